From an optimization exercise on the open Yosys and OpenROAD flow, aimed at small area and a short achievable clock period; shortcuts taken in it are not production practice. At most, simulation tests tie the RTL to the original design; equivalence was not proved. Runs are listed by start time; runs that overlapped did not see each other's results, and the first one shown may already differ from the original design. Some runs may be left out. An edit can pass the tests and still lose a function that they never use. Function not checked in runs 2 to 4, 7 and 8: the RTL went through the layout flow alone. Power figures rest on the tool's default switching activity, not on a simulated workload.

`design.v`:
```
module MUX2to1 #(parameter WIDTH = 16)(
    input wire sel,
    input wire [WIDTH-1:0] in0,
    input wire [WIDTH-1:0] in1,
    output wire [WIDTH-1:0] out
);
    assign out = sel ? in1 : in0;
endmodule
module ProgramCounter (
    input wire clk,
    input wire rst,
    input wire load,              
    input wire inc,               
    input wire [15:0] pc_in,      
    output reg [15:0] pc_out      
);
    always @(posedge clk or posedge rst) begin
        if (rst)
            pc_out <= 16'd0;
        else if (load)
            pc_out <= pc_in;
        else if (inc)
            pc_out <= pc_out + 1;
    end
endmodule
module InstructionRegister (
    input wire clk,
    input wire rst,
    input wire load,
    input wire [15:0] instr_in,
    output reg [15:0] instr_out
);
    always @(posedge clk or posedge rst) begin
        if (rst)
            instr_out <= 16'd0;
        else if (load)
            instr_out <= instr_in;
    end
endmodule
module RegisterFile (
    input wire clk,
    input wire we,
    input wire [2:0] raddr1,
    input wire [2:0] raddr2,
    input wire [2:0] waddr,
    input wire [15:0] wdata,
    input wire [2:0] reg_select,
    output wire [15:0] rdata1,
    output wire [15:0] rdata2,
    output wire [15:0] reg_data_selected
);
    reg [15:0] regs [7:0];
    always @(posedge clk) begin
        if (we && waddr != 3'b000)
            regs[waddr] <= wdata;
    end
    assign rdata1 = (raddr1 == 3'b000) ? 16'd0 : regs[raddr1];
    assign rdata2 = (raddr2 == 3'b000) ? 16'd0 : regs[raddr2];
    assign reg_data_selected = (reg_select == 3'b000) ? 16'd0 : regs[reg_select];
endmodule
module SimpleRAM (
    input wire clk,
    input wire we,                       
    input wire [5:0] addr,               
    input wire [15:0] din,               
    input wire prog_we,                  
    input wire [5:0] prog_addr,
    input wire [15:0] prog_data,
    output reg [15:0] dout               
);
    reg [15:0] mem [0:63];               
    always @(posedge clk) begin
        if (prog_we)
            mem[prog_addr] <= prog_data;
        else if (we)
            mem[addr] <= din;
        dout <= mem[addr];               
    end
endmodule
module IntegerALU (
    input wire [15:0] op1,          
    input wire [15:0] op2,          
    input wire [3:0] alu_op,        
    output reg [15:0] result,       
    output wire zero                
);
    localparam ADD = 4'b0000,
               SUB = 4'b0001,
               AND_ = 4'b0010,
               OR_  = 4'b0011,
               XOR_ = 4'b0100,
               MUL = 4'b0101,
               SLL = 4'b0110,
               SRL = 4'b0111,
               SRA = 4'b1000;
    always @(*) begin
        case (alu_op)
            ADD: result = op1 + op2;
            SUB: result = op1 - op2;
            AND_: result = op1 & op2;
            OR_:  result = op1 | op2;
            XOR_: result = op1 ^ op2;
            MUL:  result = op1 * op2;  
            SLL:  result = op1 << op2[3:0];
            SRL:  result = op1 >> op2[3:0];
            SRA:  result = $signed(op1) >>> op2[3:0];
            default: result = 16'd0;
        endcase
    end
    assign zero = (result == 16'd0);
endmodule
module FloatingPointALU (
    input wire [15:0] op1,
    input wire [15:0] op2,
    input wire [3:0] alu_op,     
    output reg [15:0] result,
    output wire zero
);
    localparam FADD = 4'b1001, FSUB = 4'b1010, FMUL = 4'b1011;
    wire sign1 = op1[15];
    wire sign2 = op2[15];
    wire [4:0] exp1 = op1[14:10];
    wire [4:0] exp2 = op2[14:10];
    wire [10:0] mant1 = {1'b1, op1[9:0]};  
    wire [10:0] mant2 = {1'b1, op2[9:0]};
    reg sign_res;
    reg [4:0] exp_res;
    reg [11:0] mant_res;  
    reg [21:0] mant_mul;  
    reg [10:0] mant_final;
    reg [4:0] exp_final;
    assign zero = (result[14:0] == 0);
    task normalize;
        input [11:0] mant_in;
        input [4:0] exp_in;
        output [10:0] mant_out;
        output [4:0] exp_out;
        reg [11:0] mant_norm;
        reg [4:0] exp_norm;
        integer i;
    begin
        mant_norm = mant_in;
        exp_norm = exp_in;
        for (i = 0; i < 31; i = i + 1) begin
            if (mant_norm[11] == 0 && exp_norm > 0) begin
                mant_norm = mant_norm << 1;
                exp_norm = exp_norm - 1;
            end
        end
        mant_out = mant_norm[11:1];
        exp_out = exp_norm;
    end
    endtask
    reg [4:0] exp_diff;
    reg [10:0] mant1_shift, mant2_shift;
    reg [11:0] mant_calc;  
    reg sign_op2;
    always @(*) begin
        sign_res = 1'b0;
        exp_res = 5'd0;
        mant_res = 12'd0;
        mant_mul = 22'd0;
        mant_final = 11'd0;
        exp_final = 5'd0;
        exp_diff = 5'd0;
        mant1_shift = 11'd0;
        mant2_shift = 11'd0;
        mant_calc = 12'd0;
        sign_op2 = 1'b0;
        case (alu_op)
            FADD, FSUB: begin
                if (exp1 > exp2) begin
                    exp_diff = exp1 - exp2;
                    mant1_shift = mant1;
                    mant2_shift = mant2 >> exp_diff;
                    exp_res = exp1;
                end else begin
                    exp_diff = exp2 - exp1;
                    mant1_shift = mant1 >> exp_diff;
                    mant2_shift = mant2;
                    exp_res = exp2;
                end
                sign_op2 = (alu_op == FSUB) ? ~sign2 : sign2;
                if (sign1 == sign_op2) begin
                    mant_calc = mant1_shift + mant2_shift;
                    sign_res = sign1;
                    if (mant_calc[11] == 1) begin
                        mant_res = mant_calc >> 1;
                        exp_res = exp_res + 1;
                    end else begin
                        mant_res = mant_calc;
                    end
                end else begin
                    if (mant1_shift >= mant2_shift) begin
                        mant_calc = mant1_shift - mant2_shift;
                        sign_res = sign1;
                        exp_res = exp_res;
                    end else begin
                        mant_calc = mant2_shift - mant1_shift;
                        sign_res = sign_op2;
                        exp_res = exp_res;
                    end
                    mant_res = mant_calc;
                end
                normalize(mant_res, exp_res, mant_final, exp_final);
                result = {sign_res, exp_final, mant_final[9:0]};
            end
            FMUL: begin
                mant_mul = mant1 * mant2;
                exp_res = exp1 + exp2 - 5'd15;
                sign_res = sign1 ^ sign2;
                if (mant_mul[21] == 1) begin
                    mant_res = mant_mul[21:10];
                    exp_res = exp_res + 1;
                end else begin
                    mant_res = mant_mul[20:9];
                end
                normalize(mant_res, exp_res, mant_final, exp_final);
                result = {sign_res, exp_final, mant_final[9:0]};
            end
            default: begin
                result = 16'd0;
            end
        endcase
    end
endmodule
module ControlUnit (
    input wire clk,
    input wire rst,
    input wire [3:0] opcode,
    input wire zero_flag,          
    output reg [2:0] state,
    output reg pc_enable,
    output reg pc_load,
    output reg ir_load,
    output reg rf_we,
    output reg mem_read,
    output reg mem_write,
    output reg [3:0] alu_op,
    output reg sel_alu_src,
    output reg pc_branch     
);
    localparam FETCH   = 3'b000,
               DECODE  = 3'b001,
               EXECUTE = 3'b010,
               MEM     = 3'b011,
               WB      = 3'b100,
               BRANCH  = 3'b101;   
    localparam OP_ADD  = 4'b0000,
               OP_SUB  = 4'b0001,
               OP_AND  = 4'b0010,
               OP_OR   = 4'b0011,
               OP_XOR  = 4'b0100,
               OP_MUL  = 4'b0101,
               OP_SLL  = 4'b0110,
               OP_SRL  = 4'b0111,
               OP_SRA  = 4'b1000,
               OP_FADD = 4'b1001,
               OP_FSUB = 4'b1010,
               OP_FMUL = 4'b1011,
               OP_LOAD = 4'b1100,
               OP_STORE= 4'b1101,
               OP_BEQ  = 4'b1110,
               OP_BNE  = 4'b1111,
               OP_JMP  = 4'b1010,
               OP_MVI  = 4'b0111,
               OP_MOV  = 4'b0110;
    reg [2:0] current_state, next_state;
    always @(posedge clk or posedge rst) begin
        if (rst)
            current_state <= FETCH;
        else
            current_state <= next_state;
    end
    always @(*) begin
        case (current_state)
            FETCH:   next_state = DECODE;
            DECODE:  begin
                case (opcode)
                    OP_LOAD, OP_STORE: next_state = EXECUTE;
                    OP_BEQ, OP_BNE, OP_JMP: next_state = BRANCH;
                    default: next_state = EXECUTE;
                endcase
            end
            EXECUTE: begin
                case (opcode)
                    OP_LOAD, OP_STORE: next_state = MEM;
                    default: next_state = WB;
                endcase
            end
            MEM:     next_state = WB;
            WB:      next_state = FETCH;
            BRANCH:  next_state = FETCH;
            default: next_state = FETCH;
        endcase
    end
    always @(*) begin
        pc_enable = 0;
        pc_load = 0;
        ir_load = 0;
        rf_we = 0;
        mem_read = 0;
        mem_write = 0;
        alu_op = 4'b0000;
        sel_alu_src = 0;
        pc_branch = 0;
        state = current_state;
        case (opcode)
            OP_ADD: alu_op = 4'b0000;
            OP_SUB: alu_op = 4'b0001;
            OP_AND: alu_op = 4'b0010;
            OP_OR: alu_op = 4'b0011;
            OP_XOR: alu_op = 4'b0100;
            OP_MUL: alu_op = 4'b0101;
            OP_SLL: alu_op = 4'b0110;
            OP_SRL: alu_op = 4'b0111;
            OP_SRA: alu_op = 4'b1000;
            OP_FADD: alu_op = 4'b1001;
            OP_FSUB: alu_op = 4'b1010;
            OP_FMUL: alu_op = 4'b1011;
            OP_LOAD, OP_STORE: alu_op = 4'b0000;  
            OP_MVI: alu_op = 4'b0000;  
            OP_MOV: alu_op = 4'b0000;  
            OP_BEQ, OP_BNE: alu_op = 4'b0001;  
            default: alu_op = 4'b0000;
        endcase
        sel_alu_src = (opcode == OP_LOAD || opcode == OP_STORE || opcode == OP_MVI || opcode == OP_SLL || opcode == OP_SRL || opcode == OP_SRA);
        case (current_state)
            FETCH: begin
                mem_read = 1;
                ir_load = 1;
                pc_enable = 1;
            end
            DECODE: begin
            end
            EXECUTE: begin
                if (opcode == OP_LOAD) mem_read = 1;
                if (opcode == OP_STORE) mem_write = 1;
            end
            MEM: begin
                if (opcode == OP_LOAD)
                    mem_read = 1;
                else if (opcode == OP_STORE)
                    mem_write = 1;
            end
            WB: begin
                if (opcode == OP_ADD || opcode == OP_SUB || opcode == OP_AND ||
                    opcode == OP_OR || opcode == OP_XOR || opcode == OP_MUL ||
                    opcode == OP_SLL || opcode == OP_SRL || opcode == OP_SRA ||
                    opcode == OP_FADD || opcode == OP_FSUB || opcode == OP_FMUL ||
                    opcode == OP_MVI || opcode == OP_MOV || opcode == OP_LOAD)
                    rf_we = 1;
            end
            BRANCH: begin
                case (opcode)
                    OP_BEQ: if (zero_flag) pc_load = 1;  
                    OP_BNE: if (!zero_flag) pc_load = 1;  
                    OP_JMP: pc_load = 1;  
                endcase
            end
        endcase
    end
endmodule
module TopLevelCPU (
    input wire clk,
    input wire rst,
    input wire mode_run,          
    input wire step,              
    input wire [2:0] reg_select,  
    input wire prog_we,           
    input wire [5:0] prog_addr,
    input wire [15:0] prog_data,
    output wire [15:0] pc_out,
    output wire [15:0] instr_out,
    output wire [15:0] reg_debug
);
    wire cpu_clk;
    assign cpu_clk = clk;
    wire [15:0] instr;
    wire [15:0] mem_out;
    wire [15:0] alu_result;
    wire [15:0] write_data;
    wire [15:0] alu_src_b;
    wire [2:0] rs = instr[8:6];
    wire [2:0] rt = instr[5:3];
    wire [2:0] rd = instr[11:9];
    wire [3:0] opcode = instr[15:12];
    wire [15:0] immediate = {13'd0, instr[2:0]};  
    wire [15:0] pc_jump_addr = {4'b0000, instr[11:0]};   
    wire pc_enable, pc_load, ir_load, rf_we, mem_read, mem_write, sel_alu_src;
    wire [3:0] alu_op;
    wire zero;
    wire [2:0] fsm_state;
    wire [15:0] op1;
    wire [15:0] op2;
    ProgramCounter PC (
        .clk(cpu_clk),
        .rst(rst),
        .load(pc_load),
        .inc(pc_enable),
        .pc_in(pc_jump_addr),
        .pc_out(pc_out)
    );
    SimpleRAM RAM (
        .clk(cpu_clk),
        .we(mem_write),
        .addr(pc_out[5:0]),   
        .din(op2),
        .prog_we(prog_we),
        .prog_addr(prog_addr),
        .prog_data(prog_data),
        .dout(mem_out)
    );
    InstructionRegister IR (
        .clk(cpu_clk),
        .rst(rst),
        .load(ir_load),
        .instr_in(mem_out),
        .instr_out(instr)
    );
    RegisterFile RF (
        .clk(cpu_clk),
        .we(rf_we),
        .raddr1(rs),
        .raddr2(rt),
        .waddr(rd),
        .wdata(write_data),
        .reg_select(reg_select),
        .rdata1(op1),
        .rdata2(op2),
        .reg_data_selected(reg_debug)
    );
    MUX2to1 #(16) alu_src_mux (
        .sel(sel_alu_src),
        .in0(op2),
        .in1(immediate),
        .out(alu_src_b)
    );
    wire [15:0] int_result, fp_result;
    wire int_zero, fp_zero;
    IntegerALU ALU (
        .op1(op1),
        .op2(alu_src_b),
        .alu_op(alu_op),
        .result(int_result),
        .zero(int_zero)
    );
    FloatingPointALU FPU (
        .op1(op1),
        .op2(alu_src_b),
        .alu_op(alu_op),
        .result(fp_result),
        .zero(fp_zero)
    );
    wire use_fp = (alu_op == 4'b1001) || (alu_op == 4'b1010) || (alu_op == 4'b1011);
    assign alu_result = use_fp ? fp_result : int_result;
    assign zero = (alu_result == 16'd0);
    MUX2to1 #(16) wb_mux (
        .sel(opcode == 4'b1100),   
        .in0(alu_result),
        .in1(mem_out),
        .out(write_data)
    );
    ControlUnit CU (
        .clk(cpu_clk),
        .rst(rst),
        .opcode(opcode),
        .zero_flag(zero),
        .state(fsm_state),
        .pc_enable(pc_enable),
        .pc_load(pc_load),
        .ir_load(ir_load),
        .rf_we(rf_we),
        .mem_read(mem_read),
        .mem_write(mem_write),
        .alu_op(alu_op),
        .sel_alu_src(sel_alu_src)
    );
    assign instr_out = instr;
endmodule
```
`config.mk`:
```
export PLATFORM = sky130hd
export DESIGN_NAME = TopLevelCPU
export DESIGN_NICKNAME = TopLevelCPU
export VERILOG_FILES = /design/flow/design.v
export SDC_FILE = /design/flow/constraint.sdc
export NUM_CORES = 4
export LEC_CHECK = 0
export CAP_MARGIN = 20
export CORE_MARGIN = 2
export CORE_UTILIZATION = 40
export PLACE_DENSITY = 0.6
export SLEW_MARGIN = 20
```
`run.sh`:
```
#!/bin/bash
# synth_recipe.tcl (not shown) runs the flow's synth.tcl, then flattens the netlist and writes it again
# the make line also repeats each setting of config.mk as NAME=value (left out here)
make -C /OpenROAD-flow-scripts/flow DESIGN_CONFIG=/design/flow/config.mk WORK_HOME=/design/flow/orfs CLKGATE_MAP_FILE= SYNTH_SCRIPT=/design/flow/synth_recipe.tcl finish
```
`constraint.sdc`:
```
create_clock -name core_clock -period 38.0 [get_ports {clk}]
set_input_delay 7.6000 -clock core_clock [delete_from_list [all_inputs] [get_ports {clk}]]
set_output_delay 7.6000 -clock core_clock [all_outputs]
set_load 0.01 [all_outputs]
```
==> flow_metrics.py, run 1 <==
metrics = {
    "run_status": {
        "status": "timing/DRC/antenna clean",
    },
    "timing": {
        "fin_worst_skew_ps": 47.31,
        "drv_slew": 0,
        "setup_viol": 0,
        "hold_viol_final": 0,
        "period_share": 0.9689,
        "fin_hold_ws_ps": 450.1,
        "worstMarginPinSlew_ps": 1084,
        "period_minus_slack_ps": 36820,
        "fmax_ghz": 0.02716,
        "relSlewSlack": 0.2715,
    },
    "worst_hold_path": {
        "holdCritPathClass": "flip-flop to flip-flop",
        "hold_path_end": "IR.instr_out[7]",
        "hold-path-cell-count": 2,
        "hold_start": "RAM.dout[7]",
    },
    "synth": {
        "synth_top_area_share": 0.3960,
        "netlist_instances": 7760,
        "ys_top_cells_by_area": "edfxtp_1 40%, mux4_2 10%, mux2i_1 3.9%",
        "yosys-top-cells-count": "1137 x edfxtp_1, 634 x nand2_1, 634 x nor2_1, 490 x inv_1, 445 x a21oi_1",
        "yosys.area.top_type": "edfxtp_1",
        "synth_cell_types": 161,
        "synth-seq-cells": 1188,
        "syn_area_per_cell_um2": 11.11,
        "async_reset_ff_frac": 0.02946,
        "ys.flop_type": "edfxtp_1",
        "synth-edff-count": 1137,
        "synthesis.area_um2": 86210,
        "synth_most_common_cell": "edfxtp_1",
        "yosysSeqAreaShare": 0.4099,
        "ys_warn_count": 7,
    },
    "drt": {
        "wl_per_cell_um": 23.73,
        "via_count": 67430,
        "dr.pass1.iters": 5,
        "routed_wl_mm": 270.2,
        "routed_via_density": 5.922,
        "ant_nets": 0,
        "dr.first_iter.drc_count": 6196,
        "route.detailed.drc": 0,
    },
    "cells_and_area": {
        "fin_nets": 8913,
        "postLayoutCellArea_um2": 103700,
        "area_delta_synth_final_pct": 20.25,
        "final_layout_size_suffix_gt1_frac": 0.2815,
    },
    "worst_setup_path": {
        "r2r_setup_slack_ps": 1180,
        "crit_fanout": 6,
        "r2r_end": "PC.pc_out[10]",
        "critPathKind": "flip-flop to flip-flop",
        "cp-end-kind": "flip-flop",
        "worst_ep_arrival_time_ps": 37390,
        "required_ps": 38570,
        "cp-start-kind": "flip-flop",
        "rr_startpoint": "IR.instr_out[4]",
        "cp_slowest_cell": "dfrtp_4",
        "cp_slowest_stage_delay_ps": 530,
        "rr_worst_depth": 199,
        "critical_path.most_common_cell": "ha_4",
    },
    "clock_network": {
        "numClockSinks": 1188,
        "cts_tree": "yes",
        "clk_path_buf_depth": 3,
        "clk_root_buffer_cell": "clkbuf_16",
        "clk_latency_ps": 730,
        "cts_max_level": 3,
        "clkTransAtPathRegs_ps": 60,
        "numCtsBuffers": 113,
    },
    "placed_design": {
        "numPortBuffers": 75,
        "dp_hpwl_mm": 194.5,
        "gp_congestion": 0.9683,
        "place_area_um2": 96490,
    },
    "grt": {
        "grt_pass1_wl_mm": 404.1,
        "antenna_found_initial": 6,
        "grt_pass1_vias": 65420,
        "overflow": 0,
        "track_usage": 0.2390,
        "grt_start_max_net_pins": 131,
    },
    "floorplanning": {
        "io_pins": 78,
        "die_w_um": 468.2,
        "core_um2": 214400,
        "start_util": 0.4021,
        "rows": 170,
        "die_h_um": 468.2,
        "die_area_um2": 219300,
    },
    "run": {
        "drv_cap": 0,
    },
}
stage by stage:
step,cells,util,TNS [ps],setup slack (ps)
floorplan,7760,-,-167690,-2474
global placement,10950,0.4500,-6045,-431.2
detailed placement,10950,0.4500,-8431,-575.6
CTS,11180,0.4695,0,6.992
global route,11390,0.4835,-4329,-316.6
finish,11390,0.4835,0,1181
placed cells by master (no fill, tap or decap), types with 37 or more instances in the layout:
master	netlist	routed
o21a_1	63	58
a31oi_1	81	77
clkbuf_16	0	114
mux2_2	182	145
a211oi_1	80	74
ha_4	0	61
nand2b_1	55	50
o211ai_1	100	100
nor2_1	634	591
mux2i_1	336	330
clkdlybuf4s50_1	0	73
or2_2	39	37
and3_1	54	50
o21ai_0	335	292
xor2_1	57	50
a22oi_1	42	41
o21ai_1	49	55
nand4_1	62	62
a21oi_1	445	416
edfxtp_1	1137	1137
nand2_1	634	592
mux4_2	389	389
inv_2	12	52
xnor2_1	155	114
and2_1	88	77
nand3_1	115	111
nor3_1	131	112
fa_1	164	157
buf_4	16	867
inv_1	490	434
a221oi_1	50	46
mux2_4	9	52
ha_1	264	185
a21o_1	89	88
o22ai_1	45	39
critical path, delay by kind of cell, from the launching register on:
family / cells / cell delay [ps]
mux: 17 / 4860
compound gates: 62 / 13420
flops: 1 / 530
fa+ha+maj: 32 / 6050
xor+xnor: 8 / 1130
simple gates: 58 / 8290
buf+inv: 22 / 2220
cells by family (layout without fill, tap and decap cells):
| kind of cell | Yosys count | count (layout) | share of synthesized area |
|---|---|---|---|
| adders and majority gates | 428 | 428 | 0.07640 |
| xor gates and xnor gates | 218 | 218 | 0.02296 |
| DFF | 1188 | 1188 | 0.4099 |
| AOI/OAI and AO/OA | 1981 | 1981 | 0.1634 |
| other | 1 | 3 | 0.00004350 |
| buffers and inverters | 918 | 1705 | 0.04215 |
| and+or+nand+nor | 2080 | 2080 | 0.1151 |
| muxes | 946 | 946 | 0.1700 |
sequential cells by signal, summed over array words and instances (netlist names):
register	cells
CU.current_state	3
RF.regs	113
PC.pc_out	16
RAM.dout	16
IR.instr_out	16
RAM.mem	1024
worst max path at each step:
stage                          start       endpoint  slack, ps  cells after the start
floorplan            IR.instr_out[4]  PC.pc_out[10]      -2470                    230
global placement     IR.instr_out[4]   PC.pc_out[9]       -430                    195
detailed placement   IR.instr_out[4]   PC.pc_out[9]       -580                    195
CTS                 IR.instr_out[15]  PC.pc_out[10]          7                    191
global route         IR.instr_out[4]  PC.pc_out[10]       -320                    200
finish               IR.instr_out[4]  PC.pc_out[10]       1180                    199
per-layer routing:
| metal | vias to the layer above | routed length, um | track usage | part of all wire |
|---|---|---|---|---|
| met2 | 2096 | 132900 | 0.4080 | 0.49 |
| met4 | 2 | 11530 | 0.09296 | 0.043 |
| met1 | 33790 | 111400 | 0.3135 | 0.41 |
| met3 | 385 | 14270 | 0.02237 | 0.053 |
| met5 | - | 12 | 0 | 0.000044 |
| li1 | 31160 | - | - | - |
area by class of cell:
cell class,count,area [um^2]
sequential,1188,35360
antenna,2,5.005
inverter,514,2008
clock inverter,70,870.8
fill,19170,110700
multi-input combinational,5654,51080
tap,2838,3551
timing repair buffer,984,7826
clock buffer,137,2969
timing repair:
item                       in CTS  in global routing
cloned                          0                  1
setup buffers                  17                208
hold buffers                    0                  0
pin swaps                      29                252
resized for setup              43                319
setup endpoints to repair      16                122
Power of run 1 is left out: the tool's default activity adds up to more than one toggle a clock period on the data nets, which glitch-free logic cannot reach.
==> run 2, diff against run 1 <==
==> design.v (replaced) <==
module ProgramCounter (
    input wire clk,
    input wire rst,
    input wire load,              
    input wire inc,               
    input wire [15:0] pc_in,
    output reg [15:0] pc_out
);
    always @(posedge clk or posedge rst) begin
        if (rst)
            pc_out <= 16'd0;
        else if (load)
            pc_out <= pc_in;
        else if (inc)
            pc_out <= pc_out + 16'd1;
    end
endmodule
module InstructionRegister (
    input wire clk,
    input wire rst,
    input wire load,
    input wire [15:0] instr_in,
    output reg [15:0] instr_out
);
    always @(posedge clk or posedge rst) begin
        if (rst)
            instr_out <= 16'd0;
        else if (load)
            instr_out <= instr_in;
    end
endmodule
module RfReadBit (
    input wire [7:1] sel,
    input wire [7:1] bits,
    output wire out
);
    wire g0, g1;
    Aoi222 u0 (.a0(sel[1]), .b0(bits[1]), .a1(sel[2]), .b1(bits[2]), .a2(sel[3]), .b2(bits[3]), .y(g0));
    Aoi222 u1 (.a0(sel[4]), .b0(bits[4]), .a1(sel[5]), .b1(bits[5]), .a2(sel[6]), .b2(bits[6]), .y(g1));
    assign out = ~(g0 & g1 & ~(sel[7] & bits[7]));
endmodule
module RegisterFile (
    input wire clk,
    input wire we,
    input wire [2:0] raddr,
    input wire [2:0] waddr,
    input wire [15:0] wdata,
    input wire [2:0] reg_select,
    output wire [15:0] rdata,
    output wire [15:0] reg_data_selected
);
    reg [15:0] regs [1:7];
    wire [15:0] regs_d [1:7];
    wire [7:0] wsel = {8{we}} & (8'd1 << waddr);
    wire [7:0] rsel = 8'd1 << raddr;
    wire [7:0] dsel = 8'd1 << reg_select;
    genvar w, b;
    generate
        for (w = 1; w < 8; w = w + 1) begin : word
            wire hold = ~wsel[w];
            for (b = 0; b < 16; b = b + 1) begin : bit_
                HoldMux hm (.ld(wsel[w]), .hold(hold), .d(wdata[b]), .q(regs[w][b]), .y(regs_d[w][b]));
            end
        end
        for (b = 0; b < 16; b = b + 1) begin : rbit
            wire [7:1] col;
            for (w = 1; w < 8; w = w + 1) begin : c
                assign col[w] = regs[w][b];
            end
            RfReadBit ra (.sel(rsel[7:1]), .bits(col), .out(rdata[b]));
            RfReadBit rd (.sel(dsel[7:1]), .bits(col), .out(reg_data_selected[b]));
        end
    endgenerate
    integer k;
    always @(posedge clk) begin
        for (k = 1; k < 8; k = k + 1)
            regs[k] <= regs_d[k];
    end
endmodule
module HoldMux (
    input wire ld,
    input wire hold,
    input wire d,
    input wire q,
    output wire y
);
    assign y = (ld & d) | (hold & q);
endmodule
module Aoi222 (
    input wire a0, b0, a1, b1, a2, b2,
    output wire y
);
    assign y = ~((a0 & b0) | (a1 & b1) | (a2 & b2));
endmodule
module Decode6 (
    input wire [5:0] a,
    input wire en,
    output wire [63:0] sel
);
    wire [7:0] lo = {8{en}} & (8'd1 << a[2:0]);
    wire [7:0] hi = 8'd1 << a[5:3];
    genvar k;
    generate
        for (k = 0; k < 64; k = k + 1) begin : g
            assign sel[k] = lo[k % 8] & hi[k / 8];
        end
    endgenerate
endmodule
module RamReadBit (
    input wire [63:0] sel,
    input wire [63:0] bits,
    output wire out
);
    wire [20:0] g;
    genvar i;
    generate
        for (i = 0; i < 21; i = i + 1) begin : t
            Aoi222 u (.a0(sel[3*i]), .b0(bits[3*i]), .a1(sel[3*i+1]), .b1(bits[3*i+1]),
                      .a2(sel[3*i+2]), .b2(bits[3*i+2]), .y(g[i]));
        end
    endgenerate
    assign out = ~(&g) | (sel[63] & bits[63]);
endmodule
module SimpleRAM (
    input wire clk,
    input wire we,
    input wire [5:0] addr,
    input wire [15:0] din,
    input wire prog_we,
    input wire [5:0] prog_addr,
    input wire [15:0] prog_data,
    output wire [15:0] dout
);
    reg [15:0] mem [0:63];
    wire [15:0] mem_d [0:63];
    reg [5:0] raddr;
    wire [5:0] waddr = prog_we ? prog_addr : addr;
    wire [15:0] wdata = prog_we ? prog_data : din;
    wire [63:0] wsel, rsel;
    Decode6 wdec (.a(waddr), .en(prog_we | we), .sel(wsel));
    Decode6 rdec (.a(raddr), .en(1'b1), .sel(rsel));
    genvar w, b;
    generate
        for (w = 0; w < 64; w = w + 1) begin : word
            wire hold = ~wsel[w];
            for (b = 0; b < 16; b = b + 1) begin : bit_
                HoldMux hm (.ld(wsel[w]), .hold(hold), .d(wdata[b]), .q(mem[w][b]), .y(mem_d[w][b]));
            end
        end
        for (b = 0; b < 16; b = b + 1) begin : rbit
            wire [63:0] col;
            for (w = 0; w < 64; w = w + 1) begin : c
                assign col[w] = mem[w][b];
            end
            RamReadBit rb (.sel(rsel), .bits(col), .out(dout[b]));
        end
    endgenerate
    integer k;
    always @(posedge clk) begin
        for (k = 0; k < 64; k = k + 1)
            mem[k] <= mem_d[k];
        raddr <= addr;
    end
endmodule
module SharedMultiplier (
    input wire [15:0] a,
    input wire [15:0] b,
    output wire [21:0] p
);
    wire pp_0_0 = a[0] & b[0];
    wire pp_0_1 = a[1] & b[0];
    wire pp_0_2 = a[2] & b[0];
    wire pp_0_3 = a[3] & b[0];
    wire pp_0_4 = a[4] & b[0];
    wire pp_0_5 = a[5] & b[0];
    wire pp_0_6 = a[6] & b[0];
    wire pp_0_7 = a[7] & b[0];
    wire pp_0_8 = a[8] & b[0];
    wire pp_0_9 = a[9] & b[0];
    wire pp_0_10 = a[10] & b[0];
    wire pp_0_11 = a[11] & b[0];
    wire pp_0_12 = a[12] & b[0];
    wire pp_0_13 = a[13] & b[0];
    wire pp_0_14 = a[14] & b[0];
    wire pp_0_15 = a[15] & b[0];
    wire pp_1_0 = a[0] & b[1];
    wire pp_1_1 = a[1] & b[1];
    wire pp_1_2 = a[2] & b[1];
    wire pp_1_3 = a[3] & b[1];
    wire pp_1_4 = a[4] & b[1];
    wire pp_1_5 = a[5] & b[1];
    wire pp_1_6 = a[6] & b[1];
    wire pp_1_7 = a[7] & b[1];
    wire pp_1_8 = a[8] & b[1];
    wire pp_1_9 = a[9] & b[1];
    wire pp_1_10 = a[10] & b[1];
    wire pp_1_11 = a[11] & b[1];
    wire pp_1_12 = a[12] & b[1];
    wire pp_1_13 = a[13] & b[1];
    wire pp_1_14 = a[14] & b[1];
    wire pp_2_0 = a[0] & b[2];
    wire pp_2_1 = a[1] & b[2];
    wire pp_2_2 = a[2] & b[2];
    wire pp_2_3 = a[3] & b[2];
    wire pp_2_4 = a[4] & b[2];
    wire pp_2_5 = a[5] & b[2];
    wire pp_2_6 = a[6] & b[2];
    wire pp_2_7 = a[7] & b[2];
    wire pp_2_8 = a[8] & b[2];
    wire pp_2_9 = a[9] & b[2];
    wire pp_2_10 = a[10] & b[2];
    wire pp_2_11 = a[11] & b[2];
    wire pp_2_12 = a[12] & b[2];
    wire pp_2_13 = a[13] & b[2];
    wire pp_3_0 = a[0] & b[3];
    wire pp_3_1 = a[1] & b[3];
    wire pp_3_2 = a[2] & b[3];
    wire pp_3_3 = a[3] & b[3];
    wire pp_3_4 = a[4] & b[3];
    wire pp_3_5 = a[5] & b[3];
    wire pp_3_6 = a[6] & b[3];
    wire pp_3_7 = a[7] & b[3];
    wire pp_3_8 = a[8] & b[3];
    wire pp_3_9 = a[9] & b[3];
    wire pp_3_10 = a[10] & b[3];
    wire pp_3_11 = a[11] & b[3];
    wire pp_3_12 = a[12] & b[3];
    wire pp_4_0 = a[0] & b[4];
    wire pp_4_1 = a[1] & b[4];
    wire pp_4_2 = a[2] & b[4];
    wire pp_4_3 = a[3] & b[4];
    wire pp_4_4 = a[4] & b[4];
    wire pp_4_5 = a[5] & b[4];
    wire pp_4_6 = a[6] & b[4];
    wire pp_4_7 = a[7] & b[4];
    wire pp_4_8 = a[8] & b[4];
    wire pp_4_9 = a[9] & b[4];
    wire pp_4_10 = a[10] & b[4];
    wire pp_4_11 = a[11] & b[4];
    wire pp_5_0 = a[0] & b[5];
    wire pp_5_1 = a[1] & b[5];
    wire pp_5_2 = a[2] & b[5];
    wire pp_5_3 = a[3] & b[5];
    wire pp_5_4 = a[4] & b[5];
    wire pp_5_5 = a[5] & b[5];
    wire pp_5_6 = a[6] & b[5];
    wire pp_5_7 = a[7] & b[5];
    wire pp_5_8 = a[8] & b[5];
    wire pp_5_9 = a[9] & b[5];
    wire pp_5_10 = a[10] & b[5];
    wire pp_6_0 = a[0] & b[6];
    wire pp_6_1 = a[1] & b[6];
    wire pp_6_2 = a[2] & b[6];
    wire pp_6_3 = a[3] & b[6];
    wire pp_6_4 = a[4] & b[6];
    wire pp_6_5 = a[5] & b[6];
    wire pp_6_6 = a[6] & b[6];
    wire pp_6_7 = a[7] & b[6];
    wire pp_6_8 = a[8] & b[6];
    wire pp_6_9 = a[9] & b[6];
    wire pp_6_10 = a[10] & b[6];
    wire pp_7_0 = a[0] & b[7];
    wire pp_7_1 = a[1] & b[7];
    wire pp_7_2 = a[2] & b[7];
    wire pp_7_3 = a[3] & b[7];
    wire pp_7_4 = a[4] & b[7];
    wire pp_7_5 = a[5] & b[7];
    wire pp_7_6 = a[6] & b[7];
    wire pp_7_7 = a[7] & b[7];
    wire pp_7_8 = a[8] & b[7];
    wire pp_7_9 = a[9] & b[7];
    wire pp_7_10 = a[10] & b[7];
    wire pp_8_0 = a[0] & b[8];
    wire pp_8_1 = a[1] & b[8];
    wire pp_8_2 = a[2] & b[8];
    wire pp_8_3 = a[3] & b[8];
    wire pp_8_4 = a[4] & b[8];
    wire pp_8_5 = a[5] & b[8];
    wire pp_8_6 = a[6] & b[8];
    wire pp_8_7 = a[7] & b[8];
    wire pp_8_8 = a[8] & b[8];
    wire pp_8_9 = a[9] & b[8];
    wire pp_8_10 = a[10] & b[8];
    wire pp_9_0 = a[0] & b[9];
    wire pp_9_1 = a[1] & b[9];
    wire pp_9_2 = a[2] & b[9];
    wire pp_9_3 = a[3] & b[9];
    wire pp_9_4 = a[4] & b[9];
    wire pp_9_5 = a[5] & b[9];
    wire pp_9_6 = a[6] & b[9];
    wire pp_9_7 = a[7] & b[9];
    wire pp_9_8 = a[8] & b[9];
    wire pp_9_9 = a[9] & b[9];
    wire pp_9_10 = a[10] & b[9];
    wire pp_10_0 = a[0] & b[10];
    wire pp_10_1 = a[1] & b[10];
    wire pp_10_2 = a[2] & b[10];
    wire pp_10_3 = a[3] & b[10];
    wire pp_10_4 = a[4] & b[10];
    wire pp_10_5 = a[5] & b[10];
    wire pp_10_6 = a[6] & b[10];
    wire pp_10_7 = a[7] & b[10];
    wire pp_10_8 = a[8] & b[10];
    wire pp_10_9 = a[9] & b[10];
    wire pp_10_10 = a[10] & b[10];
    wire pp_11_0 = a[0] & b[11];
    wire pp_11_1 = a[1] & b[11];
    wire pp_11_2 = a[2] & b[11];
    wire pp_11_3 = a[3] & b[11];
    wire pp_11_4 = a[4] & b[11];
    wire pp_12_0 = a[0] & b[12];
    wire pp_12_1 = a[1] & b[12];
    wire pp_12_2 = a[2] & b[12];
    wire pp_12_3 = a[3] & b[12];
    wire pp_13_0 = a[0] & b[13];
    wire pp_13_1 = a[1] & b[13];
    wire pp_13_2 = a[2] & b[13];
    wire pp_14_0 = a[0] & b[14];
    wire pp_14_1 = a[1] & b[14];
    wire pp_15_0 = a[0] & b[15];
    wire s1, c2;
    HalfAdd ha2 (.a(pp_0_13), .b(pp_1_12), .s(s1), .co(c2));
    wire s3, c4;
    FullAdd fa4 (.a(pp_0_14), .b(pp_1_13), .ci(pp_2_12), .s(s3), .co(c4));
    wire s5, c6;
    HalfAdd ha6 (.a(pp_3_11), .b(pp_4_10), .s(s5), .co(c6));
    wire s7, c8;
    FullAdd fa8 (.a(pp_0_15), .b(pp_1_14), .ci(pp_2_13), .s(s7), .co(c8));
    wire s9, c10;
    FullAdd fa10 (.a(pp_3_12), .b(pp_4_11), .ci(pp_5_10), .s(s9), .co(c10));
    wire s11, c12;
    HalfAdd ha12 (.a(pp_6_9), .b(pp_7_8), .s(s11), .co(c12));
    wire s13, c14;
    HalfAdd ha14 (.a(pp_0_9), .b(pp_1_8), .s(s13), .co(c14));
    wire s15, c16;
    FullAdd fa16 (.a(pp_0_10), .b(pp_1_9), .ci(pp_2_8), .s(s15), .co(c16));
    wire s17, c18;
    HalfAdd ha18 (.a(pp_3_7), .b(pp_4_6), .s(s17), .co(c18));
    wire s19, c20;
    FullAdd fa20 (.a(pp_0_11), .b(pp_1_10), .ci(pp_2_9), .s(s19), .co(c20));
    wire s21, c22;
    FullAdd fa22 (.a(pp_3_8), .b(pp_4_7), .ci(pp_5_6), .s(s21), .co(c22));
    wire s23, c24;
    HalfAdd ha24 (.a(pp_6_5), .b(pp_7_4), .s(s23), .co(c24));
    wire s25, c26;
    FullAdd fa26 (.a(pp_0_12), .b(pp_1_11), .ci(pp_2_10), .s(s25), .co(c26));
    wire s27, c28;
    FullAdd fa28 (.a(pp_3_9), .b(pp_4_8), .ci(pp_5_7), .s(s27), .co(c28));
    wire s29, c30;
    FullAdd fa30 (.a(pp_6_6), .b(pp_7_5), .ci(pp_8_4), .s(s29), .co(c30));
    wire s31, c32;
    HalfAdd ha32 (.a(pp_9_3), .b(pp_10_2), .s(s31), .co(c32));
    wire s33, c34;
    FullAdd fa34 (.a(s1), .b(pp_2_11), .ci(pp_3_10), .s(s33), .co(c34));
    wire s35, c36;
    FullAdd fa36 (.a(pp_4_9), .b(pp_5_8), .ci(pp_6_7), .s(s35), .co(c36));
    wire s37, c38;
    FullAdd fa38 (.a(pp_7_6), .b(pp_8_5), .ci(pp_9_4), .s(s37), .co(c38));
    wire s39, c40;
    FullAdd fa40 (.a(pp_10_3), .b(pp_11_2), .ci(pp_12_1), .s(s39), .co(c40));
    wire s41, c42;
    FullAdd fa42 (.a(c2), .b(s3), .ci(s5), .s(s41), .co(c42));
    wire s43, c44;
    FullAdd fa44 (.a(pp_5_9), .b(pp_6_8), .ci(pp_7_7), .s(s43), .co(c44));
    wire s45, c46;
    FullAdd fa46 (.a(pp_8_6), .b(pp_9_5), .ci(pp_10_4), .s(s45), .co(c46));
    wire s47, c48;
    FullAdd fa48 (.a(pp_11_3), .b(pp_12_2), .ci(pp_13_1), .s(s47), .co(c48));
    wire s49, c50;
    FullAdd fa50 (.a(c4), .b(c6), .ci(s7), .s(s49), .co(c50));
    wire s51, c52;
    FullAdd fa52 (.a(s9), .b(s11), .ci(pp_8_7), .s(s51), .co(c52));
    wire s53, c54;
    FullAdd fa54 (.a(pp_9_6), .b(pp_10_5), .ci(pp_11_4), .s(s53), .co(c54));
    wire s55, c56;
    FullAdd fa56 (.a(pp_12_3), .b(pp_13_2), .ci(pp_14_1), .s(s55), .co(c56));
    wire s57, c58;
    FullAdd fa58 (.a(c8), .b(c10), .ci(c12), .s(s57), .co(c58));
    wire s59, c60;
    HalfAdd ha60 (.a(pp_6_10), .b(pp_7_9), .s(s59), .co(c60));
    wire s61, c62;
    HalfAdd ha62 (.a(pp_0_6), .b(pp_1_5), .s(s61), .co(c62));
    wire s63, c64;
    FullAdd fa64 (.a(pp_0_7), .b(pp_1_6), .ci(pp_2_5), .s(s63), .co(c64));
    wire s65, c66;
    HalfAdd ha66 (.a(pp_3_4), .b(pp_4_3), .s(s65), .co(c66));
    wire s67, c68;
    FullAdd fa68 (.a(pp_0_8), .b(pp_1_7), .ci(pp_2_6), .s(s67), .co(c68));
    wire s69, c70;
    FullAdd fa70 (.a(pp_3_5), .b(pp_4_4), .ci(pp_5_3), .s(s69), .co(c70));
    wire s71, c72;
    HalfAdd ha72 (.a(pp_6_2), .b(pp_7_1), .s(s71), .co(c72));
    wire s73, c74;
    FullAdd fa74 (.a(s13), .b(pp_2_7), .ci(pp_3_6), .s(s73), .co(c74));
    wire s75, c76;
    FullAdd fa76 (.a(pp_4_5), .b(pp_5_4), .ci(pp_6_3), .s(s75), .co(c76));
    wire s77, c78;
    FullAdd fa78 (.a(pp_7_2), .b(pp_8_1), .ci(pp_9_0), .s(s77), .co(c78));
    wire s79, c80;
    FullAdd fa80 (.a(c14), .b(s15), .ci(s17), .s(s79), .co(c80));
    wire s81, c82;
    FullAdd fa82 (.a(pp_5_5), .b(pp_6_4), .ci(pp_7_3), .s(s81), .co(c82));
    wire s83, c84;
    FullAdd fa84 (.a(pp_8_2), .b(pp_9_1), .ci(pp_10_0), .s(s83), .co(c84));
    wire s85, c86;
    FullAdd fa86 (.a(c16), .b(c18), .ci(s19), .s(s85), .co(c86));
    wire s87, c88;
    FullAdd fa88 (.a(s21), .b(s23), .ci(pp_8_3), .s(s87), .co(c88));
    wire s89, c90;
    FullAdd fa90 (.a(pp_9_2), .b(pp_10_1), .ci(pp_11_0), .s(s89), .co(c90));
    wire s91, c92;
    FullAdd fa92 (.a(c20), .b(c22), .ci(c24), .s(s91), .co(c92));
    wire s93, c94;
    FullAdd fa94 (.a(s25), .b(s27), .ci(s29), .s(s93), .co(c94));
    wire s95, c96;
    FullAdd fa96 (.a(s31), .b(pp_11_1), .ci(pp_12_0), .s(s95), .co(c96));
    wire s97, c98;
    FullAdd fa98 (.a(c26), .b(c28), .ci(c30), .s(s97), .co(c98));
    wire s99, c100;
    FullAdd fa100 (.a(c32), .b(s33), .ci(s35), .s(s99), .co(c100));
    wire s101, c102;
    FullAdd fa102 (.a(s37), .b(s39), .ci(pp_13_0), .s(s101), .co(c102));
    wire s103, c104;
    FullAdd fa104 (.a(c34), .b(c36), .ci(c38), .s(s103), .co(c104));
    wire s105, c106;
    FullAdd fa106 (.a(c40), .b(s41), .ci(s43), .s(s105), .co(c106));
    wire s107, c108;
    FullAdd fa108 (.a(s45), .b(s47), .ci(pp_14_0), .s(s107), .co(c108));
    wire s109, c110;
    FullAdd fa110 (.a(c42), .b(c44), .ci(c46), .s(s109), .co(c110));
    wire s111, c112;
    FullAdd fa112 (.a(c48), .b(s49), .ci(s51), .s(s111), .co(c112));
    wire s113, c114;
    FullAdd fa114 (.a(s53), .b(s55), .ci(pp_15_0), .s(s113), .co(c114));
    wire s115, c116;
    FullAdd fa116 (.a(c50), .b(c52), .ci(c54), .s(s115), .co(c116));
    wire s117, c118;
    FullAdd fa118 (.a(c56), .b(s57), .ci(s59), .s(s117), .co(c118));
    wire s119, c120;
    FullAdd fa120 (.a(pp_8_8), .b(pp_9_7), .ci(pp_10_6), .s(s119), .co(c120));
    wire s121, c122;
    FullAdd fa122 (.a(c58), .b(c60), .ci(pp_7_10), .s(s121), .co(c122));
    wire s123, c124;
    HalfAdd ha124 (.a(pp_8_9), .b(pp_9_8), .s(s123), .co(c124));
    wire s125, c126;
    HalfAdd ha126 (.a(pp_0_4), .b(pp_1_3), .s(s125), .co(c126));
    wire s127, c128;
    FullAdd fa128 (.a(pp_0_5), .b(pp_1_4), .ci(pp_2_3), .s(s127), .co(c128));
    wire s129, c130;
    HalfAdd ha130 (.a(pp_3_2), .b(pp_4_1), .s(s129), .co(c130));
    wire s131, c132;
    FullAdd fa132 (.a(s61), .b(pp_2_4), .ci(pp_3_3), .s(s131), .co(c132));
    wire s133, c134;
    FullAdd fa134 (.a(pp_4_2), .b(pp_5_1), .ci(pp_6_0), .s(s133), .co(c134));
    wire s135, c136;
    FullAdd fa136 (.a(c62), .b(s63), .ci(s65), .s(s135), .co(c136));
    wire s137, c138;
    FullAdd fa138 (.a(pp_5_2), .b(pp_6_1), .ci(pp_7_0), .s(s137), .co(c138));
    wire s139, c140;
    FullAdd fa140 (.a(c64), .b(c66), .ci(s67), .s(s139), .co(c140));
    wire s141, c142;
    FullAdd fa142 (.a(s69), .b(s71), .ci(pp_8_0), .s(s141), .co(c142));
    wire s143, c144;
    FullAdd fa144 (.a(c68), .b(c70), .ci(c72), .s(s143), .co(c144));
    wire s145, c146;
    FullAdd fa146 (.a(s73), .b(s75), .ci(s77), .s(s145), .co(c146));
    wire s147, c148;
    FullAdd fa148 (.a(c74), .b(c76), .ci(c78), .s(s147), .co(c148));
    wire s149, c150;
    FullAdd fa150 (.a(s79), .b(s81), .ci(s83), .s(s149), .co(c150));
    wire s151, c152;
    FullAdd fa152 (.a(c80), .b(c82), .ci(c84), .s(s151), .co(c152));
    wire s153, c154;
    FullAdd fa154 (.a(s85), .b(s87), .ci(s89), .s(s153), .co(c154));
    wire s155, c156;
    FullAdd fa156 (.a(c86), .b(c88), .ci(c90), .s(s155), .co(c156));
    wire s157, c158;
    FullAdd fa158 (.a(s91), .b(s93), .ci(s95), .s(s157), .co(c158));
    wire s159, c160;
    FullAdd fa160 (.a(c92), .b(c94), .ci(c96), .s(s159), .co(c160));
    wire s161, c162;
    FullAdd fa162 (.a(s97), .b(s99), .ci(s101), .s(s161), .co(c162));
    wire s163, c164;
    FullAdd fa164 (.a(c98), .b(c100), .ci(c102), .s(s163), .co(c164));
    wire s165, c166;
    FullAdd fa166 (.a(s103), .b(s105), .ci(s107), .s(s165), .co(c166));
    wire s167, c168;
    FullAdd fa168 (.a(c104), .b(c106), .ci(c108), .s(s167), .co(c168));
    wire s169, c170;
    FullAdd fa170 (.a(s109), .b(s111), .ci(s113), .s(s169), .co(c170));
    wire s171, c172;
    FullAdd fa172 (.a(c110), .b(c112), .ci(c114), .s(s171), .co(c172));
    wire s173, c174;
    FullAdd fa174 (.a(s115), .b(s117), .ci(s119), .s(s173), .co(c174));
    wire s175, c176;
    FullAdd fa176 (.a(c116), .b(c118), .ci(c120), .s(s175), .co(c176));
    wire s177, c178;
    FullAdd fa178 (.a(s121), .b(s123), .ci(pp_10_7), .s(s177), .co(c178));
    wire s179, c180;
    FullAdd fa180 (.a(c122), .b(c124), .ci(pp_8_10), .s(s179), .co(c180));
    wire s181, c182;
    HalfAdd ha182 (.a(pp_9_9), .b(pp_10_8), .s(s181), .co(c182));
    wire s183, c184;
    HalfAdd ha184 (.a(pp_0_3), .b(pp_1_2), .s(s183), .co(c184));
    wire s185, c186;
    FullAdd fa186 (.a(s125), .b(pp_2_2), .ci(pp_3_1), .s(s185), .co(c186));
    wire s187, c188;
    FullAdd fa188 (.a(c126), .b(s127), .ci(s129), .s(s187), .co(c188));
    wire s189, c190;
    FullAdd fa190 (.a(c128), .b(c130), .ci(s131), .s(s189), .co(c190));
    wire s191, c192;
    FullAdd fa192 (.a(c132), .b(c134), .ci(s135), .s(s191), .co(c192));
    wire s193, c194;
    FullAdd fa194 (.a(c136), .b(c138), .ci(s139), .s(s193), .co(c194));
    wire s195, c196;
    FullAdd fa196 (.a(c140), .b(c142), .ci(s143), .s(s195), .co(c196));
    wire s197, c198;
    FullAdd fa198 (.a(c144), .b(c146), .ci(s147), .s(s197), .co(c198));
    wire s199, c200;
    FullAdd fa200 (.a(c148), .b(c150), .ci(s151), .s(s199), .co(c200));
    wire s201, c202;
    FullAdd fa202 (.a(c152), .b(c154), .ci(s155), .s(s201), .co(c202));
    wire s203, c204;
    FullAdd fa204 (.a(c156), .b(c158), .ci(s159), .s(s203), .co(c204));
    wire s205, c206;
    FullAdd fa206 (.a(c160), .b(c162), .ci(s163), .s(s205), .co(c206));
    wire s207, c208;
    FullAdd fa208 (.a(c164), .b(c166), .ci(s167), .s(s207), .co(c208));
    wire s209, c210;
    FullAdd fa210 (.a(c168), .b(c170), .ci(s171), .s(s209), .co(c210));
    wire s211, c212;
    FullAdd fa212 (.a(c172), .b(c174), .ci(s175), .s(s211), .co(c212));
    wire s213, c214;
    FullAdd fa214 (.a(c176), .b(c178), .ci(s179), .s(s213), .co(c214));
    wire s215, c216;
    FullAdd fa216 (.a(c180), .b(c182), .ci(pp_9_10), .s(s215), .co(c216));
    wire s217, c218;
    HalfAdd ha218 (.a(pp_0_2), .b(pp_1_1), .s(s217), .co(c218));
    wire s219, c220;
    FullAdd fa220 (.a(s183), .b(pp_2_1), .ci(pp_3_0), .s(s219), .co(c220));
    wire s221, c222;
    FullAdd fa222 (.a(c184), .b(s185), .ci(pp_4_0), .s(s221), .co(c222));
    wire s223, c224;
    FullAdd fa224 (.a(c186), .b(s187), .ci(pp_5_0), .s(s223), .co(c224));
    wire s225, c226;
    FullAdd fa226 (.a(c188), .b(s189), .ci(s133), .s(s225), .co(c226));
    wire s227, c228;
    FullAdd fa228 (.a(c190), .b(s191), .ci(s137), .s(s227), .co(c228));
    wire s229, c230;
    FullAdd fa230 (.a(c192), .b(s193), .ci(s141), .s(s229), .co(c230));
    wire s231, c232;
    FullAdd fa232 (.a(c194), .b(s195), .ci(s145), .s(s231), .co(c232));
    wire s233, c234;
    FullAdd fa234 (.a(c196), .b(s197), .ci(s149), .s(s233), .co(c234));
    wire s235, c236;
    FullAdd fa236 (.a(c198), .b(s199), .ci(s153), .s(s235), .co(c236));
    wire s237, c238;
    FullAdd fa238 (.a(c200), .b(s201), .ci(s157), .s(s237), .co(c238));
    wire s239, c240;
    FullAdd fa240 (.a(c202), .b(s203), .ci(s161), .s(s239), .co(c240));
    wire s241, c242;
    FullAdd fa242 (.a(c204), .b(s205), .ci(s165), .s(s241), .co(c242));
    wire s243, c244;
    FullAdd fa244 (.a(c206), .b(s207), .ci(s169), .s(s243), .co(c244));
    wire s245, c246;
    FullAdd fa246 (.a(c208), .b(s209), .ci(s173), .s(s245), .co(c246));
    wire s247, c248;
    FullAdd fa248 (.a(c210), .b(s211), .ci(s177), .s(s247), .co(c248));
    wire s249, c250;
    FullAdd fa250 (.a(c212), .b(s213), .ci(s181), .s(s249), .co(c250));
    wire s251, c252;
    FullAdd fa252 (.a(c214), .b(s215), .ci(pp_10_9), .s(s251), .co(c252));
    wire s253, c254;
    HalfAdd ha254 (.a(c216), .b(pp_10_10), .s(s253), .co(c254));
    assign p[0] = pp_0_0;
    wire r255;
    HalfAdd ha255 (.a(pp_0_1), .b(pp_1_0), .s(p[1]), .co(r255));
    wire r256;
    FullAdd fa256 (.a(s217), .b(pp_2_0), .ci(r255), .s(p[2]), .co(r256));
    wire r257;
    FullAdd fa257 (.a(c218), .b(s219), .ci(r256), .s(p[3]), .co(r257));
    wire r258;
    FullAdd fa258 (.a(c220), .b(s221), .ci(r257), .s(p[4]), .co(r258));
    wire r259;
    FullAdd fa259 (.a(c222), .b(s223), .ci(r258), .s(p[5]), .co(r259));
    wire r260;
    FullAdd fa260 (.a(c224), .b(s225), .ci(r259), .s(p[6]), .co(r260));
    wire r261;
    FullAdd fa261 (.a(c226), .b(s227), .ci(r260), .s(p[7]), .co(r261));
    wire r262;
    FullAdd fa262 (.a(c228), .b(s229), .ci(r261), .s(p[8]), .co(r262));
    wire r263;
    FullAdd fa263 (.a(c230), .b(s231), .ci(r262), .s(p[9]), .co(r263));
    wire r264;
    FullAdd fa264 (.a(c232), .b(s233), .ci(r263), .s(p[10]), .co(r264));
    wire r265;
    FullAdd fa265 (.a(c234), .b(s235), .ci(r264), .s(p[11]), .co(r265));
    wire r266;
    FullAdd fa266 (.a(c236), .b(s237), .ci(r265), .s(p[12]), .co(r266));
    wire r267;
    FullAdd fa267 (.a(c238), .b(s239), .ci(r266), .s(p[13]), .co(r267));
    wire r268;
    FullAdd fa268 (.a(c240), .b(s241), .ci(r267), .s(p[14]), .co(r268));
    wire r269;
    FullAdd fa269 (.a(c242), .b(s243), .ci(r268), .s(p[15]), .co(r269));
    wire r270;
    FullAdd fa270 (.a(c244), .b(s245), .ci(r269), .s(p[16]), .co(r270));
    wire r271;
    FullAdd fa271 (.a(c246), .b(s247), .ci(r270), .s(p[17]), .co(r271));
    wire r272;
    FullAdd fa272 (.a(c248), .b(s249), .ci(r271), .s(p[18]), .co(r272));
    wire r273;
    FullAdd fa273 (.a(c250), .b(s251), .ci(r272), .s(p[19]), .co(r273));
    wire r274;
    FullAdd fa274 (.a(c252), .b(s253), .ci(r273), .s(p[20]), .co(r274));
    wire r275;
    HalfAdd ha275 (.a(c254), .b(r274), .s(p[21]), .co(r275));
endmodule
module FullAdd (
    input wire a,
    input wire b,
    input wire ci,
    output wire s,
    output wire co
);
    assign s = a ^ b ^ ci;
    assign co = (a & b) | (a & ci) | (b & ci);
endmodule
module HalfAdd (
    input wire a,
    input wire b,
    output wire s,
    output wire co
);
    assign s = a ^ b;
    assign co = a & b;
endmodule
module IntegerALU (
    input wire [15:0] op1,
    input wire [15:0] op2,
    input wire [2:0] shamt,
    input wire sub,
    input wire sra,
    output wire [15:0] sum,
    output wire [15:0] and_r,
    output wire [15:0] or_r,
    output wire [15:0] xor_r,
    output wire [15:0] shr
);
    assign sum = sub ? op1 - op2 : op1 + op2;
    assign and_r = op1 & op2;
    assign or_r = op1 | op2;
    assign xor_r = op1 ^ op2;
    wire signed [16:0] shr_in = {sra & op1[15], op1};
    wire signed [16:0] shr_out = shr_in >>> shamt;
    assign shr = shr_out[15:0];
endmodule
module FloatingPointALU (
    input wire [15:0] op1,
    input wire [15:0] op2,
    input wire [21:0] mant_mul,    
    output wire [15:0] fadd,
    output wire [15:0] fmul
);
    wire s1 = op1[15];
    wire s2 = op2[15];
    wire big1 = (op1[14:0] >= op2[14:0]);
    wire [4:0] eb = big1 ? op1[14:10] : op2[14:10];
    wire [4:0] es = big1 ? op2[14:10] : op1[14:10];
    wire [10:0] mb = {1'b1, big1 ? op1[9:0] : op2[9:0]};
    wire [10:0] ms = {1'b1, big1 ? op2[9:0] : op1[9:0]};
    wire [4:0] d = eb - es;
    wire [10:0] msh = ms >> d;
    wire same = (s1 == s2);
    wire [11:0] calc = same ? {1'b0, mb} + {1'b0, msh} : {1'b0, mb} - {1'b0, msh};
    wire ovf = same & calc[11];
    wire [10:0] x0 = ovf ? calc[11:1] : calc[10:0];
    wire [4:0] er = eb + {4'd0, ovf};
    wire er_zero = (er == 5'd0);
    wire x_zero = (x0 == 11'd0);
    wire [4:0] e0 = er - 5'd1;
    wire c8 = (x0[10:3] == 8'd0) && (e0 >= 5'd8);
    wire [10:0] x1 = c8 ? {x0[2:0], 8'd0} : x0;
    wire [4:0] e1 = c8 ? e0 - 5'd8 : e0;
    wire c4 = (x1[10:7] == 4'd0) && (e1 >= 5'd4);
    wire [10:0] x2 = c4 ? {x1[6:0], 4'd0} : x1;
    wire [4:0] e2 = c4 ? e1 - 5'd4 : e1;
    wire c2 = (x2[10:9] == 2'd0) && (e2 >= 5'd2);
    wire [10:0] x3 = c2 ? {x2[8:0], 2'd0} : x2;
    wire [4:0] e3 = c2 ? e2 - 5'd2 : e2;
    wire c1 = (x3[10] == 1'b0) && (e3 >= 5'd1);
    wire [10:0] x4 = c1 ? {x3[9:0], 1'b0} : x3;
    wire [4:0] e4 = c1 ? e3 - 5'd1 : e3;
    wire [9:0] fadd_m = er_zero ? x0[10:1] : x4[9:0];
    wire [4:0] fadd_e = (er_zero || x_zero) ? 5'd0 : e4;
    assign fadd = {big1 ? s1 : s2, fadd_e, fadd_m};
    wire top = mant_mul[21];
    wire [4:0] fmul_e = op1[14:10] + op2[14:10] + 5'd17 + {4'd0, top};
    wire [9:0] fmul_m = top ? mant_mul[20:11] : mant_mul[19:10];
    assign fmul = {s1 ^ s2, fmul_e, fmul_m};
endmodule
module ControlUnit (
    input wire clk,
    input wire rst,
    input wire [3:0] opcode,
    output wire st_fetch,
    output wire st_decode,
    output wire st_exmem,      
    output wire st_wb,
    output wire st_branch
);
    localparam FETCH   = 3'b000,
               DECODE  = 3'b001,
               EXECUTE = 3'b011,
               MEM     = 3'b010,
               WB      = 3'b110,
               BRANCH  = 3'b100;
    reg [2:0] state;
    reg [2:0] next_state;
    wire op_branch = (opcode == 4'b1010) || (opcode == 4'b1110) || (opcode == 4'b1111);
    wire op_mem = (opcode == 4'b1100) || (opcode == 4'b1101);
    always @(posedge clk or posedge rst) begin
        if (rst)
            state <= FETCH;
        else
            state <= next_state;
    end
    always @(*) begin
        case (state)
            FETCH:   next_state = DECODE;
            DECODE:  next_state = op_branch ? BRANCH : EXECUTE;
            EXECUTE: next_state = op_mem ? MEM : WB;
            MEM:     next_state = WB;
            default: next_state = FETCH;
        endcase
    end
    assign st_fetch  = (state == FETCH);
    assign st_decode = (state == DECODE);
    assign st_exmem  = (state == EXECUTE) || (state == MEM);
    assign st_wb     = (state == WB);
    assign st_branch = (state == BRANCH);
endmodule
module TopLevelCPU (
    input wire clk,
    input wire rst,
    input wire mode_run,          
    input wire step,              
    input wire [2:0] reg_select,  
    input wire prog_we,           
    input wire [5:0] prog_addr,
    input wire [15:0] prog_data,
    output wire [15:0] pc_out,
    output wire [15:0] instr_out,
    output wire [15:0] reg_debug
);
    wire [15:0] instr;
    wire [15:0] mem_out;
    wire [3:0] opcode = instr[15:12];
    wire [2:0] rd = instr[11:9];
    wire [2:0] rs = instr[8:6];
    wire [2:0] rt = instr[5:3];
    wire [2:0] imm = instr[2:0];
    wire st_fetch, st_decode, st_exmem, st_wb, st_branch;
    ControlUnit CU (
        .clk(clk),
        .rst(rst),
        .opcode(opcode),
        .st_fetch(st_fetch),
        .st_decode(st_decode),
        .st_exmem(st_exmem),
        .st_wb(st_wb),
        .st_branch(st_branch)
    );
    wire [15:0] rdata;
    wire [15:0] write_data;
    reg [15:0] op2;
    wire rf_we = st_wb && (opcode != 4'b1101);
    RegisterFile RF (
        .clk(clk),
        .we(rf_we),
        .raddr(st_decode ? rt : rs),
        .waddr(rd),
        .wdata(write_data),
        .reg_select(reg_select),
        .rdata(rdata),
        .reg_data_selected(reg_debug)
    );
    always @(posedge clk) begin
        if (st_decode)
            op2 <= rdata;
    end
    wire [15:0] op1 = rdata;
    wire [15:0] xor_r;
    wire equal = (xor_r == 16'd0);
    wire pc_load = st_branch && (!opcode[2] || (opcode[0] ? !equal : equal));
    ProgramCounter PC (
        .clk(clk),
        .rst(rst),
        .load(pc_load),
        .inc(st_fetch),
        .pc_in({4'b0000, instr[11:0]}),
        .pc_out(pc_out)
    );
    SimpleRAM RAM (
        .clk(clk),
        .we(st_exmem && opcode == 4'b1101),
        .addr(pc_out[5:0]),
        .din(op2),
        .prog_we(prog_we),
        .prog_addr(prog_addr),
        .prog_data(prog_data),
        .dout(mem_out)
    );
    InstructionRegister IR (
        .clk(clk),
        .rst(rst),
        .load(st_fetch),
        .instr_in(mem_out),
        .instr_out(instr)
    );
    wire op_fmul = (opcode == 4'b1011);
    wire op_sll = (opcode == 4'b0110);
    wire [15:0] mul_a = op_fmul ? {5'd0, 1'b1, op1[9:0]} : op1;
    wire [15:0] mul_b = op_fmul ? {5'd0, 1'b1, op2[9:0]} :
                        op_sll  ? {8'd0, 8'd1 << imm} : op2;
    wire [21:0] prod;
    SharedMultiplier MUL (
        .a(mul_a),
        .b(mul_b),
        .p(prod)
    );
    wire [15:0] sum, and_r, or_r, shr;
    IntegerALU ALU (
        .op1(op1),
        .op2(op2),
        .shamt(imm),
        .sub(opcode[0]),
        .sra(opcode[3]),
        .sum(sum),
        .and_r(and_r),
        .or_r(or_r),
        .xor_r(xor_r),
        .shr(shr)
    );
    wire [15:0] fadd, fmul;
    FloatingPointALU FPU (
        .op1(op1),
        .op2(op2),
        .mant_mul(prod),
        .fadd(fadd),
        .fmul(fmul)
    );
    reg [15:0] result;
    always @(*) begin
        case (opcode)
            4'b0000, 4'b0001: result = sum;
            4'b0010: result = and_r;
            4'b0011: result = or_r;
            4'b0100: result = xor_r;
            4'b0101, 4'b0110: result = prod[15:0];
            4'b0111, 4'b1000: result = shr;
            4'b1001: result = fadd;
            4'b1011: result = fmul;
            default: result = mem_out;
        endcase
    end
    assign write_data = result;
    assign instr_out = instr;
endmodule
--- a/config.mk
+++ b/config.mk
@@ -10,3 +10,5 @@
 export CORE_UTILIZATION = 40
 export PLACE_DENSITY = 0.6
 export SLEW_MARGIN = 20
+export SYNTH_HIERARCHICAL = 1
+export SYNTH_MINIMUM_KEEP_SIZE = 0
==> run 2 against run 1 <==
  * Largest cell class unchanged
  * Non-clock buffer count is 713 lower
  * Critical path type unchanged
  * Cell count down 39%
  * Fmax increased by 94%
  * Cell area shrank 40%
==> flow_metrics.py, run 2 <==
metrics = {
    "worst_setup_path": {
        "required_ps": 38680,
        "cp_slowest_stage_delay_ps": 830,
        "cp-end-kind": "flip-flop",
        "cp_slowest_cell": "o41ai_1",
        "critical_path.most_common_cell": "ha_1",
        "cp-start-kind": "flip-flop",
        "worst_ep_arrival_time_ps": 19620,
        "r2r_setup_slack_ps": 19070,
        "crit_fanout": 31,
        "critPathKind": "flip-flop to flip-flop",
    },
    "floorplanning": {
        "core_um2": 133800,
        "die_area_um2": 138200,
        "die_h_um": 371.8,
        "rows": 134,
        "die_w_um": 371.8,
        "start_util": 0.4043,
        "io_pins": 78,
    },
    "synth": {
        "synth_top_area_share": 0.4226,
        "async_reset_ff_frac": 0.02934,
        "yosys.area.top_type": "dfxtp_1",
        "netlist_instances": 4878,
        "yosysSeqAreaShare": 0.4477,
        "synthesis.area_um2": 54100,
        "ys.flop_type": "dfxtp_1",
        "synth-edff-count": 16,
        "yosys-top-cells-count": "1143 x a22o_1, 1142 x dfxtp_1, 401 x a222oi_1, 224 x nor2_1, 192 x nand2_1",
        "syn_area_per_cell_um2": 11.09,
        "synth_cell_types": 114,
        "ys_warn_count": 16,
        "synth-seq-cells": 1193,
        "ys_top_cells_by_area": "dfxtp_1 42%, a22o_1 19%, a222oi_1 7.4%",
        "synth_most_common_cell": "a22o_1",
    },
    "drt": {
        "dr.pass1.iters": 10,
        "ant_nets": 0,
        "dr_wl_met2_mm": 85.92,
        "top_layer": "met5",
        "routed_wl_mm": 200.8,
        "wl_met1_mm": 87.42,
        "wl_met3_mm": 20.66,
        "route.detailed.drc": 0,
        "via_count": 46490,
        "dr.first_iter.drc_count": 7232,
        "routed_via_density": 6.643,
        "wl_per_cell_um": 28.69,
    },
    "clock_network": {
        "cts_setup_buffers": 0,
        "cts_tree": "yes",
        "clk_path_buf_depth": 3,
        "numCtsBuffers": 115,
        "clkTransAtPathRegs_ps": 60,
        "cts_max_level": 3,
        "postCtsHoldBufs": 0,
        "numClockSinks": 1193,
        "postCtsResizedCells": 0,
        "clk_root_buffer_cell": "clkbuf_16",
        "clk_latency_ps": 760,
    },
    "timing": {
        "fin_worst_skew_ps": 47.83,
        "drv_slew": 0,
        "rsz0062_at_grt": "false",
        "relSlewSlack": 0.2037,
        "fmax_ghz": 0.05282,
        "worstMarginPinSlew_ps": 1194,
        "period_share": 0.4983,
        "hold_viol_final": 0,
        "tns_ps": 0,
        "period_minus_slack_ps": 18930,
        "setup_viol": 0,
    },
    "cells_and_area": {
        "final_layout_size_suffix_gt1_frac": 0.1045,
        "largest_register_ffs": 1024,
        "reg.largest.list": "RAM.mem x1024, RF.regs x112",
        "top_register": "RAM.mem",
        "layout_commonest_cell": "a22o_1",
        "fin_nets": 5407,
        "layout_common_cells": "1143 x a22o_1, 1142 x dfxtp_1, 401 x a222oi_1, 223 x nor2_1, 195 x buf_4",
        "postLayoutCellArea_um2": 62000,
        "area_delta_synth_final_pct": 14.61,
    },
    "grt": {
        "antenna_found_initial": 9,
        "overflow": 0,
        "grt_pass1_wl_mm": 295.5,
        "track_usage": 0.2812,
        "grt_start_max_net_pins": 65,
        "grt_pass1_vias": 44100,
    },
    "worst_hold_path": {
        "holdCritPathClass": "flip-flop to flip-flop",
    },
    "placed_design": {
        "numPortBuffers": 75,
        "gp_congestion": 0.9816,
        "place_area_um2": 57900,
        "dp_hpwl_mm": 125.8,
    },
    "run_status": {
        "status": "timing/DRC/antenna clean",
    },
    "pwr": {
        "power_density_nw_per_um2": 102.3,
        "p_comb_frac": 0.496,
        "internal_power_w": 0.003634,
        "p_sw_frac": 0.4271,
        "peakVddDrop_mv": 0.08879,
        "p_clk_frac": 0.195,
        "power_switching_w": 0.002709,
        "cellLeakagePower_nw": 25.41,
        "pwr-share-seq": 0.309,
    },
    "run": {
        "drv_cap": 0,
    },
}
[run 2: path summary, 6_finish.rpt]
kind / start / depth (start not counted) / to
min reg2reg: RAM.mem[10][8] / 1 / RAM.mem[10][8]
min in group asynchronous: rst / 2 / CU.state[0]
max reg2reg: CU.state[2] / 61 / RF.regs[6][11]
min: RAM.mem[10][8] / 1 / RAM.mem[10][8]
max: CU.state[2] / 61 / RF.regs[6][11]
max in group asynchronous: rst / 2 / IR.instr_out[15]
[run 2: stage by stage]
stage,hold WS (ps),util,worst slack [ps],std cells,power (W)
CTS,472.0,0.4633,19170,6994,0.006277
finish,469.1,0.4634,19070,6998,0.006343
global route,479.7,0.4634,17770,6995,0.006686
detailed placement,451.5,0.4327,19250,6786,0.005025
floorplan,438.3,-,21430,4881,0.004061
global placement,450.9,0.4326,19030,6785,0.004980
[run 2: power groups by stage]
stage | sequential, W | clock (W) | combinational, W
floorplan | 0.00189 | 0 | 0.00217
global placement | 0.00196 | 0 | 0.00302
detailed placement | 0.00196 | 0 | 0.00306
CTS | 0.00195 | 0.00125 | 0.00308
global route | 0.00200 | 0.00130 | 0.00338
finish | 0.00196 | 0.00124 | 0.00314
[run 2: Yosys stat by module, one instance, submodules excluded]
| module | flip-flops and latches | cells inside | cell area (um^2) |
|---|---|---|---|
| Decode6 | 0 | 95 | 456.7 |
| IntegerALU | 0 | 302 | 2096 |
| InstructionRegister | 16 | 35 | 653.1 |
| HoldMux | 0 | 1 | 8.758 |
| RegisterFile | 112 | 144 | 2536 |
| RfReadBit | 0 | 2 | 8.758 |
| TopLevelCPU | 16 | 317 | 2560 |
| FullAdd | 0 | 1 | 20.02 |
| ProgramCounter | 16 | 101 | 917.1 |
| HalfAdd | 0 | 1 | 12.51 |
| SimpleRAM | 1030 | 1120 | 21140 |
| ControlUnit | 3 | 17 | 180.2 |
| Aoi222 | 0 | 1 | 10.01 |
| FloatingPointALU | 0 | 586 | 4160 |
| RamReadBit | 0 | 9 | 51.30 |
| SharedMultiplier | 0 | 174 | 1075 |
[run 2: final cells by class]
cell class	count	area (um^2)
fill	12490	71790
multi-input combinational	3385	28610
sequential	1193	24220
clock buffer	160	3392
timing repair buffer	271	2225
tap	1768	2212
clock inverter	48	694.4
inverter	170	638.1
antenna	3	7.507
[run 2: kinds of logic (layout without fill, tap and decap cells)]
| kind of cell | Yosys count | in the layout | share of synthesized area |
|---|---|---|---|
| AO/OA/AOI/OAI | 1950 | 1950 | 0.3113 |
| XOR/XNOR | 76 | 76 | 0.01230 |
| adder cells (fa/ha/maj) | 241 | 241 | 0.07392 |
| buffers and inverters | 303 | 649 | 0.02627 |
| flip-flops | 1193 | 1193 | 0.4477 |
| multiplexers | 143 | 143 | 0.03219 |
| other | 2 | 8 | 0.0001388 |
| AND/OR/NAND/NOR | 970 | 970 | 0.09624 |
[run 2: metal layers]
| metal | global-route usage | vias to the layer above |
|---|---|---|
| li1 | - | 20390 |
| met1 | 0.4062 | 23330 |
| met2 | 0.4147 | 2405 |
| met3 | 0.05658 | 350 |
| met4 | 0.09739 | 6 |
| met5 | 0 | - |
[run 2: critical path: cells and delay by family (launching register included)]
kind,cells,cell delay (ps)
buffers and inverters,5,1650
AND/OR/NAND/NOR,18,5480
AO/OA/AOI/OAI,26,7260
multiplexers,3,1020
adder cells (fa/ha/maj),7,2430
flip-flops,1,450
XOR/XNOR,2,510
==> run 3, diff against run 2 <==
--- a/design.v
+++ b/design.v
@@ -785,13 +785,13 @@
         .rdata(rdata),
         .reg_data_selected(reg_debug)
     );
+    reg [15:0] op1;
     always @(posedge clk) begin
         if (st_decode)
             op2 <= rdata;
+        op1 <= rdata;
     end
-    wire [15:0] op1 = rdata;
-    wire [15:0] xor_r;
-    wire equal = (xor_r == 16'd0);
+    wire equal = (rdata == op2);
     wire pc_load = st_branch && (!opcode[2] || (opcode[0] ? !equal : equal));
     ProgramCounter PC (
         .clk(clk),
@@ -829,7 +829,7 @@
         .b(mul_b),
         .p(prod)
     );
-    wire [15:0] sum, and_r, or_r, shr;
+    wire [15:0] sum, and_r, or_r, xor_r, shr;
     IntegerALU ALU (
         .op1(op1),
         .op2(op2),
--- a/config.mk
+++ b/config.mk
@@ -7,8 +7,8 @@
 export LEC_CHECK = 0
 export CAP_MARGIN = 20
 export CORE_MARGIN = 2
-export CORE_UTILIZATION = 40
-export PLACE_DENSITY = 0.6
+export CORE_UTILIZATION = 60
+export PLACE_DENSITY = 0.7
 export SLEW_MARGIN = 20
 export SYNTH_HIERARCHICAL = 1
 export SYNTH_MINIMUM_KEEP_SIZE = 0
==> run 3 against run 2 <==
  * Still clean on timing, DRC and antenna
  * Die area decreased by 33%
  * Clock skew grew 19 ps
  * Sequential power is essentially flat
  * First-iteration DRC count grew 5.7%
  * Sequential cell count increased by 16
  * Critical path type is now input port to primary output
==> flow_metrics.py, run 3 <==
metrics = {
    "run_status": {
        "status": "timing/DRC/antenna clean",
    },
    "placed_design": {
        "gp_congestion": 1.035,
        "post-place-ws_ps": 20470,
        "dp_hpwl_mm": 125.4,
        "numPortBuffers": 75,
    },
    "floorplanning": {
        "die_area_um2": 93070,
        "die_h_um": 305.1,
        "rows": 110,
        "start_util": 0.6052,
        "io_pins": 78,
        "core_um2": 89870,
        "die_w_um": 305.1,
    },
    "worst_setup_path": {
        "rr_worst_depth": 56,
        "cp-end-kind": "primary output",
        "cp-start-kind": "input port",
        "critPathKind": "input port to primary output",
        "critPathLaunch": "reg_select[0]",
        "worst_ep_arrival_time_ps": 10000,
        "cp-endpoint": "reg_debug[5]",
        "r2r_setup_slack_ps": 21890,
        "r2r_end": "RF.regs[3][14]",
        "rr_startpoint": "op1[10]",
        "required_ps": 30400,
        "crit_fanout": 16,
    },
    "clock_network": {
        "numCtsBuffers": 118,
        "clk_root_buffer_cell": "clkbuf_16",
        "postCtsHoldBufs": 0,
        "cts_max_level": 3,
        "numClockSinks": 1209,
        "clkTransAtPathRegs_ps": 60,
        "cts_tree": "yes",
        "clk_path_buf_depth": 3,
        "clk_latency_ps": 750,
        "postCtsResizedCells": 0,
        "cts_setup_buffers": 0,
    },
    "pwr": {
        "internal_power_w": 0.003423,
        "p_comb_frac": 0.461,
        "p_sw_frac": 0.4164,
        "peakVddDrop_mv": 0.1716,
        "pwr-share-seq": 0.336,
        "power_switching_w": 0.002442,
        "fin_total_pwr_w": 0.005865,
        "p_clk_frac": 0.203,
        "cellLeakagePower_nw": 25.37,
        "power_density_nw_per_um2": 95.37,
    },
    "timing": {
        "rsz0062_at_grt": "false",
        "period_minus_slack_ps": 17600,
        "period_share": 0.4632,
        "relSlewSlack": 0.1357,
        "fin_hold_ws_ps": 468.5,
        "setup_viol": 0,
        "fin_worst_skew_ps": 66.36,
        "setup_slack_ps": 20400,
        "fmax_ghz": 0.05681,
        "hold_viol_final": 0,
        "worstMarginPinSlew_ps": 1290,
        "tns_ps": 0,
        "drv_slew": 0,
    },
    "drt": {
        "wl_per_cell_um": 30.50,
        "via_count": 47370,
        "ant_nets": 0,
        "route.detailed.drc": 0,
        "routed_wl_mm": 196.7,
        "routed_via_density": 7.345,
        "dr.first_iter.drc_count": 7647,
        "dr.pass1.iters": 9,
    },
    "synth": {
        "ys.flop_type": "dfxtp_1",
        "synth_compound_gate_area_share": 0.3081,
        "synth_top_area_share": 0.4262,
        "yosysSeqAreaShare": 0.4512,
        "synth_fa_ha_area_frac": 0.07352,
        "ys_top_cells_by_area": "dfxtp_1 43%, a22o_1 18%, a222oi_1 7.4%",
        "ys_warn_count": 16,
        "synthesis.area_um2": 54390,
        "syn_area_per_cell_um2": 11.07,
        "synth-seq-cells": 1209,
        "synthMuxAreaShare": 0.03154,
        "synth_xor_area_frac": 0.01481,
        "async_reset_ff_frac": 0.02895,
        "synth_cell_types": 108,
        "synth-simple-area-share": 0.09499,
        "synth_most_common_cell": "dfxtp_1",
        "yosys-top-cells-count": "1158 x dfxtp_1, 1139 x a22o_1, 401 x a222oi_1, 234 x nor2_1, 207 x nand2_1",
        "synth_top_family_by_area": "compound AO/OA/AOI/OAI gates",
        "synth-edff-count": 16,
        "netlist_instances": 4912,
        "yosys.area.top_type": "dfxtp_1",
    },
    "grt": {
        "grt_pass1_vias": 44540,
        "use_met3": 0.08984,
        "overflow": 0,
        "grtUsageMet1": 0.5602,
        "antenna_found_initial": 2,
        "busiest_layer": "met2",
        "track_usage": 0.4068,
        "grt_pass1_wl_mm": 288.9,
        "grtUsageMet2": 0.5928,
        "grt_start_max_net_pins": 65,
    },
    "cells_and_area": {
        "fin_nets": 5444,
        "final_layout_size_suffix_gt1_frac": 0.1017,
        "reg.largest.list": "RAM.mem x1024, RF.regs x112",
        "area_delta_synth_final_pct": 13.06,
        "layout_common_cells": "1158 x dfxtp_1, 1139 x a22o_1, 401 x a222oi_1, 223 x nor2_1, 206 x nand2_1",
        "top_register": "RAM.mem",
        "fillers": 6997,
        "regArea_um2": 24540,
        "layout_commonest_cell": "dfxtp_1",
        "multi_input_area_um2": 28650,
        "largest_register_ffs": 1024,
    },
    "worst_hold_path": {
        "holdCritPathClass": "flip-flop to flip-flop",
    },
    "run": {
        "drv_cap": 0,
    },
}
run 3: through the flow:
step                      utilization  instance area (um^2)  instances
after floorplan                     -                 54400       4915
after global placement         0.6388                 57410       6224
after detailed placement       0.6388                 57410       6224
after CTS                      0.6829                 61380       6443
after global routing           0.6842                 61490       6448
final                          0.6842                 61490       6449
run 3: metal layers:
| layer | routed length [um] | share of wire | up-vias |
|---|---|---|---|
| li1 | - | - | 20470 |
| met1 | 78140 | 0.40 | 23310 |
| met2 | 83500 | 0.42 | 3013 |
| met3 | 22910 | 0.12 | 571 |
| met4 | 12180 | 0.062 | 0 |
| met5 | 0 | 0 | - |
run 3: worst max-delay path: stages:
cell             delay, ps
clkdlybuf4s50_1        600
and3b_1                800
a222oi_1               210
nand3_1                220
clkdlybuf4s50_1        570
run 3: worst min path at each step:
stage | from | end | slack [ps] | depth (start not counted)
2_1_floorplan | RAM.mem[0][0] | RAM.mem[0][0] | 440 | 1
3_3_place_gp | RAM.mem[24][13] | RAM.mem[24][13] | 450 | 1
3_5_place_dp | RAM.mem[12][1] | RAM.mem[12][1] | 450 | 1
4_1_cts | RAM.mem[6][8] | RAM.mem[6][8] | 470 | 1
5_1_grt | RAM.mem[57][13] | RAM.mem[57][13] | 480 | 1
6_report | RAM.mem[36][2] | RAM.mem[36][2] | 470 | 1
run 3: power by group through the flow:
| stage | combinational (W) | clock (W) | sequential (W) |
|---|---|---|---|
| 2_1_floorplan | 0.00183 | 0 | 0.00192 |
| 3_3_place_gp | 0.00257 | 0 | 0.00197 |
| 3_5_place_dp | 0.00262 | 0 | 0.00197 |
| 4_1_cts | 0.00263 | 0.00119 | 0.00196 |
| 5_1_grt | 0.00288 | 0.00124 | 0.00201 |
| 6_report | 0.00271 | 0.00119 | 0.00197 |
run 3: kinds of logic after synthesis:
group | after synthesis
simple gates | 979
compound gates | 1945
xor+xnor | 92
flops | 1209
mux | 144
other cells | 2
buf+inv | 300
fa+ha+maj | 241
run 3: final cells by class:
cell class	count	area share
Clock buffer	172	0.05636
Clock inverter	47	0.008159
Antenna cell	1	0.00004069
Timing Repair Buffer	267	0.03614
Inverter	171	0.01044
Multi-Input combinational cell	3406	0.4659
Tap cell	1176	0.02393
Sequential cell	1209	0.3991
run 3: modules after synthesis (local to each module, per instance), a selection:
module | area [um^2] | times used | cells
SharedMultiplier | 1075 | 1 | 174
ProgramCounter | 917.1 | 1 | 101
InstructionRegister | 653.1 | 1 | 35
ControlUnit | 180.2 | 1 | 17
RamReadBit | 51.30 | 16 | 9
HalfAdd | 12.51 | 20 | 1
HoldMux | 8.758 | 1136 | 1
RfReadBit | 8.758 | 32 | 2
==> run 4, diff against run 3 <==
--- a/config.mk
+++ b/config.mk
@@ -5,10 +5,11 @@
 export SDC_FILE = /design/flow/constraint.sdc
 export NUM_CORES = 4
 export LEC_CHECK = 0
-export CAP_MARGIN = 20
+export CAP_MARGIN = 0
 export CORE_MARGIN = 2
 export CORE_UTILIZATION = 60
+export CTS_BUF_LIST = sky130_fd_sc_hd__clkbuf_8
 export PLACE_DENSITY = 0.7
-export SLEW_MARGIN = 20
+export SLEW_MARGIN = 0
 export SYNTH_HIERARCHICAL = 1
 export SYNTH_MINIMUM_KEEP_SIZE = 0
==> run 4 against run 3 <==
  * Via count up 0.68%
  * Global-route usage rose by 0.31 points
  * Fmax decreased by 0.16%
  * Wire length grew 0.47%
  * Register-to-register slack got worse by 320 ps
  * Cell count is 1.7% higher
==> flow_metrics.py, run 4 <==
metrics = {
    "run_status": {
        "status": "timing/DRC/antenna clean",
    },
    "cells_and_area": {
        "reg.largest.list": "RAM.mem x1024, RF.regs x112",
        "largest_register_ffs": 1024,
        "regArea_um2": 24540,
        "multi_input_area_um2": 28610,
        "layout_commonest_cell": "dfxtp_1",
        "postLayoutCellArea_um2": 61210,
        "finalNonFillerCells": 6557,
        "area_delta_synth_final_pct": 12.54,
        "final_layout_size_suffix_gt1_frac": 0.1099,
        "layout_common_cells": "1158 x dfxtp_1, 1139 x a22o_1, 401 x a222oi_1, 237 x clkbuf_8, 234 x nor2_1",
        "fin_nets": 5508,
        "fillers": 7051,
        "top_register": "RAM.mem",
    },
    "clock_network": {
        "postCtsResizedCells": 0,
        "clk_path_buf_depth": 3,
        "clkTransAtPathRegs_ps": 60,
        "postCtsHoldBufs": 0,
        "cts_setup_buffers": 0,
        "cts_max_level": 4,
        "numCtsBuffers": 187,
        "cts_tree": "yes",
        "clk_root_buffer_cell": "clkbuf_8",
        "clk_latency_ps": 900,
        "numClockSinks": 1209,
    },
    "worst_hold_path": {
        "hold-path-cell-count": 1,
        "holdCritPathClass": "flip-flop to flip-flop",
        "hold_path_end": "RAM.mem[27][15]",
        "hold_start": "RAM.mem[27][15]",
    },
    "placed_design": {
        "dp_hpwl_mm": 125.4,
        "numPortBuffers": 75,
        "place_inst": 6224,
        "place_area_um2": 57410,
        "gp_congestion": 1.035,
    },
    "synth": {
        "syn_area_per_cell_um2": 11.07,
        "synth_top_area_share": 0.4262,
        "async_reset_ff_frac": 0.02895,
        "synth_most_common_cell": "dfxtp_1",
        "synthesis.area_um2": 54390,
        "yosys.area.top_type": "dfxtp_1",
        "ys_top_cells_by_area": "dfxtp_1 43%, a22o_1 18%, a222oi_1 7.4%",
        "netlist_instances": 4912,
        "synth-edff-count": 16,
        "ys.flop_type": "dfxtp_1",
        "yosys-top-cells-count": "1158 x dfxtp_1, 1139 x a22o_1, 401 x a222oi_1, 234 x nor2_1, 207 x nand2_1",
        "synth-seq-cells": 1209,
        "yosysSeqAreaShare": 0.4512,
        "ys_warn_count": 16,
        "synth_cell_types": 108,
    },
    "grt": {
        "grt_pass1_wl_mm": 290.2,
        "overflow": 0,
        "track_usage": 0.4099,
        "grt_pass1_vias": 45100,
        "antenna_found_initial": 5,
        "grt_start_max_net_pins": 65,
    },
    "worst_setup_path": {
        "cp-end-kind": "primary output",
        "required_ps": 30400,
        "rr_worst_depth": 56,
        "critPathKind": "input port to primary output",
        "r2r_setup_slack_ps": 21570,
        "r2r_end": "RF.regs[3][14]",
        "rr_startpoint": "op1[10]",
        "critPathLaunch": "reg_select[1]",
        "cp-start-kind": "input port",
        "worst_ep_arrival_time_ps": 10030,
        "crit_fanout": 16,
    },
    "floorplanning": {
        "io_pins": 78,
        "core_um2": 89870,
        "die_area_um2": 93070,
        "die_h_um": 305.1,
        "start_util": 0.6052,
        "rows": 110,
        "die_w_um": 305.1,
    },
    "drt": {
        "dr.first_iter.drc_count": 7305,
        "dr.pass1.iters": 10,
        "ant_nets": 0,
        "routed_wl_mm": 197.6,
        "via_count": 47690,
        "wl_per_cell_um": 30.14,
        "route.detailed.drc": 0,
        "routed_via_density": 7.273,
    },
    "timing": {
        "period_minus_slack_ps": 17630,
        "rsz0062_at_grt": "false",
        "fmax_ghz": 0.05672,
        "drv_slew": 0,
        "fin_hold_ws_ps": 467.7,
        "period_share": 0.4640,
        "fin_worst_skew_ps": 51.86,
        "worstMarginPinSlew_ps": 1298,
        "hold_viol_final": 0,
        "tns_ps": 0,
        "relSlewSlack": 0.1299,
        "setup_viol": 0,
    },
    "pwr": {
        "internal_power_w": 0.003326,
        "pwr-share-seq": 0.341,
        "p_sw_frac": 0.4243,
        "peakVddDrop_mv": 0.1696,
        "p_clk_frac": 0.191,
        "p_comb_frac": 0.468,
        "power_switching_w": 0.002451,
        "cellLeakagePower_nw": 25.57,
        "power_density_nw_per_um2": 94.39,
    },
    "run": {
        "drv_cap": 0,
    },
}
[run 4: worst max-delay path by stage]
stage                         end  depth (start not counted)
CTS                 reg_debug[12]                          5
finish              reg_debug[12]                          5
detailed placement  reg_debug[12]                          5
global placement     reg_debug[5]                          5
global route        reg_debug[12]                          5
floorplan            reg_debug[0]                          3
[run 4: modules after synthesis, one instance, submodules excluded, excerpt]
module               flip-flops and latches  copies in the design
TopLevelCPU                              32                     1
HoldMux                                   0                  1136
RegisterFile                            112                     1
InstructionRegister                      16                     1
SharedMultiplier                          0                     1
RfReadBit                                 0                    32
FloatingPointALU                          0                     1
RamReadBit                                0                    16
Decode6                                   0                     2
HalfAdd                                   0                    20
SimpleRAM                              1030                     1
FullAdd                                   0                   128
IntegerALU                                0                     1
[run 4: worst max-delay path, stage by stage]
cell             delay, ps
clkdlybuf4s50_1        590
and3b_1                810
a222oi_1               220
nand3_1                230
clkdlybuf4s50_1        570
[run 4: kinds of logic (layout without fill, tap and decap cells)]
kind of cell / after synthesis / count (layout) / share of synthesized area
AO/OA/AOI/OAI: 1945 / 1945 / 0.3081
flip-flops: 1209 / 1209 / 0.4512
AND/OR/NAND/NOR: 979 / 979 / 0.09499
buffers and inverters: 300 / 761 / 0.02574
adder cells (fa/ha/maj): 241 / 241 / 0.07352
multiplexers: 144 / 144 / 0.03154
XOR/XNOR: 92 / 92 / 0.01481
other: 2 / 10 / 0.0001381
[run 4: layout make-up]
| class | instances | area share |
|---|---|---|
| flip-flops and latches | 1209 | 0.4009 |
| inverters | 171 | 0.01049 |
| diodes | 5 | 0.0002044 |
| repair buffers | 262 | 0.03512 |
| multi-input cells | 3406 | 0.4674 |
| clock buffers | 237 | 0.05329 |
| clock inverters | 91 | 0.008545 |
| well taps | 1176 | 0.02404 |
[run 4: power groups by stage]
stage / Clock, W / Sequential [W] / Combinational [W]
detailed placement: 0 / 0.00197 / 0.00262
CTS: 0.00110 / 0.00196 / 0.00263
floorplan: 0 / 0.00192 / 0.00183
global route: 0.00116 / 0.00201 / 0.00287
finish: 0.00110 / 0.00197 / 0.00270
global placement: 0 / 0.00197 / 0.00257
[run 4: through the flow]
stage | total power (W) | utilization | worst slack, ps
finish | 0.005777 | 0.6810 | 20370
global placement | 0.004542 | 0.6388 | 20480
floorplan | 0.003750 | - | 21430
detailed placement | 0.004589 | 0.6388 | 20470
global route | 0.006044 | 0.6810 | 20320
CTS | 0.005689 | 0.6809 | 20470
[run 4: per-layer routing]
layer / GRT usage / wire length (um) / share of wire / vias up
met2: 0.5952 / 83980 / 0.42 / 2969
met5: 0 / 60 / 0.00030 / -
met3: 0.1058 / 23240 / 0.12 / 599
met4: 0.2320 / 12000 / 0.061 / 10
met1: 0.5547 / 78370 / 0.40 / 23490
li1: - / - / - / 20620
==> run 5, diff against run 4 <==
--- a/design.v
+++ b/design.v
@@ -22,11 +22,19 @@
     input wire [15:0] instr_in,
     output reg [15:0] instr_out
 );
+    wire [15:0] d;
+    wire hold = ~load;
+    genvar b;
+    generate
+        for (b = 0; b < 16; b = b + 1) begin : bit_
+            HoldMux hm (.ld(load), .hold(hold), .d(instr_in[b]), .q(instr_out[b]), .y(d[b]));
+        end
+    endgenerate
     always @(posedge clk or posedge rst) begin
         if (rst)
             instr_out <= 16'd0;
-        else if (load)
-            instr_out <= instr_in;
+        else
+            instr_out <= d;
     end
 endmodule
 module RfReadBit (
@@ -647,7 +655,7 @@
     output wire [15:0] xor_r,
     output wire [15:0] shr
 );
-    assign sum = sub ? op1 - op2 : op1 + op2;
+    RippleAdd #(16) add (.a(op1), .b(op2 ^ {16{sub}}), .ci(sub), .s(sum), .co());
     assign and_r = op1 & op2;
     assign or_r = op1 | op2;
     assign xor_r = op1 ^ op2;
@@ -655,6 +663,23 @@
     wire signed [16:0] shr_out = shr_in >>> shamt;
     assign shr = shr_out[15:0];
 endmodule
+module RippleAdd #(parameter W = 4) (
+    input wire [W-1:0] a,
+    input wire [W-1:0] b,
+    input wire ci,
+    output wire [W-1:0] s,
+    output wire co
+);
+    wire [W:0] c;
+    assign c[0] = ci;
+    genvar i;
+    generate
+        for (i = 0; i < W; i = i + 1) begin : fa
+            FullAdd u (.a(a[i]), .b(b[i]), .ci(c[i]), .s(s[i]), .co(c[i+1]));
+        end
+    endgenerate
+    assign co = c[W];
+endmodule
 module FloatingPointALU (
     input wire [15:0] op1,
     input wire [15:0] op2,
@@ -666,32 +691,47 @@
     wire s2 = op2[15];
     wire big1 = (op1[14:0] >= op2[14:0]);
     wire [4:0] eb = big1 ? op1[14:10] : op2[14:10];
-    wire [4:0] es = big1 ? op2[14:10] : op1[14:10];
-    wire [10:0] mb = {1'b1, big1 ? op1[9:0] : op2[9:0]};
-    wire [10:0] ms = {1'b1, big1 ? op2[9:0] : op1[9:0]};
-    wire [4:0] d = eb - es;
-    wire [10:0] msh = ms >> d;
+    wire [9:0] fb = big1 ? op1[9:0] : op2[9:0];
+    wire [9:0] fs = big1 ? op2[9:0] : op1[9:0];
+    wire [4:0] d12, d21;
+    RippleAdd #(5) dsub12 (.a(op1[14:10]), .b(~op2[14:10]), .ci(1'b1), .s(d12), .co());
+    RippleAdd #(5) dsub21 (.a(op2[14:10]), .b(~op1[14:10]), .ci(1'b1), .s(d21), .co());
+    wire [4:0] d = big1 ? d12 : d21;
+    wire [10:0] a0 = {1'b1, fs};
+    wire [10:0] a1 = d[0] ? {1'b0, a0[10:1]} : a0;
+    wire [10:0] a2 = d[1] ? {2'b0, a1[10:2]} : a1;
+    wire [10:0] a3 = d[2] ? {4'b0, a2[10:4]} : a2;
+    wire [10:0] a4 = d[3] ? {8'b0, a3[10:8]} : a3;
+    wire [10:0] msh = d[4] ? 11'd0 : a4;
     wire same = (s1 == s2);
-    wire [11:0] calc = same ? {1'b0, mb} + {1'b0, msh} : {1'b0, mb} - {1'b0, msh};
-    wire ovf = same & calc[11];
-    wire [10:0] x0 = ovf ? calc[11:1] : calc[10:0];
-    wire [4:0] er = eb + {4'd0, ovf};
-    wire er_zero = (er == 5'd0);
+    wire [10:0] addend = same ? msh : ~msh;
+    wire [11:0] sum12;
+    wire clo;
+    wire [5:0] hi0, hi1;
+    wire co0, co1;
+    RippleAdd #(5) msum_lo (.a(fb[4:0]), .b(addend[4:0]), .ci(~same), .s(sum12[4:0]), .co(clo));
+    RippleAdd #(6) msum_h0 (.a({1'b1, fb[9:5]}), .b(addend[10:5]), .ci(1'b0), .s(hi0), .co(co0));
+    RippleAdd #(6) msum_h1 (.a({1'b1, fb[9:5]}), .b(addend[10:5]), .ci(1'b1), .s(hi1), .co(co1));
+    assign sum12[11:5] = clo ? {co1, hi1} : {co0, hi0};
+    wire ovf = same & sum12[11];
+    wire [10:0] x0 = ovf ? sum12[11:1] : sum12[10:0];
+    wire [4:0] ebm1 = eb - 5'd1;
+    wire [4:0] e0 = ovf ? eb : ebm1;
+    wire er_zero = ovf ? (eb == 5'd31) : (eb == 5'd0);
     wire x_zero = (x0 == 11'd0);
-    wire [4:0] e0 = er - 5'd1;
-    wire c8 = (x0[10:3] == 8'd0) && (e0 >= 5'd8);
+    wire c8 = (x0[10:3] == 8'd0) && (e0[4] || e0[3]);
     wire [10:0] x1 = c8 ? {x0[2:0], 8'd0} : x0;
     wire [4:0] e1 = c8 ? e0 - 5'd8 : e0;
-    wire c4 = (x1[10:7] == 4'd0) && (e1 >= 5'd4);
+    wire c4 = (x1[10:7] == 4'd0) && (e1[4] || e1[3] || e1[2]);
     wire [10:0] x2 = c4 ? {x1[6:0], 4'd0} : x1;
     wire [4:0] e2 = c4 ? e1 - 5'd4 : e1;
-    wire c2 = (x2[10:9] == 2'd0) && (e2 >= 5'd2);
+    wire c2 = (x2[10:9] == 2'd0) && (e2[4:1] != 4'd0);
     wire [10:0] x3 = c2 ? {x2[8:0], 2'd0} : x2;
     wire [4:0] e3 = c2 ? e2 - 5'd2 : e2;
-    wire c1 = (x3[10] == 1'b0) && (e3 >= 5'd1);
-    wire [10:0] x4 = c1 ? {x3[9:0], 1'b0} : x3;
+    wire c1 = !x3[10] && (e3 != 5'd0);
+    wire [9:0] x4 = c1 ? x3[8:0] << 1 : x3[9:0];
     wire [4:0] e4 = c1 ? e3 - 5'd1 : e3;
-    wire [9:0] fadd_m = er_zero ? x0[10:1] : x4[9:0];
+    wire [9:0] fadd_m = er_zero ? x0[10:1] : x4;
     wire [4:0] fadd_e = (er_zero || x_zero) ? 5'd0 : e4;
     assign fadd = {big1 ? s1 : s2, fadd_e, fadd_m};
     wire top = mant_mul[21];
@@ -786,9 +826,16 @@
         .reg_data_selected(reg_debug)
     );
     reg [15:0] op1;
+    wire [15:0] op2_d;
+    wire op2_hold = ~st_decode;
+    genvar b;
+    generate
+        for (b = 0; b < 16; b = b + 1) begin : op2_bit
+            HoldMux hm (.ld(st_decode), .hold(op2_hold), .d(rdata[b]), .q(op2[b]), .y(op2_d[b]));
+        end
+    endgenerate
     always @(posedge clk) begin
-        if (st_decode)
-            op2 <= rdata;
+        op2 <= op2_d;
         op1 <= rdata;
     end
     wire equal = (rdata == op2);
==> flow/run.sh (new file) <==
#!/bin/bash
# Layout flow: the standard flow (standard.sh, standard synthesis included)
# with two changes to how the layout is made, at the design's clock and
# constraints: the port buffers are buf_4 cells instead of the slow delay
# buffers buffer_ports picks by default, and timing repair aims for a setup
# slack margin so that it also speeds up paths that already meet the clock.
# make's full output goes to run_standard.log; each step's tool output is in
# orfs/logs/.
set -euo pipefail
bash standard.sh \
  "BUFFER_PORTS_ARGS=-buffer_cell sky130_fd_sc_hd__buf_4" \
  "SETUP_SLACK_MARGIN=21" \
  finish > run_standard.log 2>&1
==> standard.sh (new file) <==
#!/bin/bash
# synth_recipe.tcl (not shown) runs the flow's synth.tcl, then flattens the netlist and writes it again
# the make line also repeats each setting of config.mk as NAME=value (left out here)
make -C /OpenROAD-flow-scripts/flow DESIGN_CONFIG=/design/flow/config.mk WORK_HOME=/design/flow/orfs CLKGATE_MAP_FILE= SYNTH_SCRIPT=/design/flow/synth_recipe.tcl "${@:-finish}"
==> config.mk (replaced) <==
export PLATFORM = sky130hd
export DESIGN_NAME = TopLevelCPU
export DESIGN_NICKNAME = TopLevelCPU
export VERILOG_FILES = /design/flow/design.v
export SDC_FILE = /design/flow/constraint.sdc
export NUM_CORES = 4
export LEC_CHECK = 0
export CAP_MARGIN = 20
export CORE_MARGIN = 2
export CORE_UTILIZATION = 60
export CTS_CLUSTER_DIAMETER = 100
export CTS_CLUSTER_SIZE = 30
export PLACE_DENSITY = 0.7
export SLEW_MARGIN = 20
export SYNTH_HIERARCHICAL = 1
export SYNTH_MINIMUM_KEEP_SIZE = 0
removed: run.sh
==> run 5 against run 4 <==
  * Non-clock buffer count up 4
  * Setup slack better by 910 ps
  * Worst hold slack better by 13 ps
  * Sequential cell count unchanged
  * Largest cell class unchanged
==> flow_metrics.py, run 5 <==
metrics = {
    "cells_and_area": {
        "fillers": 6988,
        "top_register": "RAM.mem",
        "fin_nets": 5189,
        "layout_common_cells": "1177 x a22o_1, 1174 x dfxtp_1, 406 x a222oi_1, 265 x buf_4, 173 x nor2_1",
        "final_layout_size_suffix_gt1_frac": 0.09475,
        "largest_register_ffs": 1024,
        "area_delta_synth_final_pct": 7.812,
        "reg.largest.list": "RAM.mem x1024, RF.regs x112",
        "postLayoutCellArea_um2": 57810,
        "layout_commonest_cell": "a22o_1",
        "finalNonFillerCells": 6086,
    },
    "timing": {
        "tns_ps": 0,
        "drv_slew": 0,
        "setup_slack_ps": 21280,
        "rsz0062_at_grt": "false",
        "relSlewSlack": 0.2064,
        "hold_viol_final": 0,
        "fmax_ghz": 0.05979,
        "period_share": 0.4401,
        "worstMarginPinSlew_ps": 1186,
        "setup_viol": 0,
        "fin_worst_skew_ps": 31.03,
        "period_minus_slack_ps": 16720,
    },
    "pwr": {
        "fin_total_pwr_w": 0.003312,
        "power_density_nw_per_um2": 57.30,
        "power_switching_w": 0.001157,
        "p_comb_frac": 0.300,
        "p_sw_frac": 0.3493,
        "cellLeakagePower_nw": 23.48,
        "pwr-share-seq": 0.511,
        "p_clk_frac": 0.190,
        "peakVddDrop_mv": 0.06488,
        "internal_power_w": 0.002155,
    },
    "clock_network": {
        "postCtsResizedCells": 0,
        "clk_latency_ps": 690,
        "postCtsHoldBufs": 0,
        "clk_path_buf_depth": 3,
        "numClockSinks": 1209,
        "numCtsBuffers": 46,
        "cts_tree": "yes",
        "cts_setup_buffers": 0,
        "clkTransAtPathRegs_ps": 110,
        "cts_max_level": 2,
        "clk_root_buffer_cell": "clkbuf_16",
    },
    "worst_setup_path": {
        "critPathKind": "input port to primary output",
        "crit_fanout": 16,
        "crit_family": "simple AND/OR/NAND/NOR gates",
        "cp_slowest_stage_delay_ps": 780,
        "cp.buffers_inverters": 2,
        "rr_worst_depth": 46,
        "cp-end-kind": "primary output",
        "cp_slowest_cell": "and3b_1",
        "cp-start-kind": "input port",
        "required_ps": 30400,
        "crit_cells": 5,
        "worst_ep_arrival_time_ps": 9120,
        "crit_chain": "buf_4, and3b_1, a222oi_1, nand3_1, buf_4",
        "critical_path.most_common_cell": "buf_4",
    },
    "synth": {
        "synthesis.area_um2": 53620,
        "yosys-top-cells-count": "1177 x a22o_1, 1174 x dfxtp_1, 406 x a222oi_1, 178 x nor2_1, 172 x fa_1",
        "ys_warn_count": 14,
        "synth_top_area_share": 0.4383,
        "synth-edff-count": 0,
        "netlist_instances": 4711,
        "ys_top_cells_by_area": "dfxtp_1 44%, a22o_1 19%, a222oi_1 7.6%",
        "synth_most_common_cell": "a22o_1",
        "synth-seq-cells": 1209,
        "async_reset_ff_frac": 0.02895,
        "ys.flop_type": "dfxtp_1",
        "synth_cell_types": 102,
        "yosysSeqAreaShare": 0.4547,
        "yosys.area.top_type": "dfxtp_1",
        "syn_area_per_cell_um2": 11.38,
    },
    "worst_hold_path": {
        "hold-path-cell-count": 1,
        "holdCritPathClass": "flip-flop to flip-flop",
    },
    "grt": {
        "overflow": 0,
        "grt_start_max_net_pins": 65,
        "grt_pass1_wl_mm": 266.6,
        "antenna_found_initial": 1,
        "track_usage": 0.3796,
        "grt_pass1_vias": 41430,
    },
    "placed_design": {
        "place_inst": 6024,
        "place_area_um2": 56520,
        "numPortBuffers": 75,
        "gp_congestion": 0.9865,
        "dp_hpwl_mm": 116.9,
        "post-place-ws_ps": 21390,
    },
    "drt": {
        "dr.pass1.iters": 12,
        "dr.first_iter.drc_count": 7024,
        "via_count": 44380,
        "route.detailed.drc": 0,
        "ant_nets": 0,
        "routed_via_density": 7.293,
        "wl_per_cell_um": 29.54,
        "routed_wl_mm": 179.8,
    },
    "floorplanning": {
        "rows": 109,
        "io_pins": 78,
        "die_area_um2": 91770,
        "start_util": 0.6058,
        "die_h_um": 302.9,
        "die_w_um": 302.9,
        "core_um2": 88510,
    },
    "run": {
        "drv_cap": 0,
    },
    "run_status": {
        "status": "timing/DRC/antenna clean",
    },
}
==> run 5: cell types whose count changed after synthesis, moves of 35 or more <==
cell,before,now
a21oi_1,85,39
nand2_1,207,158
a22o_1,1139,1177
fa_1,131,172
o21ai_0,100,65
nor2_1,234,178
==> run 5: power groups by stage <==
stage | Combinational [W] | Sequential [W] | Clock, W
global route | 0.00106 | 0.00172 | 0.000668
floorplan | 0.000696 | 0.00167 | 0
CTS | 0.000965 | 0.00169 | 0.000625
detailed placement | 0.000962 | 0.00171 | 0
global placement | 0.000942 | 0.00171 | 0
finish | 0.000992 | 0.00169 | 0.000628
==> run 5: per-layer routing <==
metal  track usage  part of all wire
met4        0.1647             0.049
met3       0.07096              0.10
met2        0.5620              0.43
met1        0.5427              0.42
met5             0          0.000072
==> run 5: cell families (layout without fill, tap and decap cells) <==
logic type      after synthesis  count (layout)  share of synthesized area
simple gates                845             845                    0.08615
fa+ha+maj                   251             251                    0.08265
xor+xnor                     71              71                    0.01174
flops                      1209            1209                     0.4547
buf+inv                     286             486                    0.02474
mux                         138             138                    0.02877
compound gates             1907            1907                     0.3110
other cells                   4              14                  0.0002799
==> run 5: final cells by class <==
| type | count | area, um^2 | share of cell area |
|---|---|---|---|
| Multi-Input combinational cell | 3223 | 28090 | 0.4860 |
| Clock buffer | 53 | 1209 | 0.02091 |
| Inverter | 162 | 608.1 | 0.01052 |
| Clock inverter | 5 | 51.30 | 0.0008874 |
| Sequential cell | 1209 | 24380 | 0.4218 |
| Antenna cell | 3 | 7.507 | 0.0001299 |
| Timing Repair Buffer | 266 | 2001 | 0.03461 |
| Tap cell | 1165 | 1458 | 0.02522 |
==> run 5: worst reg2reg max path: cells and delay by family, from the launching register on <==
| kind | cells | cell delay, ps |
|---|---|---|
| adders and majority gates | 10 | 3690 |
| AOI/OAI and AO/OA | 10 | 3310 |
| and+or+nand+nor | 11 | 2640 |
| muxes | 6 | 1840 |
| buffers and inverters | 6 | 1140 |
| xor gates and xnor gates | 3 | 920 |
| DFF | 1 | 910 |
==> run 5: final timing paths <==
path	slack, ps	start	end
worst max register to register	23540	op1[0]	RF.regs[3][11]
worst min register to register	480	RAM.mem[61][15]	RAM.mem[61][15]
min in group asynchronous	6830	rst	CU.state[2]
max in group asynchronous	30430	rst	PC.pc_out[5]
worst min-delay path	480	RAM.mem[61][15]	RAM.mem[61][15]
worst max-delay path	21280	reg_select[2]	reg_debug[3]
==> run 5: metrics by stage <==
step                        util  hold slack (ps)
after floorplan                -            438.3
after global placement    0.6384            450.8
after detailed placement  0.6386            451.8
after CTS                 0.6528            482.4
after global routing      0.6530            491.8
final                     0.6531            480.4
==> run 5: per-module statistics from Yosys, one instance, submodules excluded, excerpt <==
module               cell area [um^2]  flip-flops and latches
SharedMultiplier                 1075                       0
ControlUnit                     180.2                       3
Aoi222                          10.01                       0
InstructionRegister             407.9                      16
SimpleRAM                       21140                    1030
HoldMux                         8.758                       0
HalfAdd                         12.51                       0
FullAdd                         20.02                       0
RamReadBit                      51.30                       0
TopLevelCPU                      2754                      32
IntegerALU                       1279                       0
FloatingPointALU                 3408                       0
RegisterFile                     2536                     112
Decode6                         456.7                       0
RfReadBit                       8.758                       0
==> run 6, diff against run 5 <==
--- a/flow/run.sh
+++ b/flow/run.sh
@@ -9,5 +9,5 @@
 set -euo pipefail
 bash standard.sh \
   "BUFFER_PORTS_ARGS=-buffer_cell sky130_fd_sc_hd__buf_4" \
-  "SETUP_SLACK_MARGIN=21" \
+  "SETUP_SLACK_MARGIN=21.5" \
   finish > run_standard.log 2>&1
==> run 6 against run 5 <==
  * Combinational power about the same
  * Via count is 1.4% higher
  * Global-route usage is 0.88 points higher
  * Sequential share of layout area barely moved
  * Wire length grew 2.3%
  * Synthesized area unchanged
  * Core utilization grew 0.059 points
  * Critical path depth up 1
  * Setup slack improved by 250 ps
  * Clock power grew 1%
  * Still clean
  * Sequential power about the same
==> flow_metrics.py, run 6 <==
metrics = {
    "run_status": {
        "status": "timing/DRC/antenna clean",
    },
    "worst_setup_path": {
        "cp_slowest_cell": "a222oi_1",
        "cp-start-kind": "input port",
        "crit_chain": "buf_4, nor3b_2, buf_4, a222oi_1, nand3_1, buf_6",
        "worst_ep_arrival_time_ps": 8880,
        "cp_slowest_stage_delay_ps": 340,
        "critPathKind": "input port to primary output",
        "critical_path.most_common_cell": "buf_4",
        "required_ps": 30400,
        "r2r_setup_slack_ps": 23860,
        "cp-end-kind": "primary output",
        "crit_family": "buffers and inverters",
        "cp.buffers_inverters": 3,
        "crit_fanout": 16,
    },
    "clock_network": {
        "cts_max_level": 2,
        "clk_latency_ps": 670,
        "numClockSinks": 1209,
        "clkTransAtPathRegs_ps": 110,
        "postCtsHoldBufs": 0,
        "clk_root_buffer_cell": "clkbuf_16",
        "numCtsBuffers": 47,
        "cts_tree": "yes",
        "clk_path_buf_depth": 3,
        "cts_setup_buffers": 0,
    },
    "cells_and_area": {
        "largest_register_ffs": 1024,
        "layout_commonest_cell": "a22o_1",
        "fin_nets": 5189,
        "fillers": 7063,
        "layout_common_cells": "1177 x a22o_1, 1174 x dfxtp_1, 406 x a222oi_1, 262 x buf_4, 178 x nor2_1",
        "top_register": "RAM.mem",
        "postLayoutCellArea_um2": 57860,
        "final_layout_size_suffix_gt1_frac": 0.09431,
        "finalNonFillerCells": 6087,
        "area_delta_synth_final_pct": 7.911,
        "postLayoutCoreUtil": 0.6537,
        "reg.largest.list": "RAM.mem x1024, RF.regs x112",
    },
    "timing": {
        "setup_viol": 0,
        "fmax_ghz": 0.06068,
        "worstMarginPinSlew_ps": 1204,
        "hold_viol_final": 0,
        "rsz0062_at_grt": "false",
        "period_share": 0.4337,
        "period_minus_slack_ps": 16480,
        "relSlewSlack": 0.1929,
        "tns_ps": 0,
        "fin_worst_skew_ps": 52.72,
        "drv_slew": 0,
        "fin_hold_ws_ps": 479.6,
    },
    "synth": {
        "synth_compound_gate_area_share": 0.3110,
        "synth-seq-cells": 1209,
        "synth-edff-count": 0,
        "synthesis.area_um2": 53620,
        "yosysSeqAreaShare": 0.4547,
        "synth_xor_area_frac": 0.01174,
        "synth-simple-area-share": 0.08615,
        "yosys.area.top_type": "dfxtp_1",
        "synth_top_family_by_area": "compound AO/OA/AOI/OAI gates",
        "ys_warn_count": 14,
        "async_reset_ff_frac": 0.02895,
        "netlist_instances": 4711,
        "ys.flop_type": "dfxtp_1",
        "synth_most_common_cell": "a22o_1",
        "synth_fa_ha_area_frac": 0.08265,
        "synth_cell_types": 102,
        "syn_area_per_cell_um2": 11.38,
        "synth_top_area_share": 0.4383,
        "synthMuxAreaShare": 0.02877,
        "ys_top_cells_by_area": "dfxtp_1 44%, a22o_1 19%, a222oi_1 7.6%",
        "yosys-top-cells-count": "1177 x a22o_1, 1174 x dfxtp_1, 406 x a222oi_1, 178 x nor2_1, 172 x fa_1",
    },
    "grt": {
        "grt_pass1_vias": 41640,
        "grt_start_max_net_pins": 65,
        "grt_pass1_wl_mm": 270.4,
        "overflow": 0,
        "antenna_found_initial": 2,
        "track_usage": 0.3884,
    },
    "floorplanning": {
        "rows": 109,
        "start_util": 0.6058,
        "die_area_um2": 91770,
        "die_h_um": 302.9,
        "die_w_um": 302.9,
        "core_um2": 88510,
        "io_pins": 78,
    },
    "placed_design": {
        "gp_congestion": 0.9785,
        "numPortBuffers": 75,
        "place_inst": 6024,
        "place_area_um2": 56520,
        "dp_hpwl_mm": 118.2,
    },
    "worst_hold_path": {
        "holdCritPathClass": "flip-flop to flip-flop",
    },
    "drt": {
        "routed_via_density": 7.395,
        "dr.pass1.iters": 8,
        "dr.first_iter.drc_count": 7122,
        "routed_wl_mm": 184.0,
        "route.detailed.drc": 0,
        "ant_nets": 0,
        "via_count": 45020,
        "wl_per_cell_um": 30.23,
    },
    "pwr": {
        "cellLeakagePower_nw": 23.49,
        "peakVddDrop_mv": 0.05839,
        "power_density_nw_per_um2": 57.65,
    },
    "run": {
        "drv_cap": 0,
    },
}
-- run 6: cell types whose count changed in the layout (fill, tap and decap cells not counted), sizes merged --
cell,previous run,this run
buf,266,265
clkbuf,53,56
clkinv,1,4
diode,3,2
inv,166,163
-- run 6: through the flow --
step,worst slack (ps),total power (W)
after global placement,21360,0.002663
after floorplan,21510,0.002364
after CTS,21510,0.003298
after detailed placement,21320,0.002682
final,21520,0.003336
after global routing,21500,0.003466
-- run 6: logic make-up (layout without fill, tap and decap cells) --
group | Yosys count | in the layout
compound gates | 1907 | 1907
mux | 138 | 138
buf+inv | 286 | 488
fa+ha+maj | 251 | 251
flops | 1209 | 1209
simple gates | 845 | 845
xor+xnor | 71 | 71
other cells | 4 | 13
-- run 6: where the power goes --
| part | switching (W) | internal [W] |
|---|---|---|
| Combinational | 0.000612 | 0.000398 |
| Sequential | 0.000163 | 0.00153 |
| Clock | 0.000401 | 0.000236 |
-- run 6: repair_timing --
action / in CTS / in global routing
setup endpoints to repair: 16 / 6
resized for setup: 6 / 2
pin swaps: 3 / 10
-- run 6: routing by layer --
metal / up-vias / GRT usage / routed length [um] / share of wire
met3: 433 / 0.07569 / 20230 / 0.11
met5: - / 0 / 0 / 0
met1: 22300 / 0.5607 / 75920 / 0.41
li1: 19550 / - / - / -
met4: 0 / 0.1768 / 9455 / 0.051
met2: 2728 / 0.5626 / 78400 / 0.43
-- run 6: per-module statistics from Yosys (local to each module, per instance), a selection --
| module | flip-flops and latches | copies in the design | cell area [um^2] | cells inside |
|---|---|---|---|---|
| SimpleRAM | 1030 | 1 | 21140 | 1120 |
| FloatingPointALU | 0 | 1 | 3408 | 488 |
| TopLevelCPU | 32 | 1 | 2754 | 320 |
| RegisterFile | 112 | 1 | 2536 | 144 |
| IntegerALU | 0 | 1 | 1279 | 172 |
| SharedMultiplier | 0 | 1 | 1075 | 174 |
| Decode6 | 0 | 2 | 456.7 | 95 |
| InstructionRegister | 16 | 1 | 407.9 | 18 |
| ControlUnit | 3 | 1 | 180.2 | 17 |
| RamReadBit | 0 | 16 | 51.30 | 9 |
| FullAdd | 0 | 171 | 20.02 | 1 |
| HalfAdd | 0 | 20 | 12.51 | 1 |
| Aoi222 | 0 | 400 | 10.01 | 1 |
| HoldMux | 0 | 1168 | 8.758 | 1 |
| RfReadBit | 0 | 32 | 8.758 | 2 |
-- run 6: worst paths after layout --
path | start | to | cells past startpoint
worst max-delay path | reg_select[0] | reg_debug[5] | 6
max in group asynchronous | rst | PC.pc_out[0] | 2
min in group asynchronous | rst | CU.state[0] | 2
worst max register to register | op1[10] | RF.regs[4][11] | 44
worst min register to register | RAM.mem[37][14] | RAM.mem[37][14] | 1
worst min-delay path | RAM.mem[37][14] | RAM.mem[37][14] | 1
-- run 6: cell type report --
type                       count  area, um^2  share of cell area
inverter                     162       608.1             0.01051
clock inverter                 5       87.58            0.001514
tap                         1165        1458             0.02519
clock buffer                  56        1231             0.02128
antenna                        2       5.005          0.00008650
timing repair buffer         265        2001             0.03458
multi-input combinational   3223       28090              0.4855
sequential                  1209       24380              0.4214
==> run 7, diff against run 6 <==
==> design.v (replaced) <==
module ProgramCounter (
    input wire clk,
    input wire rst,
    input wire load,              
    input wire inc,               
    input wire [15:0] pc_in,
    output reg [15:0] pc_out
);
    always @(posedge clk or posedge rst) begin
        if (rst)
            pc_out <= 16'd0;
        else if (load)
            pc_out <= pc_in;
        else if (inc)
            pc_out <= pc_out + 16'd1;
    end
endmodule
module InstructionRegister (
    input wire clk,
    input wire rst,
    input wire load,
    input wire [15:0] instr_in,
    output reg [15:0] instr_out
);
    wire [15:0] d;
    wire hold = ~load;
    genvar b;
    generate
        for (b = 0; b < 16; b = b + 1) begin : bit_
            HoldMux hm (.ld(load), .hold(hold), .d(instr_in[b]), .q(instr_out[b]), .y(d[b]));
        end
    endgenerate
    always @(posedge clk or posedge rst) begin
        if (rst)
            instr_out <= 16'd0;
        else
            instr_out <= d;
    end
endmodule
module RfReadBit (
    input wire [7:1] sel,
    input wire [7:1] bits,
    output wire out
);
    wire g0, g1;
    Aoi222 u0 (.a0(sel[1]), .b0(bits[1]), .a1(sel[2]), .b1(bits[2]), .a2(sel[3]), .b2(bits[3]), .y(g0));
    Aoi222 u1 (.a0(sel[4]), .b0(bits[4]), .a1(sel[5]), .b1(bits[5]), .a2(sel[6]), .b2(bits[6]), .y(g1));
    assign out = ~(g0 & g1 & ~(sel[7] & bits[7]));
endmodule
module RfDebugBit (
    input wire [7:1] sel,
    input wire [7:1] bits,
    output wire out
);
    wire g0 = ~((sel[1] & bits[1]) | (sel[2] & bits[2]));
    wire g1 = ~((sel[3] & bits[3]) | (sel[4] & bits[4]));
    wire g2 = ~((sel[5] & bits[5]) | (sel[6] & bits[6]));
    wire g3 = ~(sel[7] & bits[7]);
    assign out = ~(g0 & g1 & g2 & g3);
endmodule
module RegisterFile (
    input wire clk,
    input wire we,
    input wire [2:0] raddr1,
    input wire [2:0] raddr2,
    input wire [2:0] waddr,
    input wire [15:0] wdata,
    input wire [2:0] reg_select,
    output wire [15:0] rdata1,
    output wire [15:0] rdata2,
    output wire [15:0] reg_data_selected
);
    reg [15:0] regs [1:7];
    wire [15:0] regs_d [1:7];
    wire [7:0] wsel = {8{we}} & (8'd1 << waddr);
    wire [7:0] rsel1 = 8'd1 << raddr1;
    wire [7:0] rsel2 = 8'd1 << raddr2;
    wire [7:0] dsel = 8'd1 << reg_select;
    genvar w, b;
    generate
        for (w = 1; w < 8; w = w + 1) begin : word
            wire hold = ~wsel[w];
            for (b = 0; b < 16; b = b + 1) begin : bit_
                HoldMux hm (.ld(wsel[w]), .hold(hold), .d(wdata[b]), .q(regs[w][b]), .y(regs_d[w][b]));
            end
        end
        for (b = 0; b < 16; b = b + 1) begin : rbit
            wire [7:1] col;
            for (w = 1; w < 8; w = w + 1) begin : c
                assign col[w] = regs[w][b];
            end
            RfReadBit ra (.sel(rsel1[7:1]), .bits(col), .out(rdata1[b]));
            RfReadBit rb (.sel(rsel2[7:1]), .bits(col), .out(rdata2[b]));
            RfDebugBit rd (.sel(dsel[7:1]), .bits(col), .out(reg_data_selected[b]));
        end
    endgenerate
    integer k;
    always @(posedge clk) begin
        for (k = 1; k < 8; k = k + 1)
            regs[k] <= regs_d[k];
    end
endmodule
module HoldMux (
    input wire ld,
    input wire hold,
    input wire d,
    input wire q,
    output wire y
);
    assign y = (ld & d) | (hold & q);
endmodule
module Aoi222 (
    input wire a0, b0, a1, b1, a2, b2,
    output wire y
);
    assign y = ~((a0 & b0) | (a1 & b1) | (a2 & b2));
endmodule
module Decode6 (
    input wire [5:0] a,
    input wire en,
    output wire [63:0] sel
);
    wire [7:0] lo = {8{en}} & (8'd1 << a[2:0]);
    wire [7:0] hi = 8'd1 << a[5:3];
    genvar k;
    generate
        for (k = 0; k < 64; k = k + 1) begin : g
            assign sel[k] = lo[k % 8] & hi[k / 8];
        end
    endgenerate
endmodule
module RamReadBit (
    input wire [63:0] sel,
    input wire [63:0] bits,
    output wire out
);
    wire [20:0] g;
    genvar i;
    generate
        for (i = 0; i < 21; i = i + 1) begin : t
            Aoi222 u (.a0(sel[3*i]), .b0(bits[3*i]), .a1(sel[3*i+1]), .b1(bits[3*i+1]),
                      .a2(sel[3*i+2]), .b2(bits[3*i+2]), .y(g[i]));
        end
    endgenerate
    assign out = ~(&g) | (sel[63] & bits[63]);
endmodule
module SimpleRAM (
    input wire clk,
    input wire we,
    input wire [5:0] addr,
    input wire [15:0] din,
    input wire prog_we,
    input wire [5:0] prog_addr,
    input wire [15:0] prog_data,
    output wire [15:0] dout
);
    reg [15:0] mem [0:63];
    wire [15:0] mem_d [0:63];
    reg [5:0] raddr;
    wire [5:0] waddr = prog_we ? prog_addr : addr;
    wire [15:0] wdata = prog_we ? prog_data : din;
    wire [63:0] wsel, rsel;
    Decode6 wdec (.a(waddr), .en(prog_we | we), .sel(wsel));
    Decode6 rdec (.a(raddr), .en(1'b1), .sel(rsel));
    genvar w, b;
    generate
        for (w = 0; w < 64; w = w + 1) begin : word
            wire hold = ~wsel[w];
            for (b = 0; b < 16; b = b + 1) begin : bit_
                HoldMux hm (.ld(wsel[w]), .hold(hold), .d(wdata[b]), .q(mem[w][b]), .y(mem_d[w][b]));
            end
        end
        for (b = 0; b < 16; b = b + 1) begin : rbit
            wire [63:0] col;
            for (w = 0; w < 64; w = w + 1) begin : c
                assign col[w] = mem[w][b];
            end
            RamReadBit rb (.sel(rsel), .bits(col), .out(dout[b]));
        end
    endgenerate
    integer k;
    always @(posedge clk) begin
        for (k = 0; k < 64; k = k + 1)
            mem[k] <= mem_d[k];
        raddr <= addr;
    end
endmodule
module SharedMultiplier (
    input wire [15:0] a,
    input wire [7:0] b,
    input wire [10:0] e,
    output wire [18:0] p
);
    wire [18:0] pn;
    assign p = ~pn;
    wire pp_0_0 = ~(a[0] & b[0]);
    wire pp_0_1 = ~(a[1] & b[0]);
    wire pp_0_2 = ~(a[2] & b[0]);
    wire pp_0_3 = ~(a[3] & b[0]);
    wire pp_0_4 = ~(a[4] & b[0]);
    wire pp_0_5 = ~(a[5] & b[0]);
    wire pp_0_6 = ~(a[6] & b[0]);
    wire pp_0_7 = ~(a[7] & b[0]);
    wire pp_0_8 = ~(a[8] & b[0]);
    wire pp_0_9 = ~(a[9] & b[0]);
    wire pp_0_10 = ~(a[10] & b[0]);
    wire pp_0_11 = ~(a[11] & b[0]);
    wire pp_0_12 = ~(a[12] & b[0]);
    wire pp_0_13 = ~(a[13] & b[0]);
    wire pp_0_14 = ~(a[14] & b[0]);
    wire pp_0_15 = ~(a[15] & b[0]);
    wire pp_1_0 = ~(a[0] & b[1]);
    wire pp_1_1 = ~(a[1] & b[1]);
    wire pp_1_2 = ~(a[2] & b[1]);
    wire pp_1_3 = ~(a[3] & b[1]);
    wire pp_1_4 = ~(a[4] & b[1]);
    wire pp_1_5 = ~(a[5] & b[1]);
    wire pp_1_6 = ~(a[6] & b[1]);
    wire pp_1_7 = ~(a[7] & b[1]);
    wire pp_1_8 = ~(a[8] & b[1]);
    wire pp_1_9 = ~(a[9] & b[1]);
    wire pp_1_10 = ~(a[10] & b[1]);
    wire pp_1_11 = ~(a[11] & b[1]);
    wire pp_1_12 = ~(a[12] & b[1]);
    wire pp_1_13 = ~(a[13] & b[1]);
    wire pp_1_14 = ~(a[14] & b[1]);
    wire pp_2_0 = ~(a[0] & b[2]);
    wire pp_2_1 = ~(a[1] & b[2]);
    wire pp_2_2 = ~(a[2] & b[2]);
    wire pp_2_3 = ~(a[3] & b[2]);
    wire pp_2_4 = ~(a[4] & b[2]);
    wire pp_2_5 = ~(a[5] & b[2]);
    wire pp_2_6 = ~(a[6] & b[2]);
    wire pp_2_7 = ~(a[7] & b[2]);
    wire pp_2_8 = ~(a[8] & b[2]);
    wire pp_2_9 = ~(a[9] & b[2]);
    wire pp_2_10 = ~(a[10] & b[2]);
    wire pp_2_11 = ~(a[11] & b[2]);
    wire pp_2_12 = ~(a[12] & b[2]);
    wire pp_2_13 = ~(a[13] & b[2]);
    wire pp_3_0 = ~(a[0] & b[3]);
    wire pp_3_1 = ~(a[1] & b[3]);
    wire pp_3_2 = ~(a[2] & b[3]);
    wire pp_3_3 = ~(a[3] & b[3]);
    wire pp_3_4 = ~(a[4] & b[3]);
    wire pp_3_5 = ~(a[5] & b[3]);
    wire pp_3_6 = ~(a[6] & b[3]);
    wire pp_3_7 = ~(a[7] & b[3]);
    wire pp_3_8 = ~(a[8] & b[3]);
    wire pp_3_9 = ~(a[9] & b[3]);
    wire pp_3_10 = ~(a[10] & b[3]);
    wire pp_3_11 = ~(a[11] & b[3]);
    wire pp_3_12 = ~(a[12] & b[3]);
    wire pp_4_0 = ~(a[0] & b[4]);
    wire pp_4_1 = ~(a[1] & b[4]);
    wire pp_4_2 = ~(a[2] & b[4]);
    wire pp_4_3 = ~(a[3] & b[4]);
    wire pp_4_4 = ~(a[4] & b[4]);
    wire pp_4_5 = ~(a[5] & b[4]);
    wire pp_4_6 = ~(a[6] & b[4]);
    wire pp_4_7 = ~(a[7] & b[4]);
    wire pp_4_8 = ~(a[8] & b[4]);
    wire pp_4_9 = ~(a[9] & b[4]);
    wire pp_4_10 = ~(a[10] & b[4]);
    wire pp_4_11 = ~(a[11] & b[4]);
    wire pp_5_0 = ~(a[0] & b[5]);
    wire pp_5_1 = ~(a[1] & b[5]);
    wire pp_5_2 = ~(a[2] & b[5]);
    wire pp_5_3 = ~(a[3] & b[5]);
    wire pp_5_4 = ~(a[4] & b[5]);
    wire pp_5_5 = ~(a[5] & b[5]);
    wire pp_5_6 = ~(a[6] & b[5]);
    wire pp_5_7 = ~(a[7] & b[5]);
    wire pp_5_8 = ~(a[8] & b[5]);
    wire pp_5_9 = ~(a[9] & b[5]);
    wire pp_5_10 = ~(a[10] & b[5]);
    wire pp_6_0 = ~(a[0] & b[6]);
    wire pp_6_1 = ~(a[1] & b[6]);
    wire pp_6_2 = ~(a[2] & b[6]);
    wire pp_6_3 = ~(a[3] & b[6]);
    wire pp_6_4 = ~(a[4] & b[6]);
    wire pp_6_5 = ~(a[5] & b[6]);
    wire pp_6_6 = ~(a[6] & b[6]);
    wire pp_6_7 = ~(a[7] & b[6]);
    wire pp_6_8 = ~(a[8] & b[6]);
    wire pp_6_9 = ~(a[9] & b[6]);
    wire pp_6_10 = ~(a[10] & b[6]);
    wire pp_7_0 = ~(a[0] & b[7]);
    wire pp_7_1 = ~(a[1] & b[7]);
    wire pp_7_2 = ~(a[2] & b[7]);
    wire pp_7_3 = ~(a[3] & b[7]);
    wire pp_7_4 = ~(a[4] & b[7]);
    wire pp_7_5 = ~(a[5] & b[7]);
    wire pp_7_6 = ~(a[6] & b[7]);
    wire pp_7_7 = ~(a[7] & b[7]);
    wire pp_7_8 = ~(a[8] & b[7]);
    wire pp_7_9 = ~(a[9] & b[7]);
    wire pp_7_10 = ~(a[10] & b[7]);
    wire ex_0 = ~e[0];
    wire ex_1 = ~e[1];
    wire ex_2 = ~e[2];
    wire ex_3 = ~e[3];
    wire ex_4 = ~e[4];
    wire ex_5 = ~e[5];
    wire ex_6 = ~e[6];
    wire ex_7 = ~e[7];
    wire ex_8 = ~e[8];
    wire ex_9 = ~e[9];
    wire ex_10 = ~e[10];
    wire s1, c2;
    FullAdd ha2 (.a(pp_0_5), .b(pp_1_4), .ci(1'b1), .s(s1), .co(c2));
    wire s3, c4;
    FullAdd fa4 (.a(pp_0_6), .b(pp_1_5), .ci(pp_2_4), .s(s3), .co(c4));
    wire s5, c6;
    FullAdd ha6 (.a(pp_3_3), .b(pp_4_2), .ci(1'b1), .s(s5), .co(c6));
    wire s7, c8;
    FullAdd fa8 (.a(pp_0_7), .b(pp_1_6), .ci(pp_2_5), .s(s7), .co(c8));
    wire s9, c10;
    FullAdd fa10 (.a(pp_3_4), .b(pp_4_3), .ci(pp_5_2), .s(s9), .co(c10));
    wire s11, c12;
    FullAdd ha12 (.a(pp_6_1), .b(pp_7_0), .ci(1'b1), .s(s11), .co(c12));
    wire s13, c14;
    FullAdd fa14 (.a(pp_0_8), .b(pp_1_7), .ci(pp_2_6), .s(s13), .co(c14));
    wire s15, c16;
    FullAdd fa16 (.a(pp_3_5), .b(pp_4_4), .ci(pp_5_3), .s(s15), .co(c16));
    wire s17, c18;
    FullAdd fa18 (.a(pp_6_2), .b(pp_7_1), .ci(ex_8), .s(s17), .co(c18));
    wire s19, c20;
    FullAdd fa20 (.a(pp_0_9), .b(pp_1_8), .ci(pp_2_7), .s(s19), .co(c20));
    wire s21, c22;
    FullAdd fa22 (.a(pp_3_6), .b(pp_4_5), .ci(pp_5_4), .s(s21), .co(c22));
    wire s23, c24;
    FullAdd fa24 (.a(pp_6_3), .b(pp_7_2), .ci(ex_9), .s(s23), .co(c24));
    wire s25, c26;
    FullAdd fa26 (.a(pp_0_10), .b(pp_1_9), .ci(pp_2_8), .s(s25), .co(c26));
    wire s27, c28;
    FullAdd fa28 (.a(pp_3_7), .b(pp_4_6), .ci(pp_5_5), .s(s27), .co(c28));
    wire s29, c30;
    FullAdd fa30 (.a(pp_6_4), .b(pp_7_3), .ci(ex_10), .s(s29), .co(c30));
    wire s31, c32;
    FullAdd fa32 (.a(pp_0_11), .b(pp_1_10), .ci(pp_2_9), .s(s31), .co(c32));
    wire s33, c34;
    FullAdd fa34 (.a(pp_3_8), .b(pp_4_7), .ci(pp_5_6), .s(s33), .co(c34));
    wire s35, c36;
    FullAdd ha36 (.a(pp_6_5), .b(pp_7_4), .ci(1'b1), .s(s35), .co(c36));
    wire s37, c38;
    FullAdd fa38 (.a(pp_0_12), .b(pp_1_11), .ci(pp_2_10), .s(s37), .co(c38));
    wire s39, c40;
    FullAdd fa40 (.a(pp_3_9), .b(pp_4_8), .ci(pp_5_7), .s(s39), .co(c40));
    wire s41, c42;
    FullAdd ha42 (.a(pp_6_6), .b(pp_7_5), .ci(1'b1), .s(s41), .co(c42));
    wire s43, c44;
    FullAdd fa44 (.a(pp_0_13), .b(pp_1_12), .ci(pp_2_11), .s(s43), .co(c44));
    wire s45, c46;
    FullAdd fa46 (.a(pp_3_10), .b(pp_4_9), .ci(pp_5_8), .s(s45), .co(c46));
    wire s47, c48;
    FullAdd ha48 (.a(pp_6_7), .b(pp_7_6), .ci(1'b1), .s(s47), .co(c48));
    wire s49, c50;
    FullAdd fa50 (.a(pp_0_14), .b(pp_1_13), .ci(pp_2_12), .s(s49), .co(c50));
    wire s51, c52;
    FullAdd fa52 (.a(pp_3_11), .b(pp_4_10), .ci(pp_5_9), .s(s51), .co(c52));
    wire s53, c54;
    FullAdd ha54 (.a(pp_6_8), .b(pp_7_7), .ci(1'b1), .s(s53), .co(c54));
    wire s55, c56;
    FullAdd fa56 (.a(pp_0_15), .b(pp_1_14), .ci(pp_2_13), .s(s55), .co(c56));
    wire s57, c58;
    FullAdd fa58 (.a(pp_3_12), .b(pp_4_11), .ci(pp_5_10), .s(s57), .co(c58));
    wire s59, c60;
    FullAdd ha60 (.a(pp_6_9), .b(pp_7_8), .ci(1'b1), .s(s59), .co(c60));
    wire s61, c62;
    FullAdd ha62 (.a(pp_0_3), .b(pp_1_2), .ci(1'b1), .s(s61), .co(c62));
    wire s63, c64;
    FullAdd fa64 (.a(pp_0_4), .b(pp_1_3), .ci(pp_2_2), .s(s63), .co(c64));
    wire s65, c66;
    FullAdd ha66 (.a(pp_3_1), .b(pp_4_0), .ci(1'b1), .s(s65), .co(c66));
    wire s67, c68;
    FullAdd fa68 (.a(s1), .b(pp_2_3), .ci(pp_3_2), .s(s67), .co(c68));
    wire s69, c70;
    FullAdd fa70 (.a(pp_4_1), .b(pp_5_0), .ci(ex_5), .s(s69), .co(c70));
    wire s71, c72;
    FullAdd fa72 (.a(c2), .b(s3), .ci(s5), .s(s71), .co(c72));
    wire s73, c74;
    FullAdd fa74 (.a(pp_5_1), .b(pp_6_0), .ci(ex_6), .s(s73), .co(c74));
    wire s75, c76;
    FullAdd fa76 (.a(c4), .b(c6), .ci(s7), .s(s75), .co(c76));
    wire s77, c78;
    FullAdd fa78 (.a(s9), .b(s11), .ci(ex_7), .s(s77), .co(c78));
    wire s79, c80;
    FullAdd fa80 (.a(c8), .b(c10), .ci(c12), .s(s79), .co(c80));
    wire s81, c82;
    FullAdd fa82 (.a(s13), .b(s15), .ci(s17), .s(s81), .co(c82));
    wire s83, c84;
    FullAdd fa84 (.a(c14), .b(c16), .ci(c18), .s(s83), .co(c84));
    wire s85, c86;
    FullAdd fa86 (.a(s19), .b(s21), .ci(s23), .s(s85), .co(c86));
    wire s87, c88;
    FullAdd fa88 (.a(c20), .b(c22), .ci(c24), .s(s87), .co(c88));
    wire s89, c90;
    FullAdd fa90 (.a(s25), .b(s27), .ci(s29), .s(s89), .co(c90));
    wire s91, c92;
    FullAdd fa92 (.a(c26), .b(c28), .ci(c30), .s(s91), .co(c92));
    wire s93, c94;
    FullAdd fa94 (.a(s31), .b(s33), .ci(s35), .s(s93), .co(c94));
    wire s95, c96;
    FullAdd fa96 (.a(c32), .b(c34), .ci(c36), .s(s95), .co(c96));
    wire s97, c98;
    FullAdd fa98 (.a(s37), .b(s39), .ci(s41), .s(s97), .co(c98));
    wire s99, c100;
    FullAdd fa100 (.a(c38), .b(c40), .ci(c42), .s(s99), .co(c100));
    wire s101, c102;
    FullAdd fa102 (.a(s43), .b(s45), .ci(s47), .s(s101), .co(c102));
    wire s103, c104;
    FullAdd fa104 (.a(c44), .b(c46), .ci(c48), .s(s103), .co(c104));
    wire s105, c106;
    FullAdd fa106 (.a(s49), .b(s51), .ci(s53), .s(s105), .co(c106));
    wire s107, c108;
    FullAdd fa108 (.a(c50), .b(c52), .ci(c54), .s(s107), .co(c108));
    wire s109, c110;
    FullAdd fa110 (.a(s55), .b(s57), .ci(s59), .s(s109), .co(c110));
    wire s111, c112;
    FullAdd fa112 (.a(c56), .b(c58), .ci(c60), .s(s111), .co(c112));
    wire s113, c114;
    FullAdd ha114 (.a(pp_6_10), .b(pp_7_9), .ci(1'b1), .s(s113), .co(c114));
    wire s115, c116;
    FullAdd ha116 (.a(pp_0_2), .b(pp_1_1), .ci(1'b1), .s(s115), .co(c116));
    wire s117, c118;
    FullAdd fa118 (.a(s61), .b(pp_2_1), .ci(pp_3_0), .s(s117), .co(c118));
    wire s119, c120;
    FullAdd fa120 (.a(c62), .b(s63), .ci(s65), .s(s119), .co(c120));
    wire s121, c122;
    FullAdd fa122 (.a(c64), .b(c66), .ci(s67), .s(s121), .co(c122));
    wire s123, c124;
    FullAdd fa124 (.a(c68), .b(c70), .ci(s71), .s(s123), .co(c124));
    wire s125, c126;
    FullAdd fa126 (.a(c72), .b(c74), .ci(s75), .s(s125), .co(c126));
    wire s127, c128;
    FullAdd fa128 (.a(c76), .b(c78), .ci(s79), .s(s127), .co(c128));
    wire s129, c130;
    FullAdd fa130 (.a(c80), .b(c82), .ci(s83), .s(s129), .co(c130));
    wire s131, c132;
    FullAdd fa132 (.a(c84), .b(c86), .ci(s87), .s(s131), .co(c132));
    wire s133, c134;
    FullAdd fa134 (.a(c88), .b(c90), .ci(s91), .s(s133), .co(c134));
    wire s135, c136;
    FullAdd fa136 (.a(c92), .b(c94), .ci(s95), .s(s135), .co(c136));
    wire s137, c138;
    FullAdd fa138 (.a(c96), .b(c98), .ci(s99), .s(s137), .co(c138));
    wire s139, c140;
    FullAdd fa140 (.a(c100), .b(c102), .ci(s103), .s(s139), .co(c140));
    wire s141, c142;
    FullAdd fa142 (.a(c104), .b(c106), .ci(s107), .s(s141), .co(c142));
    wire s143, c144;
    FullAdd fa144 (.a(c108), .b(c110), .ci(s111), .s(s143), .co(c144));
    wire s145, c146;
    FullAdd ha146 (.a(c112), .b(c114), .ci(1'b1), .s(s145), .co(c146));
    wire s147, c148;
    FullAdd ha148 (.a(pp_0_1), .b(pp_1_0), .ci(1'b1), .s(s147), .co(c148));
    wire s149, c150;
    FullAdd fa150 (.a(s115), .b(pp_2_0), .ci(ex_2), .s(s149), .co(c150));
    wire s151, c152;
    FullAdd fa152 (.a(c116), .b(s117), .ci(ex_3), .s(s151), .co(c152));
    wire s153, c154;
    FullAdd fa154 (.a(c118), .b(s119), .ci(ex_4), .s(s153), .co(c154));
    wire s155, c156;
    FullAdd fa156 (.a(c120), .b(s121), .ci(s69), .s(s155), .co(c156));
    wire s157, c158;
    FullAdd fa158 (.a(c122), .b(s123), .ci(s73), .s(s157), .co(c158));
    wire s159, c160;
    FullAdd fa160 (.a(c124), .b(s125), .ci(s77), .s(s159), .co(c160));
    wire s161, c162;
    FullAdd fa162 (.a(c126), .b(s127), .ci(s81), .s(s161), .co(c162));
    wire s163, c164;
    FullAdd fa164 (.a(c128), .b(s129), .ci(s85), .s(s163), .co(c164));
    wire s165, c166;
    FullAdd fa166 (.a(c130), .b(s131), .ci(s89), .s(s165), .co(c166));
    wire s167, c168;
    FullAdd fa168 (.a(c132), .b(s133), .ci(s93), .s(s167), .co(c168));
    wire s169, c170;
    FullAdd fa170 (.a(c134), .b(s135), .ci(s97), .s(s169), .co(c170));
    wire s171, c172;
    FullAdd fa172 (.a(c136), .b(s137), .ci(s101), .s(s171), .co(c172));
    wire s173, c174;
    FullAdd fa174 (.a(c138), .b(s139), .ci(s105), .s(s173), .co(c174));
    wire s175, c176;
    FullAdd fa176 (.a(c140), .b(s141), .ci(s109), .s(s175), .co(c176));
    wire s177, c178;
    FullAdd fa178 (.a(c142), .b(s143), .ci(s113), .s(s177), .co(c178));
    wire s179, c180;
    FullAdd fa180 (.a(c144), .b(s145), .ci(pp_7_10), .s(s179), .co(c180));
    wire r181;
    FullAdd ha181 (.a(pp_0_0), .b(ex_0), .ci(1'b1), .s(pn[0]), .co(r181));
    wire r182;
    FullAdd fa182 (.a(s147), .b(ex_1), .ci(r181), .s(pn[1]), .co(r182));
    wire r183;
    FullAdd fa183 (.a(c148), .b(s149), .ci(r182), .s(pn[2]), .co(r183));
    wire r184;
    FullAdd fa184 (.a(c150), .b(s151), .ci(r183), .s(pn[3]), .co(r184));
    wire r185;
    FullAdd fa185 (.a(c152), .b(s153), .ci(r184), .s(pn[4]), .co(r185));
    wire r186;
    FullAdd fa186 (.a(c154), .b(s155), .ci(r185), .s(pn[5]), .co(r186));
    wire r187;
    FullAdd fa187 (.a(c156), .b(s157), .ci(r186), .s(pn[6]), .co(r187));
    wire r188;
    FullAdd fa188 (.a(c158), .b(s159), .ci(r187), .s(pn[7]), .co(r188));
    wire r189;
    FullAdd fa189 (.a(c160), .b(s161), .ci(r188), .s(pn[8]), .co(r189));
    wire r190;
    FullAdd fa190 (.a(c162), .b(s163), .ci(r189), .s(pn[9]), .co(r190));
    wire r191;
    FullAdd fa191 (.a(c164), .b(s165), .ci(r190), .s(pn[10]), .co(r191));
    wire r192;
    FullAdd fa192 (.a(c166), .b(s167), .ci(r191), .s(pn[11]), .co(r192));
    wire r193;
    FullAdd fa193 (.a(c168), .b(s169), .ci(r192), .s(pn[12]), .co(r193));
    wire r194;
    FullAdd fa194 (.a(c170), .b(s171), .ci(r193), .s(pn[13]), .co(r194));
    wire r195;
    FullAdd fa195 (.a(c172), .b(s173), .ci(r194), .s(pn[14]), .co(r195));
    wire r196;
    FullAdd fa196 (.a(c174), .b(s175), .ci(r195), .s(pn[15]), .co(r196));
    wire r197;
    FullAdd fa197 (.a(c176), .b(s177), .ci(r196), .s(pn[16]), .co(r197));
    wire r198;
    FullAdd fa198 (.a(c178), .b(s179), .ci(r197), .s(pn[17]), .co(r198));
    wire r199;
    FullAdd fa199 (.a(c180), .b(c146), .ci(r198), .s(pn[18]), .co(r199));
endmodule
module FullAdd (
    input wire a,
    input wire b,
    input wire ci,
    output wire s,
    output wire co
);
    assign s = a ^ b ^ ci;
    assign co = (a & b) | (a & ci) | (b & ci);
endmodule
module HalfAdd (
    input wire a,
    input wire b,
    output wire s,
    output wire co
);
    assign s = a ^ b;
    assign co = a & b;
endmodule
module IntegerALU (
    input wire [15:0] op1,
    input wire [15:0] op2,
    input wire [2:0] shamt,
    input wire sub,
    input wire sra,
    output wire [15:0] sum,
    output wire [15:0] and_r,
    output wire [15:0] or_r,
    output wire [15:0] xor_r,
    output wire [15:0] shr
);
    RippleAdd #(16) add (.a(op1), .b(op2 ^ {16{sub}}), .ci(sub), .s(sum), .co());
    assign and_r = op1 & op2;
    assign or_r = op1 | op2;
    assign xor_r = op1 ^ op2;
    wire signed [16:0] shr_in = {sra & op1[15], op1};
    wire signed [16:0] shr_out = shr_in >>> shamt;
    assign shr = shr_out[15:0];
endmodule
module RippleAdd #(parameter W = 4) (
    input wire [W-1:0] a,
    input wire [W-1:0] b,
    input wire ci,
    output wire [W-1:0] s,
    output wire co
);
    wire [W:0] c;
    assign c[0] = ci;
    genvar i;
    generate
        for (i = 0; i < W; i = i + 1) begin : fa
            FullAdd u (.a(a[i]), .b(b[i]), .ci(c[i]), .s(s[i]), .co(c[i+1]));
        end
    endgenerate
    assign co = c[W];
endmodule
module FloatingPointALU (
    input wire [15:0] op1,
    input wire [15:0] op2,
    input wire [21:0] mant_mul,    
    output wire [15:0] fadd,
    output wire [15:0] fmul
);
    wire s1 = op1[15];
    wire s2 = op2[15];
    wire big1 = (op1[14:0] >= op2[14:0]);
    wire [4:0] eb = big1 ? op1[14:10] : op2[14:10];
    wire [9:0] fb = big1 ? op1[9:0] : op2[9:0];
    wire [9:0] fs = big1 ? op2[9:0] : op1[9:0];
    wire [4:0] d12, d21;
    RippleAdd #(5) dsub12 (.a(op1[14:10]), .b(~op2[14:10]), .ci(1'b1), .s(d12), .co());
    RippleAdd #(5) dsub21 (.a(op2[14:10]), .b(~op1[14:10]), .ci(1'b1), .s(d21), .co());
    wire [4:0] d = big1 ? d12 : d21;
    wire [10:0] a0 = {1'b1, fs};
    wire [10:0] a1 = d[0] ? {1'b0, a0[10:1]} : a0;
    wire [10:0] a2 = d[1] ? {2'b0, a1[10:2]} : a1;
    wire [10:0] a3 = d[2] ? {4'b0, a2[10:4]} : a2;
    wire [10:0] a4 = d[3] ? {8'b0, a3[10:8]} : a3;
    wire [10:0] msh = d[4] ? 11'd0 : a4;
    wire same = (s1 == s2);
    wire [10:0] addend = same ? msh : ~msh;
    wire [11:0] sum12;
    wire clo;
    wire [5:0] hi0, hi1;
    wire co0, co1;
    RippleAdd #(5) msum_lo (.a(fb[4:0]), .b(addend[4:0]), .ci(~same), .s(sum12[4:0]), .co(clo));
    RippleAdd #(6) msum_h0 (.a({1'b1, fb[9:5]}), .b(addend[10:5]), .ci(1'b0), .s(hi0), .co(co0));
    RippleAdd #(6) msum_h1 (.a({1'b1, fb[9:5]}), .b(addend[10:5]), .ci(1'b1), .s(hi1), .co(co1));
    assign sum12[11:5] = clo ? {co1, hi1} : {co0, hi0};
    wire ovf = same & sum12[11];
    wire [10:0] x0 = ovf ? sum12[11:1] : sum12[10:0];
    wire [4:0] ebm1 = eb - 5'd1;
    wire [4:0] e0 = ovf ? eb : ebm1;
    wire er_zero = ovf ? (eb == 5'd31) : (eb == 5'd0);
    wire x_zero = (x0 == 11'd0);
    wire c8 = (x0[10:3] == 8'd0) && (e0[4] || e0[3]);
    wire [10:0] x1 = c8 ? {x0[2:0], 8'd0} : x0;
    wire [4:0] e1 = c8 ? e0 - 5'd8 : e0;
    wire c4 = (x1[10:7] == 4'd0) && (e1[4] || e1[3] || e1[2]);
    wire [10:0] x2 = c4 ? {x1[6:0], 4'd0} : x1;
    wire [4:0] e2 = c4 ? e1 - 5'd4 : e1;
    wire c2 = (x2[10:9] == 2'd0) && (e2[4:1] != 4'd0);
    wire [10:0] x3 = c2 ? {x2[8:0], 2'd0} : x2;
    wire [4:0] e3 = c2 ? e2 - 5'd2 : e2;
    wire c1 = !x3[10] && (e3 != 5'd0);
    wire [9:0] x4 = c1 ? x3[8:0] << 1 : x3[9:0];
    wire [4:0] e4 = c1 ? e3 - 5'd1 : e3;
    wire [9:0] fadd_m = er_zero ? x0[10:1] : x4;
    wire [4:0] fadd_e = (er_zero || x_zero) ? 5'd0 : e4;
    assign fadd = {big1 ? s1 : s2, fadd_e, fadd_m};
    wire top = mant_mul[21];
    wire [4:0] fmul_e = op1[14:10] + op2[14:10] + 5'd17 + {4'd0, top};
    wire [9:0] fmul_m = top ? mant_mul[20:11] : mant_mul[19:10];
    assign fmul = {s1 ^ s2, fmul_e, fmul_m};
endmodule
module ControlUnit (
    input wire clk,
    input wire rst,
    input wire [3:0] opcode,
    output wire st_fetch,
    output wire st_decode,
    output wire st_exmem,      
    output wire st_wb,
    output wire st_branch
);
    localparam FETCH   = 3'b000,
               DECODE  = 3'b001,
               EXECUTE = 3'b011,
               MEM     = 3'b010,
               WB      = 3'b110,
               BRANCH  = 3'b100;
    reg [2:0] state;
    reg [2:0] next_state;
    wire op_branch = (opcode == 4'b1010) || (opcode == 4'b1110) || (opcode == 4'b1111);
    wire op_mem = (opcode == 4'b1100) || (opcode == 4'b1101);
    always @(posedge clk or posedge rst) begin
        if (rst)
            state <= FETCH;
        else
            state <= next_state;
    end
    always @(*) begin
        case (state)
            FETCH:   next_state = DECODE;
            DECODE:  next_state = op_branch ? BRANCH : EXECUTE;
            EXECUTE: next_state = op_mem ? MEM : WB;
            MEM:     next_state = WB;
            default: next_state = FETCH;
        endcase
    end
    assign st_fetch  = (state == FETCH);
    assign st_decode = (state == DECODE);
    assign st_exmem  = (state == EXECUTE) || (state == MEM);
    assign st_wb     = (state == WB);
    assign st_branch = (state == BRANCH);
endmodule
module TopLevelCPU (
    input wire clk,
    input wire rst,
    input wire mode_run,          
    input wire step,              
    input wire [2:0] reg_select,  
    input wire prog_we,           
    input wire [5:0] prog_addr,
    input wire [15:0] prog_data,
    output wire [15:0] pc_out,
    output wire [15:0] instr_out,
    output wire [15:0] reg_debug
);
    wire [15:0] instr;
    wire [15:0] mem_out;
    wire [3:0] opcode = instr[15:12];
    wire [2:0] rd = instr[11:9];
    wire [2:0] rs = instr[8:6];
    wire [2:0] rt = instr[5:3];
    wire [2:0] imm = instr[2:0];
    wire st_fetch, st_decode, st_exmem, st_wb, st_branch;
    ControlUnit CU (
        .clk(clk),
        .rst(rst),
        .opcode(opcode),
        .st_fetch(st_fetch),
        .st_decode(st_decode),
        .st_exmem(st_exmem),
        .st_wb(st_wb),
        .st_branch(st_branch)
    );
    wire [15:0] op1, op2;
    wire [15:0] write_data;
    wire rf_we = st_wb && (opcode != 4'b1101);
    RegisterFile RF (
        .clk(clk),
        .we(rf_we),
        .raddr1(rs),
        .raddr2(rt),
        .waddr(rd),
        .wdata(write_data),
        .reg_select(reg_select),
        .rdata1(op1),
        .rdata2(op2),
        .reg_data_selected(reg_debug)
    );
    wire [15:0] xor_r;
    wire equal = (xor_r == 16'd0);
    wire pc_load = st_branch && (!opcode[2] || (opcode[0] ? !equal : equal));
    ProgramCounter PC (
        .clk(clk),
        .rst(rst),
        .load(pc_load),
        .inc(st_fetch),
        .pc_in({4'b0000, instr[11:0]}),
        .pc_out(pc_out)
    );
    SimpleRAM RAM (
        .clk(clk),
        .we(st_exmem && opcode == 4'b1101),
        .addr(pc_out[5:0]),
        .din(op2),
        .prog_we(prog_we),
        .prog_addr(prog_addr),
        .prog_data(prog_data),
        .dout(mem_out)
    );
    InstructionRegister IR (
        .clk(clk),
        .rst(rst),
        .load(st_fetch),
        .instr_in(mem_out),
        .instr_out(instr)
    );
    wire op_fmul = (opcode == 4'b1011);
    wire op_sll = (opcode == 4'b0110);
    wire [15:0] mul_a = op_fmul ? {5'd0, 1'b1, op1[9:0]} : op1;
    wire [15:0] mul_b = op_fmul ? {5'd0, 1'b1, op2[9:0]} :
                        op_sll  ? {8'd0, 8'd1 << imm} : op2;
    reg [18:0] mul_acc;
    wire [18:0] mul_arr;
    SharedMultiplier MUL (
        .a(mul_a),
        .b(st_wb ? mul_b[15:8] : mul_b[7:0]),
        .e({11{st_wb}} & mul_acc[18:8]),
        .p(mul_arr)
    );
    always @(posedge clk)
        mul_acc <= mul_arr;
    wire [21:0] prod = {mul_arr[13:0], mul_acc[7:0]};
    wire [15:0] sum, and_r, or_r, shr;
    IntegerALU ALU (
        .op1(op1),
        .op2(op2),
        .shamt(imm),
        .sub(opcode[0]),
        .sra(opcode[3]),
        .sum(sum),
        .and_r(and_r),
        .or_r(or_r),
        .xor_r(xor_r),
        .shr(shr)
    );
    wire [15:0] fadd, fmul;
    FloatingPointALU FPU (
        .op1(op1),
        .op2(op2),
        .mant_mul(prod),
        .fadd(fadd),
        .fmul(fmul)
    );
    reg [15:0] result;
    always @(*) begin
        case (opcode)
            4'b0000, 4'b0001: result = sum;
            4'b0010: result = and_r;
            4'b0011: result = or_r;
            4'b0100: result = xor_r;
            4'b0101, 4'b0110: result = prod[15:0];
            4'b0111, 4'b1000: result = shr;
            4'b1001: result = fadd;
            4'b1011: result = fmul;
            default: result = mem_out;
        endcase
    end
    assign write_data = result;
    assign instr_out = instr;
endmodule
--- a/config.mk
+++ b/config.mk
@@ -10,6 +10,7 @@
 export CORE_UTILIZATION = 60
 export CTS_CLUSTER_DIAMETER = 100
 export CTS_CLUSTER_SIZE = 30
+export GPL_TIMING_DRIVEN = 0
 export PLACE_DENSITY = 0.7
 export SLEW_MARGIN = 20
 export SYNTH_HIERARCHICAL = 1
==> run 7 against run 6 <==
  * Die area shrank 1.6%
  * First-iteration DRC count grew 11%
  * Critical path depth shrank 1
  * Setup slack lost 21 ps
  * Count of clock-buffer cells in the layout shrank 3
  * Synthesized area shrank 1.7%
  * Global-route usage grew 2.6 points
  * Clock power grew 1%
==> flow_metrics.py, run 7 <==
metrics = {
    "cells_and_area": {
        "layout_common_cells": "1161 x dfxtp_1, 1155 x a22o_1, 417 x a222oi_1, 269 x nand2_1, 188 x inv_1",
        "multi_input_area_um2": 27810,
        "reg.largest.list": "RAM.mem x1024, RF.regs x112, mul_acc x19",
        "postLayoutCoreUtil": 0.6607,
        "regArea_um2": 24120,
        "largest_register_ffs": 1024,
        "fin_nets": 5162,
        "top_register": "RAM.mem",
        "fillers": 6752,
        "area_delta_synth_final_pct": 8.880,
        "final_layout_size_suffix_gt1_frac": 0.1077,
        "layout_commonest_cell": "dfxtp_1",
        "finalNonFillerCells": 6090,
    },
    "pwr": {
        "cellLeakagePower_nw": 21.63,
        "peakVddDrop_mv": 0.04836,
        "power_density_nw_per_um2": 62.39,
    },
    "synth": {
        "synth_top_area_share": 0.4408,
        "synth-edff-count": 0,
        "yosys-top-cells-count": "1161 x dfxtp_1, 1155 x a22o_1, 417 x a222oi_1, 269 x nand2_1, 199 x nor2_1",
        "ys_warn_count": 16,
        "synth_cell_types": 105,
        "synthesis.area_um2": 52730,
        "ys_top_cells_by_area": "dfxtp_1 44%, a22o_1 19%, a222oi_1 7.9%",
        "yosysSeqAreaShare": 0.4574,
        "async_reset_ff_frac": 0.02926,
        "syn_area_per_cell_um2": 11.14,
        "synth-seq-cells": 1196,
        "ys.flop_type": "dfxtp_1",
        "synth_most_common_cell": "dfxtp_1",
        "netlist_instances": 4733,
        "yosys.area.top_type": "dfxtp_1",
    },
    "drt": {
        "dr.first_iter.drc_count": 7909,
        "ant_nets": 0,
        "routed_via_density": 7.616,
        "via_count": 46380,
        "route.detailed.drc": 0,
        "routed_wl_mm": 195.2,
        "dr.pass1.iters": 15,
        "wl_per_cell_um": 32.05,
    },
    "floorplanning": {
        "die_area_um2": 90260,
        "die_h_um": 300.4,
        "core_um2": 86890,
        "io_pins": 78,
        "start_util": 0.6068,
        "rows": 108,
        "die_w_um": 300.4,
    },
    "worst_setup_path": {
        "crit_fanout": 16,
        "cp-start-kind": "input port",
        "cp-end-kind": "primary output",
        "r2r_setup_slack_ps": 22020,
        "rr_worst_depth": 49,
        "critPathKind": "input port to primary output",
        "worst_ep_arrival_time_ps": 8900,
        "required_ps": 30400,
        "r2r_end": "RF.regs[4][9]",
        "rr_startpoint": "IR.instr_out[8]",
    },
    "clock_network": {
        "cts_tree": "yes",
        "numClockSinks": 1196,
        "clk_path_buf_depth": 3,
        "clkTransAtPathRegs_ps": 110,
        "clk_root_buffer_cell": "clkbuf_16",
        "clk_latency_ps": 680,
        "cts_max_level": 2,
        "numCtsBuffers": 47,
        "postCtsHoldBufs": 0,
    },
    "worst_hold_path": {
        "hold_start": "RAM.mem[57][3]",
        "hold-path-cell-count": 1,
        "hold_path_end": "RAM.mem[57][3]",
        "holdCritPathClass": "flip-flop to flip-flop",
    },
    "timing": {
        "relSlewSlack": 0.1671,
        "period_share": 0.4342,
        "rsz0062_at_grt": "false",
        "fmax_ghz": 0.06061,
        "drv_slew": 0,
        "tns_ps": 0,
        "setup_viol": 0,
        "period_minus_slack_ps": 16500,
        "hold_viol_final": 0,
        "worstMarginPinSlew_ps": 1238,
        "fin_hold_ws_ps": 480.2,
        "fin_worst_skew_ps": 35.02,
        "setup_slack_ps": 21500,
    },
    "placed_design": {
        "place_inst": 6019,
        "post-place-ws_ps": 21260,
        "dp_hpwl_mm": 131.1,
        "gp_congestion": 1.004,
        "numPortBuffers": 75,
    },
    "grt": {
        "grtUsageMet1": 0.5759,
        "overflow": 0,
        "grt_pass1_wl_mm": 283.5,
        "grtUsageMet2": 0.6135,
        "busiest_layer": "met2",
        "grt_start_max_net_pins": 51,
        "use_met3": 0.09394,
        "track_usage": 0.4140,
        "grt_pass1_vias": 43020,
        "antenna_found_initial": 2,
    },
    "run": {
        "drv_cap": 0,
    },
    "run_status": {
        "status": "timing/DRC/antenna clean",
    },
}
## run 7: Yosys stat by module (local to each module, per instance), a selection
module / flip-flops and latches / cell area [um^2] / copies in the design
Aoi222: 0 / 10.01 / 400
ControlUnit: 3 / 180.2 / 1
Decode6: 0 / 456.7 / 2
FloatingPointALU: 0 / 3408 / 1
HoldMux: 0 / 8.758 / 1152
InstructionRegister: 16 / 407.9 / 1
IntegerALU: 0 / 1279 / 1
ProgramCounter: 16 / 917.1 / 1
RegisterFile: 112 / 2591 / 1
RfReadBit: 0 / 8.758 / 32
SharedMultiplier: 0 / 623.1 / 1
SimpleRAM: 1030 / 21140 / 1
TopLevelCPU: 19 / 2547 / 1
## run 7: worst max path at each step
stage,start,to,depth (start not counted)
3_5_place_dp,reg_select[1],reg_debug[10],5
4_1_cts,reg_select[0],reg_debug[10],6
3_3_place_gp,reg_select[0],reg_debug[5],5
6_report,reg_select[0],reg_debug[0],5
2_1_floorplan,reg_select[0],reg_debug[0],3
5_1_grt,reg_select[2],reg_debug[2],5
## run 7: through the flow
step           power (W)  area [um^2]
3_3_place_gp    0.002851        54820
5_1_grt         0.003706        57400
4_1_cts         0.003515        57110
2_1_floorplan   0.002483        52810
6_report        0.003581        57410
3_5_place_dp    0.002891        55700
## run 7: per-layer routing
metal | routed length (um) | vias to the layer above
li1 | - | 19700
met1 | 76120 | 22780
met2 | 83510 | 3319
met3 | 24540 | 572
met4 | 10990 | 2
met5 | 13 | -
## run 7: cell families after synthesis
kind of cell    synth area share
compound gates            0.3256
xor+xnor                0.009279
fa+ha+maj                0.07209
buf+inv                  0.02765
flops                     0.4574
mux                      0.02530
other cells            0.0003560
simple gates             0.08227
## run 7: cell type report
class / count / area share
Clock inverter: 7 / 0.002071
Clock buffer: 53 / 0.02142
Antenna cell: 4 / 0.0001744
Timing Repair Buffer: 117 / 0.02118
Sequential cell: 1196 / 0.4201
Inverter: 193 / 0.01262
Multi-Input combinational cell: 3236 / 0.4844
Tap cell: 1155 / 0.02517
Buffer: 129 / 0.01286
## run 7: timing repair
item,in CTS,in global routing
pin swaps,3,1
resized for setup,5,19
cloned,0,0
endpoints found under the setup margin,16,29
setup buffers,3,0
## run 7: where the power goes
group          switching, W  internal, W  leakage, nW
sequential         0.000184      0.00152         9.91
clock              0.000407     0.000239        0.656
combinational      0.000752     0.000483         11.1
## run 7: worst max-delay path, stage by stage
cell     delay, ps
buf_4          150
and3b_2        580
a22oi_1        220
nand3_1        190
buf_4          150
==> run 8, diff against run 7 <==
--- a/flow/run.sh
+++ b/flow/run.sh
@@ -9,5 +9,5 @@
 set -euo pipefail
 bash standard.sh \
   "BUFFER_PORTS_ARGS=-buffer_cell sky130_fd_sc_hd__buf_4" \
-  "SETUP_SLACK_MARGIN=21.5" \
+  "SETUP_SLACK_MARGIN=22" \
   finish > run_standard.log 2>&1
--- a/config.mk
+++ b/config.mk
@@ -7,11 +7,10 @@
 export LEC_CHECK = 0
 export CAP_MARGIN = 20
 export CORE_MARGIN = 2
-export CORE_UTILIZATION = 60
+export CORE_UTILIZATION = 70
 export CTS_CLUSTER_DIAMETER = 100
 export CTS_CLUSTER_SIZE = 30
-export GPL_TIMING_DRIVEN = 0
-export PLACE_DENSITY = 0.7
+export PLACE_DENSITY = 0.78
 export SLEW_MARGIN = 20
 export SYNTH_HIERARCHICAL = 1
 export SYNTH_MINIMUM_KEEP_SIZE = 0
==> run 8 against run 7 <==
  * Largest cell class unchanged
  * Still clean on timing, DRC and antenna
  * Via count is 0.55% higher
  * Sequential share of layout area increased by 0.24 points
  * Highest routed layer unchanged
  * Critical endpoint is now reg_debug[12]
  * Sequential cell count did not move
  * Non-clock buffer count is 33 higher
==> flow_metrics.py, run 8 <==
metrics = {
    "drt": {
        "dr.first_iter.drc_count": 9282,
        "route.detailed.drc": 0,
        "via_count": 46640,
        "ant_nets": 0,
        "routed_via_density": 7.859,
        "dr.pass1.iters": 14,
        "wl_per_cell_um": 30.81,
        "routed_wl_mm": 182.8,
    },
    "floorplanning": {
        "rows": 100,
        "core_um2": 74450,
        "die_w_um": 278.5,
        "die_h_um": 278.5,
        "io_pins": 78,
        "die_area_um2": 77530,
        "start_util": 0.7082,
    },
    "timing": {
        "tns_ps": 0,
        "relSlewSlack": 0.1126,
        "fin_worst_skew_ps": 41.22,
        "period_minus_slack_ps": 16440,
        "period_share": 0.4327,
        "rsz0062_at_grt": "true",
        "drv_slew": 0,
        "worstMarginPinSlew_ps": 1319,
        "fmax_ghz": 0.06082,
        "setup_viol": 0,
        "hold_viol_final": 0,
        "setup_slack_ps": 21560,
    },
    "cells_and_area": {
        "multi_input_area_um2": 27470,
        "largest_register_ffs": 1024,
        "regArea_um2": 24120,
        "layout_common_cells": "1161 x dfxtp_1, 1155 x a22o_1, 417 x a222oi_1, 269 x nand2_1, 258 x buf_4",
        "area_delta_synth_final_pct": 8.282,
        "top_register": "RAM.mem",
        "fillers": 5179,
        "reg.largest.list": "RAM.mem x1024, RF.regs x112, mul_acc x19",
        "final_layout_size_suffix_gt1_frac": 0.09911,
        "layout_commonest_cell": "dfxtp_1",
        "postLayoutCellArea_um2": 57090,
        "fin_nets": 5195,
    },
    "clock_network": {
        "clk_root_buffer_cell": "clkbuf_16",
        "clk_latency_ps": 680,
        "numClockSinks": 1196,
        "cts_max_level": 2,
        "cts_tree": "yes",
        "postCtsHoldBufs": 0,
        "clkTransAtPathRegs_ps": 80,
        "clk_path_buf_depth": 3,
        "numCtsBuffers": 47,
    },
    "synth": {
        "async_reset_ff_frac": 0.02926,
        "synth_top_area_share": 0.4408,
        "synth_cell_types": 105,
        "ys_top_cells_by_area": "dfxtp_1 44%, a22o_1 19%, a222oi_1 7.9%",
        "ys_warn_count": 16,
        "synthesis.area_um2": 52730,
        "yosys-top-cells-count": "1161 x dfxtp_1, 1155 x a22o_1, 417 x a222oi_1, 269 x nand2_1, 199 x nor2_1",
        "yosys.area.top_type": "dfxtp_1",
        "yosysSeqAreaShare": 0.4574,
        "synth-seq-cells": 1196,
        "netlist_instances": 4733,
        "syn_area_per_cell_um2": 11.14,
        "synth-edff-count": 0,
        "synth_most_common_cell": "dfxtp_1",
        "ys.flop_type": "dfxtp_1",
    },
    "grt": {
        "track_usage": 0.4546,
        "overflow": 0,
        "grt_start_max_net_pins": 65,
        "grt_pass1_vias": 43610,
        "antenna_found_initial": 2,
        "grt_pass1_wl_mm": 272.5,
    },
    "placed_design": {
        "dp_hpwl_mm": 115.6,
        "place_area_um2": 55390,
        "post-place-ws_ps": 21250,
        "numPortBuffers": 75,
        "gp_congestion": 0.9897,
    },
    "worst_setup_path": {
        "cp_slowest_stage_delay_ps": 380,
        "required_ps": 30400,
        "critPathKind": "input port to primary output",
        "rr_worst_depth": 49,
        "cp-end-kind": "primary output",
        "worst_ep_arrival_time_ps": 8840,
        "crit_fanout": 16,
        "crit_chain": "buf_4, and3b_2, a22oi_1, nand3_2, buf_6",
        "cp_slowest_cell": "and3b_2",
        "cp-start-kind": "input port",
    },
    "worst_hold_path": {
        "hold-path-cell-count": 1,
        "holdCritPathClass": "flip-flop to flip-flop",
    },
    "run_status": {
        "status": "timing/DRC/antenna clean",
    },
    "pwr": {
        "cellLeakagePower_nw": 21.87,
        "power_density_nw_per_um2": 61.52,
        "peakVddDrop_mv": 0.06203,
    },
    "run": {
        "drv_cap": 0,
    },
}
## run 8: cell types whose count changed in the layout (fill, tap and decap cells not counted), sizes merged
| cell | before | now |
|---|---|---|
| clkinv | 4 | 5 |
| buf | 192 | 275 |
| inv | 196 | 195 |
| clkbuf | 107 | 57 |
| diode | 4 | 1 |
## run 8: what timing repair did
item                                    in CTS  in global routing
endpoints found under the setup margin      16                 72
gates resized for setup                     18                 13
buffers inserted                             8                  0
gates cloned                                 2                  0
pin swaps                                   32                 15
## run 8: path summary, 6_finish.rpt
kind | startpoint | to | slack (ps)
max | reg_select[1] | reg_debug[12] | 21560
min | RAM.mem[48][6] | RAM.mem[48][6] | 480
max reg2reg | IR.instr_out[5] | RF.regs[1][10] | 22610
min reg2reg | RAM.mem[48][6] | RAM.mem[48][6] | 480
max in group asynchronous | rst | PC.pc_out[10] | 30530
min in group asynchronous | rst | CU.state[0] | 6790
## run 8: where the power goes
group,total (W),leakage [nW],internal (W),switching (W)
registers,0.00170,9.90,0.00152,0.000186
clock network,0.000636,0.643,0.000234,0.000403
logic,0.00117,11.3,0.000461,0.000711
## run 8: logic make-up after synthesis
group | Yosys count | synth area share
AOI/OAI and AO/OA | 1975 | 0.3256
DFF | 1196 | 0.4574
and+or+nand+nor | 851 | 0.08227
buffers and inverters | 322 | 0.02765
adders and majority gates | 212 | 0.07209
muxes | 117 | 0.02530
xor gates and xnor gates | 55 | 0.009279
other | 5 | 0.0003560
## run 8: modules after synthesis, one instance, submodules excluded, a selection
module	copies in the design	cells
InstructionRegister	1	18
SharedMultiplier	1	154
FullAdd	152	1
ControlUnit	1	17
RegisterFile	1	151
RfReadBit	32	2
FloatingPointALU	1	488
IntegerALU	1	172
SimpleRAM	1	1120
RfDebugBit	16	4
Aoi222	400	1
HoldMux	1152	1
Decode6	2	95
## run 8: worst max-delay path: cells and delay by family
kind	cells	cell delay (ps)
compound gates	1	290
buf+inv	2	340
simple gates	2	590
## run 8: layer usage
layer  track usage  up-vias  wire [um]
met5             0        -         13
met4        0.2290        2      10820
met3        0.1357      601      27700
met2        0.6360     3611      75120
met1        0.6380    22680      69170
li1              -    19740          -
## run 8: stage by stage
step / power, W / hold slack (ps) / util / cells
5_1_grt: 0.003635 / 486.2 / 0.7669 / 5933
2_1_floorplan: 0.002483 / 438.3 / - / 4754
3_5_place_dp: 0.002829 / 451.4 / 0.7441 / 5857
4_1_cts: 0.003444 / 477.8 / 0.7649 / 5927
3_3_place_gp: 0.002794 / 450.6 / 0.7440 / 5856
6_report: 0.003512 / 478.0 / 0.7669 / 5934
## run 8: area by class of cell
| type | count | share of cell area |
|---|---|---|
| clock buffer | 53 | 0.02099 |
| multi-input combinational | 3236 | 0.4812 |
| clock inverter | 7 | 0.002455 |
| inverter | 193 | 0.01269 |
| timing repair buffer | 279 | 0.03886 |
| sequential | 1196 | 0.4225 |
| tap | 969 | 0.02124 |
| antenna | 1 | 0.00004383 |
==> run 9, diff against run 8 <==
--- a/design.v
+++ b/design.v
@@ -187,11 +187,11 @@
 endmodule
 module SharedMultiplier (
     input wire [15:0] a,
-    input wire [7:0] b,
+    input wire [5:0] b,
     input wire [10:0] e,
-    output wire [18:0] p
+    output wire [16:0] p
 );
-    wire [18:0] pn;
+    wire [16:0] pn;
     assign p = ~pn;
     wire pp_0_0 = ~(a[0] & b[0]);
     wire pp_0_1 = ~(a[1] & b[0]);
@@ -274,28 +274,6 @@
     wire pp_5_8 = ~(a[8] & b[5]);
     wire pp_5_9 = ~(a[9] & b[5]);
     wire pp_5_10 = ~(a[10] & b[5]);
-    wire pp_6_0 = ~(a[0] & b[6]);
-    wire pp_6_1 = ~(a[1] & b[6]);
-    wire pp_6_2 = ~(a[2] & b[6]);
-    wire pp_6_3 = ~(a[3] & b[6]);
-    wire pp_6_4 = ~(a[4] & b[6]);
-    wire pp_6_5 = ~(a[5] & b[6]);
-    wire pp_6_6 = ~(a[6] & b[6]);
-    wire pp_6_7 = ~(a[7] & b[6]);
-    wire pp_6_8 = ~(a[8] & b[6]);
-    wire pp_6_9 = ~(a[9] & b[6]);
-    wire pp_6_10 = ~(a[10] & b[6]);
-    wire pp_7_0 = ~(a[0] & b[7]);
-    wire pp_7_1 = ~(a[1] & b[7]);
-    wire pp_7_2 = ~(a[2] & b[7]);
-    wire pp_7_3 = ~(a[3] & b[7]);
-    wire pp_7_4 = ~(a[4] & b[7]);
-    wire pp_7_5 = ~(a[5] & b[7]);
-    wire pp_7_6 = ~(a[6] & b[7]);
-    wire pp_7_7 = ~(a[7] & b[7]);
-    wire pp_7_8 = ~(a[8] & b[7]);
-    wire pp_7_9 = ~(a[9] & b[7]);
-    wire pp_7_10 = ~(a[10] & b[7]);
     wire ex_0 = ~e[0];
     wire ex_1 = ~e[1];
     wire ex_2 = ~e[2];
@@ -312,219 +290,169 @@
     wire s3, c4;
     FullAdd fa4 (.a(pp_0_6), .b(pp_1_5), .ci(pp_2_4), .s(s3), .co(c4));
     wire s5, c6;
-    FullAdd ha6 (.a(pp_3_3), .b(pp_4_2), .ci(1'b1), .s(s5), .co(c6));
+    FullAdd fa6 (.a(pp_0_7), .b(pp_1_6), .ci(pp_2_5), .s(s5), .co(c6));
     wire s7, c8;
-    FullAdd fa8 (.a(pp_0_7), .b(pp_1_6), .ci(pp_2_5), .s(s7), .co(c8));
+    FullAdd fa8 (.a(pp_0_8), .b(pp_1_7), .ci(pp_2_6), .s(s7), .co(c8));
     wire s9, c10;
-    FullAdd fa10 (.a(pp_3_4), .b(pp_4_3), .ci(pp_5_2), .s(s9), .co(c10));
+    FullAdd fa10 (.a(pp_0_9), .b(pp_1_8), .ci(pp_2_7), .s(s9), .co(c10));
     wire s11, c12;
-    FullAdd ha12 (.a(pp_6_1), .b(pp_7_0), .ci(1'b1), .s(s11), .co(c12));
+    FullAdd fa12 (.a(pp_0_10), .b(pp_1_9), .ci(pp_2_8), .s(s11), .co(c12));
     wire s13, c14;
-    FullAdd fa14 (.a(pp_0_8), .b(pp_1_7), .ci(pp_2_6), .s(s13), .co(c14));
+    FullAdd ha14 (.a(pp_0_11), .b(pp_1_10), .ci(1'b1), .s(s13), .co(c14));
     wire s15, c16;
-    FullAdd fa16 (.a(pp_3_5), .b(pp_4_4), .ci(pp_5_3), .s(s15), .co(c16));
+    FullAdd ha16 (.a(pp_0_12), .b(pp_1_11), .ci(1'b1), .s(s15), .co(c16));
     wire s17, c18;
-    FullAdd fa18 (.a(pp_6_2), .b(pp_7_1), .ci(ex_8), .s(s17), .co(c18));
+    FullAdd ha18 (.a(pp_0_13), .b(pp_1_12), .ci(1'b1), .s(s17), .co(c18));
     wire s19, c20;
-    FullAdd fa20 (.a(pp_0_9), .b(pp_1_8), .ci(pp_2_7), .s(s19), .co(c20));
+    FullAdd ha20 (.a(pp_0_14), .b(pp_1_13), .ci(1'b1), .s(s19), .co(c20));
     wire s21, c22;
-    FullAdd fa22 (.a(pp_3_6), .b(pp_4_5), .ci(pp_5_4), .s(s21), .co(c22));
+    FullAdd ha22 (.a(pp_0_15), .b(pp_1_14), .ci(1'b1), .s(s21), .co(c22));
     wire s23, c24;
-    FullAdd fa24 (.a(pp_6_3), .b(pp_7_2), .ci(ex_9), .s(s23), .co(c24));
+    FullAdd ha24 (.a(pp_0_3), .b(pp_1_2), .ci(1'b1), .s(s23), .co(c24));
     wire s25, c26;
-    FullAdd fa26 (.a(pp_0_10), .b(pp_1_9), .ci(pp_2_8), .s(s25), .co(c26));
+    FullAdd fa26 (.a(pp_0_4), .b(pp_1_3), .ci(pp_2_2), .s(s25), .co(c26));
     wire s27, c28;
-    FullAdd fa28 (.a(pp_3_7), .b(pp_4_6), .ci(pp_5_5), .s(s27), .co(c28));
+    FullAdd ha28 (.a(pp_3_1), .b(pp_4_0), .ci(1'b1), .s(s27), .co(c28));
     wire s29, c30;
-    FullAdd fa30 (.a(pp_6_4), .b(pp_7_3), .ci(ex_10), .s(s29), .co(c30));
+    FullAdd fa30 (.a(s1), .b(pp_2_3), .ci(pp_3_2), .s(s29), .co(c30));
     wire s31, c32;
-    FullAdd fa32 (.a(pp_0_11), .b(pp_1_10), .ci(pp_2_9), .s(s31), .co(c32));
+    FullAdd fa32 (.a(pp_4_1), .b(pp_5_0), .ci(ex_5), .s(s31), .co(c32));
     wire s33, c34;
-    FullAdd fa34 (.a(pp_3_8), .b(pp_4_7), .ci(pp_5_6), .s(s33), .co(c34));
+    FullAdd fa34 (.a(c2), .b(s3), .ci(pp_3_3), .s(s33), .co(c34));
     wire s35, c36;
-    FullAdd ha36 (.a(pp_6_5), .b(pp_7_4), .ci(1'b1), .s(s35), .co(c36));
+    FullAdd fa36 (.a(pp_4_2), .b(pp_5_1), .ci(ex_6), .s(s35), .co(c36));
     wire s37, c38;
-    FullAdd fa38 (.a(pp_0_12), .b(pp_1_11), .ci(pp_2_10), .s(s37), .co(c38));
+    FullAdd fa38 (.a(c4), .b(s5), .ci(pp_3_4), .s(s37), .co(c38));
     wire s39, c40;
-    FullAdd fa40 (.a(pp_3_9), .b(pp_4_8), .ci(pp_5_7), .s(s39), .co(c40));
+    FullAdd fa40 (.a(pp_4_3), .b(pp_5_2), .ci(ex_7), .s(s39), .co(c40));
     wire s41, c42;
-    FullAdd ha42 (.a(pp_6_6), .b(pp_7_5), .ci(1'b1), .s(s41), .co(c42));
+    FullAdd fa42 (.a(c6), .b(s7), .ci(pp_3_5), .s(s41), .co(c42));
     wire s43, c44;
-    FullAdd fa44 (.a(pp_0_13), .b(pp_1_12), .ci(pp_2_11), .s(s43), .co(c44));
+    FullAdd fa44 (.a(pp_4_4), .b(pp_5_3), .ci(ex_8), .s(s43), .co(c44));
     wire s45, c46;
-    FullAdd fa46 (.a(pp_3_10), .b(pp_4_9), .ci(pp_5_8), .s(s45), .co(c46));
+    FullAdd fa46 (.a(c8), .b(s9), .ci(pp_3_6), .s(s45), .co(c46));
     wire s47, c48;
-    FullAdd ha48 (.a(pp_6_7), .b(pp_7_6), .ci(1'b1), .s(s47), .co(c48));
+    FullAdd fa48 (.a(pp_4_5), .b(pp_5_4), .ci(ex_9), .s(s47), .co(c48));
     wire s49, c50;
-    FullAdd fa50 (.a(pp_0_14), .b(pp_1_13), .ci(pp_2_12), .s(s49), .co(c50));
+    FullAdd fa50 (.a(c10), .b(s11), .ci(pp_3_7), .s(s49), .co(c50));
     wire s51, c52;
-    FullAdd fa52 (.a(pp_3_11), .b(pp_4_10), .ci(pp_5_9), .s(s51), .co(c52));
+    FullAdd fa52 (.a(pp_4_6), .b(pp_5_5), .ci(ex_10), .s(s51), .co(c52));
     wire s53, c54;
-    FullAdd ha54 (.a(pp_6_8), .b(pp_7_7), .ci(1'b1), .s(s53), .co(c54));
+    FullAdd fa54 (.a(c12), .b(s13), .ci(pp_2_9), .s(s53), .co(c54));
     wire s55, c56;
-    FullAdd fa56 (.a(pp_0_15), .b(pp_1_14), .ci(pp_2_13), .s(s55), .co(c56));
+    FullAdd fa56 (.a(pp_3_8), .b(pp_4_7), .ci(pp_5_6), .s(s55), .co(c56));
     wire s57, c58;
-    FullAdd fa58 (.a(pp_3_12), .b(pp_4_11), .ci(pp_5_10), .s(s57), .co(c58));
+    FullAdd fa58 (.a(c14), .b(s15), .ci(pp_2_10), .s(s57), .co(c58));
     wire s59, c60;
-    FullAdd ha60 (.a(pp_6_9), .b(pp_7_8), .ci(1'b1), .s(s59), .co(c60));
+    FullAdd fa60 (.a(pp_3_9), .b(pp_4_8), .ci(pp_5_7), .s(s59), .co(c60));
     wire s61, c62;
-    FullAdd ha62 (.a(pp_0_3), .b(pp_1_2), .ci(1'b1), .s(s61), .co(c62));
+    FullAdd fa62 (.a(c16), .b(s17), .ci(pp_2_11), .s(s61), .co(c62));
     wire s63, c64;
-    FullAdd fa64 (.a(pp_0_4), .b(pp_1_3), .ci(pp_2_2), .s(s63), .co(c64));
+    FullAdd fa64 (.a(pp_3_10), .b(pp_4_9), .ci(pp_5_8), .s(s63), .co(c64));
     wire s65, c66;
-    FullAdd ha66 (.a(pp_3_1), .b(pp_4_0), .ci(1'b1), .s(s65), .co(c66));
+    FullAdd fa66 (.a(c18), .b(s19), .ci(pp_2_12), .s(s65), .co(c66));
     wire s67, c68;
-    FullAdd fa68 (.a(s1), .b(pp_2_3), .ci(pp_3_2), .s(s67), .co(c68));
+    FullAdd fa68 (.a(pp_3_11), .b(pp_4_10), .ci(pp_5_9), .s(s67), .co(c68));
     wire s69, c70;
-    FullAdd fa70 (.a(pp_4_1), .b(pp_5_0), .ci(ex_5), .s(s69), .co(c70));
+    FullAdd fa70 (.a(c20), .b(s21), .ci(pp_2_13), .s(s69), .co(c70));
     wire s71, c72;
-    FullAdd fa72 (.a(c2), .b(s3), .ci(s5), .s(s71), .co(c72));
+    FullAdd fa72 (.a(pp_3_12), .b(pp_4_11), .ci(pp_5_10), .s(s71), .co(c72));
     wire s73, c74;
-    FullAdd fa74 (.a(pp_5_1), .b(pp_6_0), .ci(ex_6), .s(s73), .co(c74));
+    FullAdd ha74 (.a(pp_0_2), .b(pp_1_1), .ci(1'b1), .s(s73), .co(c74));
     wire s75, c76;
-    FullAdd fa76 (.a(c4), .b(c6), .ci(s7), .s(s75), .co(c76));
+    FullAdd fa76 (.a(s23), .b(pp_2_1), .ci(pp_3_0), .s(s75), .co(c76));
     wire s77, c78;
-    FullAdd fa78 (.a(s9), .b(s11), .ci(ex_7), .s(s77), .co(c78));
+    FullAdd fa78 (.a(c24), .b(s25), .ci(s27), .s(s77), .co(c78));
     wire s79, c80;
-    FullAdd fa80 (.a(c8), .b(c10), .ci(c12), .s(s79), .co(c80));
+    FullAdd fa80 (.a(c26), .b(c28), .ci(s29), .s(s79), .co(c80));
     wire s81, c82;
-    FullAdd fa82 (.a(s13), .b(s15), .ci(s17), .s(s81), .co(c82));
+    FullAdd fa82 (.a(c30), .b(c32), .ci(s33), .s(s81), .co(c82));
     wire s83, c84;
-    FullAdd fa84 (.a(c14), .b(c16), .ci(c18), .s(s83), .co(c84));
+    FullAdd fa84 (.a(c34), .b(c36), .ci(s37), .s(s83), .co(c84));
     wire s85, c86;
-    FullAdd fa86 (.a(s19), .b(s21), .ci(s23), .s(s85), .co(c86));
+    FullAdd fa86 (.a(c38), .b(c40), .ci(s41), .s(s85), .co(c86));
     wire s87, c88;
-    FullAdd fa88 (.a(c20), .b(c22), .ci(c24), .s(s87), .co(c88));
+    FullAdd fa88 (.a(c42), .b(c44), .ci(s45), .s(s87), .co(c88));
     wire s89, c90;
-    FullAdd fa90 (.a(s25), .b(s27), .ci(s29), .s(s89), .co(c90));
+    FullAdd fa90 (.a(c46), .b(c48), .ci(s49), .s(s89), .co(c90));
     wire s91, c92;
-    FullAdd fa92 (.a(c26), .b(c28), .ci(c30), .s(s91), .co(c92));
+    FullAdd fa92 (.a(c50), .b(c52), .ci(s53), .s(s91), .co(c92));
     wire s93, c94;
-    FullAdd fa94 (.a(s31), .b(s33), .ci(s35), .s(s93), .co(c94));
+    FullAdd fa94 (.a(c54), .b(c56), .ci(s57), .s(s93), .co(c94));
     wire s95, c96;
-    FullAdd fa96 (.a(c32), .b(c34), .ci(c36), .s(s95), .co(c96));
+    FullAdd fa96 (.a(c58), .b(c60), .ci(s61), .s(s95), .co(c96));
     wire s97, c98;
-    FullAdd fa98 (.a(s37), .b(s39), .ci(s41), .s(s97), .co(c98));
+    FullAdd fa98 (.a(c62), .b(c64), .ci(s65), .s(s97), .co(c98));
     wire s99, c100;
-    FullAdd fa100 (.a(c38), .b(c40), .ci(c42), .s(s99), .co(c100));
+    FullAdd fa100 (.a(c66), .b(c68), .ci(s69), .s(s99), .co(c100));
     wire s101, c102;
-    FullAdd fa102 (.a(s43), .b(s45), .ci(s47), .s(s101), .co(c102));
+    FullAdd ha102 (.a(c70), .b(c72), .ci(1'b1), .s(s101), .co(c102));
     wire s103, c104;
-    FullAdd fa104 (.a(c44), .b(c46), .ci(c48), .s(s103), .co(c104));
+    FullAdd ha104 (.a(pp_0_1), .b(pp_1_0), .ci(1'b1), .s(s103), .co(c104));
     wire s105, c106;
-    FullAdd fa106 (.a(s49), .b(s51), .ci(s53), .s(s105), .co(c106));
+    FullAdd fa106 (.a(s73), .b(pp_2_0), .ci(ex_2), .s(s105), .co(c106));
     wire s107, c108;
-    FullAdd fa108 (.a(c50), .b(c52), .ci(c54), .s(s107), .co(c108));
+    FullAdd fa108 (.a(c74), .b(s75), .ci(ex_3), .s(s107), .co(c108));
     wire s109, c110;
-    FullAdd fa110 (.a(s55), .b(s57), .ci(s59), .s(s109), .co(c110));
+    FullAdd fa110 (.a(c76), .b(s77), .ci(ex_4), .s(s109), .co(c110));
     wire s111, c112;
-    FullAdd fa112 (.a(c56), .b(c58), .ci(c60), .s(s111), .co(c112));
+    FullAdd fa112 (.a(c78), .b(s79), .ci(s31), .s(s111), .co(c112));
     wire s113, c114;
-    FullAdd ha114 (.a(pp_6_10), .b(pp_7_9), .ci(1'b1), .s(s113), .co(c114));
+    FullAdd fa114 (.a(c80), .b(s81), .ci(s35), .s(s113), .co(c114));
     wire s115, c116;
-    FullAdd ha116 (.a(pp_0_2), .b(pp_1_1), .ci(1'b1), .s(s115), .co(c116));
+    FullAdd fa116 (.a(c82), .b(s83), .ci(s39), .s(s115), .co(c116));
     wire s117, c118;
-    FullAdd fa118 (.a(s61), .b(pp_2_1), .ci(pp_3_0), .s(s117), .co(c118));
+    FullAdd fa118 (.a(c84), .b(s85), .ci(s43), .s(s117), .co(c118));
     wire s119, c120;
-    FullAdd fa120 (.a(c62), .b(s63), .ci(s65), .s(s119), .co(c120));
+    FullAdd fa120 (.a(c86), .b(s87), .ci(s47), .s(s119), .co(c120));
     wire s121, c122;
-    FullAdd fa122 (.a(c64), .b(c66), .ci(s67), .s(s121), .co(c122));
+    FullAdd fa122 (.a(c88), .b(s89), .ci(s51), .s(s121), .co(c122));
     wire s123, c124;
-    FullAdd fa124 (.a(c68), .b(c70), .ci(s71), .s(s123), .co(c124));
+    FullAdd fa124 (.a(c90), .b(s91), .ci(s55), .s(s123), .co(c124));
     wire s125, c126;
-    FullAdd fa126 (.a(c72), .b(c74), .ci(s75), .s(s125), .co(c126));
+    FullAdd fa126 (.a(c92), .b(s93), .ci(s59), .s(s125), .co(c126));
     wire s127, c128;
-    FullAdd fa128 (.a(c76), .b(c78), .ci(s79), .s(s127), .co(c128));
+    FullAdd fa128 (.a(c94), .b(s95), .ci(s63), .s(s127), .co(c128));
     wire s129, c130;
-    FullAdd fa130 (.a(c80), .b(c82), .ci(s83), .s(s129), .co(c130));
+    FullAdd fa130 (.a(c96), .b(s97), .ci(s67), .s(s129), .co(c130));
     wire s131, c132;
-    FullAdd fa132 (.a(c84), .b(c86), .ci(s87), .s(s131), .co(c132));
+    FullAdd fa132 (.a(c98), .b(s99), .ci(s71), .s(s131), .co(c132));
     wire s133, c134;
-    FullAdd fa134 (.a(c88), .b(c90), .ci(s91), .s(s133), .co(c134));
-    wire s135, c136;
-    FullAdd fa136 (.a(c92), .b(c94), .ci(s95), .s(s135), .co(c136));
-    wire s137, c138;
-    FullAdd fa138 (.a(c96), .b(c98), .ci(s99), .s(s137), .co(c138));
-    wire s139, c140;
-    FullAdd fa140 (.a(c100), .b(c102), .ci(s103), .s(s139), .co(c140));
-    wire s141, c142;
-    FullAdd fa142 (.a(c104), .b(c106), .ci(s107), .s(s141), .co(c142));
-    wire s143, c144;
-    FullAdd fa144 (.a(c108), .b(c110), .ci(s111), .s(s143), .co(c144));
-    wire s145, c146;
-    FullAdd ha146 (.a(c112), .b(c114), .ci(1'b1), .s(s145), .co(c146));
-    wire s147, c148;
-    FullAdd ha148 (.a(pp_0_1), .b(pp_1_0), .ci(1'b1), .s(s147), .co(c148));
-    wire s149, c150;
-    FullAdd fa150 (.a(s115), .b(pp_2_0), .ci(ex_2), .s(s149), .co(c150));
-    wire s151, c152;
-    FullAdd fa152 (.a(c116), .b(s117), .ci(ex_3), .s(s151), .co(c152));
-    wire s153, c154;
-    FullAdd fa154 (.a(c118), .b(s119), .ci(ex_4), .s(s153), .co(c154));
-    wire s155, c156;
-    FullAdd fa156 (.a(c120), .b(s121), .ci(s69), .s(s155), .co(c156));
-    wire s157, c158;
-    FullAdd fa158 (.a(c122), .b(s123), .ci(s73), .s(s157), .co(c158));
-    wire s159, c160;
-    FullAdd fa160 (.a(c124), .b(s125), .ci(s77), .s(s159), .co(c160));
-    wire s161, c162;
-    FullAdd fa162 (.a(c126), .b(s127), .ci(s81), .s(s161), .co(c162));
-    wire s163, c164;
-    FullAdd fa164 (.a(c128), .b(s129), .ci(s85), .s(s163), .co(c164));
-    wire s165, c166;
-    FullAdd fa166 (.a(c130), .b(s131), .ci(s89), .s(s165), .co(c166));
-    wire s167, c168;
-    FullAdd fa168 (.a(c132), .b(s133), .ci(s93), .s(s167), .co(c168));
-    wire s169, c170;
-    FullAdd fa170 (.a(c134), .b(s135), .ci(s97), .s(s169), .co(c170));
-    wire s171, c172;
-    FullAdd fa172 (.a(c136), .b(s137), .ci(s101), .s(s171), .co(c172));
-    wire s173, c174;
-    FullAdd fa174 (.a(c138), .b(s139), .ci(s105), .s(s173), .co(c174));
-    wire s175, c176;
-    FullAdd fa176 (.a(c140), .b(s141), .ci(s109), .s(s175), .co(c176));
-    wire s177, c178;
-    FullAdd fa178 (.a(c142), .b(s143), .ci(s113), .s(s177), .co(c178));
-    wire s179, c180;
-    FullAdd fa180 (.a(c144), .b(s145), .ci(pp_7_10), .s(s179), .co(c180));
-    wire r181;
-    FullAdd ha181 (.a(pp_0_0), .b(ex_0), .ci(1'b1), .s(pn[0]), .co(r181));
-    wire r182;
-    FullAdd fa182 (.a(s147), .b(ex_1), .ci(r181), .s(pn[1]), .co(r182));
-    wire r183;
-    FullAdd fa183 (.a(c148), .b(s149), .ci(r182), .s(pn[2]), .co(r183));
-    wire r184;
-    FullAdd fa184 (.a(c150), .b(s151), .ci(r183), .s(pn[3]), .co(r184));
-    wire r185;
-    FullAdd fa185 (.a(c152), .b(s153), .ci(r184), .s(pn[4]), .co(r185));
-    wire r186;
-    FullAdd fa186 (.a(c154), .b(s155), .ci(r185), .s(pn[5]), .co(r186));
-    wire r187;
-    FullAdd fa187 (.a(c156), .b(s157), .ci(r186), .s(pn[6]), .co(r187));
-    wire r188;
-    FullAdd fa188 (.a(c158), .b(s159), .ci(r187), .s(pn[7]), .co(r188));
-    wire r189;
-    FullAdd fa189 (.a(c160), .b(s161), .ci(r188), .s(pn[8]), .co(r189));
-    wire r190;
-    FullAdd fa190 (.a(c162), .b(s163), .ci(r189), .s(pn[9]), .co(r190));
-    wire r191;
-    FullAdd fa191 (.a(c164), .b(s165), .ci(r190), .s(pn[10]), .co(r191));
-    wire r192;
-    FullAdd fa192 (.a(c166), .b(s167), .ci(r191), .s(pn[11]), .co(r192));
-    wire r193;
-    FullAdd fa193 (.a(c168), .b(s169), .ci(r192), .s(pn[12]), .co(r193));
-    wire r194;
-    FullAdd fa194 (.a(c170), .b(s171), .ci(r193), .s(pn[13]), .co(r194));
-    wire r195;
-    FullAdd fa195 (.a(c172), .b(s173), .ci(r194), .s(pn[14]), .co(r195));
-    wire r196;
-    FullAdd fa196 (.a(c174), .b(s175), .ci(r195), .s(pn[15]), .co(r196));
-    wire r197;
-    FullAdd fa197 (.a(c176), .b(s177), .ci(r196), .s(pn[16]), .co(r197));
-    wire r198;
-    FullAdd fa198 (.a(c178), .b(s179), .ci(r197), .s(pn[17]), .co(r198));
-    wire r199;
-    FullAdd fa199 (.a(c180), .b(c146), .ci(r198), .s(pn[18]), .co(r199));
+    FullAdd fa134 (.a(c100), .b(s101), .ci(c22), .s(s133), .co(c134));
+    wire r135;
+    FullAdd ha135 (.a(pp_0_0), .b(ex_0), .ci(1'b1), .s(pn[0]), .co(r135));
+    wire r136;
+    FullAdd fa136 (.a(s103), .b(ex_1), .ci(r135), .s(pn[1]), .co(r136));
+    wire r137;
+    FullAdd fa137 (.a(c104), .b(s105), .ci(r136), .s(pn[2]), .co(r137));
+    wire r138;
+    FullAdd fa138 (.a(c106), .b(s107), .ci(r137), .s(pn[3]), .co(r138));
+    wire r139;
+    FullAdd fa139 (.a(c108), .b(s109), .ci(r138), .s(pn[4]), .co(r139));
+    wire r140;
+    FullAdd fa140 (.a(c110), .b(s111), .ci(r139), .s(pn[5]), .co(r140));
+    wire r141;
+    FullAdd fa141 (.a(c112), .b(s113), .ci(r140), .s(pn[6]), .co(r141));
+    wire r142;
+    FullAdd fa142 (.a(c114), .b(s115), .ci(r141), .s(pn[7]), .co(r142));
+    wire r143;
+    FullAdd fa143 (.a(c116), .b(s117), .ci(r142), .s(pn[8]), .co(r143));
+    wire r144;
+    FullAdd fa144 (.a(c118), .b(s119), .ci(r143), .s(pn[9]), .co(r144));
+    wire r145;
+    FullAdd fa145 (.a(c120), .b(s121), .ci(r144), .s(pn[10]), .co(r145));
+    wire r146;
+    FullAdd fa146 (.a(c122), .b(s123), .ci(r145), .s(pn[11]), .co(r146));
+    wire r147;
+    FullAdd fa147 (.a(c124), .b(s125), .ci(r146), .s(pn[12]), .co(r147));
+    wire r148;
+    FullAdd fa148 (.a(c126), .b(s127), .ci(r147), .s(pn[13]), .co(r148));
+    wire r149;
+    FullAdd fa149 (.a(c128), .b(s129), .ci(r148), .s(pn[14]), .co(r149));
+    wire r150;
+    FullAdd fa150 (.a(c130), .b(s131), .ci(r149), .s(pn[15]), .co(r150));
+    wire r151;
+    FullAdd fa151 (.a(c132), .b(s133), .ci(r150), .s(pn[16]), .co(r151));
 endmodule
 module FullAdd (
     input wire a,
@@ -545,22 +473,35 @@
     assign s = a ^ b;
     assign co = a & b;
 endmodule
+module LogicBit (
+    input wire a,
+    input wire b,
+    input wire t12,
+    input wire t3,
+    output wire y
+);
+    assign y = (a & b) ? t3 : ((a | b) ? t12 : 1'b0);
+endmodule
 module IntegerALU (
     input wire [15:0] op1,
     input wire [15:0] op2,
     input wire [2:0] shamt,
     input wire sub,
     input wire sra,
+    input wire [3:0] opcode,
     output wire [15:0] sum,
-    output wire [15:0] and_r,
-    output wire [15:0] or_r,
-    output wire [15:0] xor_r,
+    output wire [15:0] logic_r,
     output wire [15:0] shr
 );
     RippleAdd #(16) add (.a(op1), .b(op2 ^ {16{sub}}), .ci(sub), .s(sum), .co());
-    assign and_r = op1 & op2;
-    assign or_r = op1 | op2;
-    assign xor_r = op1 ^ op2;
+    wire t12 = (opcode != 4'b0010);
+    wire t3 = (opcode == 4'b0010) || (opcode == 4'b0011);
+    genvar i;
+    generate
+        for (i = 0; i < 16; i = i + 1) begin : lb
+            LogicBit u (.a(op1[i]), .b(op2[i]), .t12(t12), .t3(t3), .y(logic_r[i]));
+        end
+    endgenerate
     wire signed [16:0] shr_in = {sra & op1[15], op1};
     wire signed [16:0] shr_out = shr_in >>> shamt;
     assign shr = shr_out[15:0];
@@ -728,8 +669,8 @@
         .rdata2(op2),
         .reg_data_selected(reg_debug)
     );
-    wire [15:0] xor_r;
-    wire equal = (xor_r == 16'd0);
+    wire [15:0] logic_r;
+    wire equal = (logic_r == 16'd0);
     wire pc_load = st_branch && (!opcode[2] || (opcode[0] ? !equal : equal));
     ProgramCounter PC (
         .clk(clk),
@@ -761,28 +702,32 @@
     wire [15:0] mul_a = op_fmul ? {5'd0, 1'b1, op1[9:0]} : op1;
     wire [15:0] mul_b = op_fmul ? {5'd0, 1'b1, op2[9:0]} :
                         op_sll  ? {8'd0, 8'd1 << imm} : op2;
-    reg [18:0] mul_acc;
-    wire [18:0] mul_arr;
+    reg [16:0] mul_acc;
+    reg [5:0] mul_low;
+    wire [16:0] mul_arr;
+    wire [5:0] mul_bpass = st_decode ? mul_b[5:0] :
+                           st_wb     ? {2'b00, mul_b[15:12]} : mul_b[11:6];
     SharedMultiplier MUL (
         .a(mul_a),
-        .b(st_wb ? mul_b[15:8] : mul_b[7:0]),
-        .e({11{st_wb}} & mul_acc[18:8]),
+        .b(mul_bpass),
+        .e({11{!st_decode}} & mul_acc[16:6]),
         .p(mul_arr)
     );
-    always @(posedge clk)
+    always @(posedge clk) begin
         mul_acc <= mul_arr;
-    wire [21:0] prod = {mul_arr[13:0], mul_acc[7:0]};
-    wire [15:0] sum, and_r, or_r, shr;
+        mul_low <= mul_acc[5:0];
+    end
+    wire [21:0] prod = {mul_arr[9:0], mul_acc[5:0], mul_low};
+    wire [15:0] sum, shr;
     IntegerALU ALU (
         .op1(op1),
         .op2(op2),
         .shamt(imm),
         .sub(opcode[0]),
         .sra(opcode[3]),
+        .opcode(opcode),
         .sum(sum),
-        .and_r(and_r),
-        .or_r(or_r),
-        .xor_r(xor_r),
+        .logic_r(logic_r),
         .shr(shr)
     );
     wire [15:0] fadd, fmul;
@@ -797,9 +742,7 @@
     always @(*) begin
         case (opcode)
             4'b0000, 4'b0001: result = sum;
-            4'b0010: result = and_r;
-            4'b0011: result = or_r;
-            4'b0100: result = xor_r;
+            4'b0010, 4'b0011, 4'b0100: result = logic_r;
             4'b0101, 4'b0110: result = prod[15:0];
             4'b0111, 4'b1000: result = shr;
             4'b1001: result = fadd;
--- a/config.mk
+++ b/config.mk
@@ -7,10 +7,11 @@
 export LEC_CHECK = 0
 export CAP_MARGIN = 20
 export CORE_MARGIN = 2
-export CORE_UTILIZATION = 70
+export CORE_UTILIZATION = 60
 export CTS_CLUSTER_DIAMETER = 100
 export CTS_CLUSTER_SIZE = 30
-export PLACE_DENSITY = 0.78
+export GPL_TIMING_DRIVEN = 0
+export PLACE_DENSITY = 0.7
 export SLEW_MARGIN = 20
 export SYNTH_HIERARCHICAL = 1
 export SYNTH_MINIMUM_KEEP_SIZE = 0
==> run 9 against run 8 <==
  * Core utilization fell by 10 points
  * Critical path depth increased by 2
  * Highest routed layer unchanged
  * Critical endpoint is now reg_debug[2]
  * Fmax is essentially flat
  * Global-route usage is 6.0 points lower
  * Wire length shrank 2.7%
==> flow_metrics.py, run 9 <==
metrics = {
    "cells_and_area": {
        "final_layout_size_suffix_gt1_frac": 0.1004,
        "layout_commonest_cell": "dfxtp_1",
        "layout_common_cells": "1165 x dfxtp_1, 1155 x a22o_1, 449 x a222oi_1, 262 x nand2_1, 137 x inv_1",
        "largest_register_ffs": 1024,
        "top_register": "RAM.mem",
        "reg.largest.list": "RAM.mem x1024, RF.regs x112, mul_acc x17",
        "area_delta_synth_final_pct": 9.277,
        "postLayoutCoreUtil": 0.6636,
        "fin_nets": 4855,
        "postLayoutCellArea_um2": 55620,
    },
    "worst_setup_path": {
        "crit_fanout": 8,
        "required_ps": 30400,
        "crit_chain": "buf_12, nor3b_4, buf_4, buf_16, a222oi_1, nand3_1, buf_6",
        "cp-end-kind": "primary output",
        "critPathKind": "input port to primary output",
        "r2r_setup_slack_ps": 22390,
        "rr_startpoint": "IR.instr_out[6]",
        "cp.buffers_inverters": 4,
        "cp_slowest_stage_delay_ps": 300,
        "worst_ep_arrival_time_ps": 8850,
        "r2r_end": "RF.regs[2][3]",
        "cp-start-kind": "input port",
        "crit_family": "buffers and inverters",
        "rr_worst_depth": 46,
        "cp_slowest_cell": "a222oi_1",
    },
    "clock_network": {
        "cts_tree": "yes",
        "numClockSinks": 1200,
        "numCtsBuffers": 48,
        "postCtsHoldBufs": 0,
        "cts_max_level": 2,
        "clk_path_buf_depth": 3,
        "clk_latency_ps": 690,
        "clk_root_buffer_cell": "clkbuf_16",
        "clkTransAtPathRegs_ps": 120,
    },
    "timing": {
        "relSlewSlack": 0.1258,
        "setup_slack_ps": 21550,
        "fin_worst_skew_ps": 61.47,
        "worstMarginPinSlew_ps": 1299,
        "drv_slew": 0,
        "period_minus_slack_ps": 16450,
        "fin_hold_ws_ps": 376.6,
        "setup_viol": 0,
        "tns_ps": 0,
        "hold_viol_final": 0,
        "rsz0062_at_grt": "true",
        "fmax_ghz": 0.06080,
        "period_share": 0.4328,
    },
    "grt": {
        "grt_pass1_vias": 40510,
        "track_usage": 0.3944,
        "grt_start_max_net_pins": 51,
        "overflow": 0,
        "antenna_found_initial": 4,
        "grt_pass1_wl_mm": 262.3,
    },
    "floorplanning": {
        "die_area_um2": 87180,
        "die_w_um": 295.3,
        "rows": 106,
        "io_pins": 78,
        "core_um2": 83820,
        "start_util": 0.6072,
        "die_h_um": 295.3,
    },
    "pwr": {
        "cellLeakagePower_nw": 20.88,
        "peakVddDrop_mv": 0.05968,
        "power_density_nw_per_um2": 60.75,
    },
    "synth": {
        "netlist_instances": 4477,
        "syn_area_per_cell_um2": 11.37,
        "synth_most_common_cell": "dfxtp_1",
        "ys_warn_count": 16,
        "synth-seq-cells": 1200,
        "synth_top_area_share": 0.4582,
        "yosys.area.top_type": "dfxtp_1",
        "ys.flop_type": "dfxtp_1",
        "synth-edff-count": 0,
        "synthesis.area_um2": 50900,
        "async_reset_ff_frac": 0.02917,
        "synth_cell_types": 105,
        "yosys-top-cells-count": "1165 x dfxtp_1, 1155 x a22o_1, 449 x a222oi_1, 262 x nand2_1, 164 x nor2_1",
        "yosysSeqAreaShare": 0.4754,
        "ys_top_cells_by_area": "dfxtp_1 46%, a22o_1 20%, a222oi_1 8.8%",
    },
    "drt": {
        "via_count": 43740,
        "routed_via_density": 7.519,
        "dr.pass1.iters": 14,
        "dr.first_iter.drc_count": 7780,
        "ant_nets": 0,
        "route.detailed.drc": 0,
        "wl_per_cell_um": 30.59,
        "routed_wl_mm": 177.9,
    },
    "worst_hold_path": {
        "holdCritPathClass": "flip-flop to flip-flop",
        "hold_start": "mul_acc[0]",
        "hold-path-cell-count": 0,
        "hold_path_end": "mul_low[0]",
    },
    "run_status": {
        "status": "timing/DRC/antenna clean",
    },
    "placed_design": {
        "place_area_um2": 53920,
        "post-place-ws_ps": 21300,
        "gp_congestion": 0.9848,
        "numPortBuffers": 75,
        "dp_hpwl_mm": 117.9,
    },
    "run": {
        "drv_cap": 0,
    },
}
## run 9: cell count changes in the layout (fill, tap and decap cells not counted), moves of 15 or more
| cell | previous run | this run |
|---|---|---|
| nor2_2 | 11 | 118 |
| a21oi_1 | 53 | 33 |
| mux2i_1 | 47 | 75 |
| a222oi_1 | 417 | 449 |
| buf_2 | 1 | 21 |
| clkbuf_1 | 6 | 43 |
| nor2_1 | 191 | 49 |
| and2_1 | 20 | 5 |
| ha_1 | 59 | 27 |
| inv_1 | 188 | 137 |
| fa_1 | 153 | 128 |
| buf_6 | 11 | 38 |
| buf_4 | 258 | 93 |
| a22oi_1 | 64 | 39 |
## run 9: worst max-delay path by stage
stage | from | endpoint | cells after the start
global route | reg_select[0] | reg_debug[0] | 6
CTS | reg_select[0] | reg_debug[15] | 6
floorplan | reg_select[0] | reg_debug[0] | 3
global placement | reg_select[1] | reg_debug[15] | 5
finish | reg_select[0] | reg_debug[2] | 7
detailed placement | reg_select[1] | reg_debug[15] | 5
## run 9: kinds of logic (layout without fill, tap and decap cells)
| family | count (synthesis) | count (layout) | share of synthesized area |
|---|---|---|---|
| AOI/OAI and AO/OA | 1887 | 1887 | 0.3264 |
| xor gates and xnor gates | 55 | 55 | 0.009612 |
| adders and majority gates | 155 | 155 | 0.05698 |
| buffers and inverters | 233 | 420 | 0.02082 |
| DFF | 1200 | 1200 | 0.4754 |
| muxes | 129 | 129 | 0.02773 |
| other | 5 | 24 | 0.0003688 |
| and+or+nand+nor | 813 | 813 | 0.08269 |
## run 9: report_power, final
group / total (W) / switching, W / internal, W
clock: 0.000650 / 0.000406 / 0.000243
combinational: 0.00103 / 0.000612 / 0.000416
sequential: 0.00170 / 0.000176 / 0.00152
total: 0.00338 / 0.00120 / 0.00218
## run 9: Yosys stat by module (local to each module, per instance), excerpt
module               cell area [um^2]  cells inside  copies in the design  flops+latches
HoldMux                         8.758             1                  1152              0
RfReadBit                       8.758             2                    32              0
SharedMultiplier                467.9           117                     1              0
InstructionRegister             407.9            18                     1             16
Decode6                         456.7            95                     2              0
RfDebugBit                      30.03             4                    16              0
ControlUnit                     180.2            17                     1              3
TopLevelCPU                      1560           182                     1             23
## run 9: repair_timing
action / CTS / global route
endpoints found under the setup margin: 16 / 73
pin swaps: 35 / 12
resized for setup: 12 / 12
cloned: 1 / 0
setup buffers: 5 / 1
## run 9: area by class of cell
cell class / instances / area (um^2)
diodes: 1 / 2.502
plain buffers: 92 / 531.8
clock buffers: 55 / 1249
clock inverters: 7 / 150.1
fillers: 6573 / 28200
inverters: 141 / 529.3
multi-input cells: 3062 / 26200
flip-flops and latches: 1200 / 24200
well taps: 1134 / 1419
repair buffers: 125 / 1346
## run 9: metrics by stage
stage          power, W  cells
2_1_floorplan  0.002362   4495
3_3_place_gp   0.002657   5704
3_5_place_dp   0.002700   5744
4_1_cts        0.003333   5812
5_1_grt        0.003511   5817
6_report       0.003379   5817
## run 9: layer usage
layer	vias up	part of all wire	track usage
met1	21460	0.40	0.5603
li1	18930	-	-
met2	2864	0.42	0.5724
met3	483	0.12	0.08954
met4	4	0.054	0.1782
met5	-	0.00014	0
==> run 10, diff against run 9 <==
--- a/config.mk
+++ b/config.mk
@@ -5,13 +5,13 @@
 export SDC_FILE = /design/flow/constraint.sdc
 export NUM_CORES = 4
 export LEC_CHECK = 0
-export CAP_MARGIN = 20
+export CAP_MARGIN = 5
 export CORE_MARGIN = 2
 export CORE_UTILIZATION = 60
 export CTS_CLUSTER_DIAMETER = 100
 export CTS_CLUSTER_SIZE = 30
 export GPL_TIMING_DRIVEN = 0
 export PLACE_DENSITY = 0.7
-export SLEW_MARGIN = 20
+export SLEW_MARGIN = 5
 export SYNTH_HIERARCHICAL = 1
 export SYNTH_MINIMUM_KEEP_SIZE = 0
==> run 10 against run 9 <==
  * Clock skew rose by 9.8 ps
  * Critical endpoint is now reg_debug[15]
  * Total power shrank 0.15%
  * Non-clock buffer count decreased by 10
  * Still clean
  * Critical path depth is 1 lower
  * Wire length down 0.21%
  * Largest power group unchanged
  * Synthesized cell count stayed put
  * Core utilization decreased by 0.28 points
  * Sequential power is essentially flat
  * First-iteration DRC count shrank 5.8%
  * Highest routed layer unchanged
  * Cell count is 0.15% lower
  * Synthesized area stayed put
==> flow_metrics.py, run 10 <==
metrics = {
    "run_status": {
        "status": "timing/DRC/antenna clean",
    },
    "synth": {
        "async_reset_ff_frac": 0.02917,
        "ys.flop_type": "dfxtp_1",
        "syn_area_per_cell_um2": 11.37,
        "synth_xor_area_frac": 0.009612,
        "synth_top_area_share": 0.4582,
        "synth_top_family_by_area": "compound AO/OA/AOI/OAI gates",
        "synth-simple-area-share": 0.08269,
        "synth-edff-count": 0,
        "synth_compound_gate_area_share": 0.3264,
        "yosys.area.top_type": "dfxtp_1",
        "netlist_instances": 4477,
        "synth_most_common_cell": "dfxtp_1",
        "yosysSeqAreaShare": 0.4754,
        "synthesis.area_um2": 50900,
        "yosys-top-cells-count": "1165 x dfxtp_1, 1155 x a22o_1, 449 x a222oi_1, 262 x nand2_1, 164 x nor2_1",
        "synth_cell_types": 105,
        "ys_top_cells_by_area": "dfxtp_1 46%, a22o_1 20%, a222oi_1 8.8%",
        "synth-seq-cells": 1200,
        "synth_fa_ha_area_frac": 0.05698,
        "synthMuxAreaShare": 0.02773,
        "ys_warn_count": 16,
    },
    "clock_network": {
        "clk_path_buf_depth": 3,
        "postCtsHoldBufs": 0,
        "cts_tree": "yes",
        "cts_max_level": 2,
        "clk_root_buffer_cell": "clkbuf_16",
        "numCtsBuffers": 48,
        "clkTransAtPathRegs_ps": 110,
        "clk_latency_ps": 690,
        "numClockSinks": 1200,
    },
    "placed_design": {
        "place_inst": 5728,
        "gp_congestion": 0.9848,
        "place_area_um2": 53580,
        "dp_hpwl_mm": 116.0,
        "numPortBuffers": 75,
        "post-place-ws_ps": 21300,
    },
    "worst_hold_path": {
        "holdCritPathClass": "flip-flop to flip-flop",
        "hold-path-cell-count": 0,
    },
    "worst_setup_path": {
        "critPathKind": "input port to primary output",
        "required_ps": 30400,
        "cp_slowest_cell": "a222oi_1",
        "cp-start-kind": "input port",
        "critical_path.most_common_cell": "buf_6",
        "worst_ep_arrival_time_ps": 8850,
        "crit_chain": "buf_6, nor3b_4, buf_6, a222oi_1, nand3_1, buf_6",
        "cp_slowest_stage_delay_ps": 340,
        "rr_worst_depth": 46,
        "cp-end-kind": "primary output",
        "crit_fanout": 8,
    },
    "pwr": {
        "peakVddDrop_mv": 0.06142,
        "p_sw_frac": 0.3522,
        "power_density_nw_per_um2": 60.91,
        "p_clk_frac": 0.194,
        "pwr-share-seq": 0.504,
        "p_comb_frac": 0.302,
        "power_switching_w": 0.001188,
        "internal_power_w": 0.002186,
        "cellLeakagePower_nw": 20.91,
    },
    "drt": {
        "route.detailed.drc": 0,
        "wl_per_cell_um": 30.57,
        "via_count": 43820,
        "routed_wl_mm": 177.6,
        "dr.pass1.iters": 13,
        "ant_nets": 0,
        "routed_via_density": 7.545,
        "dr.first_iter.drc_count": 7329,
    },
    "cells_and_area": {
        "area_delta_synth_final_pct": 8.818,
        "final_layout_size_suffix_gt1_frac": 0.07900,
        "finalNonFillerCells": 5808,
        "postLayoutCellArea_um2": 55390,
        "reg.largest.list": "RAM.mem x1024, RF.regs x112, mul_acc x17",
        "postLayoutCoreUtil": 0.6608,
        "top_register": "RAM.mem",
        "largest_register_ffs": 1024,
        "fin_nets": 4845,
        "layout_commonest_cell": "dfxtp_1",
        "layout_common_cells": "1165 x dfxtp_1, 1155 x a22o_1, 449 x a222oi_1, 262 x nand2_1, 148 x nor2_1",
    },
    "timing": {
        "tns_ps": 0,
        "relSlewSlack": 0.05177,
        "worstMarginPinSlew_ps": 1415,
        "drv_slew": 0,
        "period_minus_slack_ps": 16450,
        "rsz0062_at_grt": "true",
        "hold_viol_final": 0,
        "period_share": 0.4328,
        "setup_slack_ps": 21550,
        "fin_worst_skew_ps": 71.27,
        "setup_viol": 0,
        "fmax_ghz": 0.06081,
    },
    "floorplanning": {
        "rows": 106,
        "start_util": 0.6072,
        "io_pins": 78,
        "core_um2": 83820,
        "die_w_um": 295.3,
        "die_h_um": 295.3,
        "die_area_um2": 87180,
    },
    "run": {
        "drv_cap": 0,
    },
    "grt": {
        "grt_start_max_net_pins": 54,
        "track_usage": 0.3926,
        "grt_pass1_vias": 40540,
        "overflow": 0,
        "antenna_found_initial": 5,
        "grt_pass1_wl_mm": 261.3,
    },
}
[run 10: Yosys stat by module (local to each module, per instance), a selection]
| module | flops+latches | cells inside | times used | area (um^2) |
|---|---|---|---|---|
| ProgramCounter | 16 | 101 | 1 | 917.1 |
| FullAdd | 0 | 1 | 127 | 20.02 |
| FloatingPointALU | 0 | 488 | 1 | 3408 |
| LogicBit | 0 | 3 | 16 | 23.77 |
| TopLevelCPU | 23 | 182 | 1 | 1560 |
| Aoi222 | 0 | 1 | 400 | 10.01 |
| IntegerALU | 0 | 94 | 1 | 714.4 |
| RfReadBit | 0 | 2 | 32 | 8.758 |
| SharedMultiplier | 0 | 117 | 1 | 467.9 |
| HoldMux | 0 | 1 | 1152 | 8.758 |
| SimpleRAM | 1030 | 1120 | 1 | 21140 |
| RfDebugBit | 0 | 4 | 16 | 30.03 |
| InstructionRegister | 16 | 18 | 1 | 407.9 |
[run 10: power groups by stage]
stage               sequential [W]  clock [W]  combinational [W]
global route               0.00173   0.000695            0.00108
floorplan                  0.00167          0           0.000692
finish                     0.00170   0.000653            0.00102
detailed placement         0.00172          0           0.000978
CTS                        0.00169   0.000653           0.000982
global placement           0.00171          0           0.000943
[run 10: final timing paths]
check	start	slack (ps)	end
min in group asynchronous	rst	6860	CU.state[0]
max	reg_select[2]	21550	reg_debug[15]
min reg2reg	mul_acc[0]	380	mul_low[0]
max in group asynchronous	rst	30510	PC.pc_out[11]
min	mul_acc[0]	380	mul_low[0]
max reg2reg	IR.instr_out[6]	22610	RF.regs[2][3]
[run 10: cell families after synthesis]
| kind of cell | after synthesis |
|---|---|
| adder cells (fa/ha/maj) | 155 |
| flip-flops | 1200 |
| multiplexers | 129 |
| AO/OA/AOI/OAI | 1887 |
| other | 5 |
| AND/OR/NAND/NOR | 813 |
| buffers and inverters | 233 |
| XOR/XNOR | 55 |
[run 10: stage by stage]
stage / power [W] / hold WS (ps)
global route: 0.003507 / 381.7
global placement: 0.002657 / 342.3
floorplan: 0.002362 / 329.8
finish: 0.003374 / 380.4
CTS: 0.003328 / 373.8
detailed placement: 0.002693 / 356.3
[run 10: per-layer routing]
| layer | wire (um) | GRT usage |
|---|---|---|
| met4 | 9384 | 0.1795 |
| met1 | 72090 | 0.5572 |
| met3 | 21430 | 0.09585 |
| met5 | 11 | 0 |
| met2 | 74630 | 0.5641 |
[run 10: worst max-delay path: cells and delay by family]
family | cells | cell delay (ps)
AND/OR/NAND/NOR | 2 | 430
AO/OA/AOI/OAI | 1 | 340
buffers and inverters | 3 | 470
[run 10: repair_timing]
item                                    4_1_cts  5_1_grt
setup buffers                                 5        2
gates cloned                                  1        0
endpoints found under the setup margin       16      110
resized for setup                            12       29
endpoints found under the hold margin         0        0
pin swaps                                    35       10
[run 10: layout make-up]
type | count | area, um^2
antenna | 3 | 7.507
buffer | 92 | 530.5
clock buffer | 53 | 1262
clock inverter | 8 | 152.6
fill | 6648 | 28430
inverter | 141 | 529.3
multi-input combinational | 3062 | 25990
sequential | 1200 | 24200
tap | 1134 | 1419
timing repair buffer | 115 | 1296
==> run 11, diff against run 10 <==
--- a/design.v
+++ b/design.v
@@ -6,13 +6,20 @@
     input wire [15:0] pc_in,
     output reg [15:0] pc_out
 );
+    wire [15:0] pc_next;
+    wire [16:0] c;
+    assign c[0] = inc;
+    genvar i;
+    generate
+        for (i = 0; i < 16; i = i + 1) begin : inc_
+            HalfAdd u (.a(pc_out[i]), .b(c[i]), .s(pc_next[i]), .co(c[i+1]));
+        end
+    endgenerate
     always @(posedge clk or posedge rst) begin
         if (rst)
             pc_out <= 16'd0;
-        else if (load)
-            pc_out <= pc_in;
-        else if (inc)
-            pc_out <= pc_out + 16'd1;
+        else
+            pc_out <= load ? pc_in : pc_next;
     end
 endmodule
 module InstructionRegister (
==> run 11 against run 10 <==
  * The layout now fails its checks (capacitance limit)
  * Combinational power is essentially flat
  * Synthesized area shrank 0.13%
  * Core utilization shrank 0.11 points
  * Fmax grew 0.23%
  * Via count shrank 0.31%
  * Register-to-register slack gained 40 ps
  * Sequential cell count is the same
  * Largest power group unchanged
  * Highest routed layer unchanged
==> flow_metrics.py, run 11 <==
metrics = {
    "worst_setup_path": {
        "cp-end-kind": "primary output",
        "worst_ep_arrival_time_ps": 8810,
        "critPathKind": "input port to primary output",
        "required_ps": 30400,
        "crit_fanout": 16,
        "rr_startpoint": "IR.instr_out[5]",
        "rr_worst_depth": 48,
        "critPathLaunch": "reg_select[1]",
        "cp-start-kind": "input port",
        "r2r_end": "RF.regs[5][9]",
        "r2r_setup_slack_ps": 22650,
        "cp-endpoint": "reg_debug[9]",
    },
    "timing": {
        "worstMarginPinSlew_ps": 1465,
        "tns_ps": 0,
        "hold_viol_final": 0,
        "period_share": 0.4318,
        "rsz0062_at_grt": "true",
        "relSlewSlack": 0.01844,
        "drv_slew": 0,
        "fin_worst_skew_ps": 56.57,
        "period_minus_slack_ps": 16410,
        "fmax_ghz": 0.06095,
        "setup_viol": 0,
    },
    "synth": {
        "synth_top_area_share": 0.4588,
        "yosys.area.top_type": "dfxtp_1",
        "syn_area_per_cell_um2": 11.48,
        "ys.flop_type": "dfxtp_1",
        "async_reset_ff_frac": 0.02917,
        "synthesis.area_um2": 50840,
        "synth-edff-count": 0,
        "ys_top_cells_by_area": "dfxtp_1 46%, a22o_1 20%, a222oi_1 8.8%",
        "yosys-top-cells-count": "1165 x dfxtp_1, 1155 x a22o_1, 449 x a222oi_1, 242 x nand2_1, 162 x nor2_1",
        "synth_most_common_cell": "dfxtp_1",
        "synth_cell_types": 105,
        "ys_warn_count": 16,
        "synth-seq-cells": 1200,
        "yosysSeqAreaShare": 0.4760,
        "netlist_instances": 4427,
    },
    "clock_network": {
        "cts_max_level": 2,
        "numCtsBuffers": 47,
        "clkTransAtPathRegs_ps": 120,
        "postCtsHoldBufs": 0,
        "cts_tree": "yes",
        "clk_path_buf_depth": 3,
        "clk_latency_ps": 650,
        "numClockSinks": 1200,
        "clk_root_buffer_cell": "clkbuf_16",
    },
    "floorplanning": {
        "die_w_um": 295.1,
        "start_util": 0.6065,
        "rows": 106,
        "die_area_um2": 87070,
        "core_um2": 83820,
        "die_h_um": 295.1,
        "io_pins": 78,
    },
    "run_status": {
        "so_faults": "capacitance limit",
        "status": "complete, but fails checks",
    },
    "placed_design": {
        "dp_hpwl_mm": 115.7,
        "numPortBuffers": 75,
        "gp_congestion": 0.9711,
        "place_inst": 5679,
    },
    "drt": {
        "dr.first_iter.drc_count": 8001,
        "routed_wl_mm": 177.2,
        "ant_nets": 0,
        "route.detailed.drc": 0,
        "via_count": 43690,
        "wl_per_cell_um": 30.83,
        "dr.pass1.iters": 13,
        "routed_via_density": 7.600,
    },
    "grt": {
        "antenna_found_initial": 2,
        "overflow": 0,
        "grt_start_max_net_pins": 62,
        "grt_pass1_vias": 39860,
        "grt_pass1_wl_mm": 260.8,
        "track_usage": 0.3908,
    },
    "cells_and_area": {
        "final_layout_size_suffix_gt1_frac": 0.08411,
        "finalNonFillerCells": 5748,
        "layout_commonest_cell": "dfxtp_1",
        "layout_common_cells": "1165 x dfxtp_1, 1155 x a22o_1, 449 x a222oi_1, 242 x nand2_1, 148 x nor2_1",
        "largest_register_ffs": 1024,
        "reg.largest.list": "RAM.mem x1024, RF.regs x112, mul_acc x17",
        "fin_nets": 4804,
        "area_delta_synth_final_pct": 8.777,
        "top_register": "RAM.mem",
    },
    "pwr": {
        "peakVddDrop_mv": 0.04323,
        "power_density_nw_per_um2": 60.81,
        "cellLeakagePower_nw": 21.07,
    },
    "worst_hold_path": {
        "hold-path-cell-count": 0,
        "holdCritPathClass": "flip-flop to flip-flop",
    },
    "run": {
        "drv_cap": 1,
    },
}
-- run 11: cell types whose count changed after synthesis, moves of 8 or more --
cell / change
nand2_1: -20
mux2_4: +10
o21ai_0: -13
ha_1: +15
xnor2_1: -8
-- run 11: final cells by class --
| cell class | instances | area (um^2) |
|---|---|---|
| well taps | 1134 | 1419 |
| repair buffers | 110 | 1234 |
| clock buffers | 50 | 1187 |
| inverters | 138 | 518.0 |
| clock inverters | 8 | 151.4 |
| multi-input cells | 3017 | 26040 |
| flip-flops and latches | 1200 | 24200 |
| diodes | 1 | 2.502 |
| plain buffers | 90 | 545.5 |
| fillers | 6568 | 28520 |
-- run 11: layer usage --
metal  wire [um]  up-vias  GRT usage
li1            -    18740          -
met1       73450    21550     0.5899
met2       73900     3023     0.5528
met3       23530      368    0.08871
met4        6216        5     0.1192
met5          84        -          0
-- run 11: Yosys stat by module (local to each module, per instance), excerpt --
module          flops+latches  times used  cells
RegisterFile              112           1    151
ProgramCounter             16           1     35
ControlUnit                 3           1     17
RamReadBit                  0          16      9
RfDebugBit                  0          16      4
FullAdd                     0         127      1
Aoi222                      0         400      1
HoldMux                     0        1152      1
RfReadBit                   0          32      2
-- run 11: kinds of logic (layout without fill, tap and decap cells) --
logic type | count (synthesis) | after routing | share of synthesized area
buf+inv | 228 | 396 | 0.02092
mux | 141 | 141 | 0.03123
flops | 1200 | 1200 | 0.4760
other cells | 5 | 24 | 0.0003692
xor+xnor | 42 | 42 | 0.007384
simple gates | 769 | 769 | 0.07802
fa+ha+maj | 170 | 170 | 0.06074
compound gates | 1872 | 1872 | 0.3253
-- run 11: worst min path at each step --
stage                     startpoint    endpoint  slack, ps
after CTS                 mul_acc[3]  mul_low[3]        360
after global placement    mul_acc[0]  mul_low[0]        350
final                     mul_acc[3]  mul_low[3]        370
after global routing      mul_acc[3]  mul_low[3]        380
after floorplan           mul_acc[0]  mul_low[0]        330
after detailed placement  mul_acc[3]  mul_low[3]        360
-- run 11: where the power goes --
part	total (W)	leakage, nW	internal (W)	switching [W]
clock	0.000645	0.651	0.000245	0.000400
sequential	0.00170	9.94	0.00153	0.000175
combinational	0.00102	10.5	0.000419	0.000597
-- run 11: repair_timing --
item / CTS / global route
hold endpoints to repair: 0 / 0
resized for setup: 13 / 49
gates cloned: 2 / 0
endpoints found under the setup margin: 16 / 119
pin swaps: 30 / 6
setup buffers: 3 / 0
-- run 11: critical path: stages --
cell     delay, ps
buf_4          150
and3b_2        560
a22oi_1        140
nand3_1        190
buf_4          150
-- run 11: stage by stage --
stage / setup slack, ps / total power (W) / utilization / hold WS, ps / area (um^2)
global placement: 21130 / 0.002659 / 0.6313 / 350.9 / 52920
floorplan: 22070 / 0.002358 / - / 329.8 / 50940
detailed placement: 21260 / 0.002691 / 0.6383 / 355.8 / 53500
global route: 21540 / 0.003496 / 0.6597 / 377.4 / 55290
finish: 21590 / 0.003363 / 0.6597 / 366.2 / 55300
CTS: 21610 / 0.003316 / 0.6560 / 364.5 / 54990
==> run 12, diff against run 11 <==
--- a/config.mk
+++ b/config.mk
@@ -5,13 +5,13 @@
 export SDC_FILE = /design/flow/constraint.sdc
 export NUM_CORES = 4
 export LEC_CHECK = 0
-export CAP_MARGIN = 5
+export CAP_MARGIN = 10
 export CORE_MARGIN = 2
 export CORE_UTILIZATION = 60
 export CTS_CLUSTER_DIAMETER = 100
 export CTS_CLUSTER_SIZE = 30
 export GPL_TIMING_DRIVEN = 0
 export PLACE_DENSITY = 0.7
-export SLEW_MARGIN = 5
+export SLEW_MARGIN = 10
 export SYNTH_HIERARCHICAL = 1
 export SYNTH_MINIMUM_KEEP_SIZE = 0
==> run 12 against run 11 <==
  * Now clean on timing, DRC and antenna
  * Sequential share of layout area hardly changed
  * Fmax shrank 0.11%
  * Synthesized cell count stayed put
  * Sequential cell count unchanged
  * Via count fell by 0.15%
  * Combinational power is essentially flat
  * Total power fell by 0.49%
  * Worst hold slack worse by 6.8 ps
  * Register-to-register slack worse by 170 ps
  * Highest routed layer unchanged
==> flow_metrics.py, run 12 <==
metrics = {
    "floorplanning": {
        "rows": 106,
        "core_um2": 83820,
        "start_util": 0.6065,
        "die_h_um": 295.1,
        "die_area_um2": 87070,
        "io_pins": 78,
        "die_w_um": 295.1,
    },
    "synth": {
        "synth_cell_types": 105,
        "ys.flop_type": "dfxtp_1",
        "ys_top_cells_by_area": "dfxtp_1 46%, a22o_1 20%, a222oi_1 8.8%",
        "synth_top_area_share": 0.4588,
        "synth-seq-cells": 1200,
        "async_reset_ff_frac": 0.02917,
        "yosysSeqAreaShare": 0.4760,
        "yosys.area.top_type": "dfxtp_1",
        "synth-edff-count": 0,
        "synth_most_common_cell": "dfxtp_1",
        "syn_area_per_cell_um2": 11.48,
        "yosys-top-cells-count": "1165 x dfxtp_1, 1155 x a22o_1, 449 x a222oi_1, 242 x nand2_1, 162 x nor2_1",
        "netlist_instances": 4427,
        "ys_warn_count": 16,
        "synthesis.area_um2": 50840,
    },
    "drt": {
        "routed_via_density": 7.584,
        "routed_wl_mm": 177.2,
        "route.detailed.drc": 0,
        "dr.pass1.iters": 11,
        "via_count": 43620,
        "ant_nets": 0,
        "dr.first_iter.drc_count": 7701,
        "wl_per_cell_um": 30.81,
    },
    "pwr": {
        "p_clk_frac": 0.187,
        "cellLeakagePower_nw": 21.04,
        "p_sw_frac": 0.3500,
        "internal_power_w": 0.002175,
        "power_switching_w": 0.001171,
        "pwr-share-seq": 0.508,
        "power_density_nw_per_um2": 60.47,
        "peakVddDrop_mv": 0.04695,
        "p_comb_frac": 0.305,
    },
    "timing": {
        "worstMarginPinSlew_ps": 1363,
        "tns_ps": 0,
        "relSlewSlack": 0.08765,
        "period_minus_slack_ps": 16430,
        "fin_worst_skew_ps": 46.72,
        "hold_viol_final": 0,
        "fmax_ghz": 0.06088,
        "rsz0062_at_grt": "true",
        "drv_slew": 0,
        "setup_viol": 0,
        "period_share": 0.4322,
    },
    "worst_setup_path": {
        "cp-start-kind": "input port",
        "required_ps": 30400,
        "rr_startpoint": "IR.instr_out[3]",
        "critical_path.most_common_cell": "buf_4",
        "crit_chain": "buf_4, and3b_2, a22oi_1, nand3_1, buf_4",
        "cp.buffers_inverters": 2,
        "critPathKind": "input port to primary output",
        "crit_fanout": 16,
        "critPathLaunch": "reg_select[1]",
        "cp_slowest_cell": "and3b_2",
        "worst_ep_arrival_time_ps": 8830,
        "cp_slowest_stage_delay_ps": 380,
        "cp-end-kind": "primary output",
        "crit_family": "simple AND/OR/NAND/NOR gates",
    },
    "placed_design": {
        "place_inst": 5680,
        "numPortBuffers": 75,
        "dp_hpwl_mm": 116.0,
        "gp_congestion": 0.9711,
    },
    "clock_network": {
        "numClockSinks": 1200,
        "clk_path_buf_depth": 3,
        "cts_tree": "yes",
        "cts_max_level": 2,
        "clk_root_buffer_cell": "clkbuf_16",
        "numCtsBuffers": 46,
        "clkTransAtPathRegs_ps": 110,
        "postCtsHoldBufs": 0,
        "clk_latency_ps": 650,
    },
    "cells_and_area": {
        "largest_register_ffs": 1024,
        "layout_commonest_cell": "dfxtp_1",
        "fillers": 6641,
        "fin_nets": 4809,
        "area_delta_synth_final_pct": 8.841,
        "layout_common_cells": "1165 x dfxtp_1, 1155 x a22o_1, 449 x a222oi_1, 242 x nand2_1, 134 x inv_1",
        "finalNonFillerCells": 5752,
        "top_register": "RAM.mem",
        "reg.largest.list": "RAM.mem x1024, RF.regs x112, mul_acc x17",
        "final_layout_size_suffix_gt1_frac": 0.09205,
    },
    "worst_hold_path": {
        "holdCritPathClass": "flip-flop to flip-flop",
        "hold_start": "mul_acc[3]",
    },
    "grt": {
        "track_usage": 0.3925,
        "grt_pass1_wl_mm": 261.6,
        "antenna_found_initial": 2,
        "grt_start_max_net_pins": 59,
        "overflow": 0,
        "grt_pass1_vias": 40150,
    },
    "run_status": {
        "status": "timing/DRC/antenna clean",
    },
    "run": {
        "drv_cap": 0,
    },
}
## run 12: cell types whose count changed in the layout (fill, tap and decap cells not counted), moves of 2 or more
cell,before,now
and3b_4,0,2
dfrtp_2,2,0
bufinv_16,2,0
nand3_1,76,79
buf_4,88,97
buf_6,27,24
nand3_2,15,13
nor2_1,148,109
nor2_2,17,56
dfrtp_1,33,35
and3b_2,9,7
## run 12: layout make-up
cell class	instances	area, um^2	area share
Antenna cell	1	2.502	0.00004523
Clock buffer	51	1191	0.02153
Tap cell	1134	1419	0.02564
Sequential cell	1200	24200	0.4373
Clock inverter	5	66.31	0.001199
Buffer	90	546.8	0.009882
Timing Repair Buffer	116	1270	0.02295
Multi-Input combinational cell	3017	26120	0.4720
Inverter	138	518.0	0.009362
## run 12: path summary, 6_finish.rpt
path	end	slack (ps)	cells past startpoint
worst max-delay path	reg_debug[9]	21570	5
worst min-delay path	mul_low[3]	360	0
max in group asynchronous	PC.pc_out[5]	30410	2
worst min register to register	mul_low[3]	360	0
worst max register to register	RF.regs[1][5]	22480	47
min in group asynchronous	CU.state[1]	6870	2
## run 12: per-layer routing
metal,share of wire,track usage,up-vias
met5,0.000073,0,-
met4,0.036,0.1233,2
met3,0.13,0.09555,394
met2,0.42,0.5535,2909
met1,0.41,0.5883,21560
li1,-,-,18760
## run 12: per-module statistics from Yosys (local to each module, per instance), a selection
module / cells / cell area [um^2] / flip-flops and latches / times used
ControlUnit: 17 / 180.2 / 3 / 1
Decode6: 95 / 456.7 / 0 / 2
FloatingPointALU: 488 / 3408 / 0 / 1
FullAdd: 1 / 20.02 / 0 / 127
InstructionRegister: 18 / 407.9 / 16 / 1
IntegerALU: 94 / 714.4 / 0 / 1
## run 12: cells by family after synthesis
| group | synth area share |
|---|---|
| XOR/XNOR | 0.007384 |
| AO/OA/AOI/OAI | 0.3253 |
| AND/OR/NAND/NOR | 0.07802 |
| adder cells (fa/ha/maj) | 0.06074 |
| multiplexers | 0.03123 |
| other | 0.0003692 |
| buffers and inverters | 0.02092 |
| flip-flops | 0.4760 |
## run 12: power by group through the flow
stage               Clock, W  Sequential (W)  Combinational (W)
floorplan                  0         0.00167           0.000689
global route        0.000667         0.00173            0.00108
CTS                 0.000625         0.00169           0.000981
detailed placement         0         0.00172           0.000977
global placement           0         0.00171           0.000945
finish              0.000625         0.00170            0.00102
## run 12: what timing repair did
item,in CTS,in global routing
pin swaps,33,5
cloned,2,0
setup buffers,3,2
setup endpoints to repair,16,114
gates resized for setup,13,45
## run 12: metrics by stage
step           setup WS [ps]  area (um^2)    util  power, W  hold slack [ps]
4_1_cts                21610        54910  0.6551  0.003299            351.5
3_5_place_dp           21260        53500  0.6383  0.002692            349.4
5_1_grt                21560        55330  0.6601  0.003479            366.6
6_report               21570        55330  0.6601  0.003346            359.4
2_1_floorplan          22070        50940       -  0.002358            329.8
3_3_place_gp           21130        52920  0.6313  0.002659            350.9
==> run 13, diff against run 12 <==
--- a/config.mk
+++ b/config.mk
@@ -5,13 +5,13 @@
 export SDC_FILE = /design/flow/constraint.sdc
 export NUM_CORES = 4
 export LEC_CHECK = 0
-export CAP_MARGIN = 10
+export CAP_MARGIN = 20
 export CORE_MARGIN = 2
 export CORE_UTILIZATION = 60
 export CTS_CLUSTER_DIAMETER = 100
 export CTS_CLUSTER_SIZE = 30
 export GPL_TIMING_DRIVEN = 0
 export PLACE_DENSITY = 0.7
-export SLEW_MARGIN = 10
+export SLEW_MARGIN = 5
 export SYNTH_HIERARCHICAL = 1
 export SYNTH_MINIMUM_KEEP_SIZE = 0
==> run 13 against run 12 <==
  * Still clean on timing, DRC and antenna
  * Cell area increased by 2.0%
  * Setup slack gained 26 ps
  * Count of clock-buffer cells in the layout unchanged
  * Register-to-register slack better by 190 ps
  * Combinational power is essentially flat
  * Critical path type unchanged
==> flow_metrics.py, run 13 <==
metrics = {
    "timing": {
        "setup_viol": 0,
        "fin_hold_ws_ps": 376.5,
        "relSlewSlack": 0.1930,
        "period_share": 0.4316,
        "drv_slew": 0,
        "hold_viol_final": 0,
        "worstMarginPinSlew_ps": 1211,
        "tns_ps": 0,
        "fmax_ghz": 0.06098,
        "fin_worst_skew_ps": 41.70,
        "setup_slack_ps": 21600,
        "rsz0062_at_grt": "true",
        "period_minus_slack_ps": 16400,
    },
    "synth": {
        "syn_area_per_cell_um2": 11.48,
        "netlist_instances": 4427,
        "synth-seq-cells": 1200,
        "synthesis.area_um2": 50840,
        "synth_top_area_share": 0.4588,
        "ys.flop_type": "dfxtp_1",
        "synth_most_common_cell": "dfxtp_1",
        "ys_top_cells_by_area": "dfxtp_1 46%, a22o_1 20%, a222oi_1 8.8%",
        "yosys.area.top_type": "dfxtp_1",
        "synth-edff-count": 0,
        "synth_cell_types": 105,
        "async_reset_ff_frac": 0.02917,
        "ys_warn_count": 16,
        "yosys-top-cells-count": "1165 x dfxtp_1, 1155 x a22o_1, 449 x a222oi_1, 242 x nand2_1, 162 x nor2_1",
        "yosysSeqAreaShare": 0.4760,
    },
    "drt": {
        "dr.pass1.iters": 14,
        "dr.first_iter.drc_count": 8140,
        "via_count": 44130,
        "wl_per_cell_um": 30.35,
        "route.detailed.drc": 0,
        "routed_wl_mm": 178.2,
        "routed_via_density": 7.514,
        "ant_nets": 0,
    },
    "placed_design": {
        "place_area_um2": 54260,
        "gp_congestion": 0.9711,
        "post-place-ws_ps": 21280,
        "numPortBuffers": 75,
        "dp_hpwl_mm": 119.3,
    },
    "clock_network": {
        "cts_max_level": 2,
        "clk_path_buf_depth": 3,
        "cts_tree": "yes",
        "numClockSinks": 1200,
        "postCtsHoldBufs": 0,
        "numCtsBuffers": 46,
        "clkTransAtPathRegs_ps": 120,
        "clk_latency_ps": 670,
        "clk_root_buffer_cell": "clkbuf_16",
    },
    "run_status": {
        "status": "timing/DRC/antenna clean",
    },
    "cells_and_area": {
        "fin_nets": 4930,
        "layout_commonest_cell": "dfxtp_1",
        "postLayoutCellArea_um2": 56420,
        "postLayoutCoreUtil": 0.6731,
        "largest_register_ffs": 1024,
        "layout_common_cells": "1165 x dfxtp_1, 1155 x a22o_1, 449 x a222oi_1, 242 x nand2_1, 162 x nor2_1",
        "reg.largest.list": "RAM.mem x1024, RF.regs x112, mul_acc x17",
        "final_layout_size_suffix_gt1_frac": 0.1057,
        "area_delta_synth_final_pct": 10.98,
        "diodes": 0,
        "top_register": "RAM.mem",
    },
    "grt": {
        "grt_start_max_net_pins": 62,
        "grt_pass1_vias": 40700,
        "track_usage": 0.3938,
        "overflow": 0,
        "antenna_found_initial": 9,
        "grt_pass1_wl_mm": 263.0,
    },
    "floorplanning": {
        "start_util": 0.6065,
        "io_pins": 78,
        "die_area_um2": 87070,
        "rows": 106,
        "core_um2": 83820,
        "die_w_um": 295.1,
        "die_h_um": 295.1,
    },
    "worst_hold_path": {
        "holdCritPathClass": "flip-flop to flip-flop",
    },
    "worst_setup_path": {
        "cp-endpoint": "reg_debug[5]",
        "crit_fanout": 8,
        "critPathLaunch": "reg_select[2]",
        "cp-end-kind": "primary output",
        "worst_ep_arrival_time_ps": 8800,
        "r2r_end": "RF.regs[5][9]",
        "rr_startpoint": "IR.instr_out[8]",
        "critPathKind": "input port to primary output",
        "required_ps": 30400,
        "rr_worst_depth": 46,
        "r2r_setup_slack_ps": 22670,
        "cp-start-kind": "input port",
    },
    "pwr": {
        "power_density_nw_per_um2": 59.55,
        "cellLeakagePower_nw": 21.78,
        "peakVddDrop_mv": 0.04813,
    },
    "run": {
        "drv_cap": 0,
    },
}
[run 13: cell counts after synthesis]
No cell type changed its count.
[run 13: report_power, final]
group / internal (W) / leakage [nW] / total [W] / switching (W)
combinational: 0.000427 / 11.2 / 0.00103 / 0.000602
clock: 0.000231 / 0.622 / 0.000629 / 0.000397
sequential: 0.00153 / 9.94 / 0.00170 / 0.000176
[run 13: modules after synthesis (local to each module, per instance), excerpt]
module,area (um^2),copies in the design,cells inside
HalfAdd,12.51,16,1
HoldMux,8.758,1152,1
InstructionRegister,407.9,1,18
FullAdd,20.02,127,1
Decode6,456.7,2,95
ProgramCounter,653.1,1,35
ControlUnit,180.2,1,17
LogicBit,23.77,16,3
SharedMultiplier,467.9,1,117
TopLevelCPU,1560,1,182
IntegerALU,714.4,1,94
RfDebugBit,30.03,16,4
RegisterFile,2591,1,151
RamReadBit,51.30,16,9
[run 13: cell families after synthesis]
family,synth area share
adder cells (fa/ha/maj),0.06074
multiplexers,0.03123
other,0.0003692
flip-flops,0.4760
AO/OA/AOI/OAI,0.3253
XOR/XNOR,0.007384
AND/OR/NAND/NOR,0.07802
buffers and inverters,0.02092
[run 13: critical path: stages]
cell	delay [ps]
buf_12	110
nor3b_4	170
buf_12	150
a222oi_1	310
nand3_1	250
buf_6	190
[run 13: final cells by class]
class | count | area [um^2]
Buffer | 90 | 545.5
Clock buffer | 51 | 1201
Clock inverter | 5 | 66.31
Fill cell | 6464 | 27400
Inverter | 138 | 518.0
Multi-Input combinational cell | 3017 | 26010
Sequential cell | 1200 | 24200
Tap cell | 1134 | 1419
Timing Repair Buffer | 237 | 2457
[run 13: what timing repair did]
item,4_1_cts,5_1_grt
endpoints found under the setup margin,16,115
resized for setup,12,59
pin swaps,29,21
cloned,2,0
buffers inserted,3,2
[run 13: worst min path at each step]
stage,start,end,slack (ps),cells past startpoint
floorplan,mul_acc[0],mul_low[0],330,0
global placement,mul_acc[0],mul_low[0],350,0
detailed placement,mul_acc[3],mul_low[3],360,0
CTS,mul_acc[3],mul_low[3],380,0
global route,mul_acc[3],mul_low[3],380,0
finish,mul_acc[3],mul_low[3],380,0
[run 13: metal layers]
metal / track usage / share of wire / vias to the layer above
li1: - / - / 18990
met1: 0.5783 / 0.42 / 21740
met2: 0.5582 / 0.42 / 2967
met3: 0.1016 / 0.13 / 415
met4: 0.1384 / 0.038 / 12
met5: 0 / 0.00045 / -
[run 13: per-stage QoR]
stage	std cells	power, W
CTS	5817	0.003306
global route	5872	0.003491
detailed placement	5756	0.002697
floorplan	4445	0.002358
global placement	5654	0.002659
finish	5872	0.003360

## port drivers added, routing unchanged
In the flow no input, the clock included, has a driving cell. The finished layouts below were timed again as built, in two steps.
Step 1, drivers: a clkbuf_16 drives clk and a buf_2 each remaining input, both assumed.
Step 2 times the ports against the registers' clock, not the clock port: input delays grow and output delays shrink by t, the midpoint of the rising clock arrivals with the driver on.
a / b / c = no drivers / after step 1 / after step 2; a / b = the first two.
run	t (ns)	setup WS [ns]	hold slack, ns
run 1	0.776	1.181 / 1.181 / 1.181	0.450 / 0.450 / 0.450
run 2	0.806	19.066 / 19.066 / 19.066	0.469 / 0.469 / 0.469
run 3	0.791	20.399 / 20.375 / 20.375	0.468 / 0.468 / 0.468
run 4	0.945	20.370 / 20.343 / 20.343	0.468 / 0.468 / 0.468
run 5	0.750	21.275 / 21.255 / 21.255	0.480 / 0.480 / 0.480
run 6	0.717	21.521 / 21.496 / 21.496	0.480 / 0.480 / 0.480
run 7	0.738	21.500 / 21.470 / 21.470	0.480 / 0.480 / 0.480
run 8	0.738	21.559 / 21.510 / 21.510	0.478 / 0.478 / 0.478
run 9	0.728	21.552 / 21.503 / 21.503	0.377 / 0.377 / 0.377
run 10	0.724	21.554 / 21.508 / 21.508	0.380 / 0.380 / 0.380
run 11	0.695	21.592 / 21.539 / 21.539	0.366 / 0.366 / 0.366
run 12	0.703	21.575 / 21.535 / 21.535	0.359 / 0.359 / 0.359
run 13	0.709	21.600 / 21.543 / 21.543	0.376 / 0.376 / 0.376
For run 13, which loses most, drivers alone change the setup slack by -0.057 ns; drivers and shift together by -0.057 ns.
